Context: an optimization exercise on an open-source flow, tuned for small area. The choices shown serve that exercise and are no tape-out recipe.
RTL that was checked went through simulation tests only; none was proved equivalent to the original.
Order is by start time. A run may have started before the one above it ended, and the first run may already hold edits.
The series may have gaps, and a smaller design here may also do less where the tests do not look.
The RTL of run 6 was laid out without a check of its function.

## flow/run.sh

```bash
#!/bin/bash
# synth_recipe.tcl (not shown) runs the flow's synth.tcl, then flattens the netlist and writes it again
# the make line also repeats each setting of config.mk as NAME=value (left out here)
make -C /OpenROAD-flow-scripts/flow DESIGN_CONFIG=/design/flow/config.mk WORK_HOME=/design/flow/orfs CLKGATE_MAP_FILE= SYNTH_SCRIPT=/design/flow/synth_recipe.tcl finish
```

## flow/config.mk

```make
export PLATFORM = sky130hd
export DESIGN_NAME = linked_list
export DESIGN_NICKNAME = linked_list
export VERILOG_FILES = /design/flow/design.v
export SDC_FILE = /design/flow/constraint.sdc
export NUM_CORES = 4
export LEC_CHECK = 0
export CAP_MARGIN = 20
export CORE_MARGIN = 2
export CORE_UTILIZATION = 30
export PLACE_DENSITY = 0.5
export SLEW_MARGIN = 20
```

## flow/constraint.sdc

```tcl
create_clock -name core_clock -period 8.0 [get_ports {clk}]
set_input_delay 1.6000 -clock core_clock [delete_from_list [all_inputs] [get_ports {clk}]]
set_output_delay 1.6000 -clock core_clock [all_outputs]
set_load 0.01 [all_outputs]
```

## flow/design.v

```verilog
`timescale 1ns / 1ps
module debounce #(
    parameter STABLE_CYCLE = 22   
)(
    input wire clk,
    input wire sw_in,
    output wire sw_out
);
    reg [STABLE_CYCLE-1:0] counter;
    reg sw_state;
    assign sw_out = sw_state;
    always @(posedge clk) begin
        if (sw_in != sw_state) begin
            counter <= counter + 1;
            if (&counter) begin
                sw_state <= sw_in;
                counter  <= 0;
            end
        end else begin
            counter <= 0;
        end
    end
endmodule
module seven_segment_display(
    input wire reset,
    input wire clk,
    input wire [7:0] value,
    input wire enable,
    output reg [3:0] an,
    output reg [6:0] seg
);
    function [6:0] hex2seg(input [3:0] h);
        case(h)
            4'h0: hex2seg = 7'b1000000;
            4'h1: hex2seg = 7'b1111001;
            4'h2: hex2seg = 7'b0100100;
            4'h3: hex2seg = 7'b0110000;
            4'h4: hex2seg = 7'b0011001;
            4'h5: hex2seg = 7'b0010010;
            4'h6: hex2seg = 7'b0000010;
            4'h7: hex2seg = 7'b1111000;
            4'h8: hex2seg = 7'b0000000;
            4'h9: hex2seg = 7'b0010000;
            4'hA: hex2seg = 7'b0001000;
            4'hB: hex2seg = 7'b0000011;
            4'hC: hex2seg = 7'b1000110;
            4'hD: hex2seg = 7'b0100001;
            4'hE: hex2seg = 7'b0000110;
            4'hF: hex2seg = 7'b0001110;
            default: hex2seg=7'b1111111;
        endcase
    endfunction
    reg reset_active;
    reg [29:0] reset_counter;
    reg [19:0] display_counter;
    reg [1:0] curr_digit;
    reg [6:0] dataout [3:0];
    always @(posedge clk or posedge reset) begin
        if (reset) begin
            reset_active <= 1'b1;
            reset_counter <= 30'd0;
            display_counter <= 20'd0;
            curr_digit <= 2'd0;
            an <= 4'b1111;
            seg <= 7'b1111111;
            dataout[0] <= 7'b0000111;
            dataout[1] <= 7'b0010010;
            dataout[2] <= 7'b0101111;
            dataout[3] <= 7'b0111111;
        end else begin
            if (reset_active) begin
                reset_counter <= reset_counter + 1;
                if (reset_counter == 30'd10) begin  
                    reset_active <= 1'b0;
                end
            end
            else begin
                if(enable) begin
                    dataout[0] <= hex2seg(value[3:0]);
                    dataout[1] <= hex2seg(value[7:4]);
                end else begin
                    dataout[0] <= 7'b1111111;
                    dataout[1] <= 7'b1111111;
                end
                dataout[2] <= 7'b1111111;
                dataout[3] <= 7'b1111111;
            end
            display_counter <= display_counter + 1;
            if (display_counter == 20'd1) begin  
                display_counter <= 20'd0;
                curr_digit <= curr_digit + 1;
                case (curr_digit)
                    2'd0: begin an <= 4'b1110; seg <= dataout[0]; end
                    2'd1: begin an <= 4'b1101; seg <= dataout[1]; end
                    2'd2: begin an <= 4'b1011; seg <= dataout[2]; end
                    2'd3: begin an <= 4'b0111; seg <= dataout[3]; end
                    default: begin an <= 4'b1111; seg <= 7'b1111111; end
                endcase
            end
        end
    end
endmodule
module linked_list #( parameter NUM_NODES = 32, width = 6 )(
    input wire clk,
    input wire btnC,
    input [15:0] sw,
    output [3:0] an,
    output [6:0] seg,
    output reg [1:0] led
    );
    localparam [width-1:0] NULL = NUM_NODES;
    reg [width-1:0] head, tail, next, curr, prev;
    reg [7:0] data_array [0:NUM_NODES-1];
    reg [width-1:0] next_array [0:NUM_NODES-1];
    reg [7:0] display_val;
    reg display_enable;
    wire [7:0] in_data = sw[7:0];
    wire [2:0] op = sw[15:13];
    reg [2:0] op_to_do;
    reg op_pending;
    reg search;
    reg traverse;
    reg [2:0] op_prev;
    wire op_new;
    always@(posedge clk)begin
        op_prev <= op;
    end
    assign op_new = (op&~ op_prev) && (op != 3'b000 && op != 3'b001 && op != 3'b010 && op != 3'b011);
    wire btnc_clean;
    reg  btnc_del;
    wire btnc_on_1_pulse;
    debounce #(.STABLE_CYCLE(4)) db_btnc (
        .clk(clk),
        .sw_in(btnC),
        .sw_out(btnc_clean)
    );
    always @(posedge clk) begin
        btnc_del <= btnc_clean;
    end
    assign btnc_on_1_pulse = btnc_clean & ~btnc_del;
    reg [29:0] delay_counter;
    integer i;
    always @(posedge clk) begin
        if(btnc_on_1_pulse) begin
            for (i = 0; i < NUM_NODES-1; i = i + 1) begin
                next_array[i] <= i + 1;
                data_array[i] <= 0;
            end
            next_array[NUM_NODES-1] <= NULL;
            data_array[NUM_NODES-1] <= 0;
            next <= 0;
            head <= NULL;
            tail <= NULL;
            led <= 2'b00;
            display_val <= 0;
            display_enable <= 0;
            delay_counter <= 0;
            op_pending <= 0;
            search <= 0;
            traverse <= 0;
        end else begin
            if(op_new && !op_pending && !search && !traverse) begin
                op_to_do <= op;
                op_pending <= 1;
            end
            if(op_pending)begin
                op_pending <= 0;
                case(op_to_do)
                    3'b100: begin
                        if(next == NULL)
                            led[0] <= 1;
                        else begin
                            led[0] <= 0;
                            led[1]<=0;
                            data_array[next] <= in_data;
                            next_array[next] <= head;
                            head <= next;
                            if(tail==NULL)
                                tail <= next;
                            next <= next_array[next];
                        end
                    end
                    3'b101: begin
                        if(next==NULL)
                            led[0] <= 1;
                        else begin
                            led[0] <= 0;
                                  led[1]<=0;
                            data_array[next] <= in_data;
                            next_array[next] <= NULL;
                            if(tail!=NULL)
                                next_array[tail] <= next;
                            else
                                head <= next;
                            tail <= next;
                            next <= next_array[next];
                        end
                    end
                    3'b110: begin
                        if(head==NULL)
                            led[1] <= 1;
                        else begin
                            curr <= head;
                            prev <= NULL;
                            led[1] <= 0;
                            search <= 1;
                        end
                    end
                    3'b111: begin
                        delay_counter <= 0;
                        if(head==NULL)
                            led[1] <= 1;
                        else begin
                            curr <= head;
                            traverse <= 1;
                            led[1] <= 0;
                        end
                    end
                endcase
            end
            if(search) begin
                if(curr==NULL) begin
                    search <= 0;
                end
                else if(data_array[curr] == in_data) begin
                    if(prev==NULL)
                        head <= next_array[curr];
                    else
                        next_array[prev] <= next_array[curr];
                    if(curr==tail)
                        tail <= prev;
                    next_array[curr] <= next;
                    next <= curr;
                    search <= 0;
                    data_array[curr] <= 0;
                    led[0] <= 0;
                end else begin
                    prev <= curr;
                    curr <= next_array[curr];
                end
            end
            if(traverse) begin
                if(delay_counter == 30'd10) begin
                    delay_counter <= 0;
                    if(curr==NULL) begin
                        display_enable <= 0;
                        traverse <= 0;
                    end else begin
                        display_val <= data_array[curr];
                        display_enable <= 1;
                        curr <= next_array[curr];
                    end
                end else
                    delay_counter <= delay_counter + 1;
            end
        end
    end
    seven_segment_display sseg_inst (
        .reset(btnC),
        .clk(clk),
        .value(display_val),
        .enable(display_enable),
        .an(an),
        .seg(seg)
    );
endmodule
```

==> impl_metrics.json, run 1 <==
{
  "dp_hpwl_um": 112400,
  "holdWs_ns": 0.4284,
  "tightest_slew_ns": 1.276,
  "worst_setup_path_start_kind": "flop",
  "worstSetupEndpointType": "flop",
  "h-tree-depth": 3,
  "arrival_ns": 6.69,
  "synth_fp_nets": 3851,
  "setup_viol": 0,
  "numCtsBuffers": 76,
  "cap_violations": 0,
  "final_cells": 5402,
  "first_pass_iters": 9,
  "grt_use_total_pct": 26.26,
  "grt_pass1_wl_um": 237800,
  "crit_fanout": 26,
  "antenna_found_initial": 7,
  "routed_wl_um": 169500,
  "grt_max_degree": 80,
  "io_pins": 31,
  "clock.fmax_mhz": 162.0,
  "rows": 127,
  "final_nets": 3771,
  "ys_types": 76,
  "root_buffer": "clkbuf_16",
  "yosys_register_bits": 632,
  "path_class": "flop to flop",
  "syn_area_per_cell_um2": 9.565,
  "final.period_utilization_pct": 77.15,
  "post_dp_cell_area_um2": 38740,
  "grt_pass1_vias": 31670,
  "cp.required_ns": 8.52,
  "cts.sinks": 632,
  "clkTransAtPathRegs_ns": 0.06,
  "die_y_um": 352.4,
  "hold_viol": 0,
  "relSlewSlack_pct": 14.70,
  "ys_async_sr_fraction_pct": 12.50,
  "dp_cells": 5260,
  "ant_nets": 0,
  "drc": 0,
  "core_area_um2": 120100,
  "die_area_um2": 124200,
  "fin_worst_skew_ns": 0.05769,
  "fin_area_um2": 41380,
  "syn_to_final_growth_pct": 13.61,
  "die-width_um": 352.4,
  "viasPerCell": 6.395,
  "post-cts-setup-buffer-count": 0,
  "drive_above_1_share_pct": 14.63,
  "status": "complete, no violations",
  "portBuffers": 25,
  "synth-edff-count": 208,
  "clk_path_buf_depth": 3,
  "initial_utilization_pct": 30.32,
  "wl_per_cell_um": 31.38,
  "drt_iter0_markers": 5200,
  "fillers": 12330,
  "hp-class": "flop to flop",
  "yosys_most_used_dff": "dfxtp_1",
  "tns_ns": 0,
  "ys.warnings.count": 4,
  "routed-via-count": 34550,
  "ys_seq_area_share_pct": 41.60,
  "period_minus_slack_ns": 6.172,
  "gp_congestion": 1.006,
  "maxSlewViolCount": 0,
  "cts_resized": 0,
  "rsz0062_at_grt": "no",
  "mappedNetlistArea_um2": 36420,
  "grt.overflow.total": 0,
  "cts_tree": "built",
  "clk_latency_ns": 0.72,
  "cts_hold_buf": 0,
  "synth_cells": 3808
}
worst max-delay path, cell delays in order (launching register included):
cell and delay, ns:
dfxtp_2 0.86, and2_0 0.98, a22oi_1 0.14, a211oi_1 0.61
nor4_1 0.15, buf_4 0.20, xnor2_1 0.16, nand4_1 0.68
buf_4 0.56, nor4_4 1.10, a22oi_1 0.26, mux2i_1 0.24
synth_stat cells (22+ instances only):
cell	number	share of area, %
a211oi_1	36	0.74
a21oi_1	247	3.4
a221oi_1	37	0.89
a22o_1	106	2.5
a22oi_1	97	2.0
a31oi_1	60	1.0
a32o_1	71	2.0
and3_1	33	0.57
buf_1	43	0.44
buf_2	22	0.30
clkbuf_1	285	2.9
dfrtp_1	62	4.3
dfxtp_1	345	19
edfxtp_1	208	17
ha_1	25	0.86
inv_1	48	0.49
mux2i_1	163	4.5
mux4_2	150	9.3
nand2_1	371	3.8
nand3_1	219	3.0
nand4_1	52	0.89
nor2_1	331	3.4
nor3_1	103	1.4
nor4_1	50	0.86
o21ai_0	117	1.6
o22ai_1	73	1.3
o31ai_1	34	0.70
xnor2_1	50	1.2
layout make-up:
| class | count | area [µm²] | area share, % |
|---|---|---|---|
| Sequential cell | 632 | 15170 | 36.67 |
| Antenna cell | 4 | 10.01 | 0.02419 |
| Inverter | 51 | 195.2 | 0.4717 |
| Multi-Input combinational cell | 2768 | 19860 | 47.98 |
| Clock inverter | 33 | 416.7 | 1.007 |
| Timing Repair Buffer | 199 | 1543 | 3.728 |
| Tap cell | 1612 | 2017 | 4.874 |
| Clock buffer | 103 | 2171 | 5.246 |
final timing paths:
path                       cells after the start  start  slack (ns)                             to
max                                           11   flop        1.83              next_array[30][2]
min                                            2   flop        0.43        sseg_inst.dataout[0][1]
max reg2reg                                   11   flop        1.83              next_array[30][2]
min reg2reg                                    2   flop        0.43        sseg_inst.dataout[0][1]
max in group asynchronous                      3   btnC        5.98        sseg_inst.dataout[1][0]
min in group asynchronous                      3   btnC        1.49  sseg_inst.display_counter[15]
registers in the layout, summed over array words and instances, names as in the netlist, 7 cells and up, named ones only:
| register | cells |
|---|---|
| data_array | 256 |
| delay_counter | 30 |
| next_array | 192 |
| display_val | 8 |
| sseg_inst.reset_counter | 30 |
| sseg_inst.display_counter | 20 |
| sseg_inst.seg | 7 |
| sseg_inst.dataout | 15 |
metrics by stage:
step | util (%) | setup slack (ns)
finish | 34.45 | 1.828
global route | 34.44 | 1.692
CTS | 34.40 | 1.942
detailed placement | 32.25 | 2.007
global placement | 32.24 | 1.992
floorplan | - | 3.969
metal layers:
layer | vias up | wire, µm | GRT usage [%]
li1 | 14510 | - | -
met1 | 16920 | 67060 | 34.57
met2 | 2412 | 68070 | 36.65
met3 | 696 | 22570 | 9.925
met4 | 12 | 11710 | 14.75
met5 | - | 78 | 0
layout by cell type (no fill, tap or decap), types with 19 or more instances in the layout:
cell and n:
ha_1 25, mux4_2 150, nor2_1 327, dfxtp_1 336, a211oi_1 35, xnor2_1 50, inv_1 46, nand3_1 218
nor3_1 99, a32o_1 71, buf_4 170, nand4_1 52, and3_1 33, nand2_1 370, a31oi_1 59, nand3b_1 19
a221oi_1 37, a2bb2oi_1 21, nor4_1 45, or3_1 19, a22oi_1 97, edfxtp_1 208, mux2i_1 162, a22o_1 106
a21oi_1 247, o21ai_0 116, clkbuf_16 79, o22ai_1 73, dfrtp_1 62, o31ai_1 34
cell families after synthesis:
kind of cell / share of synthesized area, %
DFF: 41.60
and+or+nand+nor: 17.12
muxes: 14.28
buffers and inverters: 4.394
AOI/OAI and AO/OA: 20.14
xor gates and xnor gates: 1.611
adders and majority gates: 0.8588
Power of run 1 is not shown: the default activity estimate is doubtful for this run.
==> run 2, diff against run 1 <==
==> flow/design.v (replaced) <==
`timescale 1ns / 1ps
module linked_list (
    input wire clk,
    input wire btnC,
    input [15:0] sw,
    output [3:0] an,
    output [6:0] seg,
    output reg [1:0] led
    );
    localparam [1:0] S_IDLE = 2'd0, S_PEND = 2'd1, S_SRCH = 2'd2, S_TRAV = 2'd3;
    wire [7:0] in_data = sw[7:0];
    wire [2:0] op = sw[15:13];
    reg [3:0] db_cnt;
    reg db_state;
    reg btnc_del;
    reg [2:0] op_prev;
    always @(posedge clk) begin
        if (btnC != db_state) begin
            db_cnt <= db_cnt + 1'b1;
            if (&db_cnt) begin
                db_state <= btnC;
                db_cnt <= 4'd0;
            end
        end else begin
            db_cnt <= 4'd0;
        end
        btnc_del <= db_state;
        op_prev <= op;
    end
    wire clr = db_state & ~btnc_del;
    wire op_new = (|(op & ~op_prev)) & op[2];
    reg [1:0] st;
    reg [1:0] opd;           
    reg [4:0] h;             
    reg [5:0] len;           
    reg [5:0] k;             
    reg [3:0] dc;            
    reg en;                  
    reg en_d;                
    reg [7:0] R [0:31];
    wire full = len[5];
    wire empty = (len == 6'd0);
    wire [4:0] addr = h + k[4:0];
    wire [5:0] k1 = k + 1'b1;
    wire [31:0] a_ge, h_ge, a_eq;
    genvar gi;
    generate
        for (gi = 0; gi < 32; gi = gi + 1) begin : g_dec
            assign a_ge[gi] = (gi >= addr);
            assign h_ge[gi] = (gi >= h);
            assign a_eq[gi] = (gi == addr);
        end
    endgenerate
    reg [7:0] rd;
    integer j;
    always @(*) begin
        rd = 8'd0;
        for (j = 0; j < 32; j = j + 1)
            rd = rd | (R[j] & {8{a_eq[j]}});
    end
    wire kend = (k == len);
    wire match = (rd == in_data);
    wire ins_go = (st == S_PEND) & ~opd[1] & ~full;
    wire del_go = (st == S_SRCH) & ~kend & match;
    wire wrap = (addr < h);
    wire [31:0] prefix = wrap ? (h_ge | ~a_ge) : (h_ge & ~a_ge);
    generate
        for (gi = 0; gi < 32; gi = gi + 1) begin : g_slot
            wire we = ins_go & a_eq[gi];
            wire sh = del_go & ~prefix[gi];
            wire hd = ~we & ~sh;
            always @(posedge clk)
                R[gi] <= ({8{we}} & in_data) | ({8{sh}} & R[(gi + 1) % 32]) | ({8{hd}} & R[gi]);
        end
    endgenerate
    always @(posedge clk) begin
        en_d <= en;
        if (dc == 4'd0 && en)
            k <= k1;
        if (clr) begin
            len <= 6'd0;
            led <= 2'b00;
            en <= 1'b0;
            dc <= 4'd0;
            st <= S_IDLE;
        end else begin
            case (st)
                S_IDLE: begin
                    if (op_new) begin
                        st <= S_PEND;
                        opd <= op[1:0];
                        case (op[1:0])
                            2'b01: k <= len;
                            2'b10: k <= 6'd0;
                            default: k <= 6'h3f;
                        endcase
                    end
                end
                S_PEND: begin
                    st <= S_IDLE;
                    case (opd)
                        2'b00, 2'b01: begin
                            if (full)
                                led[0] <= 1'b1;
                            else begin
                                led <= 2'b00;
                                len <= len + 1'b1;
                                if (~opd[0])
                                    h <= addr;
                            end
                        end
                        2'b10: begin
                            if (empty)
                                led[1] <= 1'b1;
                            else begin
                                led[1] <= 1'b0;
                                st <= S_SRCH;
                            end
                        end
                        2'b11: begin
                            dc <= 4'd0;
                            if (empty)
                                led[1] <= 1'b1;
                            else begin
                                led[1] <= 1'b0;
                                st <= S_TRAV;
                            end
                        end
                    endcase
                end
                S_SRCH: begin
                    if (kend)
                        st <= S_IDLE;
                    else if (match) begin
                        st <= S_IDLE;
                        led[0] <= 1'b0;
                        len <= len - 1'b1;
                    end else
                        k <= k1;
                end
                S_TRAV: begin
                    if (dc == 4'd10) begin
                        dc <= 4'd0;
                        if (k1 == len) begin
                            en <= 1'b0;
                            st <= S_IDLE;
                        end else
                            en <= 1'b1;
                    end else
                        dc <= dc + 1'b1;
                end
            endcase
        end
    end
    function [6:0] hex2seg(input [3:0] x);
        case (x)
            4'h0: hex2seg = 7'b1000000;
            4'h1: hex2seg = 7'b1111001;
            4'h2: hex2seg = 7'b0100100;
            4'h3: hex2seg = 7'b0110000;
            4'h4: hex2seg = 7'b0011001;
            4'h5: hex2seg = 7'b0010010;
            4'h6: hex2seg = 7'b0000010;
            4'h7: hex2seg = 7'b1111000;
            4'h8: hex2seg = 7'b0000000;
            4'h9: hex2seg = 7'b0010000;
            4'hA: hex2seg = 7'b0001000;
            4'hB: hex2seg = 7'b0000011;
            4'hC: hex2seg = 7'b1000110;
            4'hD: hex2seg = 7'b0100001;
            4'hE: hex2seg = 7'b0000110;
            default: hex2seg = 7'b0001110;
        endcase
    endfunction
    reg [2:0] ph;            
    reg c3;                  
    reg done;                
    reg [6:0] seg_r;
    wire [1:0] digit = ph[2:1];
    always @(posedge clk or posedge btnC) begin
        if (btnC) begin
            ph <= 3'd0;
            c3 <= 1'b0;
            done <= 1'b0;
            seg_r <= 7'b1111111;
        end else begin
            ph <= ph + 1'b1;
            if (ph == 3'd7)
                c3 <= 1'b1;
            if (c3 && ph == 3'd3)
                done <= 1'b1;
            if (ph[0]) begin
                if (!done) begin
                    case (digit)
                        2'd0: seg_r <= 7'b0000111;
                        2'd1: seg_r <= 7'b0010010;
                        2'd2: seg_r <= 7'b0101111;
                        default: seg_r <= 7'b0111111;
                    endcase
                end else if (digit[1] | ~en_d)
                    seg_r <= 7'b1111111;
                else
                    seg_r <= hex2seg(digit[0] ? rd[7:4] : rd[3:0]);
            end
        end
    end
    wire started = c3 | ph[2] | ph[1];
    wire [1:0] shown = digit - 1'b1;
    assign an = started ? ~(4'b0001 << shown) : 4'b1111;
    assign seg = seg_r;
endmodule
==> impl_metrics.json, run 2 <==
{
  "tightest_slew_ns": 1.034,
  "yosys_register_bits": 306,
  "synth_area_leaders": "dfxtp_1 34%, a221o_1 11%, and2_1 5.6%",
  "portBuffers": 25,
  "clk_latency_ns": 0.57,
  "drt_iter0_markers": 1652,
  "core_area_um2": 56170,
  "synth_cells": 1888,
  "ys_async_sr_fraction_pct": 3.922,
  "maxSlewViolCount": 0,
  "final_cells": 2654,
  "tns_ns": 0,
  "yosys-top-cells-count": "286 x dfxtp_1, 180 x a221o_1, 153 x and2_1, 114 x nor2_1, 111 x nand2_1",
  "hp-class": "flop to flop",
  "largest_reg_flops": 256,
  "period_minus_slack_ns": 6.684,
  "cts_hold_buf": 0,
  "ys.warnings.count": 2,
  "gp_congestion": 1.005,
  "hold_viol": 0,
  "yosysMostFrequentCell": "dfxtp_1",
  "final.period_utilization_pct": 83.55,
  "ys_types": 86,
  "die_area_um2": 58580,
  "viasPerCell": 6.026,
  "mappedNetlistArea_um2": 17000,
  "grt.overflow.total": 0,
  "crit_fanout": 34,
  "relSlewSlack_pct": 29.08,
  "yosys_most_used_dff": "dfxtp_1",
  "path_class": "flop to flop",
  "final_cell_mix": "286 x dfxtp_1, 180 x a221o_1, 153 x and2_1",
  "drive_above_1_share_pct": 9.536,
  "routed-via-count": 15990,
  "reg_top3": "R x256, seg_r x7",
  "crit_path_max_incr_delay_ns": 0.72,
  "cap_violations": 0,
  "antenna_found_initial": 1,
  "die-width_um": 242.0,
  "cts_tree": "built",
  "dp_hpwl_um": 52290,
  "drc": 0,
  "crit_slowest_cell": "nand2_1",
  "synth_largest_area_cell": "dfxtp_1",
  "numCtsBuffers": 38,
  "syn_area_per_cell_um2": 9.003,
  "ant_nets": 0,
  "synth_top_area_share_pct": 33.68,
  "arrival_ns": 7.12,
  "mostFrequentLayoutCell": "dfxtp_1",
  "rows": 87,
  "die_y_um": 242.0,
  "ys_seq_area_share_pct": 36.92,
  "fin_worst_skew_ns": 0.02715,
  "worst_setup_path_start_kind": "flop",
  "clock.fmax_mhz": 149.6,
  "dp_cells": 2587,
  "first_pass_iters": 6,
  "syn_to_final_growth_pct": 13.72,
  "initial_utilization_pct": 30.26,
  "synth_fp_nets": 1934,
  "clkTransAtPathRegs_ns": 0.06,
  "grt_pass1_vias": 15370,
  "rsz0062_at_grt": "no",
  "h-tree-depth": 2,
  "post-cts-setup-buffer-count": 0,
  "fillers": 5809,
  "status": "complete, no violations",
  "synth-edff-count": 8,
  "cp_cell_sequence": "ha_1, and3_1, or3_1, nand2_4, nand2_1, o22ai_1, a311oi_1, nand4_1, xnor2_1, nand4_1, buf_4, or2_1, buf_4, nor2_1, a221o_1",
  "cp.required_ns": 8.43,
  "final_nets": 1917,
  "grt_pass1_wl_um": 106300,
  "setup_viol": 0,
  "grt_max_degree": 51,
  "cts.sinks": 306,
  "clk_path_buf_depth": 3,
  "top_register": "R",
  "root_buffer": "clkbuf_16",
  "antennaDiodeCount": 0,
  "grt_use_total_pct": 24.06,
  "worstSetupEndpointType": "flop",
  "wl_per_cell_um": 27.33,
  "cts_resized": 0,
  "routed_wl_um": 72540,
  "io_pins": 31
}
## run 2: changes by cell type after synthesis, sizes merged, moves of 149 or more
cell | previous run | this run
a21oi | 247 | 81
a221o | 13 | 180
clkbuf | 285 | 91
edfxtp | 208 | 8
nand2 | 371 | 112
nand3 | 219 | 70
nor2 | 331 | 133
## run 2: logic make-up after synthesis
logic type	synth area share (%)
adders and majority gates	2.989
and+or+nand+nor	19.04
xor gates and xnor gates	1.678
AOI/OAI and AO/OA	32.02
buffers and inverters	3.835
muxes	3.526
DFF	36.92
## run 2: area by class of cell
type / instances / area [µm²] / area share [%]
clock inverter: 10 / 138.9 / 0.7185
inverter: 33 / 123.9 / 0.6408
multi-input combinational: 1421 / 10120 / 52.33
timing repair buffer: 71 / 595.6 / 3.081
clock buffer: 57 / 1135 / 5.871
tap: 756 / 945.9 / 4.894
sequential: 306 / 6275 / 32.46
## run 2: metal layers
layer  vias to the layer above  track usage, %  wire length, µm
met4                         0           10.68             3307
li1                       7233               -                -
met3                       159           5.395             6103
met1                      7880           31.50            30650
met5                         -               0                0
met2                       721           37.84            32480
## run 2: worst max-delay path, delay by kind of cell, from the launching register on
| family | cells | cell delay (ns) |
|---|---|---|
| flip-flops | 1 | 0.65 |
| buffers and inverters | 2 | 0.96 |
| adder cells (fa/ha/maj) | 1 | 0.55 |
| AO/OA/AOI/OAI | 3 | 1.14 |
| XOR/XNOR | 1 | 0.20 |
| AND/OR/NAND/NOR | 8 | 2.96 |
## run 2: final timing paths
kind	slack, ns	cells after the start	start	end
min in group asynchronous	1.44	2	btnC	ph[0]
hold / removal	0.38	0	en	en_d
setup reg to reg	1.32	15	h[2]	R[31][1]
max in group asynchronous	6.23	2	btnC	seg_r[4]
hold reg to reg	0.38	0	en	en_d
setup / recovery	1.32	15	h[2]	R[31][1]
## run 2: metrics by stage
step	hold slack, ns	util (%)	setup slack, ns	instance area [µm²]
2_1_floorplan	0.3512	-	3.362	17000
3_3_place_gp	0.3643	32.14	1.532	18050
3_5_place_dp	0.3662	32.14	1.525	18050
4_1_cts	0.3813	34.40	1.499	19320
5_1_grt	0.3920	34.41	1.166	19330
6_report	0.3781	34.41	1.316	19330
Power of run 2 is not shown: the default activity estimate is doubtful for this run.
==> run 3, diff against run 2 <==
--- a/flow/design.v
+++ b/flow/design.v
@@ -44,3 +44,3 @@
     wire [5:0] k1 = k + 1'b1;
-    wire [31:0] a_ge, h_ge, a_eq;
+    wire [31:0] a_eq, h_eq;
     genvar gi;
@@ -48,5 +48,4 @@
         for (gi = 0; gi < 32; gi = gi + 1) begin : g_dec
-            assign a_ge[gi] = (gi >= addr);
-            assign h_ge[gi] = (gi >= h);
             assign a_eq[gi] = (gi == addr);
+            assign h_eq[gi] = (gi == h);
         end
@@ -64,4 +63,11 @@
     wire del_go = (st == S_SRCH) & ~kend & match;
-    wire wrap = (addr < h);
-    wire [31:0] prefix = wrap ? (h_ge | ~a_ge) : (h_ge & ~a_ge);
+    wire wrap = ({1'b0, h} + {1'b0, k[4:0]}) >> 5;
+    wire [32:0] pchain;
+    assign pchain[0] = wrap;
+    generate
+        for (gi = 0; gi < 32; gi = gi + 1) begin : g_pre
+            assign pchain[gi + 1] = (pchain[gi] | h_eq[gi]) & ~a_eq[gi];
+        end
+    endgenerate
+    wire [31:0] prefix = pchain[32:1];
     generate
--- a/flow/config.mk
+++ b/flow/config.mk
@@ -7,2 +7,3 @@
 export LEC_CHECK = 0
+export ABC_AREA = 1
 export CAP_MARGIN = 20
==> impl_metrics.json, run 3 <==
{
  "cts_resized": 0,
  "clk_latency_ns": 0.55,
  "tightest_slew_ns": 1.365,
  "post-cts-setup-buffer-count": 0,
  "crit_slowest_cell": "a2111oi_0",
  "ant_nets": 0,
  "top_register": "R",
  "synth_area_leaders": "dfxtp_1 36%, nand2_1 11%, o221ai_1 11%",
  "cp.required_ns": 8.38,
  "cts_tree": "built",
  "rsz0062_at_grt": "no",
  "cts.sinks": 306,
  "crit_fanout": 19,
  "multi_input_area_um2": 8054,
  "relSlewSlack_pct": 6.624,
  "ff_latch_area_um2": 6276,
  "synth_top_area_share_pct": 36.44,
  "rows": 83,
  "antenna_found_initial": 2,
  "die_y_um": 232.8,
  "ys_types": 55,
  "grt.met1_usage_pct": 26.55,
  "ys_seq_area_share_pct": 39.94,
  "ys_async_sr_fraction_pct": 3.922,
  "grt.met3_usage_pct": 3.100,
  "routed-via-count": 14880,
  "path_class": "flop to flop",
  "grt_use_total_pct": 19.94,
  "yosys_register_bits": 306,
  "drc": 0,
  "final_nets": 2100,
  "arrival_ns": 7.78,
  "reg_top3": "R x256, seg_r x7",
  "status": "complete, no violations",
  "viasPerCell": 5.384,
  "core_area_um2": 51510,
  "mappedNetlistArea_um2": 15710,
  "h-tree-depth": 2,
  "yosysMostFrequentCell": "nand2_1",
  "die_area_um2": 54210,
  "synth-edff-count": 8,
  "wl_per_cell_um": 19.53,
  "grt_pass1_wl_um": 84590,
  "die-width_um": 232.8,
  "io_pins": 31,
  "numCtsBuffers": 37,
  "clkTransAtPathRegs_ns": 0.06,
  "grt_util_met2_pct": 31.59,
  "mostFrequentLayoutCell": "nand2_1",
  "drt_iter0_markers": 1121,
  "first_pass_iters": 5,
  "drive_above_1_share_pct": 10.09,
  "tns_ns": 0,
  "grt.overflow.total": 0,
  "crit_path_frequent_cell": "nand2_1",
  "hp-class": "flop to flop",
  "dp_hpwl_um": 39620,
  "crit_buf_inv": 8,
  "grt_max_degree": 60,
  "worst_setup_path_start_kind": "flop",
  "worstSetupEndpointType": "flop",
  "yosys_most_used_dff": "dfxtp_1",
  "root_buffer": "clkbuf_16",
  "cts_hold_buf": 0,
  "fillers": 5517,
  "grt_pass1_vias": 14560,
  "setup_viol": 0,
  "synth_fp_nets": 2056,
  "cp_top_family": "compound AO/OA/AOI/OAI gates",
  "initial_utilization_pct": 30.50,
  "yosys-top-cells-count": "444 x nand2_1, 299 x inv_1, 286 x dfxtp_1, 190 x o221ai_1, 145 x nand3_1",
  "ys.warnings.count": 2,
  "largest_reg_flops": 256,
  "grt.busiest_layer": "met2",
  "maxSlewViolCount": 0,
  "period_minus_slack_ns": 7.398,
  "portBuffers": 25,
  "holdWs_ns": 0.4232,
  "r2r_slack_ns": 0.60,
  "syn_to_final_growth_pct": 14.89,
  "final_cell_mix": "444 x nand2_1, 298 x inv_1, 285 x dfxtp_1",
  "routed_wl_um": 53970,
  "fin_worst_skew_ns": 0.01226,
  "hold_viol": 0,
  "clk_path_buf_depth": 3,
  "syn_area_per_cell_um2": 7.812,
  "final.period_utilization_pct": 92.48,
  "synth_cells": 2011,
  "gp_congestion": 0.9011,
  "crit_path_max_incr_delay_ns": 0.85,
  "cap_violations": 0,
  "clock.fmax_mhz": 135.2,
  "synth_largest_area_cell": "dfxtp_1"
}
[run 3: worst paths after layout]
| check | startpoint | end | cells after the start |
|---|---|---|---|
| max reg2reg | h[0] | len[3] | 30 |
| min reg2reg | en | en_d | 0 |
| max | h[0] | len[3] | 30 |
| min in group asynchronous | btnC | done | 2 |
| min | en | en_d | 0 |
| max in group asynchronous | btnC | seg_r[5] | 2 |
[run 3: logic make-up (layout without fill, tap and decap cells)]
family	count (synthesis)	count (layout)	share of synthesized area, %
AND/OR/NAND/NOR	805	805	24.12
XOR/XNOR	28	28	1.561
AO/OA/AOI/OAI	488	488	23.29
adder cells (fa/ha/maj)	27	27	2.198
buffers and inverters	357	428	8.896
flip-flops	306	306	39.94
other	0	2	0
[run 3: layout make-up]
| cell class | instances | share of cell area (%) |
|---|---|---|
| antenna | 2 | 0.02773 |
| clock inverter | 15 | 0.9220 |
| inverter | 305 | 6.343 |
| multi-input combinational | 1348 | 44.62 |
| timing repair buffer | 57 | 2.787 |
| clock buffer | 51 | 5.809 |
| sequential | 306 | 34.77 |
| tap | 680 | 4.714 |
[run 3: per-layer routing]
| metal | up-vias | part of all wire (%) | routed length, µm |
|---|---|---|---|
| met2 | 431 | 45 | 24190 |
| li1 | 7207 | - | - |
| met3 | 118 | 4.9 | 2645 |
| met4 | 0 | 4.4 | 2380 |
| met1 | 7126 | 46 | 24750 |
| met5 | - | 0 | 0 |
[run 3: worst register-to-register path: cells and delay by family, from the launching register on]
| kind | cells | cell delay, ns |
|---|---|---|
| fa+ha+maj | 2 | 0.61 |
| buf+inv | 8 | 1.63 |
| compound gates | 7 | 2.35 |
| xor+xnor | 1 | 0.24 |
| simple gates | 12 | 1.96 |
| flops | 1 | 0.44 |
[run 3: through the flow]
stage	utilization, %	setup slack, ns	std cells	cell area (µm²)
2_1_floorplan	-	1.941	2011	15710
3_5_place_dp	32.65	0.6186	2696	16820
3_3_place_gp	32.65	0.6786	2696	16820
4_1_cts	35.01	0.5707	2762	18030
5_1_grt	35.03	0.003366	2762	18040
6_report	35.04	0.6019	2764	18050
Power of run 3 is not shown: the default activity estimate is doubtful for this run.
==> run 4, diff against run 3 <==
==> flow/flow/run.sh (new file) <==
#!/bin/bash
# The standard flow, except that ABC maps the logic with the area-oriented
# script flow/abc_area_min.script. Every Yosys step before ABC, and so every
# register, is the standard synthesis's.
set -euo pipefail
W=$(pwd)
sed "s|source \$::env(SCRIPTS_DIR)/synth.tcl|source $W/my_synth.tcl|" synth_recipe.tcl > my_synth_recipe.tcl
grep -q "my_synth.tcl" my_synth_recipe.tcl
sed "s|log_cmd abc {\*}\$abc_args|log_cmd abc -script $W/flow/abc_area_min.script {*}\$lib_args {*}\$lib_dont_use_args|" "$FLOW_HOME/scripts/synth.tcl" > my_synth.tcl
grep -q "abc_area_min" my_synth.tcl
sed "s|SYNTH_SCRIPT=[^ ]*|SYNTH_SCRIPT=$W/my_synth_recipe.tcl|" standard.sh > my_standard.sh
grep -q "my_synth_recipe" my_standard.sh
bash my_standard.sh > flow_make.log 2>&1
==> flow/flow/abc_area_min.script (new file) <==
&get -n
&st
&dch
&nf -R 1000 -p
&st
&syn2
&dch
&nf -R 1000 -p
&st
&dch -f
&nf -R 1000 -p
&put
==> flow/standard.sh (new file) <==
#!/bin/bash
# synth_recipe.tcl (not shown) runs the flow's synth.tcl, then flattens the netlist and writes it again
# the make line also repeats each setting of config.mk as NAME=value (left out here)
make -C /OpenROAD-flow-scripts/flow DESIGN_CONFIG=/design/flow/config.mk WORK_HOME=/design/flow/orfs CLKGATE_MAP_FILE= SYNTH_SCRIPT=/design/flow/synth_recipe.tcl "${@:-finish}"
--- a/flow/config.mk
+++ b/flow/config.mk
@@ -7,3 +7,2 @@
 export LEC_CHECK = 0
-export ABC_AREA = 1
 export CAP_MARGIN = 20
removed: flow/run.sh
==> impl_metrics.json, run 4 <==
{
  "final.period_utilization_pct": 96.33,
  "hold_viol": 0,
  "tightest_slew_ns": 1.184,
  "grt_pass1_wl_um": 97060,
  "r2r_slack_ns": 0.29,
  "rsz0062_at_grt": "yes",
  "numCtsBuffers": 37,
  "synth_top_area_share_pct": 40.11,
  "cap_violations": 0,
  "clock.fmax_mhz": 129.8,
  "post_dp_cell_area_um2": 15880,
  "routed_wl_um": 66710,
  "yosys_register_bits": 306,
  "worst_setup_path_start_kind": "flop",
  "clk_latency_ns": 0.56,
  "clkTransAtPathRegs_ns": 0.06,
  "largest_reg_flops": 256,
  "drc": 0,
  "initial_utilization_pct": 30.53,
  "reg_top3": "R x256, seg_r x7",
  "final_cells": 2559,
  "grt.overflow.total": 0,
  "ys_async_sr_fraction_pct": 3.922,
  "dp_hpwl_um": 48290,
  "crit_fanout": 8,
  "die_y_um": 222.1,
  "clk_path_buf_depth": 3,
  "die_area_um2": 49350,
  "synth_largest_area_cell": "dfxtp_1",
  "io_pins": 31,
  "drt_iter0_markers": 2316,
  "yosys-top-cells-count": "583 x nand2_1, 286 x dfxtp_1, 283 x a22oi_1, 149 x nor2_1, 44 x a21oi_1",
  "wl_per_cell_um": 26.07,
  "grt_use_total_pct": 26.47,
  "setup_viol": 0,
  "maxSlewViolCount": 0,
  "mostFrequentLayoutCell": "nand2_1",
  "die-width_um": 222.1,
  "grt_pass1_vias": 14010,
  "syn_to_final_growth_pct": 21.44,
  "status": "complete, no violations",
  "core_area_um2": 46750,
  "arrival_ns": 8.13,
  "synth_fp_nets": 1808,
  "cts_tree": "built",
  "gp_congestion": 1.044,
  "place_worst_setup_slack_ns": 0.1688,
  "final_cell_mix": "582 x nand2_1, 286 x dfxtp_1, 283 x a22oi_1",
  "final_nets": 1971,
  "crit_slowest_cell": "fa_2",
  "relSlewSlack_pct": 20.48,
  "antennaDiodeCount": 0,
  "syn_area_per_cell_um2": 8.098,
  "yosysMostFrequentCell": "nand2_1",
  "setup_ws_ns": 0.2932,
  "cts.sinks": 306,
  "fin_area_um2": 17340,
  "fin_worst_skew_ns": 0.02100,
  "routed-via-count": 15210,
  "antenna_found_initial": 0,
  "synth_area_leaders": "dfxtp_1 40%, nand2_1 15%, a22oi_1 15%",
  "synth-edff-count": 8,
  "yosys_most_used_dff": "dfxtp_1",
  "synth_cells": 1763,
  "top_register": "R",
  "crit_path_frequent_cell": "nor2_1",
  "ys.warnings.count": 2,
  "dp_cells": 2479,
  "viasPerCell": 5.945,
  "ant_nets": 0,
  "first_pass_iters": 8,
  "drive_above_1_share_pct": 10.25,
  "path_class": "flop to flop",
  "ys_seq_area_share_pct": 43.95,
  "portBuffers": 25,
  "grt_max_degree": 34,
  "rows": 79,
  "hp-class": "flop to flop",
  "ys_types": 51,
  "cp.required_ns": 8.43,
  "crit_path_max_incr_delay_ns": 0.38,
  "period_minus_slack_ns": 7.707,
  "root_buffer": "clkbuf_16",
  "tns_ns": 0,
  "h-tree-depth": 2,
  "worstSetupEndpointType": "flop",
  "mappedNetlistArea_um2": 14280
}
==> run 4: cell types whose count changed after synthesis, sizes merged, moves of 66 or more <==
cell | previous run | this run
nor2 | 83 | 149
nand3 | 154 | 34
inv | 301 | 0
o211ai | 81 | 4
a22oi | 0 | 283
o221ai | 190 | 1
==> run 4: kinds of logic (layout without fill, tap and decap cells) <==
logic type	after synthesis	in the layout	share of synthesized area (%)
compound gates	480	480	24.98
xor+xnor	33	33	2.025
fa+ha+maj	27	27	2.419
buf+inv	26	215	0.6836
flops	306	306	43.95
mux	7	7	0.4908
simple gates	884	884	25.45
==> run 4: cell type report <==
class,count,area (µm²)
repair buffers,124,957.2
fillers,4869,29420
well taps,607,759.5
clock inverters,11,120.1
clock buffers,54,1114
flip-flops and latches,306,6275
inverters,26,97.59
multi-input cells,1431,8014
==> run 4: what timing repair did <==
item                       4_1_cts  5_1_grt
hold buffers                     0        0
setup endpoints to repair        0       56
buffers inserted                 0       15
resized for setup                0       32
==> run 4: final timing paths <==
path,from,endpoint,depth (start not counted)
hold reg to reg,en,en_d,0
setup reg to reg,h[0],R[31][5],61
hold / removal,en,en_d,0
max in group asynchronous,btnC,seg_r[1],2
setup / recovery,h[0],R[31][5],61
min in group asynchronous,btnC,ph[2],2
==> run 4: metal layers <==
metal / track usage (%) / vias to the layer above / routed length (µm)
met4: 15.48 / 0 / 4399
met2: 39.17 / 796 / 27860
met3: 5.049 / 196 / 6513
met5: 0 / - / 0
li1: - / 6838 / -
met1: 35.81 / 7383 / 27940
==> run 4: metrics by stage <==
step	utilization (%)	hold slack, ns
floorplan	-	0.3509
global placement	33.96	0.3726
detailed placement	33.97	0.3772
CTS	36.61	0.3801
global route	37.08	0.3965
finish	37.08	0.3755
==> run 4: critical path: cells and delay by family, from the launching register on <==
kind,cells,cell delay [ns]
and+or+nand+nor,28,3.80
AOI/OAI and AO/OA,28,2.54
adders and majority gates,2,0.58
DFF,1,0.35
buffers and inverters,2,0.20
xor gates and xnor gates,1,0.10
Power of run 4 is not shown: the default activity estimate is doubtful for this run.
==> run 5, diff against run 4 <==
==> flow/run.sh (new file) <==
#!/bin/bash
# synth_recipe.tcl (not shown) runs the flow's synth.tcl, then flattens the netlist and writes it again
# the make line also repeats each setting of config.mk as NAME=value (left out here)
make -C /OpenROAD-flow-scripts/flow DESIGN_CONFIG=/design/flow/config.mk WORK_HOME=/design/flow/orfs CLKGATE_MAP_FILE= SYNTH_SCRIPT=/design/flow/synth_recipe.tcl finish
--- a/flow/config.mk
+++ b/flow/config.mk
@@ -7,2 +7,3 @@
 export LEC_CHECK = 0
+export ABC_AREA = 1
 export CAP_MARGIN = 20
@@ -10,2 +11,3 @@
 export CORE_UTILIZATION = 30
+export CTS_BUF_LIST = sky130_fd_sc_hd__clkbuf_4
 export PLACE_DENSITY = 0.5
removed: flow/flow/run.sh
removed: flow/flow/abc_area_min.script
removed: flow/standard.sh
==> impl_metrics.json, run 5 <==
{
  "h-tree-depth": 3,
  "synth_largest_area_cell": "dfxtp_1",
  "cts_hold_buf": 0,
  "viasPerCell": 5.365,
  "tns_ns": 0,
  "clk_latency_ns": 0.83,
  "yosys-top-cells-count": "444 x nand2_1, 299 x inv_1, 286 x dfxtp_1, 190 x o221ai_1, 145 x nand3_1",
  "worst_setup_path_start_kind": "flop",
  "ys_types": 55,
  "wl_per_cell_um": 19.24,
  "maxSlewViolCount": 0,
  "portBuffers": 25,
  "relSlewSlack_pct": 18.43,
  "fillers": 5576,
  "synth-edff-count": 8,
  "holdWs_ns": 0.4251,
  "clkTransAtPathRegs_ns": 0.06,
  "syn_to_final_growth_pct": 14.47,
  "synth_area_leaders": "dfxtp_1 36%, nand2_1 11%, o221ai_1 11%",
  "synth_top_area_share_pct": 36.44,
  "synth_fp_nets": 2056,
  "crit_path_frequent_cell": "nand2_4",
  "mappedNetlistArea_um2": 15710,
  "setup_viol": 0,
  "min-delay-start": "en",
  "initial_utilization_pct": 30.50,
  "r2r-start": "h[0]",
  "antenna_found_initial": 1,
  "clk_path_buf_depth": 3,
  "cts.sinks": 306,
  "synth_cells": 2011,
  "io_pins": 31,
  "drive_above_1_share_pct": 13.36,
  "tightest_slew_ns": 1.193,
  "crit_path_max_incr_delay_ns": 0.47,
  "crit_slowest_cell": "edfxtp_1",
  "ys_seq_area_share_pct": 39.94,
  "ff2ff_path_depth": 66,
  "grt_max_degree": 60,
  "period_minus_slack_ns": 7.391,
  "largest_reg_flops": 256,
  "routed_wl_um": 54870,
  "yosysMostFrequentCell": "nand2_1",
  "crit_fanout": 10,
  "die-width_um": 232.8,
  "yosys_most_used_dff": "dfxtp_1",
  "rsz0062_at_grt": "no",
  "numCtsBuffers": 87,
  "final_cell_mix": "443 x nand2_1, 298 x inv_1, 285 x dfxtp_1",
  "gp_congestion": 0.9011,
  "min_path_cells": 0,
  "reg_top3": "R x256, seg_r x7",
  "syn_area_per_cell_um2": 7.812,
  "status": "complete, no violations",
  "cap_violations": 0,
  "r2r_slack_ns": 0.61,
  "place_worst_setup_slack_ns": 0.6186,
  "grt_pass1_wl_um": 85860,
  "grt.overflow.total": 0,
  "final_nets": 2150,
  "die_y_um": 232.8,
  "hold-path-endpoint": "en_d",
  "yosys_register_bits": 306,
  "core_area_um2": 51510,
  "root_buffer": "clkbuf_4",
  "mostFrequentLayoutCell": "nand2_1",
  "routed-via-count": 15300,
  "worstSetupEndpointType": "flop",
  "fin_util_pct": 34.91,
  "dp_hpwl_um": 39620,
  "cts_tree": "built",
  "rows": 83,
  "drt_iter0_markers": 1243,
  "cp.required_ns": 8.69,
  "setup_ws_ns": 0.6092,
  "path_class": "flop to flop",
  "grt_pass1_vias": 14970,
  "hp-class": "flop to flop",
  "final.period_utilization_pct": 92.38,
  "top_register": "R",
  "arrival_ns": 8.08,
  "first_pass_iters": 6,
  "post-cts-setup-buffer-count": 0,
  "rr_endpoint": "R[30][6]",
  "ant_nets": 0,
  "grt_use_total_pct": 20.31,
  "die_area_um2": 54210,
  "ys_async_sr_fraction_pct": 3.922,
  "ys.warnings.count": 2,
  "fin_worst_skew_ns": 0.05425,
  "hold_viol": 0,
  "drc": 0,
  "clock.fmax_mhz": 135.3
}
run 5: cell count changes after synthesis, moves of 72 or more:
cell,delta
nand3_1,+111
inv_1,+299
nor2_1,-72
a22oi_1,-283
o211ai_1,+77
o221ai_1,+189
nand2_1,-139
run 5: timing repair:
action / 4_1_cts / 5_1_grt
resized for setup: 0 / 5
setup endpoints to repair: 0 / 13
hold endpoints to repair: 0 / 0
run 5: kinds of logic after synthesis:
logic type | share of synthesized area (%)
AND/OR/NAND/NOR | 24.12
AO/OA/AOI/OAI | 23.29
buffers and inverters | 8.896
flip-flops | 39.94
XOR/XNOR | 1.561
adder cells (fa/ha/maj) | 2.198
run 5: worst max-delay path by stage:
stage / startpoint / end / cells past startpoint
after CTS: k[0] / R[30][6] / 67
after detailed placement: k[0] / R[30][5] / 67
final: h[0] / R[30][6] / 66
after floorplan: h[0] / R[30][0] / 66
after global routing: h[0] / R[30][6] / 72
after global placement: k[0] / len[3] / 30
run 5: critical path: cells and delay by family (launching register included):
kind            cells  cell delay (ns)
fa+ha+maj           2             0.72
buf+inv             1             0.07
compound gates      1             0.25
simple gates       62             5.71
flops               1             0.47
run 5: metal layers:
metal  wire (µm)  track usage [%]  vias to the layer above
li1            -                -                     7355
met1       25080            26.86                     7356
met2       25000            32.47                      459
met3        2731            3.297                      131
met4        2055            9.037                        0
met5           0                0                        -
run 5: per-stage QoR:
step	cell area (µm²)	instances
2_1_floorplan	15710	2011
3_3_place_gp	16820	2696
3_5_place_dp	16820	2696
4_1_cts	17960	2851
5_1_grt	17980	2852
6_report	17980	2852
run 5: area by class of cell:
cell class,count,area (µm²),area share (%)
Antenna cell,1,2.502,0.01391
Clock inverter,20,127.6,0.7097
Timing Repair Buffer,57,506.7,2.818
Inverter,305,1145,6.366
Clock buffer,135,1013,5.636
Multi-Input combinational cell,1348,8061,44.83
Sequential cell,306,6276,34.90
Tap cell,680,850.8,4.731
Power of run 5 is not shown: the default activity estimate is doubtful for this run.
==> run 6, diff against run 5 <==
--- a/flow/design.v
+++ b/flow/design.v
@@ -34,4 +34,5 @@
     reg [4:0] h;             
-    reg [5:0] len;           
-    reg [5:0] k;             
+    reg [4:0] t;             
+    reg full;                
+    reg [4:0] p;             
     reg [3:0] dc;            
@@ -40,6 +41,5 @@
     reg [7:0] R [0:31];
-    wire full = len[5];
-    wire empty = (len == 6'd0);
-    wire [4:0] addr = h + k[4:0];
-    wire [5:0] k1 = k + 1'b1;
+    wire empty = (h == t) & ~full;
+    wire [4:0] addr = p;
+    wire [4:0] p1 = p + 1'b1;
     wire [31:0] a_eq, h_eq;
@@ -59,3 +59,3 @@
     end
-    wire kend = (k == len);
+    wire kend = (p == t) & ~(full & dc[0]);
     wire match = (rd == in_data);
@@ -63,11 +63,26 @@
     wire del_go = (st == S_SRCH) & ~kend & match;
-    wire wrap = ({1'b0, h} + {1'b0, k[4:0]}) >> 5;
+    wire wrap = (addr < h);
+    wire [8:0] bchain;
     wire [32:0] pchain;
-    assign pchain[0] = wrap;
-    generate
-        for (gi = 0; gi < 32; gi = gi + 1) begin : g_pre
-            assign pchain[gi + 1] = (pchain[gi] | h_eq[gi]) & ~a_eq[gi];
-        end
-    endgenerate
-    wire [31:0] prefix = pchain[32:1];
+    assign bchain[0] = wrap;
+    generate
+        for (gi = 0; gi < 8; gi = gi + 1) begin : g_blk
+            wire [3:0] hb = h_eq[4*gi +: 4];
+            wire [3:0] ab = a_eq[4*gi +: 4];
+            wire t = ~|ab;
+            wire g = (hb[3] & ~ab[3]) | (hb[2] & ~|ab[3:2]) | (hb[1] & ~|ab[3:1]) | (hb[0] & t);
+            assign bchain[gi + 1] = (bchain[gi] & t) | g;
+            assign pchain[4*gi] = bchain[gi];
+            genvar gj;
+            for (gj = 0; gj < 3; gj = gj + 1) begin : g_in
+                assign pchain[4*gi + gj + 1] = (pchain[4*gi + gj] | hb[gj]) & ~ab[gj];
+            end
+        end
+    endgenerate
+    wire [31:0] prefix;
+    generate
+        for (gi = 0; gi < 32; gi = gi + 1) begin : g_pfx
+            assign prefix[gi] = (pchain[gi] | h_eq[gi]) & ~a_eq[gi];
+        end
+    endgenerate
     generate
@@ -84,5 +99,6 @@
         if (dc == 4'd0 && en)
-            k <= k1;
+            p <= p1;
         if (clr) begin
-            len <= 6'd0;
+            t <= h;
+            full <= 1'b0;
             led <= 2'b00;
@@ -98,5 +114,5 @@
                         case (op[1:0])
-                            2'b01: k <= len;
-                            2'b10: k <= 6'd0;
-                            default: k <= 6'h3f;
+                            2'b01: p <= t;
+                            2'b10: p <= h;
+                            default: p <= h - 1'b1;
                         endcase
@@ -112,5 +128,9 @@
                                 led <= 2'b00;
-                                len <= len + 1'b1;
-                                if (~opd[0])
-                                    h <= addr;
+                                if (~opd[0]) begin
+                                    h <= p;
+                                    full <= (p == t);
+                                end else begin
+                                    t <= p1;
+                                    full <= (p1 == h);
+                                end
                             end
@@ -118,2 +138,3 @@
                         2'b10: begin
+                            dc[0] <= 1'b1;
                             if (empty)
@@ -142,5 +163,8 @@
                         led[0] <= 1'b0;
-                        len <= len - 1'b1;
-                    end else
-                        k <= k1;
+                        t <= t - 1'b1;
+                        full <= 1'b0;
+                    end else begin
+                        p <= p1;
+                        dc[0] <= 1'b0;
+                    end
                 end
@@ -149,3 +173,3 @@
                         dc <= 4'd0;
-                        if (k1 == len) begin
+                        if (p1 == t && (en || !full)) begin
                             en <= 1'b0;
==> flow/flow/run.sh (new file) <==
#!/bin/bash
# The standard flow (standard.sh), with these changes:
#  - synthesis maps the logic with two area-oriented ABC passes
#    (flow/abc_two_pass.tcl) in place of ORFS's single ABC call; every Yosys
#    step before ABC, and so every register, is the standard synthesis's;
#  - clock tree synthesis uses clkbuf_8 buffers, sink clusters of at most 16
#    flip-flops and no dummy loads.
# Each tool's output is in orfs/logs/ (ORFS's own per-step logs) and make's in
# flow_make.log.
set -euo pipefail
W=$(pwd)
sed "s|source \$::env(SCRIPTS_DIR)/synth.tcl|source $W/my_synth.tcl|" synth_recipe.tcl > my_synth_recipe.tcl
grep -q "my_synth.tcl" my_synth_recipe.tcl
sed "s|^  log_cmd abc {\*}\$abc_args$|  source $W/flow/abc_two_pass.tcl|" "$FLOW_HOME/scripts/synth.tcl" > my_synth.tcl
grep -q "abc_two_pass.tcl" my_synth.tcl
sed "s|SYNTH_SCRIPT=[^ ]*|SYNTH_SCRIPT=$W/my_synth_recipe.tcl|" standard.sh > my_standard.sh
grep -q "my_synth_recipe" my_standard.sh
export CTS_ARGS="-sink_clustering_enable -repair_clock_nets -dont_use_dummy_load -buf_list sky130_fd_sc_hd__clkbuf_8 -sink_clustering_size 16 -sink_clustering_max_diameter 60"
bash my_standard.sh > flow_make.log 2>&1
==> flow/flow/abc_area_min.script (new file) <==
&get -n
&st
&dch
&nf -R 1000 -p
&st
&syn2
&dch
&nf -R 1000 -p
&st
&dch -f
&nf -R 1000 -p
&put
==> flow/flow/abc_storage.script (new file) <==
strash
dch
amap
topo
==> flow/flow/abc_two_pass.tcl (new file) <==
# Replaces the single ABC call of ORFS's synth.tcl. Registers are already
# mapped at this point, so neither pass touches them.
# Pass 1: the next-state logic of the list storage (the gates within a few
# levels of the R registers' D inputs) is mapped with amap, which finds the
# and-or-invert cell that selects among hold, shift and load for each bit.
# Pass 2: everything else, with an area-oriented &nf script.
set flow_dir [file dirname [info script]]
select -set stor_cone {w:$0\\R*} %ci7 {t:$_*_} %i
log_cmd abc -script $flow_dir/abc_storage.script {*}$lib_args {*}$lib_dont_use_args @stor_cone
select -clear
log_cmd abc -script $flow_dir/abc_area_min.script {*}$lib_args {*}$lib_dont_use_args
==> flow/standard.sh (new file) <==
#!/bin/bash
# synth_recipe.tcl (not shown) runs the flow's synth.tcl, then flattens the netlist and writes it again
# the make line also repeats each setting of config.mk as NAME=value (left out here)
make -C /OpenROAD-flow-scripts/flow DESIGN_CONFIG=/design/flow/config.mk WORK_HOME=/design/flow/orfs CLKGATE_MAP_FILE= SYNTH_SCRIPT=/design/flow/synth_recipe.tcl "${@:-finish}"
--- a/flow/config.mk
+++ b/flow/config.mk
@@ -7,8 +7,7 @@
 export LEC_CHECK = 0
-export ABC_AREA = 1
 export CAP_MARGIN = 20
 export CORE_MARGIN = 2
-export CORE_UTILIZATION = 30
-export CTS_BUF_LIST = sky130_fd_sc_hd__clkbuf_4
-export PLACE_DENSITY = 0.5
+export CORE_UTILIZATION = 50
+export GPL_TIMING_DRIVEN = 0
+export PLACE_DENSITY = 0.6
 export SLEW_MARGIN = 20
removed: flow/run.sh
==> impl_metrics.json, run 6 <==
{
  "yosysMostFrequentCell": "clkinv_1",
  "first_pass_iters": 14,
  "die-width_um": 173.2,
  "grt.overflow.total": 0,
  "antenna_found_initial": 2,
  "synth_xor_area_share_pct": 1.775,
  "ys_seq_area_share_pct": 44.06,
  "crit_start": "p[2]",
  "portBuffers": 25,
  "cts_tree": "built",
  "clock.fmax_mhz": 138.4,
  "rsz0062_at_grt": "no",
  "crit_path_max_incr_delay_ns": 0.82,
  "period_minus_slack_ns": 7.225,
  "wl_per_cell_um": 29.28,
  "clkTransAtPathRegs_ns": 0.10,
  "relSlewSlack_pct": 15.66,
  "arrival_ns": 7.74,
  "setup_viol": 0,
  "maxSlewViolCount": 0,
  "dp_hpwl_um": 44500,
  "gp_congestion": 1.078,
  "drive_above_1_share_pct": 3.720,
  "synth_largest_area_cell": "dfxtp_1",
  "status": "complete, no violations",
  "synth-edff-count": 13,
  "tns_ns": 0,
  "place_worst_setup_slack_ns": 0.5606,
  "die_y_um": 173.2,
  "largest_reg_flops": 256,
  "h-tree-depth": 1,
  "worst_setup_path_start_kind": "flop",
  "yosys.area_share.simple_pct": 11.34,
  "holdWs_ns": 0.4356,
  "numCtsBuffers": 26,
  "initial_utilization_pct": 51.09,
  "hold_viol": 0,
  "ys_types": 57,
  "grt_use_total_pct": 38.24,
  "syn_to_final_growth_pct": 9.312,
  "reg_top3": "R x256, seg_r x7",
  "rr_endpoint": "R[31][1]",
  "cap_violations": 0,
  "yosys_register_bits": 305,
  "worstSetupEndpointType": "flop",
  "clk_path_buf_depth": 3,
  "grt_pass1_vias": 13240,
  "die_area_um2": 29990,
  "clk_latency_ns": 0.62,
  "cts_hold_buf": 0,
  "synth_compound_area_share_pct": 30.65,
  "r2r_slack_ns": 0.78,
  "ant_nets": 0,
  "yosys_most_used_dff": "dfxtp_1",
  "routed_wl_um": 59090,
  "drt_iter0_markers": 3422,
  "r2r-start": "p[2]",
  "ys.warnings.count": 2,
  "ff2ff_path_depth": 32,
  "synth.area.mux_share_pct": 0.5683,
  "mostFrequentLayoutCell": "clkinv_1",
  "routed-via-count": 14420,
  "final_cell_mix": "325 x clkinv_1, 285 x a222oi_1, 280 x dfxtp_1",
  "ys_async_sr_fraction_pct": 3.934,
  "synth_top_family_by_area": "compound AO/OA/AOI/OAI gates",
  "root_buffer": "clkbuf_8",
  "top_register": "R",
  "core_area_um2": 28010,
  "viasPerCell": 7.145,
  "synth_fa_ha_area_share_pct": 3.060,
  "antennaDiodeCount": 0,
  "cp.required_ns": 8.51,
  "synth_top_area_share_pct": 39.17,
  "crit_path_frequent_cell": "nor2_1",
  "hp-class": "flop to flop",
  "synth_area_leaders": "dfxtp_1 39%, a222oi_1 20%, clkinv_1 8.6%",
  "syn_area_per_cell_um2": 9.086,
  "yosys-top-cells-count": "326 x clkinv_1, 285 x a222oi_1, 280 x dfxtp_1, 182 x nor2_1, 67 x nand2_1",
  "endpoint": "R[31][1]",
  "rows": 61,
  "io_pins": 31,
  "synth_cells": 1575,
  "final_nets": 1695,
  "grt_max_degree": 33,
  "path_class": "flop to flop",
  "drc": 0,
  "grt_pass1_wl_um": 87200,
  "tightest_slew_ns": 1.261,
  "cts.sinks": 305,
  "crit_slowest_cell": "nor2_1",
  "fin_worst_skew_ns": 0.06801,
  "crit_fanout": 15,
  "mappedNetlistArea_um2": 14310,
  "final.period_utilization_pct": 90.31,
  "setup_ws_ns": 0.7750,
  "synth_fp_nets": 1628
}
-- run 6: logic make-up (layout without fill, tap and decap cells) --
group                    Yosys count  after routing
XOR/XNOR                          29             29
AO/OA/AOI/OAI                    507            507
AND/OR/NAND/NOR                  365            365
multiplexers                       8              8
adder cells (fa/ha/maj)           35             35
flip-flops                       305            305
buffers and inverters            326            391
-- run 6: timing repair --
action / in CTS / in global routing
buffers inserted: 0 / 4
resized for setup: 0 / 1
endpoints found under the setup margin: 0 / 22
-- run 6: how the worst min path moves through the flow --
stage / start / endpoint / cells past startpoint
2_1_floorplan: en / en_d / 0
5_1_grt: en / en_d / 0
6_report: en / en_d / 0
3_3_place_gp: en / en_d / 0
4_1_cts: en / en_d / 0
3_5_place_dp: en / en_d / 0
-- run 6: layout make-up --
| cell class | instances | area, µm² |
|---|---|---|
| multi-input cells | 944 | 6799 |
| well taps | 378 | 473.0 |
| inverters | 326 | 1227 |
| flip-flops and latches | 305 | 6305 |
| repair buffers | 39 | 480.5 |
| clock buffers | 26 | 357.8 |
| fillers | 2648 | 12370 |
-- run 6: critical path, delay by kind of cell (launching register included) --
kind / cells / cell delay (ns)
buf+inv: 2 / 0.19
compound gates: 12 / 2.63
flops: 1 / 0.51
simple gates: 18 / 3.80
-- run 6: per-layer routing --
| layer | share of wire [%] | global-route usage, % | routed length (µm) | vias to the layer above |
|---|---|---|---|---|
| met5 | 0.020 | 0 | 12 | - |
| met4 | 6.4 | 20.80 | 3770 | 2 |
| met3 | 11 | 7.762 | 6649 | 178 |
| met2 | 43 | 58.08 | 25320 | 984 |
| met1 | 39 | 51.11 | 23340 | 6960 |
| li1 | - | - | - | 6295 |
-- run 6: through the flow --
stage               util (%)  cells  instance area (µm²)
floorplan                  -   1575                14310
global placement       53.67   1978                15030
global route           55.84   2018                15640
detailed placement     54.42   1987                15240
finish                 55.84   2018                15640
CTS                    55.70   2013                15600
Power of run 6 is not shown: the default activity estimate is doubtful for this run.
==> run 7, diff against run 6 <==
--- a/flow/design.v
+++ b/flow/design.v
@@ -40,2 +40,3 @@
     reg en_d;                
+    reg [7:0] c;             
     reg [7:0] R [0:31];
@@ -44,3 +45,3 @@
     wire [4:0] p1 = p + 1'b1;
-    wire [31:0] a_eq, h_eq;
+    wire [31:0] a_eq;
     genvar gi;
@@ -49,3 +50,2 @@
             assign a_eq[gi] = (gi == addr);
-            assign h_eq[gi] = (gi == h);
         end
@@ -62,34 +62,9 @@
     wire ins_go = (st == S_PEND) & ~opd[1] & ~full;
-    wire del_go = (st == S_SRCH) & ~kend & match;
-    wire wrap = (addr < h);
-    wire [8:0] bchain;
-    wire [32:0] pchain;
-    assign bchain[0] = wrap;
-    generate
-        for (gi = 0; gi < 8; gi = gi + 1) begin : g_blk
-            wire [3:0] hb = h_eq[4*gi +: 4];
-            wire [3:0] ab = a_eq[4*gi +: 4];
-            wire t = ~|ab;
-            wire g = (hb[3] & ~ab[3]) | (hb[2] & ~|ab[3:2]) | (hb[1] & ~|ab[3:1]) | (hb[0] & t);
-            assign bchain[gi + 1] = (bchain[gi] & t) | g;
-            assign pchain[4*gi] = bchain[gi];
-            genvar gj;
-            for (gj = 0; gj < 3; gj = gj + 1) begin : g_in
-                assign pchain[4*gi + gj + 1] = (pchain[4*gi + gj] | hb[gj]) & ~ab[gj];
-            end
-        end
-    endgenerate
-    wire [31:0] prefix;
-    generate
-        for (gi = 0; gi < 32; gi = gi + 1) begin : g_pfx
-            assign prefix[gi] = (pchain[gi] | h_eq[gi]) & ~a_eq[gi];
-        end
-    endgenerate
+    wire srch = (st == S_SRCH);
+    wire [7:0] wbus = srch ? c : in_data;
     generate
         for (gi = 0; gi < 32; gi = gi + 1) begin : g_slot
-            wire we = ins_go & a_eq[gi];
-            wire sh = del_go & ~prefix[gi];
-            wire hd = ~we & ~sh;
             always @(posedge clk)
-                R[gi] <= ({8{we}} & in_data) | ({8{sh}} & R[(gi + 1) % 32]) | ({8{hd}} & R[gi]);
+                if ((ins_go | srch) & a_eq[gi])
+                    R[gi] <= wbus;
         end
@@ -98,2 +73,3 @@
         en_d <= en;
+        c <= rd;
         if (dc == 4'd0 && en)
@@ -158,8 +134,10 @@
                 S_SRCH: begin
-                    if (kend)
+                    if (kend) begin
                         st <= S_IDLE;
-                    else if (match) begin
+                        h <= h + 1'b1;
+                        t <= p1;
+                    end else if (match) begin
                         st <= S_IDLE;
                         led[0] <= 1'b0;
-                        t <= t - 1'b1;
+                        h <= h + 1'b1;
                         full <= 1'b0;
--- a/flow/flow/run.sh
+++ b/flow/flow/run.sh
@@ -2,5 +2,5 @@
 # The standard flow (standard.sh), with these changes:
-#  - synthesis maps the logic with two area-oriented ABC passes
-#    (flow/abc_two_pass.tcl) in place of ORFS's single ABC call; every Yosys
-#    step before ABC, and so every register, is the standard synthesis's;
+#  - ABC maps the logic with the area-oriented script flow/abc_area_min.script
+#    in place of ORFS's abc script; every Yosys step before ABC, and so every
+#    register, is the standard synthesis's;
 #  - clock tree synthesis uses clkbuf_8 buffers, sink clusters of at most 16
@@ -13,4 +13,4 @@
 grep -q "my_synth.tcl" my_synth_recipe.tcl
-sed "s|^  log_cmd abc {\*}\$abc_args$|  source $W/flow/abc_two_pass.tcl|" "$FLOW_HOME/scripts/synth.tcl" > my_synth.tcl
-grep -q "abc_two_pass.tcl" my_synth.tcl
+sed "s|^  log_cmd abc {\*}\$abc_args$|  log_cmd abc -script $W/flow/abc_area_min.script {*}\$lib_args {*}\$lib_dont_use_args|" "$FLOW_HOME/scripts/synth.tcl" > my_synth.tcl
+grep -q "abc_area_min" my_synth.tcl
 sed "s|SYNTH_SCRIPT=[^ ]*|SYNTH_SCRIPT=$W/my_synth_recipe.tcl|" standard.sh > my_standard.sh
removed: flow/flow/abc_storage.script
removed: flow/flow/abc_two_pass.tcl
==> impl_metrics.json, run 7 <==
{
  "ff_latch_area_um2": 9031,
  "rows": 58,
  "yosys_register_bits": 313,
  "worstSetupEndpointType": "flop",
  "routed-via-count": 8367,
  "rr_endpoint": "h[0]",
  "r2r_slack_ns": 2.17,
  "ys_async_sr_fraction_pct": 3.834,
  "cts_resized": 0,
  "ant_nets": 0,
  "io_pins": 31,
  "clk_latency_ns": 0.61,
  "clk_path_buf_depth": 3,
  "yosys-top-cells-count": "269 x edfxtp_1, 65 x nor2_1, 54 x a22oi_1, 43 x nor3_1, 42 x nand2_1",
  "final.period_utilization_pct": 72.90,
  "routed_wl_um": 35730,
  "yosys_most_used_dff": "edfxtp_1",
  "grt.overflow.total": 0,
  "largest_reg_flops": 256,
  "tightest_slew_ns": 1.228,
  "endpoint": "h[0]",
  "wl_per_cell_um": 27.91,
  "synth_largest_area_cell": "edfxtp_1",
  "cts_tree": "built",
  "die_y_um": 163.9,
  "dp_hpwl_um": 24550,
  "fin_util_pct": 56.46,
  "multi_input_area_um2": 3787,
  "synth_fp_nets": 921,
  "period_minus_slack_ns": 5.832,
  "hp-class": "flop to flop",
  "die_area_um2": 26850,
  "setup_viol": 0,
  "crit_start": "p[2]",
  "cp.required_ns": 8.18,
  "synth-edff-count": 269,
  "tns_ns": 0,
  "status": "complete, no violations",
  "fin_worst_skew_ns": 0.06899,
  "antennaDiodeCount": 0,
  "synth_area_leaders": "edfxtp_1 63%, dfxtp_1 5.0%, a22oi_1 3.2%",
  "ys_types": 45,
  "synth_top_area_share_pct": 63.23,
  "syn_area_per_cell_um2": 14.57,
  "drc": 0,
  "rsz0062_at_grt": "no",
  "mappedNetlistArea_um2": 12780,
  "syn_to_final_growth_pct": 10.96,
  "portBuffers": 25,
  "drt_iter0_markers": 907,
  "fillers": 2027,
  "core_area_um2": 25110,
  "hold_viol": 0,
  "maxSlewViolCount": 0,
  "root_buffer": "clkbuf_8",
  "antenna_found_initial": 0,
  "mostFrequentLayoutCell": "edfxtp_1",
  "ys.warnings.count": 2,
  "final_nets": 996,
  "drive_above_1_share_pct": 10.21,
  "ys_seq_area_share_pct": 70.66,
  "die-width_um": 163.9,
  "grt_use_total_pct": 27.13,
  "initial_utilization_pct": 50.88,
  "ff2ff_path_depth": 10,
  "grt_pass1_wl_um": 53040,
  "h-tree-depth": 1,
  "reg_top3": "R x256, c x8, seg_r x7",
  "grt_pass1_vias": 8320,
  "grt_max_degree": 33,
  "cts.sinks": 313,
  "crit_fanout": 28,
  "yosysMostFrequentCell": "edfxtp_1",
  "cts_hold_buf": 0,
  "r2r-start": "p[2]",
  "arrival_ns": 6.02,
  "cap_violations": 0,
  "final_cell_mix": "269 x edfxtp_1, 63 x nor2_1, 54 x a22oi_1",
  "post-cts-setup-buffer-count": 0,
  "numCtsBuffers": 26,
  "first_pass_iters": 6,
  "worst_setup_path_start_kind": "flop",
  "synth_cells": 877,
  "path_class": "flop to flop",
  "top_register": "R",
  "relSlewSlack_pct": 17.83,
  "viasPerCell": 6.537,
  "clock.fmax_mhz": 171.5,
  "clkTransAtPathRegs_ns": 0.08,
  "gp_congestion": 0.9221
}
run 7: cell type report:
cell class,instances,share of cell area (%)
Inverter,31,0.8208
Timing Repair Buffer,47,3.319
Tap cell,330,2.913
Multi-Input combinational cell,533,26.72
Sequential cell,313,63.71
Clock buffer,26,2.524
run 7: cells by family (layout without fill, tap and decap cells):
group           count (synthesis)  count (layout)  synth area share [%]
buf+inv                        31             104                0.9108
simple gates                  233             233                 8.834
compound gates                202             202                 11.60
xor+xnor                       33              33                 2.262
flops                         313             313                 70.66
mux                            39              39                 3.193
fa+ha+maj                      26              26                 2.546
run 7: through the flow:
stage          hold WS, ns  setup WS [ns]  cell area [µm²]  instances
2_1_floorplan       0.3677          3.993            12780        877
3_3_place_gp        0.4051          1.722            13440       1232
3_5_place_dp        0.4038          2.301            13810       1254
4_1_cts             0.3842          2.286            14170       1280
5_1_grt             0.3983          1.999            14180       1280
6_report            0.3799          2.168            14180       1280
run 7: how the worst min path moves through the flow:
stage	from	to	cells after the start
2_1_floorplan	en	en_d	0
3_3_place_gp	en	en_d	0
3_5_place_dp	en	en_d	0
4_1_cts	en	en_d	0
5_1_grt	en	en_d	0
6_report	en	en_d	0
run 7: critical path, cell delays in order (launching register included):
cell	delay, ns
dfxtp_2	0.80
or2_0	0.91
nor2_1	0.53
a221oi_1	0.74
nand3_1	0.25
or3_1	0.45
xor2_1	0.18
nor4_1	0.27
nand4_1	0.23
and3_1	0.33
nor3_1	0.74
run 7: metal layers:
| metal | GRT usage (%) | part of all wire, % | wire length (µm) | up-vias |
|---|---|---|---|---|
| met2 | 44.42 | 48 | 17060 | 432 |
| met3 | 5.530 | 8.9 | 3187 | 82 |
| met5 | 0 | 0 | 0 | - |
| li1 | - | - | - | 3631 |
| met1 | 35.43 | 39 | 13880 | 4222 |
| met4 | 11.48 | 4.5 | 1596 | 0 |
Power of run 7 is not shown: the default activity estimate is doubtful for this run.
==> run 8, diff against run 7 <==
==> flow/flow/run.sh (replaced) <==
#!/bin/bash
# The standard flow (standard.sh), with these changes:
#  - ABC maps the logic with the area-oriented script flow/abc_area_min.script
#    in place of ORFS's abc script, and adders are left to ABC too (no
#    ADDER_MAP_FILE); every Yosys step that maps registers is the standard
#    synthesis's, so the registers are the same;
#  - the port buffers are buf_1 cells;
#  - clock tree synthesis uses clkbuf_4 buffers, sink clusters of at most 12
#    flip-flops and no dummy loads.
# Each tool's output is in orfs/logs/ (ORFS's own per-step logs) and make's in
# flow_make.log.
set -euo pipefail
W=$(pwd)
sed "s|source \$::env(SCRIPTS_DIR)/synth.tcl|source $W/my_synth.tcl|" synth_recipe.tcl > my_synth_recipe.tcl
grep -q "my_synth.tcl" my_synth_recipe.tcl
sed "s|^  log_cmd abc {\*}\$abc_args$|  log_cmd abc -script $W/flow/abc_area_min.script {*}\$lib_args {*}\$lib_dont_use_args|" "$FLOW_HOME/scripts/synth.tcl" > my_synth.tcl
grep -q "abc_area_min" my_synth.tcl
sed "s|SYNTH_SCRIPT=[^ ]*|SYNTH_SCRIPT=$W/my_synth_recipe.tcl ADDER_MAP_FILE=|" standard.sh > my_standard.sh
grep -q "my_synth_recipe" my_standard.sh
export BUFFER_PORTS_ARGS="-buffer_cell sky130_fd_sc_hd__buf_1"
export CTS_ARGS="-sink_clustering_enable -repair_clock_nets -dont_use_dummy_load -buf_list sky130_fd_sc_hd__clkbuf_4 -sink_clustering_size 9 -sink_clustering_max_diameter 40"
bash my_standard.sh > flow_make.log 2>&1
==> impl_metrics.json, run 8 <==
{
  "routed_wl_um": 29840,
  "crit_buf_inv": 0,
  "synth_xor_area_share_pct": 1.973,
  "post-cts-setup-buffer-count": 0,
  "synth_top_family_by_area": "compound AO/OA/AOI/OAI gates",
  "fillers": 2010,
  "dp_hpwl_um": 20890,
  "ys.warnings.count": 2,
  "path_class": "flop to flop",
  "cts_hold_buf": 0,
  "numCtsBuffers": 47,
  "h-tree-depth": 2,
  "syn_to_final_growth_pct": 10.03,
  "portBuffers": 25,
  "cts.sinks": 313,
  "final_nets": 973,
  "setup_viol": 0,
  "core_area_um2": 24390,
  "ys_types": 47,
  "clk_latency_ns": 0.69,
  "cap_violations": 0,
  "hp-class": "flop to flop",
  "ff2ff_path_depth": 11,
  "synth_cells": 871,
  "rsz0062_at_grt": "no",
  "synth_fa_ha_area_share_pct": 0,
  "drt_iter0_markers": 808,
  "relSlewSlack_pct": 25.10,
  "synth_fp_nets": 889,
  "largest_reg_flops": 256,
  "r2r-start": "p[0]",
  "cp_cell_sequence": "nand2b_1, nor2_1, a22o_1, a221oi_1, nand4_1, nor3_1, xor2_1, nand4_1, o21bai_1, nor2_1, a2111oi_2",
  "final.period_utilization_pct": 66.31,
  "gp_congestion": 0.8786,
  "cp.required_ns": 8.28,
  "antenna_found_initial": 1,
  "io_pins": 31,
  "mostFrequentLayoutCell": "edfxtp_1",
  "rr_endpoint": "h[0]",
  "status": "complete, no violations",
  "worstSetupEndpointType": "flop",
  "root_buffer": "clkbuf_4",
  "crit_slowest_cell": "dfxtp_1",
  "viasPerCell": 6.277,
  "top_register": "R",
  "tightest_slew_ns": 1.115,
  "synth-edff-count": 269,
  "worst_setup_path_start_kind": "flop",
  "clock.fmax_mhz": 188.5,
  "reg_top3": "R x256, c x8, seg_r x7",
  "wl_per_cell_um": 23.35,
  "setup_ws_ns": 2.695,
  "crit_cells": 11,
  "ys_seq_area_share_pct": 72.62,
  "arrival_ns": 5.58,
  "clk_path_buf_depth": 3,
  "grt_pass1_wl_um": 46040,
  "first_pass_iters": 7,
  "grt_max_degree": 33,
  "synth_compound_area_share_pct": 13.27,
  "mappedNetlistArea_um2": 12430,
  "final_cell_mix": "269 x edfxtp_1, 86 x nor2_1, 66 x a22oi_1",
  "synth_top_area_share_pct": 64.98,
  "r2r_slack_ns": 2.70,
  "crit_start": "p[0]",
  "hold_viol": 0,
  "cts_tree": "built",
  "drc": 0,
  "ant_nets": 0,
  "routed-via-count": 8022,
  "fin_worst_skew_ns": 0.07335,
  "maxSlewViolCount": 0,
  "initial_utilization_pct": 50.96,
  "syn_area_per_cell_um2": 14.27,
  "cts_resized": 0,
  "rows": 57,
  "yosysMostFrequentCell": "edfxtp_1",
  "endpoint": "h[0]",
  "die-width_um": 161.7,
  "period_minus_slack_ns": 5.305,
  "die_y_um": 161.7,
  "die_area_um2": 26140,
  "grt.overflow.total": 0,
  "yosys.area_share.simple_pct": 11.04,
  "cp_top_family": "simple AND/OR/NAND/NOR gates",
  "grt_use_total_pct": 23.27,
  "grt_pass1_vias": 8024,
  "yosys_most_used_dff": "edfxtp_1",
  "crit_fanout": 22,
  "synth.area.mux_share_pct": 0.4026,
  "yosys_register_bits": 313,
  "place_worst_setup_slack_ns": 2.728,
  "synth_largest_area_cell": "edfxtp_1",
  "drive_above_1_share_pct": 10.60,
  "yosys-top-cells-count": "269 x edfxtp_1, 95 x nor2_1, 66 x a22oi_1, 44 x nor3_1, 34 x a221oi_1",
  "ys_async_sr_fraction_pct": 3.834,
  "tns_ns": 0,
  "clkTransAtPathRegs_ns": 0.07,
  "crit_path_max_incr_delay_ns": 0.97,
  "synth_area_leaders": "edfxtp_1 65%, dfxtp_1 5.2%, a22oi_1 4.0%"
}
[run 8: area by class of cell]
class	instances	area (µm²)	share of cell area [%]
sequential	313	9027	66.00
inverter	23	86.33	0.6312
clock buffer	47	352.8	2.580
timing repair buffer	35	281.5	2.058
multi-input combinational	535	3521	25.74
antenna	1	2.502	0.01830
tap	324	405.4	2.964
[run 8: worst min path at each step]
stage | start | end | slack, ns | cells after the start
after floorplan | en | en_d | 0.36 | 0
after global placement | en | en_d | 0.37 | 0
after detailed placement | en | en_d | 0.37 | 0
after CTS | en | en_d | 0.38 | 0
after global routing | en | en_d | 0.39 | 0
final | en | en_d | 0.38 | 0
[run 8: layer usage]
| layer | routed length [µm] | GRT usage, % | vias up |
|---|---|---|---|
| met5 | 0 | 0 | - |
| met4 | 1118 | 9.131 | 0 |
| met3 | 1955 | 4.035 | 86 |
| met2 | 14280 | 38.66 | 304 |
| met1 | 12490 | 30.91 | 3984 |
| li1 | - | - | 3648 |
[run 8: worst reg2reg max path: stages, from the launching register on]
cell       delay, ns
dfxtp_1         0.97
nand2b_1        0.44
nor2_1          0.27
a22o_1          0.29
a221oi_1        0.52
nand4_1         0.33
nor3_1          0.62
xor2_1          0.19
nand4_1         0.13
o21bai_1        0.21
nor2_1          0.19
a2111oi_2       0.78
[run 8: kinds of logic (layout without fill, tap and decap cells)]
kind of cell	count (synthesis)	count (layout)
AO/OA/AOI/OAI	223	223
XOR/XNOR	28	28
buffers and inverters	23	105
flip-flops	313	313
multiplexers	5	5
other	0	1
AND/OR/NAND/NOR	279	279
[run 8: stage by stage]
| stage | utilization (%) | instance area (µm²) | std cells | hold WS (ns) |
|---|---|---|---|---|
| after detailed placement | 54.48 | 13290 | 1230 | 0.3705 |
| after global placement | 53.01 | 12930 | 1220 | 0.3713 |
| final | 56.07 | 13680 | 1278 | 0.3781 |
| after global routing | 56.07 | 13680 | 1278 | 0.3866 |
| after floorplan | - | 12430 | 871 | 0.3553 |
| after CTS | 55.93 | 13640 | 1277 | 0.3794 |
Power of run 8 is not shown: the default activity estimate is doubtful for this run.
==> run 9, diff against run 8 <==
--- a/flow/flow/run.sh
+++ b/flow/flow/run.sh
@@ -20,3 +20,3 @@
 export BUFFER_PORTS_ARGS="-buffer_cell sky130_fd_sc_hd__buf_1"
-export CTS_ARGS="-sink_clustering_enable -repair_clock_nets -dont_use_dummy_load -buf_list sky130_fd_sc_hd__clkbuf_4 -sink_clustering_size 9 -sink_clustering_max_diameter 40"
+export CTS_ARGS="-sink_clustering_enable -repair_clock_nets -dont_use_dummy_load -buf_list sky130_fd_sc_hd__clkbuf_8 -sink_clustering_size 20 -sink_clustering_max_diameter 60"
 bash my_standard.sh > flow_make.log 2>&1
--- a/flow/config.mk
+++ b/flow/config.mk
@@ -7,3 +7,3 @@
 export LEC_CHECK = 0
-export CAP_MARGIN = 20
+export CAP_MARGIN = 5
 export CORE_MARGIN = 2
@@ -12,2 +12,2 @@
 export PLACE_DENSITY = 0.6
-export SLEW_MARGIN = 20
+export SLEW_MARGIN = 5
==> impl_metrics.json, run 9 <==
{
  "final_nets": 954,
  "ff_latch_area_um2": 9027,
  "synth_fp_nets": 889,
  "rsz0062_at_grt": "no",
  "gp_congestion": 0.8786,
  "post-cts-setup-buffer-count": 0,
  "yosys_register_bits": 313,
  "drt_iter0_markers": 907,
  "grt_use_total_pct": 23.04,
  "path_class": "flop to flop",
  "mostFrequentLayoutCell": "edfxtp_1",
  "dp_hpwl_um": 20590,
  "rows": 57,
  "first_pass_iters": 6,
  "ant_nets": 0,
  "relSlewSlack_pct": 11.45,
  "die-width_um": 161.7,
  "yosysMostFrequentCell": "edfxtp_1",
  "grt.overflow.total": 0,
  "dp_cells": 1229,
  "routed-via-count": 7920,
  "synth.area.mux_share_pct": 0.4026,
  "yosys-top-cells-count": "269 x edfxtp_1, 95 x nor2_1, 66 x a22oi_1, 44 x nor3_1, 34 x a221oi_1",
  "syn_area_per_cell_um2": 14.27,
  "synth_area_leaders": "edfxtp_1 65%, dfxtp_1 5.2%, a22oi_1 4.0%",
  "final_cells": 1258,
  "maxSlewViolCount": 0,
  "tightest_slew_ns": 1.318,
  "clock.fmax_mhz": 185.5,
  "clkTransAtPathRegs_ns": 0.09,
  "wl_per_cell_um": 23.54,
  "final.period_utilization_pct": 67.39,
  "io_pins": 31,
  "ys_async_sr_fraction_pct": 3.834,
  "status": "complete, no violations",
  "routed_wl_um": 29610,
  "viasPerCell": 6.296,
  "ys.warnings.count": 2,
  "numCtsBuffers": 26,
  "die_area_um2": 26140,
  "place_worst_setup_slack_ns": 2.799,
  "initial_utilization_pct": 50.96,
  "synth_fa_ha_area_share_pct": 0,
  "cap_violations": 0,
  "top_register": "R",
  "portBuffers": 25,
  "fin_worst_skew_ns": 0.06601,
  "ys_seq_area_share_pct": 72.62,
  "fillers": 1998,
  "hp-class": "flop to flop",
  "synth_largest_area_cell": "edfxtp_1",
  "arrival_ns": 5.63,
  "yosys.area_share.simple_pct": 11.04,
  "mappedNetlistArea_um2": 12430,
  "tns_ns": 0,
  "antennaDiodeCount": 0,
  "cts_hold_buf": 0,
  "syn_to_final_growth_pct": 8.737,
  "final_cell_mix": "269 x edfxtp_1, 86 x nor2_1, 66 x a22oi_1",
  "drive_above_1_share_pct": 6.959,
  "cts_tree": "built",
  "clk_latency_ns": 0.59,
  "setup_viol": 0,
  "ys_types": 47,
  "antenna_found_initial": 0,
  "synth_top_family_by_area": "compound AO/OA/AOI/OAI gates",
  "worstSetupEndpointType": "flop",
  "hold_viol": 0,
  "largest_reg_flops": 256,
  "h-tree-depth": 1,
  "grt_pass1_vias": 7937,
  "yosys_most_used_dff": "edfxtp_1",
  "grt_pass1_wl_um": 46120,
  "clk_path_buf_depth": 3,
  "synth_compound_area_share_pct": 13.27,
  "setup_ws_ns": 2.609,
  "grt_max_degree": 33,
  "synth_top_area_share_pct": 64.98,
  "period_minus_slack_ns": 5.391,
  "cts.sinks": 313,
  "crit_fanout": 22,
  "drc": 0,
  "reg_top3": "R x256, c x8, seg_r x7",
  "core_area_um2": 24390,
  "die_y_um": 161.7,
  "cp.required_ns": 8.24,
  "worst_setup_path_start_kind": "flop",
  "synth-edff-count": 269,
  "cts_resized": 0,
  "multi_input_area_um2": 3423,
  "root_buffer": "clkbuf_8",
  "synth_xor_area_share_pct": 1.973,
  "synth_cells": 871
}
run 9: cell counts after synthesis:
No cell type changed its count.
run 9: layout make-up:
class / instances / area share [%]
timing repair buffer: 37 / 1.601
multi-input combinational: 535 / 25.33
clock buffer: 26 / 2.647
sequential: 313 / 66.79
tap: 324 / 2.999
inverter: 23 / 0.6387
run 9: cell families (layout without fill, tap and decap cells):
group,Yosys count,count (layout)
muxes,5,5
AOI/OAI and AO/OA,223,223
and+or+nand+nor,279,279
xor gates and xnor gates,28,28
buffers and inverters,23,86
DFF,313,313
run 9: final timing paths:
check | startpoint | endpoint | slack, ns | cells past startpoint
max | p[0] | h[3] | 2.61 | 12
min | en | en_d | 0.37 | 0
max reg2reg | p[0] | h[3] | 2.61 | 12
min reg2reg | en | en_d | 0.37 | 0
max in group asynchronous | btnC | seg_r[3] | 6.66 | 2
min in group asynchronous | btnC | ph[1] | 1.07 | 2
run 9: worst max-delay path, cell delays in order, from the launching register on:
cell and delay (ns):
dfxtp_1 0.94, nand2b_1 0.38, nor2_1 0.26, a22o_1 0.29, a221oi_1 0.52, nand4_1 0.35, nor3_1 0.67, xor2_1 0.20
nand4_1 0.14, o21bai_1 0.21, nor2_1 0.19, a2111oi_1 0.68, buf_2 0.27
run 9: through the flow:
stage	instance area, µm²	util [%]	hold WS (ns)
after floorplan	12430	-	0.3553
after global placement	12930	53.01	0.3713
after detailed placement	13120	53.81	0.3721
after CTS	13480	55.27	0.3797
after global routing	13520	55.42	0.3898
final	13520	55.42	0.3737
run 9: metal layers:
metal  routed length (µm)  part of all wire [%]  track usage [%]
met1                12700                    43            31.16
met2                14490                    49            39.43
met3                 1565                   5.3            3.294
met4                  850                   2.9            6.476
met5                    0                     0                0
Power of run 9 is not shown: the default activity estimate is doubtful for this run.
==> run 10, diff against run 9 <==
--- a/flow/flow/run.sh
+++ b/flow/flow/run.sh
@@ -7,3 +7,3 @@
 #  - the port buffers are buf_1 cells;
-#  - clock tree synthesis uses clkbuf_4 buffers, sink clusters of at most 12
+#  - clock tree synthesis uses clkbuf_8 buffers, sink clusters of at most 20
 #    flip-flops and no dummy loads.
==> impl_metrics.json, run 10 <==
{
  "top_register": "R",
  "post-cts-setup-buffer-count": 0,
  "yosys_most_used_dff": "edfxtp_1",
  "cp_cell_sequence": "nand2b_1, nor2_1, a22o_1, a221oi_1, nand4_1, nor3_1, xor2_1, nand4_1, o21bai_1, nor2_1, a2111oi_1, buf_2",
  "post_dp_cell_area_um2": 13120,
  "final_cell_mix": "269 x edfxtp_1, 86 x nor2_1, 66 x a22oi_1",
  "status": "complete, no violations",
  "drt_iter0_markers": 907,
  "crit_slowest_cell": "dfxtp_1",
  "mostFrequentLayoutCell": "edfxtp_1",
  "synth_fa_ha_area_share_pct": 0,
  "wl_per_cell_um": 23.54,
  "synth_largest_area_cell": "edfxtp_1",
  "core_area_um2": 24390,
  "ys_types": 47,
  "yosys.area_share.simple_pct": 11.04,
  "synth_cells": 871,
  "synth_compound_area_share_pct": 13.27,
  "antennaDiodeCount": 0,
  "tightest_slew_ns": 1.318,
  "clk_path_buf_depth": 3,
  "ff2ff_path_depth": 12,
  "ys.warnings.count": 2,
  "ys_async_sr_fraction_pct": 3.834,
  "syn_area_per_cell_um2": 14.27,
  "r2r_slack_ns": 2.61,
  "synth_fp_nets": 889,
  "yosys_register_bits": 313,
  "cp_top_family": "simple AND/OR/NAND/NOR gates",
  "dp_hpwl_um": 20590,
  "grt_pass1_vias": 7937,
  "path_class": "flop to flop",
  "die_y_um": 161.7,
  "crit_buf_inv": 1,
  "rr_endpoint": "h[3]",
  "arrival_ns": 5.63,
  "synth_area_leaders": "edfxtp_1 65%, dfxtp_1 5.2%, a22oi_1 4.0%",
  "crit_start": "p[0]",
  "die-width_um": 161.7,
  "period_minus_slack_ns": 5.391,
  "root_buffer": "clkbuf_8",
  "die_area_um2": 26140,
  "topRoutingLayerUsed": "met4",
  "portBuffers": 25,
  "worst_setup_path_start_kind": "flop",
  "fin_util_pct": 55.42,
  "ys_seq_area_share_pct": 72.62,
  "cts_hold_buf": 0,
  "io_pins": 31,
  "yosys-top-cells-count": "269 x edfxtp_1, 95 x nor2_1, 66 x a22oi_1, 44 x nor3_1, 34 x a221oi_1",
  "cts_resized": 0,
  "routed_wl_um": 29610,
  "initial_utilization_pct": 50.96,
  "syn_to_final_growth_pct": 8.737,
  "synth_xor_area_share_pct": 1.973,
  "synth_top_area_share_pct": 64.98,
  "ant_nets": 0,
  "fin_worst_skew_ns": 0.06601,
  "worstSetupEndpointType": "flop",
  "largest_reg_flops": 256,
  "h-tree-depth": 1,
  "crit_cells": 12,
  "cts.sinks": 313,
  "reg_top3": "R x256, c x8, seg_r x7",
  "clk_latency_ns": 0.59,
  "antenna_found_initial": 0,
  "cap_violations": 0,
  "relSlewSlack_pct": 11.45,
  "r2r-start": "p[0]",
  "endpoint": "h[3]",
  "synth-edff-count": 269,
  "rsz0062_at_grt": "no",
  "fin_area_um2": 13520,
  "mappedNetlistArea_um2": 12430,
  "cp.required_ns": 8.24,
  "viasPerCell": 6.296,
  "crit_fanout": 22,
  "grt_use_total_pct": 23.04,
  "hp-class": "flop to flop",
  "met3WireLength_um": 1565,
  "crit_path_max_incr_delay_ns": 0.94,
  "cts_tree": "built",
  "yosysMostFrequentCell": "edfxtp_1",
  "routed-via-count": 7920,
  "clkTransAtPathRegs_ns": 0.09,
  "synth.area.mux_share_pct": 0.4026,
  "maxSlewViolCount": 0,
  "tns_ns": 0,
  "grt_max_degree": 33,
  "final.period_utilization_pct": 67.39,
  "met1Wirelength_um": 12700,
  "rows": 57,
  "first_pass_iters": 6,
  "grt.overflow.total": 0,
  "synth_top_family_by_area": "compound AO/OA/AOI/OAI gates",
  "gp_congestion": 0.8786,
  "dr_wl_met2_um": 14490,
  "hold_viol": 0,
  "setup_viol": 0,
  "final_nets": 954,
  "numCtsBuffers": 26,
  "grt_pass1_wl_um": 46120,
  "drive_above_1_share_pct": 6.959,
  "clock.fmax_mhz": 185.5,
  "drc": 0
}
run 10: cells by family (layout without fill, tap and decap cells):
kind of cell | count (synthesis) | after routing
XOR/XNOR | 28 | 28
AND/OR/NAND/NOR | 279 | 279
multiplexers | 5 | 5
buffers and inverters | 23 | 86
flip-flops | 313 | 313
AO/OA/AOI/OAI | 223 | 223
run 10: how the worst min path moves through the flow:
stage | startpoint | endpoint | cells after the start
6_report | en | en_d | 0
3_5_place_dp | en | en_d | 0
5_1_grt | en | en_d | 0
3_3_place_gp | en | en_d | 0
2_1_floorplan | en | en_d | 0
4_1_cts | en | en_d | 0
run 10: through the flow:
| stage | hold slack, ns | cells | worst slack, ns |
|---|---|---|---|
| floorplan | 0.3553 | 871 | 3.972 |
| global placement | 0.3713 | 1220 | 2.219 |
| detailed placement | 0.3721 | 1229 | 2.799 |
| CTS | 0.3797 | 1255 | 2.741 |
| global route | 0.3898 | 1258 | 2.312 |
| finish | 0.3737 | 1258 | 2.609 |
run 10: worst register-to-register path, stage by stage, from the launching register on:
cell and delay [ns]:
dfxtp_1 0.94, nand2b_1 0.39, nor2_1 0.26, a22o_1 0.29, a221oi_1 0.52, nand4_1 0.35
nor3_1 0.67, xor2_1 0.20, nand4_1 0.14, o21bai_1 0.21, nor2_1 0.19, a2111oi_1 0.68
buf_2 0.27
run 10: cell type report:
class,count,area [µm²]
clock buffers,26,357.8
fillers,1998,10870
inverters,23,86.33
multi-input cells,535,3423
flip-flops and latches,313,9027
well taps,324,405.4
repair buffers,37,216.5
run 10: per-layer routing:
metal / up-vias / track usage [%]
met1: 4028 / 31.16
met3: 53 / 3.294
met2: 241 / 39.43
met5: - / 0
li1: 3598 / -
met4: 0 / 6.476
Power of run 10 is not shown: the default activity estimate is doubtful for this run.
==> run 11, diff against run 10 <==
==> flow/flow/abc_area_min.script (replaced) <==
&get -n
&st
&deepsyn -T 60
&st
&dch
&nf -R 1000 -p
&st
&dch -f
&nf -R 1000 -p
&put
==> impl_metrics.json, run 11 <==
{
  "routed-via-count": 7905,
  "synth.area.mux_share_pct": 0.5041,
  "syn_to_final_growth_pct": 10.96,
  "final.period_utilization_pct": 76.31,
  "tightest_slew_ns": 1.327,
  "yosysMostFrequentCell": "edfxtp_1",
  "top_register": "R",
  "synth_fp_nets": 838,
  "syn_area_per_cell_um2": 14.83,
  "largest_reg_flops": 256,
  "fillers": 1978,
  "portBuffers": 25,
  "grt_max_degree": 33,
  "gp_congestion": 0.8862,
  "die_area_um2": 25590,
  "setup_viol": 0,
  "antennaDiodeCount": 0,
  "root_buffer": "clkbuf_8",
  "hp-class": "flop to flop",
  "grt_pass1_vias": 7626,
  "viasPerCell": 6.485,
  "cts_resized": 0,
  "grt.overflow.total": 0,
  "first_pass_iters": 5,
  "initial_utilization_pct": 50.45,
  "maxSlewViolCount": 0,
  "yosys-top-cells-count": "269 x edfxtp_1, 96 x nor2_1, 67 x a22oi_1, 43 x nor3_1",
  "status": "complete, no violations",
  "r2r_slack_ns": 1.90,
  "crit_fanout": 17,
  "synth_xor_area_share_pct": 2.233,
  "place_worst_setup_slack_ns": 2.146,
  "io_pins": 31,
  "final_nets": 915,
  "period_minus_slack_ns": 6.105,
  "drt_iter0_markers": 1076,
  "cp.required_ns": 8.45,
  "fin_worst_skew_ns": 0.04449,
  "grt_pass1_wl_um": 50050,
  "antenna_found_initial": 1,
  "synth_fa_ha_area_share_pct": 0,
  "cap_violations": 0,
  "core_area_um2": 24110,
  "synth_area_leaders": "edfxtp_1 66%, dfxtp_1 5.3%, a22oi_1 4.1%",
  "synth_cells": 820,
  "fin_util_pct": 55.98,
  "drive_above_1_share_pct": 10.50,
  "ys.warnings.count": 2,
  "h-tree-depth": 1,
  "cts.sinks": 313,
  "synth-edff-count": 269,
  "ys_types": 49,
  "clock.fmax_mhz": 163.8,
  "post_dp_cell_area_um2": 13120,
  "synth_top_family_by_area": "compound AO/OA/AOI/OAI gates",
  "synth_compound_area_share_pct": 12.45,
  "cts_tree": "built",
  "mostFrequentLayoutCell": "edfxtp_1",
  "reg_top3": "R x256, c x8, seg_r x7",
  "fin_area_um2": 13490,
  "numCtsBuffers": 25,
  "ys_async_sr_fraction_pct": 3.834,
  "post-cts-setup-buffer-count": 0,
  "clk_latency_ns": 0.58,
  "synth_largest_area_cell": "edfxtp_1",
  "worst_setup_path_start_kind": "flop",
  "routed_wl_um": 34110,
  "final_cell_mix": "269 x edfxtp_1, 87 x nor2_1, 67 x a22oi_1",
  "drc": 0,
  "mappedNetlistArea_um2": 12160,
  "ys_seq_area_share_pct": 74.23,
  "die-width_um": 160.0,
  "wl_per_cell_um": 27.98,
  "yosys_most_used_dff": "edfxtp_1",
  "relSlewSlack_pct": 10.88,
  "die_y_um": 160.0,
  "rows": 57,
  "cts_hold_buf": 0,
  "yosys.area_share.simple_pct": 10.19,
  "synth_top_area_share_pct": 66.42,
  "path_class": "flop to flop",
  "arrival_ns": 6.55,
  "hold_viol": 0,
  "setup_ws_ns": 1.895,
  "yosys_register_bits": 313,
  "worstSetupEndpointType": "flop",
  "clkTransAtPathRegs_ns": 0.11,
  "ant_nets": 0,
  "rsz0062_at_grt": "no",
  "grt_use_total_pct": 26.64,
  "dp_hpwl_um": 23480,
  "tns_ns": 0,
  "clk_path_buf_depth": 3
}
-- run 11: changes by cell type after synthesis, sizes merged, moves of 3 or more --
cell,delta
nor2b,-11
clkinv,-10
nand2b,-9
nand3,-9
or3,+9
o21ai,-6
a21o,-5
nand2,-5
and2,+4
o2bb2ai,-4
a2111oi,-3
o21a,+3
-- run 11: per-stage QoR --
| step | hold slack, ns | cells |
|---|---|---|
| final | 0.3559 | 1219 |
| after global routing | 0.3818 | 1219 |
| after global placement | 0.3760 | 1169 |
| after detailed placement | 0.3769 | 1193 |
| after CTS | 0.3685 | 1218 |
| after floorplan | 0.3547 | 820 |
-- run 11: final cells by class --
class                   instances  area [µm²]  share of cell area [%]
well taps                     324       405.4                   3.004
multi-input cells             494        3254                   24.12
inverters                      13       48.80                  0.3616
flip-flops and latches        313        9027                   66.90
clock buffers                  25       344.1                   2.550
repair buffers                 50       414.1                   3.069
-- run 11: metal layers --
metal  track usage (%)  up-vias  share of wire, %
met2             43.59      410                47
met1             36.76     3988                40
li1                  -     3437                 -
met5                 0        -                 0
met4             8.518        0               3.6
met3             4.649       70               9.5
-- run 11: kinds of logic (layout without fill, tap and decap cells) --
family / after synthesis / count (layout)
mux: 6 / 6
flops: 313 / 313
xor+xnor: 31 / 31
buf+inv: 13 / 88
compound gates: 202 / 202
simple gates: 255 / 255
-- run 11: worst max-delay path: stages, from the launching register on --
cell,delay (ns)
dfxtp_1,0.65
or2_0,1.04
nor2_1,0.64
a221oi_1,0.76
nand4_1,0.28
or3_1,0.56
xor2_1,0.19
nor4_1,0.25
nand4_1,0.20
and2_0,0.27
a2bb2oi_1,0.60
o21ba_1,0.19
nor3_1,0.05
a221o_1,0.28
-- run 11: worst paths after layout --
kind,cells past startpoint,end,start
setup / recovery,13,p[2],p[0]
hold / removal,0,en_d,en
setup reg to reg,13,p[2],p[0]
hold reg to reg,0,en_d,en
max in group asynchronous,2,seg_r[6],btnC
min in group asynchronous,2,ph[2],btnC
Power of run 11 is not shown: the default activity estimate is doubtful for this run.
==> run 12, diff against run 11 <==
--- a/flow/config.mk
+++ b/flow/config.mk
@@ -9,5 +9,5 @@
 export CORE_MARGIN = 2
-export CORE_UTILIZATION = 50
+export CORE_UTILIZATION = 65
 export GPL_TIMING_DRIVEN = 0
-export PLACE_DENSITY = 0.6
+export PLACE_DENSITY = 0.75
 export SLEW_MARGIN = 5
==> impl_metrics.json, run 12 <==
{
  "h-tree-depth": 1,
  "fillers": 1198,
  "clk_path_buf_depth": 3,
  "cp_cell_sequence": "or2_0, nor2_1, a22o_1, a221oi_1, nand4_1, or3_1, xor2_1, nor4_1, nand4_1, and2_0, a2111oi_1, buf_2",
  "relSlewSlack_pct": 8.744,
  "ys_types": 49,
  "routed-via-count": 7979,
  "status": "complete, no violations",
  "ant_nets": 0,
  "antenna_found_initial": 0,
  "grt.overflow.total": 0,
  "die-width_um": 140.8,
  "syn_to_final_growth_pct": 9.363,
  "cp.required_ns": 8.29,
  "crit_path_frequent_cell": "nand4_1",
  "crit_fanout": 17,
  "top_register": "R",
  "yosysMostFrequentCell": "edfxtp_1",
  "synth-edff-count": 269,
  "gp_congestion": 0.9312,
  "clock.fmax_mhz": 166.9,
  "numCtsBuffers": 22,
  "largest_reg_flops": 256,
  "dp_hpwl_um": 21820,
  "cts_resized": 0,
  "final_nets": 909,
  "antennaDiodeCount": 0,
  "yosys_most_used_dff": "edfxtp_1",
  "synth_largest_area_cell": "edfxtp_1",
  "synth_cells": 820,
  "ys_async_sr_fraction_pct": 3.834,
  "crit_path_max_incr_delay_ns": 1.06,
  "cts.sinks": 313,
  "die_y_um": 140.8,
  "rows": 50,
  "root_buffer": "clkbuf_8",
  "grt_pass1_wl_um": 47680,
  "drive_above_1_share_pct": 10.01,
  "syn_area_per_cell_um2": 14.83,
  "period_minus_slack_ns": 5.993,
  "yosys.area_share.simple_pct": 10.19,
  "die_area_um2": 19820,
  "grt_max_degree": 33,
  "cts_hold_buf": 0,
  "hp-class": "flop to flop",
  "yosys-top-cells-count": "269 x edfxtp_1, 96 x nor2_1, 67 x a22oi_1, 43 x nor3_1",
  "maxSlewViolCount": 0,
  "grt_pass1_vias": 7685,
  "rsz0062_at_grt": "no",
  "wl_per_cell_um": 28.74,
  "routed_wl_um": 32280,
  "tightest_slew_ns": 1.358,
  "core_area_um2": 18520,
  "cts_tree": "built",
  "setup_ws_ns": 2.007,
  "grt_use_total_pct": 32.96,
  "clkTransAtPathRegs_ns": 0.12,
  "arrival_ns": 6.28,
  "mostFrequentLayoutCell": "edfxtp_1",
  "place_worst_setup_slack_ns": 2.121,
  "synth_fa_ha_area_share_pct": 0,
  "viasPerCell": 7.105,
  "io_pins": 31,
  "drt_iter0_markers": 1116,
  "portBuffers": 25,
  "setup_viol": 0,
  "fin_worst_skew_ns": 0.05949,
  "synth.area.mux_share_pct": 0.5041,
  "reg_top3": "R x256, c x8, seg_r x7",
  "synth_compound_area_share_pct": 12.45,
  "cap_violations": 0,
  "final_cell_mix": "269 x edfxtp_1, 87 x nor2_1, 67 x a22oi_1",
  "synth_fp_nets": 838,
  "synth_top_area_share_pct": 66.42,
  "ys_seq_area_share_pct": 74.23,
  "synth_top_family_by_area": "compound AO/OA/AOI/OAI gates",
  "worst_setup_path_start_kind": "flop",
  "cp_top_family": "simple AND/OR/NAND/NOR gates",
  "path_class": "flop to flop",
  "final.period_utilization_pct": 74.91,
  "multi_input_area_um2": 3259,
  "ff_latch_area_um2": 9027,
  "holdWs_ns": 0.3127,
  "post-cts-setup-buffer-count": 0,
  "yosys_register_bits": 313,
  "mappedNetlistArea_um2": 12160,
  "clk_latency_ns": 0.57,
  "ys.warnings.count": 2,
  "worstSetupEndpointType": "flop",
  "drc": 0,
  "crit_buf_inv": 1,
  "synth_area_leaders": "edfxtp_1 66%, dfxtp_1 5.3%, a22oi_1 4.1%",
  "hold_viol": 0,
  "first_pass_iters": 5,
  "synth_xor_area_share_pct": 2.233,
  "initial_utilization_pct": 65.68,
  "crit_slowest_cell": "or2_0",
  "tns_ns": 0
}
[run 12: worst paths after layout]
kind	from	endpoint	slack, ns	cells past startpoint
max	p[0]	h[3]	2.01	12
min	en	en_d	0.31	0
max reg2reg	p[0]	h[3]	2.01	12
min in group asynchronous	btnC	c3	0.97	2
max in group asynchronous	btnC	seg_r[0]	6.75	2
min reg2reg	en	en_d	0.31	0
[run 12: stage by stage]
stage	instance area, µm²	cells	util, %
2_1_floorplan	12160	820	-
3_3_place_gp	12550	1079	67.76
3_5_place_dp	12960	1100	70.00
4_1_cts	13270	1122	71.64
5_1_grt	13300	1123	71.82
6_report	13300	1123	71.82
[run 12: layout make-up]
class	count	share of cell area, %
repair buffers	47	2.775
inverters	13	0.3669
clock buffers	22	2.277
multi-input cells	494	24.51
well taps	234	2.201
flip-flops and latches	313	67.87
[run 12: cells by family after synthesis]
| kind of cell | count (synthesis) |
|---|---|
| muxes | 6 |
| xor gates and xnor gates | 31 |
| DFF | 313 |
| AOI/OAI and AO/OA | 202 |
| buffers and inverters | 13 |
| and+or+nand+nor | 255 |
[run 12: layer usage]
metal	part of all wire, %	vias to the layer above	wire [µm]	track usage (%)
met5	0	-	0	0
met4	4.9	0	1570	12.63
met3	11	104	3698	5.469
met2	48	561	15370	54.51
met1	36	3890	11640	44.79
li1	-	3424	-	-
[run 12: worst reg2reg max path: cells and delay by family (launching register included)]
family	cells	cell delay [ns]
and+or+nand+nor	7	3.31
AOI/OAI and AO/OA	3	1.39
DFF	1	0.59
buffers and inverters	1	0.29
xor gates and xnor gates	1	0.18
Power of run 12 is not shown: the default activity estimate is doubtful for this run.
==> run 13, diff against run 12 <==
==> flow/flow/abc_area_min.script (replaced) <==
&get -n
&st
&dch
&nf -R 1000 -p
&st
&syn2
&dch
&nf -R 1000 -p
&st
&dch -f
&nf -R 1000 -p
&put
==> impl_metrics.json, run 13 <==
{
  "status": "complete, no violations",
  "post_dp_cell_area_um2": 13030,
  "synth_fp_nets": 889,
  "path_class": "flop to flop",
  "top_register": "R",
  "die_y_um": 142.3,
  "yosys_register_bits": 313,
  "dp_hpwl_um": 19750,
  "ys_types": 47,
  "arrival_ns": 5.43,
  "hp-class": "flop to flop",
  "viasPerCell": 6.918,
  "syn_area_per_cell_um2": 14.27,
  "routed_wl_um": 28060,
  "min_path_cells": 0,
  "min-delay-start": "en",
  "die_area_um2": 20250,
  "relSlewSlack_pct": 11.43,
  "syn_to_final_growth_pct": 7.267,
  "routed-via-count": 8053,
  "ant_nets": 0,
  "crit_path_max_incr_delay_ns": 1.07,
  "holdWs_ns": 0.3705,
  "grt_pass1_wl_um": 42990,
  "grt_pass1_vias": 7677,
  "r2r-start": "p[1]",
  "post-cts-setup-buffer-count": 0,
  "cp_top_family": "simple AND/OR/NAND/NOR gates",
  "clock.fmax_mhz": 193.9,
  "fillers": 1263,
  "maxSlewViolCount": 0,
  "grt.overflow.total": 0,
  "synth_largest_area_cell": "edfxtp_1",
  "portBuffers": 25,
  "numCtsBuffers": 21,
  "ys.warnings.count": 2,
  "drive_above_1_share_pct": 6.237,
  "cts_resized": 0,
  "fin_worst_skew_ns": 0.03834,
  "cp_cell_sequence": "nand2_1, nor3_1, a22o_1, a221oi_1, nand4_1, nor3_1, xor2_1, nand4_1, o21bai_1, nor2_1, a2111oi_1, buf_2",
  "antennaDiodeCount": 0,
  "cp.required_ns": 8.27,
  "synth_cells": 871,
  "cts_tree": "built",
  "root_buffer": "clkbuf_8",
  "ff_latch_area_um2": 9027,
  "crit_fanout": 21,
  "crit_slowest_cell": "nor3_1",
  "io_pins": 31,
  "grt_use_total_pct": 28.03,
  "largest_reg_flops": 256,
  "gp_congestion": 0.9219,
  "tns_ns": 0,
  "mappedNetlistArea_um2": 12430,
  "r2r_slack_ns": 2.84,
  "grt_max_degree": 33,
  "clk_path_buf_depth": 3,
  "worst_setup_path_start_kind": "flop",
  "worstSetupEndpointType": "flop",
  "initial_utilization_pct": 66.45,
  "hold_viol": 0,
  "die-width_um": 142.3,
  "synth_area_leaders": "edfxtp_1 65%, dfxtp_1 5.2%, a22oi_1 4.0%",
  "crit_buf_inv": 1,
  "first_pass_iters": 5,
  "reg_top3": "R x256, c x8, seg_r x7",
  "clkTransAtPathRegs_ns": 0.11,
  "final.period_utilization_pct": 64.46,
  "ff2ff_path_depth": 12,
  "fin_area_um2": 13330,
  "drc": 0,
  "wl_per_cell_um": 24.10,
  "antenna_found_initial": 0,
  "ys_seq_area_share_pct": 72.62,
  "tightest_slew_ns": 1.318,
  "core_area_um2": 18710,
  "final_cell_mix": "269 x edfxtp_1, 86 x nor2_1, 66 x a22oi_1",
  "period_minus_slack_ns": 5.157,
  "yosys-top-cells-count": "269 x edfxtp_1, 95 x nor2_1, 66 x a22oi_1, 44 x nor3_1, 34 x a221oi_1",
  "setup_viol": 0,
  "ys_async_sr_fraction_pct": 3.834,
  "drt_iter0_markers": 713,
  "yosys_most_used_dff": "edfxtp_1",
  "rsz0062_at_grt": "no",
  "rows": 50,
  "final_nets": 950,
  "hold-path-endpoint": "en_d",
  "cap_violations": 0,
  "synth-edff-count": 269,
  "mostFrequentLayoutCell": "edfxtp_1",
  "clk_latency_ns": 0.55,
  "cts_hold_buf": 0,
  "cts.sinks": 313,
  "rr_endpoint": "h[2]",
  "h-tree-depth": 1,
  "multi_input_area_um2": 3392,
  "yosysMostFrequentCell": "edfxtp_1",
  "synth_top_area_share_pct": 64.98
}
## run 13: metal layers
metal / track usage (%) / vias up / wire, µm
li1: - / 3599 / -
met1: 39.38 / 3935 / 11250
met2: 46.30 / 445 / 13690
met3: 4.004 / 74 / 2141
met4: 8.807 / 0 / 980
met5: 0 / - / 0
## run 13: layout make-up
class / count / area share, %
flip-flops and latches: 313 / 67.70
multi-input cells: 535 / 25.44
well taps: 234 / 2.196
clock buffers: 21 / 2.168
repair buffers: 38 / 1.849
inverters: 23 / 0.6475
## run 13: kinds of logic after synthesis
| family | synth area share, % |
|---|---|
| AOI/OAI and AO/OA | 13.27 |
| and+or+nand+nor | 11.04 |
| xor gates and xnor gates | 1.973 |
| buffers and inverters | 0.6945 |
| DFF | 72.62 |
| muxes | 0.4026 |
## run 13: worst reg2reg max path: cells and delay by family, from the launching register on
family	cells	cell delay [ns]
and+or+nand+nor	6	2.42
AOI/OAI and AO/OA	4	1.16
DFF	1	0.90
buffers and inverters	1	0.25
xor gates and xnor gates	1	0.17
## run 13: stage by stage
stage	utilization (%)	instances	worst slack (ns)
2_1_floorplan	-	871	3.972
3_3_place_gp	68.52	1130	2.507
3_5_place_dp	69.63	1142	2.978
4_1_cts	71.18	1163	2.972
5_1_grt	71.28	1164	2.491
6_report	71.28	1164	2.843
## run 13: worst max path at each step
stage	start	end	slack, ns	cells past startpoint
floorplan	p[0]	h[0]	3.97	12
global placement	p[1]	h[1]	2.51	11
detailed placement	p[1]	h[0]	2.98	12
CTS	p[1]	h[2]	2.97	12
global route	p[1]	h[2]	2.49	12
finish	p[1]	h[2]	2.84	12
Power of run 13 is not shown: the default activity estimate is doubtful for this run.
==> run 14, diff against run 13 <==
--- a/flow/design.v
+++ b/flow/design.v
@@ -63,3 +63,3 @@
     wire srch = (st == S_SRCH);
-    wire [7:0] wbus = srch ? c : in_data;
+    wire [7:0] wbus = srch ? c : ins_go ? in_data : rd;
     generate
@@ -67,3 +67,3 @@
             always @(posedge clk)
-                if ((ins_go | srch) & a_eq[gi])
+                if (a_eq[gi])
                     R[gi] <= wbus;
--- a/flow/flow/run.sh
+++ b/flow/flow/run.sh
@@ -3,4 +3,4 @@
 #  - ABC maps the logic with the area-oriented script flow/abc_area_min.script
-#    in place of ORFS's abc script, and adders are left to ABC too (no
-#    ADDER_MAP_FILE); every Yosys step that maps registers is the standard
+#    (a time-limited &deepsyn, then &nf) in place of ORFS's abc script, and
+#    adders are left to ABC too (no ADDER_MAP_FILE); every Yosys step that maps registers is the standard
 #    synthesis's, so the registers are the same;
==> flow/flow/abc_area_min.script (replaced) <==
&get -n
&st
&deepsyn -T 60
&st
&dch
&nf -R 1000 -p
&st
&dch -f
&nf -R 1000 -p
&put
==> impl_metrics.json, run 14 <==
{
  "io_pins": 31,
  "grt_pass1_wl_um": 42400,
  "dp_hpwl_um": 18180,
  "clkTransAtPathRegs_ns": 0.11,
  "synth_cells": 794,
  "gp_congestion": 0.9108,
  "clk_latency_ns": 0.55,
  "yosysMostFrequentCell": "edfxtp_1",
  "hold_viol": 0,
  "yosys_register_bits": 313,
  "crit_fanout": 16,
  "r2r-start": "p[2]",
  "drive_above_1_share_pct": 10.24,
  "cap_violations": 0,
  "top_register": "R",
  "rr_endpoint": "p[3]",
  "synth_fp_nets": 812,
  "root_buffer": "clkbuf_8",
  "relSlewSlack_pct": 15.61,
  "cts.sinks": 313,
  "worstSetupEndpointType": "flop",
  "ys_seq_area_share_pct": 75.07,
  "drc": 0,
  "syn_area_per_cell_um2": 15.15,
  "routed-via-count": 7551,
  "path_class": "flop to flop",
  "endpoint": "p[3]",
  "antennaDiodeCount": 0,
  "grt_pass1_vias": 7280,
  "die-width_um": 140.0,
  "die_area_um2": 19600,
  "r2r_slack_ns": 3.13,
  "ff2ff_path_depth": 15,
  "hp-class": "flop to flop",
  "portBuffers": 25,
  "tightest_slew_ns": 1.263,
  "syn_to_final_growth_pct": 9.593,
  "antenna_found_initial": 1,
  "first_pass_iters": 19,
  "maxSlewViolCount": 0,
  "worst_setup_path_start_kind": "flop",
  "rows": 49,
  "ys_async_sr_fraction_pct": 3.834,
  "yosys_most_used_dff": "edfxtp_1",
  "final_cell_mix": "269 x edfxtp_1, 72 x a22oi_1, 53 x nand2_1",
  "wl_per_cell_um": 24.78,
  "ant_nets": 0,
  "ys_types": 46,
  "synth_area_leaders": "edfxtp_1 67%, dfxtp_1 5.3%, a22oi_1 4.5%",
  "synth-edff-count": 269,
  "routed_wl_um": 27200,
  "fillers": 1090,
  "reg_top3": "R x256, c x8, seg_r x7",
  "initial_utilization_pct": 66.49,
  "ys.warnings.count": 2,
  "mostFrequentLayoutCell": "edfxtp_1",
  "grt.overflow.total": 0,
  "post-cts-setup-buffer-count": 0,
  "synth_top_area_share_pct": 67.17,
  "grt_max_degree": 33,
  "die_y_um": 140.0,
  "cts_resized": 0,
  "status": "complete, no violations",
  "numCtsBuffers": 21,
  "mappedNetlistArea_um2": 12030,
  "h-tree-depth": 1,
  "largest_reg_flops": 256,
  "yosys-top-cells-count": "269 x edfxtp_1, 72 x a22oi_1, 71 x nor2_1, 53 x nand2_1, 34 x a221oi_1",
  "crit_start": "p[2]",
  "viasPerCell": 6.877,
  "final.period_utilization_pct": 60.84,
  "drt_iter0_markers": 845,
  "tns_ns": 0,
  "cts_hold_buf": 0,
  "fin_worst_skew_ns": 0.04302,
  "clk_path_buf_depth": 3,
  "clock.fmax_mhz": 205.5,
  "rsz0062_at_grt": "no",
  "cts_tree": "built",
  "arrival_ns": 5.31,
  "cp.required_ns": 8.44,
  "period_minus_slack_ns": 4.867,
  "setup_viol": 0,
  "core_area_um2": 18090,
  "final_nets": 889,
  "synth_largest_area_cell": "edfxtp_1",
  "grt_use_total_pct": 28.18
}
==> run 14: cell type report <==
cell class                 count  area, µm²  share of cell area (%)
clock buffer                  21      289.0                   2.193
inverter                      15      56.30                  0.4272
tap                          229      286.5                   2.174
timing repair buffer          54      489.2                   3.712
multi-input combinational    466       3030                   22.99
sequential                   313       9027                   68.50
==> run 14: cell families after synthesis <==
kind of cell	Yosys count	synth area share [%]
DFF	313	75.07
AOI/OAI and AO/OA	207	13.04
muxes	4	0.3330
and+or+nand+nor	228	9.125
xor gates and xnor gates	27	1.967
buffers and inverters	15	0.4682
==> run 14: how the worst min path moves through the flow <==
| stage | start | endpoint | depth (start not counted) |
|---|---|---|---|
| after floorplan | en | en_d | 0 |
| after global placement | en | en_d | 0 |
| after detailed placement | en | en_d | 0 |
| after CTS | en | en_d | 0 |
| after global routing | en | en_d | 0 |
| final | en | en_d | 0 |
==> run 14: metrics by stage <==
stage | setup slack [ns] | hold slack (ns) | cell area, µm² | std cells | utilization, %
finish | 3.133 | 0.3800 | 13180 | 1098 | 72.87
global route | 2.829 | 0.3811 | 13180 | 1098 | 72.87
CTS | 3.191 | 0.3708 | 13180 | 1098 | 72.87
detailed placement | 3.231 | 0.3829 | 12890 | 1077 | 71.27
global placement | 1.498 | 0.3850 | 12410 | 1048 | 68.59
floorplan | 3.777 | 0.3552 | 12030 | 794 | -
==> run 14: per-layer routing <==
layer	up-vias	GRT usage, %	part of all wire [%]
met5	-	0	0
met1	3739	41.06	42
li1	3357	-	-
met2	395	45.32	47
met3	60	3.692	8.9
met4	0	9.038	2.8
==> run 14: worst max-delay path, cell delays in order (launching register included) <==
cell	delay [ns]
dfxtp_1	0.65
or2_0	0.67
nor2_2	0.37
a22o_1	0.32
a221oi_1	0.39
nand4_1	0.22
or3_1	0.55
xnor2_1	0.18
nand4_1	0.09
nor2_1	0.06
nor3_1	0.29
nand2_1	0.16
o21a_1	0.25
nor2_1	0.13
o22ai_1	0.09
a221oi_1	0.33
Power of run 14 is not shown: the default activity estimate is doubtful for this run.
==> run 15, diff against run 14 <==
--- a/flow/flow/run.sh
+++ b/flow/flow/run.sh
@@ -3,7 +3,8 @@
 #  - ABC maps the logic with the area-oriented script flow/abc_area_min.script
-#    (a time-limited &deepsyn, then &nf) in place of ORFS's abc script, and
-#    adders are left to ABC too (no ADDER_MAP_FILE); every Yosys step that maps registers is the standard
+#    (&deepsyn, which stops after 50 steps without a gain, then &nf) in place
+#    of ORFS's abc script, and adders are left to ABC too (no
+#    ADDER_MAP_FILE); every Yosys step that maps registers is the standard
 #    synthesis's, so the registers are the same;
 #  - the port buffers are buf_1 cells;
-#  - clock tree synthesis uses clkbuf_8 buffers, sink clusters of at most 20
+#  - clock tree synthesis uses clkbuf_8 buffers, sink clusters of at most 16
 #    flip-flops and no dummy loads.
@@ -20,3 +21,3 @@
 export BUFFER_PORTS_ARGS="-buffer_cell sky130_fd_sc_hd__buf_1"
-export CTS_ARGS="-sink_clustering_enable -repair_clock_nets -dont_use_dummy_load -buf_list sky130_fd_sc_hd__clkbuf_8 -sink_clustering_size 20 -sink_clustering_max_diameter 60"
+export CTS_ARGS="-sink_clustering_enable -repair_clock_nets -dont_use_dummy_load -buf_list sky130_fd_sc_hd__clkbuf_8 -sink_clustering_size 16 -sink_clustering_max_diameter 60"
 bash my_standard.sh > flow_make.log 2>&1
==> flow/flow/abc_area_min.script (replaced) <==
&get -n
&st
&deepsyn -J 50 -T 300
&st
&dch
&nf -R 1000 -p
&st
&dch -f
&nf -R 1000 -p
&put
==> impl_metrics.json, run 15 <==
{
  "ys.warnings.count": 2,
  "synth_cells": 790,
  "hp-class": "flop to flop",
  "die_area_um2": 19590,
  "largest_reg_flops": 256,
  "ff2ff_path_depth": 14,
  "r2r-start": "p[0]",
  "final_cell_mix": "269 x edfxtp_1, 76 x a22oi_1, 49 x nand2_1",
  "rr_endpoint": "p[2]",
  "grt.overflow.total": 0,
  "viasPerCell": 6.887,
  "yosys_register_bits": 313,
  "ys_seq_area_share_pct": 75.11,
  "grt_pass1_wl_um": 41970,
  "numCtsBuffers": 24,
  "routed_wl_um": 27030,
  "worstSetupEndpointType": "flop",
  "path_class": "flop to flop",
  "syn_area_per_cell_um2": 15.21,
  "fin_util_pct": 73.42,
  "clock.fmax_mhz": 201.5,
  "post-cts-setup-buffer-count": 0,
  "mappedNetlistArea_um2": 12020,
  "r2r_slack_ns": 3.04,
  "arrival_ns": 5.39,
  "synth_top_area_share_pct": 67.21,
  "final_nets": 886,
  "synth-edff-count": 269,
  "portBuffers": 25,
  "cts_resized": 0,
  "grt_pass1_vias": 7225,
  "synth_area_leaders": "edfxtp_1 67%, dfxtp_1 5.3%, a22oi_1 4.7%",
  "rows": 49,
  "synth_fp_nets": 808,
  "die-width_um": 140.0,
  "setup_viol": 0,
  "top_register": "R",
  "cts_hold_buf": 0,
  "rsz0062_at_grt": "no",
  "antenna_found_initial": 0,
  "cap_violations": 0,
  "antennaDiodeCount": 0,
  "reg_top3": "R x256, c x8, seg_r x7",
  "grt_use_total_pct": 27.93,
  "crit_fanout": 11,
  "cp.required_ns": 8.43,
  "cts_tree": "built",
  "yosysMostFrequentCell": "edfxtp_1",
  "ys_async_sr_fraction_pct": 3.834,
  "drt_iter0_markers": 665,
  "core_area_um2": 18020,
  "clk_path_buf_depth": 3,
  "worst_setup_path_start_kind": "flop",
  "hold_viol": 0,
  "dp_hpwl_um": 18030,
  "syn_to_final_growth_pct": 10.11,
  "yosys_most_used_dff": "edfxtp_1",
  "final.period_utilization_pct": 62.03,
  "synth_largest_area_cell": "edfxtp_1",
  "yosys-top-cells-count": "269 x edfxtp_1, 76 x a22oi_1, 69 x nor2_1, 49 x nand2_1, 34 x a221oi_1",
  "routed-via-count": 7541,
  "first_pass_iters": 5,
  "status": "complete, no violations",
  "tns_ns": 0,
  "grt_max_degree": 33,
  "io_pins": 31,
  "drive_above_1_share_pct": 10.39,
  "gp_congestion": 0.8815,
  "tightest_slew_ns": 0.9649,
  "relSlewSlack_pct": 35.52,
  "fin_worst_skew_ns": 0.03837,
  "ys_types": 45,
  "clk_latency_ns": 0.56,
  "wl_per_cell_um": 24.69,
  "ant_nets": 0,
  "root_buffer": "clkbuf_8",
  "min-delay-start": "en",
  "drc": 0,
  "clkTransAtPathRegs_ns": 0.08,
  "mostFrequentLayoutCell": "edfxtp_1",
  "cts.sinks": 313,
  "maxSlewViolCount": 0,
  "initial_utilization_pct": 66.68,
  "die_y_um": 140.0,
  "h-tree-depth": 1,
  "crit_start": "p[0]",
  "period_minus_slack_ns": 4.962,
  "endpoint": "p[2]"
}
run 15: worst min path at each step:
stage,endpoint,slack (ns),cells past startpoint
after floorplan,en_d,0.36,0
after global placement,en_d,0.41,0
after detailed placement,en_d,0.41,0
after CTS,en_d,0.42,0
after global routing,en_d,0.42,0
final,en_d,0.42,0
run 15: through the flow:
step | hold slack, ns | cells | cell area (µm²) | setup WS [ns]
global route | 0.4249 | 1095 | 13230 | 2.814
detailed placement | 0.4059 | 1071 | 12900 | 3.124
global placement | 0.4135 | 1044 | 12400 | 2.969
finish | 0.4157 | 1095 | 13230 | 3.038
CTS | 0.4188 | 1095 | 13230 | 3.097
floorplan | 0.3561 | 790 | 12020 | 4.442
run 15: routing by layer:
metal | up-vias | track usage (%) | part of all wire (%)
met3 | 59 | 5.402 | 9.0
met4 | 0 | 9.211 | 3.3
met1 | 3768 | 40.15 | 41
met2 | 383 | 43.98 | 47
li1 | 3331 | - | -
met5 | - | 0 | 0
run 15: cell families (layout without fill, tap and decap cells):
kind of cell              Yosys count  count (layout)  share of synthesized area, %
DFF                               313             313                         75.11
and+or+nand+nor                   217             217                         8.849
AOI/OAI and AO/OA                 215             215                         13.25
xor gates and xnor gates           27              27                         1.967
buffers and inverters              13              89                        0.4060
muxes                               5               5                        0.4164
run 15: critical path, cell delays in order (launching register included):
cell	delay [ns]
dfxtp_1	0.59
or2_0	0.72
nor2_2	0.33
buf_6	0.25
a22o_1	0.24
a221oi_1	0.25
nand4_1	0.16
or3_1	0.52
xnor2_1	0.18
nand4_1	0.14
o21ai_0	0.48
o22ai_1	0.29
nor2b_1	0.28
xnor2_1	0.18
a222oi_1	0.24
run 15: area by class of cell:
| class | count | area (µm²) |
|---|---|---|
| Sequential cell | 313 | 9027 |
| Clock buffer | 24 | 330.3 |
| Multi-Input combinational cell | 464 | 3023 |
| Fill cell | 1121 | 4791 |
| Tap cell | 229 | 286.5 |
| Timing Repair Buffer | 52 | 518.0 |
| Inverter | 13 | 48.80 |
Power of run 15 is not shown: the default activity estimate is doubtful for this run.
==> run 16, diff against run 15 <==
--- a/flow/flow/run.sh
+++ b/flow/flow/run.sh
@@ -8,3 +8,3 @@
 #  - the port buffers are buf_1 cells;
-#  - clock tree synthesis uses clkbuf_8 buffers, sink clusters of at most 16
+#  - clock tree synthesis uses clkbuf_8 buffers, sink clusters of at most 20
 #    flip-flops and no dummy loads.
@@ -21,3 +21,3 @@
 export BUFFER_PORTS_ARGS="-buffer_cell sky130_fd_sc_hd__buf_1"
-export CTS_ARGS="-sink_clustering_enable -repair_clock_nets -dont_use_dummy_load -buf_list sky130_fd_sc_hd__clkbuf_8 -sink_clustering_size 16 -sink_clustering_max_diameter 60"
+export CTS_ARGS="-sink_clustering_enable -repair_clock_nets -dont_use_dummy_load -buf_list sky130_fd_sc_hd__clkbuf_8 -sink_clustering_size 20 -sink_clustering_max_diameter 60"
 bash my_standard.sh > flow_make.log 2>&1
==> impl_metrics.json, run 16 <==
{
  "antenna_found_initial": 0,
  "first_pass_iters": 5,
  "fin_util_pct": 73.12,
  "syn_area_per_cell_um2": 15.21,
  "clk_latency_ns": 0.55,
  "ys_async_sr_fraction_pct": 3.834,
  "drc": 0,
  "routed_wl_um": 26890,
  "yosys-top-cells-count": "269 x edfxtp_1, 76 x a22oi_1, 69 x nor2_1, 49 x nand2_1, 34 x a221oi_1",
  "viasPerCell": 6.876,
  "cts_tree": "built",
  "crit_buf_inv": 1,
  "synth_area_leaders": "edfxtp_1 67%, dfxtp_1 5.3%, a22oi_1 4.7%",
  "io_pins": 31,
  "grt_pass1_vias": 7207,
  "synth.area.mux_share_pct": 0.4164,
  "antennaDiodeCount": 0,
  "yosys.area_share.simple_pct": 8.849,
  "synth_fp_nets": 808,
  "crit_fanout": 11,
  "grt_max_degree": 33,
  "cp_cell_sequence": "or2_0, nor2_2, buf_6, a22o_1, a221oi_1, nand4_1, or3_1, xnor2_1, nand4_1, o21ai_0, o22ai_1, nor2b_1, xnor2_1, a222oi_1",
  "grt_use_total_pct": 27.68,
  "ff2ff_path_depth": 14,
  "mostFrequentLayoutCell": "edfxtp_1",
  "routed-via-count": 7502,
  "maxSlewViolCount": 0,
  "core_area_um2": 18020,
  "post-cts-setup-buffer-count": 0,
  "clk_path_buf_depth": 3,
  "cap_violations": 0,
  "initial_utilization_pct": 66.68,
  "crit_path_max_incr_delay_ns": 0.72,
  "worst_setup_path_start_kind": "flop",
  "multi_input_area_um2": 3023,
  "relSlewSlack_pct": 33.64,
  "ant_nets": 0,
  "worstSetupEndpointType": "flop",
  "clkTransAtPathRegs_ns": 0.11,
  "endpoint": "p[2]",
  "fillers": 1131,
  "die_y_um": 140.0,
  "yosys_register_bits": 313,
  "clock.fmax_mhz": 202.6,
  "h-tree-depth": 1,
  "synth_cells": 790,
  "final.period_utilization_pct": 61.70,
  "tightest_slew_ns": 0.9930,
  "wl_per_cell_um": 24.65,
  "dp_hpwl_um": 18030,
  "die-width_um": 140.0,
  "cts.sinks": 313,
  "die_area_um2": 19590,
  "drive_above_1_share_pct": 9.977,
  "grt.overflow.total": 0,
  "ys.warnings.count": 2,
  "synth_top_area_share_pct": 67.21,
  "status": "complete, no violations",
  "gp_congestion": 0.8815,
  "ys_types": 45,
  "synth-edff-count": 269,
  "numCtsBuffers": 20,
  "path_class": "flop to flop",
  "ff_latch_area_um2": 9027,
  "period_minus_slack_ns": 4.936,
  "rr_endpoint": "p[2]",
  "cp_top_family": "simple AND/OR/NAND/NOR gates",
  "synth_compound_area_share_pct": 13.25,
  "hp-class": "flop to flop",
  "yosys_most_used_dff": "edfxtp_1",
  "drt_iter0_markers": 646,
  "ys_seq_area_share_pct": 75.11,
  "reg_top3": "R x256, c x8, seg_r x7",
  "largest_reg_flops": 256,
  "arrival_ns": 5.37,
  "rsz0062_at_grt": "no",
  "cp.required_ns": 8.43,
  "hold_viol": 0,
  "crit_cells": 14,
  "syn_to_final_growth_pct": 9.650,
  "crit_start": "p[1]",
  "top_register": "R",
  "cts_resized": 0,
  "fin_worst_skew_ns": 0.04798,
  "synth_largest_area_cell": "edfxtp_1",
  "crit_slowest_cell": "or2_0",
  "portBuffers": 25,
  "synth_fa_ha_area_share_pct": 0,
  "synth_top_family_by_area": "compound AO/OA/AOI/OAI gates",
  "mappedNetlistArea_um2": 12020,
  "setup_viol": 0,
  "synth_xor_area_share_pct": 1.968,
  "r2r_slack_ns": 3.06,
  "final_nets": 882,
  "yosysMostFrequentCell": "edfxtp_1",
  "r2r-start": "p[1]",
  "final_cell_mix": "269 x edfxtp_1, 76 x a22oi_1, 49 x nand2_1",
  "tns_ns": 0,
  "rows": 49,
  "grt_pass1_wl_um": 41590,
  "root_buffer": "clkbuf_8",
  "cts_hold_buf": 0
}
## run 16: layout make-up
cell class,count,share of cell area (%)
repair buffers,52,3.931
clock buffers,20,2.089
flip-flops and latches,313,68.50
well taps,229,2.174
inverters,13,0.3703
multi-input cells,464,22.94
## run 16: worst min path at each step
stage                     slack (ns)  cells past startpoint  endpoint  from
after floorplan                 0.36                      0      en_d    en
after global placement          0.41                      0      en_d    en
after detailed placement        0.41                      0      en_d    en
after CTS                       0.40                      0      en_d    en
after global routing            0.39                      0      en_d    en
final                           0.39                      0      en_d    en
## run 16: layer usage
| metal | part of all wire, % | global-route usage [%] |
|---|---|---|
| met5 | 0 | 0 |
| met4 | 4.0 | 10.89 |
| met3 | 8.7 | 5.128 |
| met2 | 46 | 43.13 |
| met1 | 41 | 39.57 |
## run 16: logic make-up (layout without fill, tap and decap cells)
| logic type | count (synthesis) | in the layout |
|---|---|---|
| buffers and inverters | 13 | 85 |
| multiplexers | 5 | 5 |
| XOR/XNOR | 27 | 27 |
| flip-flops | 313 | 313 |
| AND/OR/NAND/NOR | 217 | 217 |
| AO/OA/AOI/OAI | 215 | 215 |
## run 16: metrics by stage
stage	cells	cell area (µm²)	worst slack (ns)	hold WS, ns
finish	1091	13180	3.064	0.3891
global route	1091	13180	2.848	0.3942
CTS	1091	13180	3.127	0.3993
detailed placement	1071	12900	3.124	0.4059
global placement	1044	12400	2.969	0.4135
floorplan	790	12020	4.442	0.3561
## run 16: worst register-to-register path, cell delays in order, from the launching register on
cell and delay (ns):
dfxtp_1 0.57, or2_0 0.72, nor2_2 0.33, buf_6 0.24
a22o_1 0.24, a221oi_1 0.25, nand4_1 0.16, or3_1 0.52
xnor2_1 0.18, nand4_1 0.14, o21ai_0 0.48, o22ai_1 0.30
nor2b_1 0.28, xnor2_1 0.19, a222oi_1 0.24
Power of run 16 is not shown: the default activity estimate is doubtful for this run.
==> run 17, diff against run 16 <==
--- a/flow/config.mk
+++ b/flow/config.mk
@@ -7,3 +7,3 @@
 export LEC_CHECK = 0
-export CAP_MARGIN = 5
+export CAP_MARGIN = 0
 export CORE_MARGIN = 2
@@ -12,2 +12,2 @@
 export PLACE_DENSITY = 0.75
-export SLEW_MARGIN = 5
+export SLEW_MARGIN = 0
==> impl_metrics.json, run 17 <==
{
  "status": "complete, no violations",
  "drive_above_1_share_pct": 9.229,
  "yosys-top-cells-count": "269 x edfxtp_1, 76 x a22oi_1, 69 x nor2_1, 49 x nand2_1, 34 x a221oi_1",
  "final.period_utilization_pct": 62.21,
  "ys_seq_area_share_pct": 75.11,
  "cp.required_ns": 8.40,
  "cts_hold_buf": 0,
  "root_buffer": "clkbuf_8",
  "multi_input_area_um2": 3020,
  "ys_async_sr_fraction_pct": 3.834,
  "viasPerCell": 6.910,
  "core_area_um2": 18020,
  "numCtsBuffers": 21,
  "reg_top3": "R x256, c x8, seg_r x7",
  "cp_top_family": "simple AND/OR/NAND/NOR gates",
  "crit_fanout": 11,
  "hp-class": "flop to flop",
  "clkTransAtPathRegs_ns": 0.09,
  "gp_congestion": 0.8815,
  "grt_pass1_vias": 7307,
  "tightest_slew_ns": 1.055,
  "largest_reg_flops": 256,
  "ys_types": 45,
  "tns_ns": 0,
  "portBuffers": 25,
  "ant_nets": 0,
  "period_minus_slack_ns": 4.977,
  "fillers": 1166,
  "antennaDiodeCount": 0,
  "worstSetupEndpointType": "flop",
  "antenna_found_initial": 0,
  "min-delay-start": "en",
  "drt_iter0_markers": 863,
  "clock.fmax_mhz": 200.9,
  "crit_slowest_cell": "or2_0",
  "mostFrequentLayoutCell": "edfxtp_1",
  "yosys_most_used_dff": "edfxtp_1",
  "routed_wl_um": 26860,
  "top_register": "R",
  "yosysMostFrequentCell": "edfxtp_1",
  "io_pins": 31,
  "synth_fp_nets": 808,
  "h-tree-depth": 1,
  "post-cts-setup-buffer-count": 0,
  "dp_hpwl_um": 17540,
  "ys.warnings.count": 2,
  "clk_path_buf_depth": 3,
  "synth-edff-count": 269,
  "grt.overflow.total": 0,
  "die_area_um2": 19590,
  "hold_viol": 0,
  "ff_latch_area_um2": 9027,
  "synth_area_leaders": "edfxtp_1 67%, dfxtp_1 5.3%, a22oi_1 4.7%",
  "routed-via-count": 7497,
  "crit_start": "p[0]",
  "synth_top_area_share_pct": 67.21,
  "clk_latency_ns": 0.56,
  "crit_buf_inv": 1,
  "cts_tree": "built",
  "dr_wl_met2_um": 12490,
  "syn_to_final_growth_pct": 8.838,
  "rows": 49,
  "grt_max_degree": 33,
  "mappedNetlistArea_um2": 12020,
  "worst_setup_path_start_kind": "flop",
  "r2r-start": "p[0]",
  "first_pass_iters": 6,
  "cts.sinks": 313,
  "yosys_register_bits": 313,
  "arrival_ns": 5.38,
  "fin_worst_skew_ns": 0.05940,
  "met3WireLength_um": 2395,
  "die-width_um": 140.0,
  "path_class": "flop to flop",
  "setup_viol": 0,
  "rsz0062_at_grt": "no",
  "r2r_slack_ns": 3.02,
  "topRoutingLayerUsed": "met4",
  "final_cell_mix": "269 x edfxtp_1, 76 x a22oi_1, 49 x nand2_1",
  "crit_path_max_incr_delay_ns": 0.75,
  "wl_per_cell_um": 24.76,
  "syn_area_per_cell_um2": 15.21,
  "final_nets": 876,
  "cp_cell_sequence": "or2_0, nor2_2, buf_6, a22o_1, a221oi_1, nand4_1, or3_1, xnor2_1, nand4_1, o21ai_0, o22ai_1, nor2b_1, xnor2_1, a222oi_1",
  "met1Wirelength_um": 10950,
  "cap_violations": 0,
  "grt_use_total_pct": 27.68,
  "die_y_um": 140.0,
  "initial_utilization_pct": 66.68,
  "cts_resized": 0,
  "maxSlewViolCount": 0,
  "synth_cells": 790,
  "drc": 0,
  "synth_largest_area_cell": "edfxtp_1",
  "relSlewSlack_pct": 29.60,
  "grt_pass1_wl_um": 41540
}
-- run 17: cell count changes in the layout (fill, tap and decap cells not counted) --
cell	before	now
buf_4	0	1
buf_6	5	4
buf_8	19	12
clkbuf_8	20	21
nor2_1	37	38
nor2_2	32	31
-- run 17: path summary, 6_finish.rpt --
path | end | depth (start not counted)
max | p[2] | 14
min | en_d | 0
max reg2reg | p[2] | 14
min reg2reg | en_d | 0
max in group asynchronous | seg_r[6] | 2
min in group asynchronous | done | 2
-- run 17: metal layers --
metal / up-vias / global-route usage (%)
li1: 3322 / -
met1: 3742 / 39.39
met2: 359 / 43.29
met3: 74 / 5.573
met4: 0 / 10.26
met5: - / 0
-- run 17: final cells by class --
cell class                      instances  share of cell area, %
Clock buffer                           21                  2.209
Inverter                               13                 0.3730
Multi-Input combinational cell        464                  23.09
Sequential cell                       313                  69.01
Tap cell                              229                  2.190
Timing Repair Buffer                   45                  3.128
-- run 17: worst reg2reg max path, stage by stage, from the launching register on --
cell and delay, ns:
dfxtp_1 0.57, or2_0 0.76, nor2_2 0.31, buf_6 0.25, a22o_1 0.24, a221oi_1 0.24
nand4_1 0.15, or3_1 0.52, xnor2_1 0.18, nand4_1 0.14, o21ai_0 0.51, o22ai_1 0.31
nor2b_1 0.28, xnor2_1 0.18, a222oi_1 0.23
-- run 17: kinds of logic after synthesis --
kind of cell	count (synthesis)	share of synthesized area, %
DFF	313	75.11
muxes	5	0.4164
and+or+nand+nor	217	8.849
xor gates and xnor gates	27	1.967
AOI/OAI and AO/OA	215	13.25
buffers and inverters	13	0.4060
-- run 17: stage by stage --
stage,area [µm²],hold slack [ns],setup slack [ns],util [%],std cells
finish,13080,0.4041,3.023,72.57,1085
global placement,12400,0.4135,2.969,68.79,1044
CTS,13070,0.4017,2.959,72.53,1085
global route,13080,0.4080,2.659,72.57,1085
floorplan,12020,0.3561,4.442,-,790
detailed placement,12780,0.4004,2.992,70.93,1064
Power of run 17 is not shown: the default activity estimate is doubtful for this run.
==> run 18, diff against run 17 <==
--- a/flow/flow/run.sh
+++ b/flow/flow/run.sh
@@ -8,2 +8,3 @@
 #  - the port buffers are buf_1 cells;
+#  - repair may resize a gate to any drive strength (MATCH_CELL_FOOTPRINT=0);
 #  - clock tree synthesis uses clkbuf_8 buffers, sink clusters of at most 20
@@ -18,3 +19,3 @@
 grep -q "abc_area_min" my_synth.tcl
-sed "s|SYNTH_SCRIPT=[^ ]*|SYNTH_SCRIPT=$W/my_synth_recipe.tcl ADDER_MAP_FILE=|" standard.sh > my_standard.sh
+sed "s|SYNTH_SCRIPT=[^ ]*|SYNTH_SCRIPT=$W/my_synth_recipe.tcl ADDER_MAP_FILE= MATCH_CELL_FOOTPRINT=0|" standard.sh > my_standard.sh
 grep -q "my_synth_recipe" my_standard.sh
==> impl_metrics.json, run 18 <==
{
  "routed_wl_um": 26940,
  "relSlewSlack_pct": 25.43,
  "yosys_register_bits": 313,
  "yosysMostFrequentCell": "edfxtp_1",
  "post-cts-setup-buffer-count": 0,
  "crit_fanout": 11,
  "gp_congestion": 0.8815,
  "drt_iter0_markers": 753,
  "hold-path-endpoint": "en_d",
  "dp_cells": 1064,
  "clk_latency_ns": 0.56,
  "yosys-top-cells-count": "269 x edfxtp_1, 76 x a22oi_1, 69 x nor2_1, 49 x nand2_1, 34 x a221oi_1",
  "final_cell_mix": "269 x edfxtp_1, 76 x a22oi_1, 49 x nand2_1",
  "status": "complete, no violations",
  "die-width_um": 140.0,
  "ys_seq_area_share_pct": 75.11,
  "maxSlewViolCount": 0,
  "first_pass_iters": 5,
  "syn_to_final_growth_pct": 8.744,
  "synth-edff-count": 269,
  "r2r_slack_ns": 3.03,
  "io_pins": 31,
  "syn_area_per_cell_um2": 15.21,
  "cts_resized": 0,
  "min_path_cells": 0,
  "r2r-start": "p[0]",
  "grt_max_degree": 33,
  "clk_path_buf_depth": 3,
  "synth_fp_nets": 808,
  "portBuffers": 25,
  "final.period_utilization_pct": 62.14,
  "ff_latch_area_um2": 9027,
  "clkTransAtPathRegs_ns": 0.10,
  "synth_cells": 790,
  "core_area_um2": 18020,
  "arrival_ns": 5.37,
  "ant_nets": 0,
  "largest_reg_flops": 256,
  "rsz0062_at_grt": "no",
  "antennaDiodeCount": 0,
  "tns_ns": 0,
  "routed-via-count": 7434,
  "reg_top3": "R x256, c x8, seg_r x7",
  "cp.required_ns": 8.39,
  "cts_tree": "built",
  "synth_top_area_share_pct": 67.21,
  "setup_viol": 0,
  "top_register": "R",
  "synth_largest_area_cell": "edfxtp_1",
  "wl_per_cell_um": 24.83,
  "grt_pass1_wl_um": 41630,
  "mostFrequentLayoutCell": "edfxtp_1",
  "h-tree-depth": 1,
  "cap_violations": 0,
  "grt_pass1_vias": 7275,
  "viasPerCell": 6.852,
  "drive_above_1_share_pct": 9.229,
  "antenna_found_initial": 0,
  "numCtsBuffers": 21,
  "cts_hold_buf": 0,
  "ff2ff_path_depth": 14,
  "mappedNetlistArea_um2": 12020,
  "grt.overflow.total": 0,
  "drc": 0,
  "clock.fmax_mhz": 201.1,
  "dp_hpwl_um": 17600,
  "fillers": 1156,
  "cts.sinks": 313,
  "grt_use_total_pct": 27.73,
  "hp-class": "flop to flop",
  "period_minus_slack_ns": 4.972,
  "fin_worst_skew_ns": 0.06217,
  "root_buffer": "clkbuf_8",
  "multi_input_area_um2": 3020,
  "worstSetupEndpointType": "flop",
  "initial_utilization_pct": 66.68,
  "yosys_most_used_dff": "edfxtp_1",
  "die_y_um": 140.0,
  "hold_viol": 0,
  "ys.warnings.count": 2,
  "path_class": "flop to flop",
  "ys_async_sr_fraction_pct": 3.834,
  "ys_types": 45,
  "die_area_um2": 19590,
  "tightest_slew_ns": 1.117,
  "final_nets": 876,
  "rows": 49,
  "worst_setup_path_start_kind": "flop",
  "min-delay-start": "en",
  "final_cells": 1085,
  "synth_area_leaders": "edfxtp_1 67%, dfxtp_1 5.3%, a22oi_1 4.7%",
  "rr_endpoint": "p[2]"
}
==> run 18: kinds of logic (layout without fill, tap and decap cells) <==
| family | after synthesis | after routing | share of synthesized area, % |
|---|---|---|---|
| AOI/OAI and AO/OA | 215 | 215 | 13.25 |
| buffers and inverters | 13 | 79 | 0.4060 |
| and+or+nand+nor | 217 | 217 | 8.849 |
| muxes | 5 | 5 | 0.4164 |
| DFF | 313 | 313 | 75.11 |
| xor gates and xnor gates | 27 | 27 | 1.967 |
==> run 18: critical path, cell delays in order, from the launching register on <==
cell and delay, ns:
dfxtp_1 0.58, or2_0 0.73, nor2_2 0.32, buf_6 0.25, a22o_1 0.23, a221oi_1 0.26, nand4_1 0.15, or3_1 0.51
xnor2_1 0.18, nand4_1 0.14, o21ai_0 0.49, o22ai_1 0.30, nor2b_1 0.28, xnor2_1 0.18, a222oi_1 0.24
==> run 18: how the worst max path moves through the flow <==
| stage | cells after the start | start | to | slack (ns) |
|---|---|---|---|---|
| 3_5_place_dp | 13 | p[0] | p[2] | 3.00 |
| 4_1_cts | 13 | p[0] | p[2] | 2.97 |
| 3_3_place_gp | 13 | p[2] | p[2] | 2.97 |
| 5_1_grt | 14 | p[0] | p[2] | 2.76 |
| 6_report | 14 | p[0] | p[2] | 3.03 |
| 2_1_floorplan | 13 | p[2] | p[2] | 4.44 |
==> run 18: cell type report <==
class | count | share of cell area [%]
well taps | 229 | 2.192
flip-flops and latches | 313 | 69.07
inverters | 13 | 0.3733
repair buffers | 45 | 3.044
clock buffers | 21 | 2.211
multi-input cells | 464 | 23.11
==> run 18: metal layers <==
metal  wire [µm]  GRT usage (%)  vias up
met5           0              0        -
met3        2330          4.821       61
met1       11050          39.90     3706
li1            -              -     3324
met2       12680          44.13      343
met4         881          8.947        0
==> run 18: through the flow <==
| stage | utilization [%] | hold slack [ns] | cell area [µm²] | worst slack [ns] |
|---|---|---|---|---|
| 6_report | 72.51 | 0.3926 | 13070 | 3.028 |
| 5_1_grt | 72.51 | 0.3976 | 13070 | 2.761 |
| 4_1_cts | 72.47 | 0.3963 | 13060 | 2.974 |
| 3_5_place_dp | 70.87 | 0.4074 | 12770 | 3.005 |
| 3_3_place_gp | 68.79 | 0.4135 | 12400 | 2.969 |
| 2_1_floorplan | - | 0.3561 | 12020 | 4.442 |
Power of run 18 is not shown: the default activity estimate is doubtful for this run.
==> run 19, diff against run 18 <==
--- a/flow/flow/run.sh
+++ b/flow/flow/run.sh
@@ -8,3 +8,2 @@
 #  - the port buffers are buf_1 cells;
-#  - repair may resize a gate to any drive strength (MATCH_CELL_FOOTPRINT=0);
 #  - clock tree synthesis uses clkbuf_8 buffers, sink clusters of at most 20
@@ -19,3 +18,3 @@
 grep -q "abc_area_min" my_synth.tcl
-sed "s|SYNTH_SCRIPT=[^ ]*|SYNTH_SCRIPT=$W/my_synth_recipe.tcl ADDER_MAP_FILE= MATCH_CELL_FOOTPRINT=0|" standard.sh > my_standard.sh
+sed "s|SYNTH_SCRIPT=[^ ]*|SYNTH_SCRIPT=$W/my_synth_recipe.tcl ADDER_MAP_FILE=|" standard.sh > my_standard.sh
 grep -q "my_synth_recipe" my_standard.sh
--- a/flow/config.mk
+++ b/flow/config.mk
@@ -9,5 +9,5 @@
 export CORE_MARGIN = 2
-export CORE_UTILIZATION = 65
+export CORE_UTILIZATION = 75
 export GPL_TIMING_DRIVEN = 0
-export PLACE_DENSITY = 0.75
+export PLACE_DENSITY = 0.85
 export SLEW_MARGIN = 0
==> impl_metrics.json, run 19 <==
{
  "clock.fmax_mhz": 198.6,
  "grt_use_total_pct": 32.89,
  "first_pass_iters": 6,
  "yosys_register_bits": 313,
  "mappedNetlistArea_um2": 12020,
  "cp_top_family": "simple AND/OR/NAND/NOR gates",
  "r2r_slack_ns": 2.96,
  "arrival_ns": 5.45,
  "synth_area_leaders": "edfxtp_1 67%, dfxtp_1 5.3%, a22oi_1 4.7%",
  "hold_viol": 0,
  "grt.overflow.total": 0,
  "mostFrequentLayoutCell": "edfxtp_1",
  "syn_to_final_growth_pct": 7.547,
  "hold-path-endpoint": "en_d",
  "cts.sinks": 313,
  "fillers": 797,
  "synth-edff-count": 269,
  "crit_path_max_incr_delay_ns": 0.73,
  "core_area_um2": 15770,
  "crit_slowest_cell": "or2_0",
  "yosys_most_used_dff": "edfxtp_1",
  "drc": 0,
  "period_minus_slack_ns": 5.036,
  "yosys-top-cells-count": "269 x edfxtp_1, 76 x a22oi_1, 69 x nor2_1, 49 x nand2_1, 34 x a221oi_1",
  "min-delay-start": "en",
  "status": "complete, no violations",
  "io_pins": 31,
  "post_dp_cell_area_um2": 12640,
  "drive_above_1_share_pct": 8.146,
  "min_path_cells": 0,
  "crit_fanout": 16,
  "fin_area_um2": 12930,
  "clk_path_buf_depth": 3,
  "largest_reg_flops": 256,
  "gp_congestion": 0.8626,
  "clkTransAtPathRegs_ns": 0.12,
  "cp.required_ns": 8.42,
  "numCtsBuffers": 20,
  "routed-via-count": 7710,
  "root_buffer": "clkbuf_8",
  "syn_area_per_cell_um2": 15.21,
  "final_cell_mix": "269 x edfxtp_1, 76 x a22oi_1, 49 x nand2_1",
  "drt_iter0_markers": 1031,
  "clk_latency_ns": 0.57,
  "cap_violations": 0,
  "ys_async_sr_fraction_pct": 3.834,
  "grt_pass1_wl_um": 41260,
  "hp-class": "flop to flop",
  "routed_wl_um": 27680,
  "ant_nets": 0,
  "antenna_found_initial": 0,
  "portBuffers": 25,
  "relSlewSlack_pct": 7.187,
  "path_class": "flop to flop",
  "synth_top_area_share_pct": 67.21,
  "die-width_um": 130.6,
  "setup_viol": 0,
  "grt_max_degree": 33,
  "post-cts-setup-buffer-count": 0,
  "crit_buf_inv": 0,
  "ff2ff_path_depth": 13,
  "cts_hold_buf": 0,
  "ys_types": 45,
  "rsz0062_at_grt": "no",
  "grt_pass1_vias": 7356,
  "final.period_utilization_pct": 62.94,
  "cp_cell_sequence": "or2_0, nor2_2, a22o_1, a221oi_1, nand4_1, or3_1, xnor2_1, nand4_1, o21ai_0, o22ai_1, nor2b_1, xnor2_1, a222oi_1",
  "synth_largest_area_cell": "edfxtp_1",
  "ys_seq_area_share_pct": 75.11,
  "ys.warnings.count": 2,
  "tns_ns": 0,
  "maxSlewViolCount": 0,
  "die_y_um": 130.6,
  "antennaDiodeCount": 0,
  "fin_worst_skew_ns": 0.06331,
  "viasPerCell": 7.253,
  "synth_cells": 790,
  "r2r-start": "p[0]",
  "final_nets": 867,
  "cts_tree": "built",
  "worstSetupEndpointType": "flop",
  "top_register": "R",
  "reg_top3": "R x256, c x8, seg_r x7",
  "dp_hpwl_um": 17580,
  "synth_fp_nets": 808,
  "initial_utilization_pct": 76.21,
  "rows": 46,
  "tightest_slew_ns": 1.387,
  "cts_resized": 0,
  "yosysMostFrequentCell": "edfxtp_1",
  "rr_endpoint": "p[2]",
  "die_area_um2": 17050,
  "h-tree-depth": 1,
  "holdWs_ns": 0.3822,
  "wl_per_cell_um": 26.04,
  "worst_setup_path_start_kind": "flop"
}
run 19: per-layer routing:
layer,vias up,GRT usage (%),part of all wire (%)
li1,3300,-,-
met3,104,6.963,11
met1,3775,44.58,38
met4,0,16.02,4.2
met2,531,52.02,47
met5,-,0,0
run 19: worst max path at each step:
| stage | start | endpoint | slack (ns) | cells after the start |
|---|---|---|---|---|
| 6_report | p[0] | p[2] | 2.96 | 13 |
| 5_1_grt | p[0] | p[2] | 2.73 | 13 |
| 4_1_cts | p[0] | p[2] | 2.95 | 13 |
| 3_5_place_dp | p[0] | p[2] | 3.01 | 13 |
| 3_3_place_gp | p[2] | p[2] | 2.84 | 13 |
| 2_1_floorplan | p[2] | p[2] | 4.44 | 13 |
run 19: worst register-to-register path, cell delays in order, from the launching register on:
cell and delay [ns]:
dfxtp_1 0.61, or2_0 0.74, nor2_2 0.45, a22o_1 0.38, a221oi_1 0.25, nand4_1 0.24
or3_1 0.47, xnor2_1 0.17, nand4_1 0.13, o21ai_0 0.44, o22ai_1 0.29, nor2b_1 0.28
xnor2_1 0.18, a222oi_1 0.30
run 19: cells by family after synthesis:
group	count (synthesis)	synth area share (%)
compound gates	215	13.25
mux	5	0.4164
xor+xnor	27	1.967
simple gates	217	8.849
flops	313	75.11
buf+inv	13	0.4060
run 19: final cells by class:
type | count | area, µm² | area share, %
timing repair buffer | 37 | 286.5 | 2.217
clock buffer | 20 | 275.3 | 2.130
tap | 216 | 270.3 | 2.091
inverter | 13 | 48.80 | 0.3775
sequential | 313 | 9027 | 69.84
multi-input combinational | 464 | 3018 | 23.35
run 19: through the flow:
stage,worst slack [ns],util [%],std cells
floorplan,4.442,-,790
detailed placement,3.015,80.14,1043
finish,2.964,81.97,1063
global route,2.732,81.97,1063
CTS,2.948,81.89,1063
global placement,2.843,78.52,1031
Power of run 19 is not shown: the default activity estimate is doubtful for this run.
==> run 20, diff against run 19 <==
--- a/flow/flow/run.sh
+++ b/flow/flow/run.sh
@@ -8,3 +8,4 @@
 #  - the port buffers are buf_1 cells;
-#  - clock tree synthesis uses clkbuf_8 buffers, sink clusters of at most 20
+#  - repair may resize a gate to any drive strength (MATCH_CELL_FOOTPRINT=0);
+#  - clock tree synthesis uses clkbuf_8 buffers, sink clusters of at most 18
 #    flip-flops and no dummy loads.
@@ -18,6 +19,6 @@
 grep -q "abc_area_min" my_synth.tcl
-sed "s|SYNTH_SCRIPT=[^ ]*|SYNTH_SCRIPT=$W/my_synth_recipe.tcl ADDER_MAP_FILE=|" standard.sh > my_standard.sh
+sed "s|SYNTH_SCRIPT=[^ ]*|SYNTH_SCRIPT=$W/my_synth_recipe.tcl ADDER_MAP_FILE= MATCH_CELL_FOOTPRINT=0|" standard.sh > my_standard.sh
 grep -q "my_synth_recipe" my_standard.sh
 export BUFFER_PORTS_ARGS="-buffer_cell sky130_fd_sc_hd__buf_1"
-export CTS_ARGS="-sink_clustering_enable -repair_clock_nets -dont_use_dummy_load -buf_list sky130_fd_sc_hd__clkbuf_8 -sink_clustering_size 20 -sink_clustering_max_diameter 60"
+export CTS_ARGS="-sink_clustering_enable -repair_clock_nets -dont_use_dummy_load -buf_list sky130_fd_sc_hd__clkbuf_8 -sink_clustering_size 18 -sink_clustering_max_diameter 50"
 bash my_standard.sh > flow_make.log 2>&1
--- a/flow/config.mk
+++ b/flow/config.mk
@@ -9,5 +9,5 @@
 export CORE_MARGIN = 2
-export CORE_UTILIZATION = 75
+export CORE_UTILIZATION = 80
 export GPL_TIMING_DRIVEN = 0
-export PLACE_DENSITY = 0.85
+export PLACE_DENSITY = 0.88
 export SLEW_MARGIN = 0
==> impl_metrics.json, run 20 <==
{
  "crit_buf_inv": 0,
  "yosys_register_bits": 313,
  "initial_utilization_pct": 82.38,
  "numCtsBuffers": 25,
  "ys_types": 45,
  "relSlewSlack_pct": 12.99,
  "syn_area_per_cell_um2": 15.21,
  "reg_top3": "R x256, c x8, seg_r x7",
  "synth-edff-count": 269,
  "gp_congestion": 0.8876,
  "final_cells": 1039,
  "crit_fanout": 16,
  "syn_to_final_growth_pct": 7.558,
  "routed-via-count": 8209,
  "largest_reg_flops": 256,
  "portBuffers": 25,
  "routed_wl_um": 32360,
  "status": "complete, no violations",
  "cp_top_family": "simple AND/OR/NAND/NOR gates",
  "final.period_utilization_pct": 62.68,
  "die_y_um": 126.6,
  "yosys_most_used_dff": "edfxtp_1",
  "min-delay-start": "en",
  "crit_cells": 13,
  "crit_slowest_cell": "or2_0",
  "hold_viol": 0,
  "grt.overflow.total": 0,
  "r2r-start": "p[1]",
  "ys_seq_area_share_pct": 75.11,
  "path_class": "flop to flop",
  "clock.fmax_mhz": 199.4,
  "mostFrequentLayoutCell": "edfxtp_1",
  "yosys-top-cells-count": "269 x edfxtp_1, 76 x a22oi_1, 69 x nor2_1, 49 x nand2_1, 34 x a221oi_1",
  "synth_area_leaders": "edfxtp_1 67%, dfxtp_1 5.3%, a22oi_1 4.7%",
  "root_buffer": "clkbuf_8",
  "clk_path_buf_depth": 3,
  "place_worst_setup_slack_ns": 3.165,
  "final_nets": 874,
  "maxSlewViolCount": 0,
  "grt_use_total_pct": 41.23,
  "yosys.area_share.simple_pct": 8.849,
  "cp_cell_sequence": "or2_0, nor2_2, a22o_1, a221oi_1, nand4_1, or3_1, xnor2_1, nand4_1, o21ai_0, o22ai_1, nor2b_1, xnor2_1, a222oi_1",
  "cp.required_ns": 8.40,
  "worstSetupEndpointType": "flop",
  "yosysMostFrequentCell": "edfxtp_1",
  "setup_viol": 0,
  "synth_top_family_by_area": "compound AO/OA/AOI/OAI gates",
  "top_register": "R",
  "synth_fp_nets": 808,
  "cap_violations": 0,
  "die-width_um": 126.6,
  "post_dp_cell_area_um2": 12570,
  "final_cell_mix": "269 x edfxtp_1, 76 x a22oi_1, 49 x nand2_1",
  "tightest_slew_ns": 1.302,
  "ant_nets": 0,
  "wl_per_cell_um": 31.14,
  "drc": 0,
  "rsz0062_at_grt": "no",
  "synth_compound_area_share_pct": 13.25,
  "mappedNetlistArea_um2": 12020,
  "clk_latency_ns": 0.60,
  "die_area_um2": 16020,
  "setup_ws_ns": 2.985,
  "drt_iter0_markers": 1258,
  "core_area_um2": 14590,
  "crit_start": "p[1]",
  "grt_pass1_wl_um": 48690,
  "synth_xor_area_share_pct": 1.968,
  "ys_async_sr_fraction_pct": 3.834,
  "fin_worst_skew_ns": 0.09166,
  "ys.warnings.count": 2,
  "min_path_cells": 0,
  "hp-class": "flop to flop",
  "drive_above_1_share_pct": 8.782,
  "worst_setup_path_start_kind": "flop",
  "ff2ff_path_depth": 13,
  "synth_top_area_share_pct": 67.21,
  "synth_largest_area_cell": "edfxtp_1",
  "viasPerCell": 7.901,
  "tns_ns": 0,
  "rows": 44,
  "post-cts-setup-buffer-count": 0,
  "grt_max_degree": 33,
  "fin_area_um2": 12930,
  "antenna_found_initial": 2,
  "h-tree-depth": 1,
  "io_pins": 31,
  "arrival_ns": 5.41,
  "cts_hold_buf": 0,
  "crit_path_max_incr_delay_ns": 0.72,
  "cts_tree": "built",
  "synth_fa_ha_area_share_pct": 0,
  "synth.area.mux_share_pct": 0.4164,
  "first_pass_iters": 8,
  "cts.sinks": 313,
  "dp_cells": 1013,
  "clkTransAtPathRegs_ns": 0.11,
  "cts_resized": 0,
  "synth_cells": 790,
  "period_minus_slack_ns": 5.015,
  "dp_hpwl_um": 18070,
  "grt_pass1_vias": 8205
}
-- run 20: cell counts after synthesis --
No cell type changed its count.
-- run 20: stage by stage --
step / util (%) / hold slack [ns]
final: 88.61 / 0.3991
after global routing: 88.59 / 0.4156
after CTS: 88.49 / 0.4008
after detailed placement: 86.13 / 0.4210
after global placement: 84.61 / 0.4165
after floorplan: - / 0.3561
-- run 20: final cells by class --
cell class              count  area (µm²)
inverters                  13       48.80
fillers                   532        1662
multi-input cells         464        3015
repair buffers             39       259.0
clock buffers              25       344.1
diodes                      1       2.502
flip-flops and latches    313        9027
well taps                 184       230.2
-- run 20: cell families after synthesis --
group	Yosys count
buffers and inverters	13
XOR/XNOR	27
AND/OR/NAND/NOR	217
multiplexers	5
flip-flops	313
AO/OA/AOI/OAI	215
-- run 20: path summary, 6_finish.rpt --
check	end	slack, ns
min in group asynchronous	c3	1.00
max in group asynchronous	seg_r[4]	6.73
worst max register to register	p[2]	2.99
worst max-delay path	p[2]	2.99
worst min-delay path	en_d	0.40
worst min register to register	en_d	0.40
-- run 20: layer usage --
metal	routed length, µm	vias up	GRT usage (%)
met5	0	-	0
met4	2031	0	23.01
met3	4633	195	11.05
met2	15270	819	64.20
met1	10420	3879	53.83
li1	-	3316	-
Power of run 20 is not shown: the default activity estimate is doubtful for this run.
==> run 21, diff against run 20 <==
--- a/flow/flow/run.sh
+++ b/flow/flow/run.sh
@@ -9,3 +9,3 @@
 #  - repair may resize a gate to any drive strength (MATCH_CELL_FOOTPRINT=0);
-#  - clock tree synthesis uses clkbuf_8 buffers, sink clusters of at most 18
+#  - clock tree synthesis uses clkbuf_8 buffers, sink clusters of at most 20
 #    flip-flops and no dummy loads.
@@ -22,3 +22,3 @@
 export BUFFER_PORTS_ARGS="-buffer_cell sky130_fd_sc_hd__buf_1"
-export CTS_ARGS="-sink_clustering_enable -repair_clock_nets -dont_use_dummy_load -buf_list sky130_fd_sc_hd__clkbuf_8 -sink_clustering_size 18 -sink_clustering_max_diameter 50"
+export CTS_ARGS="-sink_clustering_enable -repair_clock_nets -dont_use_dummy_load -buf_list sky130_fd_sc_hd__clkbuf_8 -sink_clustering_size 20 -sink_clustering_max_diameter 60"
 bash my_standard.sh > flow_make.log 2>&1
--- a/flow/config.mk
+++ b/flow/config.mk
@@ -9,5 +9,5 @@
 export CORE_MARGIN = 2
-export CORE_UTILIZATION = 80
+export CORE_UTILIZATION = 75
 export GPL_TIMING_DRIVEN = 0
-export PLACE_DENSITY = 0.88
+export PLACE_DENSITY = 0.85
 export SLEW_MARGIN = 0
==> impl_metrics.json, run 21 <==
{
  "status": "complete, no violations",
  "mostFrequentLayoutCell": "edfxtp_1",
  "grt_use_total_pct": 32.69,
  "top_register": "R",
  "drt_iter0_markers": 920,
  "crit_slowest_cell": "nor2_1",
  "viasPerCell": 7.188,
  "cp_cell_sequence": "or3b_1, nor2_1, a22oi_1, nand4_1, or3_1, xnor2_1, nand4_1, o21ai_0, o22ai_1, nor2b_1, xnor2_1, a222oi_1",
  "fin_worst_skew_ns": 0.05846,
  "multi_input_area_um2": 3018,
  "drc": 0,
  "worst_setup_path_start_kind": "flop",
  "ys.warnings.count": 2,
  "die-width_um": 130.6,
  "cts_tree": "built",
  "initial_utilization_pct": 76.21,
  "yosys_register_bits": 313,
  "root_buffer": "clkbuf_8",
  "cts_resized": 0,
  "synth_fp_nets": 808,
  "tns_ns": 0,
  "hold_viol": 0,
  "die_y_um": 130.6,
  "antenna_found_initial": 0,
  "cp.required_ns": 8.42,
  "reg_top3": "R x256, c x8, seg_r x7",
  "post-cts-setup-buffer-count": 0,
  "mappedNetlistArea_um2": 12020,
  "fillers": 798,
  "ys_types": 45,
  "yosysMostFrequentCell": "edfxtp_1",
  "core_area_um2": 15770,
  "ant_nets": 0,
  "rows": 46,
  "grt_pass1_vias": 7363,
  "synth_top_area_share_pct": 67.21,
  "antennaDiodeCount": 0,
  "syn_to_final_growth_pct": 7.516,
  "routed_wl_um": 27230,
  "cts.sinks": 313,
  "synth-edff-count": 269,
  "ff_latch_area_um2": 9027,
  "h-tree-depth": 1,
  "synth_area_leaders": "edfxtp_1 67%, dfxtp_1 5.3%, a22oi_1 4.7%",
  "tightest_slew_ns": 1.396,
  "worstSetupEndpointType": "flop",
  "final_nets": 867,
  "period_minus_slack_ns": 4.968,
  "clk_latency_ns": 0.56,
  "fin_util_pct": 81.94,
  "cap_violations": 0,
  "numCtsBuffers": 20,
  "ys_async_sr_fraction_pct": 3.834,
  "clkTransAtPathRegs_ns": 0.11,
  "crit_buf_inv": 0,
  "synth_cells": 790,
  "crit_fanout": 16,
  "grt_pass1_wl_um": 41120,
  "first_pass_iters": 5,
  "yosys_most_used_dff": "edfxtp_1",
  "final.period_utilization_pct": 62.10,
  "routed-via-count": 7641,
  "syn_area_per_cell_um2": 15.21,
  "cp_top_family": "simple AND/OR/NAND/NOR gates",
  "gp_congestion": 0.8626,
  "hp-class": "flop to flop",
  "setup_viol": 0,
  "wl_per_cell_um": 25.62,
  "ys_seq_area_share_pct": 75.11,
  "cts_hold_buf": 0,
  "die_area_um2": 17050,
  "maxSlewViolCount": 0,
  "largest_reg_flops": 256,
  "clk_path_buf_depth": 3,
  "arrival_ns": 5.39,
  "grt_max_degree": 33,
  "crit_path_max_incr_delay_ns": 1.08,
  "rsz0062_at_grt": "no",
  "grt.overflow.total": 0,
  "io_pins": 31,
  "synth_largest_area_cell": "edfxtp_1",
  "path_class": "flop to flop",
  "clock.fmax_mhz": 201.3,
  "relSlewSlack_pct": 6.602,
  "drive_above_1_share_pct": 8.146,
  "dp_hpwl_um": 17570,
  "yosys-top-cells-count": "269 x edfxtp_1, 76 x a22oi_1, 69 x nor2_1, 49 x nand2_1, 34 x a221oi_1",
  "final_cell_mix": "269 x edfxtp_1, 76 x a22oi_1, 49 x nand2_1",
  "portBuffers": 25
}
==> run 21: worst paths after layout <==
kind,end,cells past startpoint,slack (ns),start
worst max register to register,p[2],12,3.03,p[3]
worst min-delay path,en_d,0,0.40,en
worst min register to register,en_d,0,0.40,en
worst max-delay path,p[2],12,3.03,p[3]
min in group asynchronous,ph[0],2,1.00,btnC
max in group asynchronous,seg_r[6],2,6.73,btnC
==> run 21: cell families after synthesis <==
group,synth area share (%)
flip-flops,75.11
AND/OR/NAND/NOR,8.849
AO/OA/AOI/OAI,13.25
XOR/XNOR,1.967
buffers and inverters,0.4060
multiplexers,0.4164
==> run 21: final cells by class <==
type                       count  share of cell area [%]
timing repair buffer          37                   2.188
sequential                   313                   69.86
clock buffer                  20                   2.130
tap                          216                   2.091
multi-input combinational    464                   23.35
inverter                      13                  0.3776
==> run 21: through the flow <==
step                      cells  hold slack [ns]  worst slack (ns)  cell area (µm²)
final                      1063           0.4002             3.032            12920
after global routing       1063           0.4243             2.814            12920
after CTS                  1063           0.3965             3.029            12910
after detailed placement   1043           0.4020             3.071            12630
after global placement     1031           0.4052             2.843            12380
after floorplan             790           0.3561             4.442            12020
==> run 21: layer usage <==
| layer | vias up | global-route usage, % | part of all wire [%] |
|---|---|---|---|
| met5 | - | 0 | 0 |
| met4 | 0 | 14.89 | 4.6 |
| met3 | 88 | 5.375 | 11 |
| met2 | 502 | 52.33 | 47 |
| met1 | 3744 | 45.33 | 38 |
| li1 | 3307 | - | - |
Power of run 21 is not shown: the default activity estimate is doubtful for this run.

static timing again, ports no longer ideal:
Ports are ideal in the flow. The routed layouts listed here were re-timed in OpenROAD. Step 1 sets driving cells, clkbuf_16 on the clock port and buf_2 on the other inputs (assumed; they add their load-dependent delay and slew). Step 2 also shifts input and output timing later by t, the mid clock arrival at the registers, as if the neighbouring blocks saw the same clock. Three values: ideal ports, drivers, drivers and shift; two values: the first two.
run	t (ns)	slack for setup (ns)	latest minus earliest clock arrival (ns)	pins driven straight from the clock port
run 1	0.766	1.828 / 1.828 / 1.828	0.058 / 0.058	1
run 2	0.615	1.316 / 1.316 / 1.316	0.027 / 0.027	1
run 3	0.601	0.602 / 0.602 / 0.602	0.012 / 0.013	1
run 4	0.603	0.293 / 0.293 / 0.293	0.021 / 0.021	1
run 5	0.851	0.609 / 0.609 / 0.609	0.054 / 0.054	1
run 6	0.636	0.775 / 0.775 / 0.775	0.068 / 0.068	1
run 7	0.615	2.168 / 2.168 / 2.168	0.069 / 0.069	1
run 8	0.693	2.695 / 2.695 / 2.695	0.076 / 0.076	1
run 9	0.597	2.609 / 2.609 / 2.609	0.066 / 0.066	1
run 10	0.597	2.609 / 2.609 / 2.609	0.066 / 0.066	1
run 11	0.599	1.895 / 1.895 / 1.895	0.047 / 0.047	1
run 12	0.586	2.007 / 2.007 / 2.007	0.059 / 0.059	1
run 13	0.577	2.843 / 2.843 / 2.843	0.043 / 0.043	1
run 14	0.568	3.133 / 3.133 / 3.133	0.044 / 0.044	1
run 15	0.578	3.038 / 3.038 / 3.038	0.039 / 0.038	1
run 16	0.566	3.064 / 3.064 / 3.064	0.048 / 0.048	1
run 17	0.572	3.023 / 3.023 / 3.023	0.060 / 0.060	1
run 18	0.570	3.028 / 3.028 / 3.028	0.063 / 0.062	1
run 19	0.579	2.964 / 2.964 / 2.964	0.063 / 0.063	1
run 20	0.600	2.985 / 2.985 / 2.985	0.091 / 0.092	1
run 21	0.570	3.032 / 3.032 / 3.032	0.058 / 0.059	1
After both steps every run listed still meets setup and hold.
